This design comes from an exercise in tuning for small area on the open sky130 flow, not from production work.
Where RTL was checked, it was by simulation tests only, not by an equivalence proof against the original.
The runs stand in the order in which they began. Some may have run side by side, so a run need not build on the results above it, and the first need not be the original design.
Not every run is shown, and edits may drop behaviour that the tests do not exercise.
Only the layout flow was run in run 3; the RTL was not checked for function there.
The clock input has no modelled driver; a real chip could not lean on it and would need a root buffer or a full tree.

==> flow/design.v <==
`timescale 1ns / 100ps
module crc(
  input [7:0] data_in,
  input crc_en,
  output [31:0] crc_out,
  input rst,
  input clk);
  reg [31:0] lfsr_q,lfsr_c;
  assign crc_out = lfsr_q;
  always @(*) begin
    lfsr_c[0] = lfsr_q[24] ^ lfsr_q[30] ^ data_in[0] ^ data_in[6];
    lfsr_c[1] = lfsr_q[24] ^ lfsr_q[25] ^ lfsr_q[30] ^ lfsr_q[31] ^ data_in[0] ^ data_in[1] ^ data_in[6] ^ data_in[7];
    lfsr_c[2] = lfsr_q[24] ^ lfsr_q[25] ^ lfsr_q[26] ^ lfsr_q[30] ^ lfsr_q[31] ^ data_in[0] ^ data_in[1] ^ data_in[2] ^ data_in[6] ^ data_in[7];
    lfsr_c[3] = lfsr_q[25] ^ lfsr_q[26] ^ lfsr_q[27] ^ lfsr_q[31] ^ data_in[1] ^ data_in[2] ^ data_in[3] ^ data_in[7];
    lfsr_c[4] = lfsr_q[24] ^ lfsr_q[26] ^ lfsr_q[27] ^ lfsr_q[28] ^ lfsr_q[30] ^ data_in[0] ^ data_in[2] ^ data_in[3] ^ data_in[4] ^ data_in[6];
    lfsr_c[5] = lfsr_q[24] ^ lfsr_q[25] ^ lfsr_q[27] ^ lfsr_q[28] ^ lfsr_q[29] ^ lfsr_q[30] ^ lfsr_q[31] ^ data_in[0] ^ data_in[1] ^ data_in[3] ^ data_in[4] ^ data_in[5] ^ data_in[6] ^ data_in[7];
    lfsr_c[6] = lfsr_q[25] ^ lfsr_q[26] ^ lfsr_q[28] ^ lfsr_q[29] ^ lfsr_q[30] ^ lfsr_q[31] ^ data_in[1] ^ data_in[2] ^ data_in[4] ^ data_in[5] ^ data_in[6] ^ data_in[7];
    lfsr_c[7] = lfsr_q[24] ^ lfsr_q[26] ^ lfsr_q[27] ^ lfsr_q[29] ^ lfsr_q[31] ^ data_in[0] ^ data_in[2] ^ data_in[3] ^ data_in[5] ^ data_in[7];
    lfsr_c[8] = lfsr_q[0] ^ lfsr_q[24] ^ lfsr_q[25] ^ lfsr_q[27] ^ lfsr_q[28] ^ data_in[0] ^ data_in[1] ^ data_in[3] ^ data_in[4];
    lfsr_c[9] = lfsr_q[1] ^ lfsr_q[25] ^ lfsr_q[26] ^ lfsr_q[28] ^ lfsr_q[29] ^ data_in[1] ^ data_in[2] ^ data_in[4] ^ data_in[5];
    lfsr_c[10] = lfsr_q[2] ^ lfsr_q[24] ^ lfsr_q[26] ^ lfsr_q[27] ^ lfsr_q[29] ^ data_in[0] ^ data_in[2] ^ data_in[3] ^ data_in[5];
    lfsr_c[11] = lfsr_q[3] ^ lfsr_q[24] ^ lfsr_q[25] ^ lfsr_q[27] ^ lfsr_q[28] ^ data_in[0] ^ data_in[1] ^ data_in[3] ^ data_in[4];
    lfsr_c[12] = lfsr_q[4] ^ lfsr_q[24] ^ lfsr_q[25] ^ lfsr_q[26] ^ lfsr_q[28] ^ lfsr_q[29] ^ lfsr_q[30] ^ data_in[0] ^ data_in[1] ^ data_in[2] ^ data_in[4] ^ data_in[5] ^ data_in[6];
    lfsr_c[13] = lfsr_q[5] ^ lfsr_q[25] ^ lfsr_q[26] ^ lfsr_q[27] ^ lfsr_q[29] ^ lfsr_q[30] ^ lfsr_q[31] ^ data_in[1] ^ data_in[2] ^ data_in[3] ^ data_in[5] ^ data_in[6] ^ data_in[7];
    lfsr_c[14] = lfsr_q[6] ^ lfsr_q[26] ^ lfsr_q[27] ^ lfsr_q[28] ^ lfsr_q[30] ^ lfsr_q[31] ^ data_in[2] ^ data_in[3] ^ data_in[4] ^ data_in[6] ^ data_in[7];
    lfsr_c[15] = lfsr_q[7] ^ lfsr_q[27] ^ lfsr_q[28] ^ lfsr_q[29] ^ lfsr_q[31] ^ data_in[3] ^ data_in[4] ^ data_in[5] ^ data_in[7];
    lfsr_c[16] = lfsr_q[8] ^ lfsr_q[24] ^ lfsr_q[28] ^ lfsr_q[29] ^ data_in[0] ^ data_in[4] ^ data_in[5];
    lfsr_c[17] = lfsr_q[9] ^ lfsr_q[25] ^ lfsr_q[29] ^ lfsr_q[30] ^ data_in[1] ^ data_in[5] ^ data_in[6];
    lfsr_c[18] = lfsr_q[10] ^ lfsr_q[26] ^ lfsr_q[30] ^ lfsr_q[31] ^ data_in[2] ^ data_in[6] ^ data_in[7];
    lfsr_c[19] = lfsr_q[11] ^ lfsr_q[27] ^ lfsr_q[31] ^ data_in[3] ^ data_in[7];
    lfsr_c[20] = lfsr_q[12] ^ lfsr_q[28] ^ data_in[4];
    lfsr_c[21] = lfsr_q[13] ^ lfsr_q[29] ^ data_in[5];
    lfsr_c[22] = lfsr_q[14] ^ lfsr_q[24] ^ data_in[0];
    lfsr_c[23] = lfsr_q[15] ^ lfsr_q[24] ^ lfsr_q[25] ^ lfsr_q[30] ^ data_in[0] ^ data_in[1] ^ data_in[6];
    lfsr_c[24] = lfsr_q[16] ^ lfsr_q[25] ^ lfsr_q[26] ^ lfsr_q[31] ^ data_in[1] ^ data_in[2] ^ data_in[7];
    lfsr_c[25] = lfsr_q[17] ^ lfsr_q[26] ^ lfsr_q[27] ^ data_in[2] ^ data_in[3];
    lfsr_c[26] = lfsr_q[18] ^ lfsr_q[24] ^ lfsr_q[27] ^ lfsr_q[28] ^ lfsr_q[30] ^ data_in[0] ^ data_in[3] ^ data_in[4] ^ data_in[6];
    lfsr_c[27] = lfsr_q[19] ^ lfsr_q[25] ^ lfsr_q[28] ^ lfsr_q[29] ^ lfsr_q[31] ^ data_in[1] ^ data_in[4] ^ data_in[5] ^ data_in[7];
    lfsr_c[28] = lfsr_q[20] ^ lfsr_q[26] ^ lfsr_q[29] ^ lfsr_q[30] ^ data_in[2] ^ data_in[5] ^ data_in[6];
    lfsr_c[29] = lfsr_q[21] ^ lfsr_q[27] ^ lfsr_q[30] ^ lfsr_q[31] ^ data_in[3] ^ data_in[6] ^ data_in[7];
    lfsr_c[30] = lfsr_q[22] ^ lfsr_q[28] ^ lfsr_q[31] ^ data_in[4] ^ data_in[7];
    lfsr_c[31] = lfsr_q[23] ^ lfsr_q[29] ^ data_in[5];
  end  
  always @(posedge clk) begin
    if(rst) begin
      lfsr_q <= {32{1'b1}};
    end
    else begin
      lfsr_q <= crc_en ? lfsr_c : lfsr_q;
    end
  end  
endmodule  
`timescale 1ns / 100ps
module TX_MAC (
	TX_CLK,
	SYS_RST,
	TX_START,
	TX_BUSY,
	GMII_TXD,
	GMII_TX_EN,
	CONTROL_IN
);
input wire TX_CLK;
input wire SYS_RST;
input wire TX_START;
output reg TX_BUSY;
output reg [7:0] GMII_TXD;
output reg GMII_TX_EN;
input wire [7:0] CONTROL_IN;
reg tx_start_d;
reg tx_start_dd;
reg [7:0] control_in_d;
parameter ENABLE_PADDING = 1'b1;
parameter MIN_FRAME_LENGTH = 64;
parameter [2:0] IDLE 		= 3'b000,	 
		 PREAMBLE 	= 3'b001,	 
		 CNTRL 		= 3'b010,	 
		 PAYLOAD	= 3'b011,	 
	         PAD		= 3'b100,	 
		 FCS		= 3'b101,	 
		 IFG		= 3'b110;	 
reg [2:0] state;
reg [15:0] frame_count; 
reg crc_update;
reg crc_reset;
wire [31:0] crc_out;
reg [7:0] data_count;
reg [7:0] data_out_count;
reg [7:0] IFG_delay_count;
crc inst_crc(
  .data_in(GMII_TXD),
  .crc_en(crc_update),
  .crc_out(crc_out),
  .rst(crc_reset),
  .clk(TX_CLK)
);
always @(posedge TX_CLK) begin
	if(SYS_RST) begin
		tx_start_d <= 1'b0;
		tx_start_dd <= 1'b0;
	end
	else begin
		tx_start_d <= TX_START;
		tx_start_dd <= tx_start_d;		
	end
end
always @(posedge TX_CLK) begin
	if(SYS_RST) begin
		control_in_d <= 8'h00;
	end
	else begin
		if(TX_BUSY == 1'b1) begin
			control_in_d <= CONTROL_IN;	
		end	
		else begin
			control_in_d <= 8'h00;	
		end
	end
end
always @(posedge TX_CLK) begin
	if(SYS_RST) begin
		state <= IDLE;
		GMII_TXD <= 8'h00;
		GMII_TX_EN <= 1'b0;
		TX_BUSY	<= 1'b0;
		frame_count <= 16'd0;
		data_count <= 8'h00;
		data_out_count <= 8'h00;
		crc_update <= 1'b0;
		crc_reset <= 1'b1;
		IFG_delay_count <= 8'h00;
	end
	else begin
	case(state)
	IDLE:		begin  
			if(tx_start_d == 1'b1 && tx_start_dd == 1'b0) begin
				TX_BUSY <= 1'b1;
				frame_count <= 16'd0;
				data_count <= 8'h00;
				data_out_count <= 8'h00;
				GMII_TXD <= 8'h00;
				GMII_TX_EN <= 1'b0;
				crc_update <= 1'b0;
				crc_reset <= 1'b1;
				IFG_delay_count <= 8'h0C;
				state <= PREAMBLE;
			end			
			end
	PREAMBLE:	begin
			frame_count <= frame_count + 1'b1;
			crc_reset <= 1'b1;
			crc_update <= 1'b0;
			GMII_TXD <= 8'h55;
			GMII_TX_EN <= 1'b1;
			if(frame_count == 16'd7) begin
				GMII_TXD <= 8'hD5;
				state	 <= CNTRL;
				crc_reset <= 1'b0;
				crc_update <= 1'b1;
			end		
			end
	CNTRL:		begin
			frame_count <= frame_count + 1'b1;
			data_count <= control_in_d[7:0];
			GMII_TXD <= control_in_d[7:0];
			state <= PAYLOAD; 						
			end
	PAYLOAD:	begin
			frame_count <= frame_count + 1'b1;
			GMII_TXD <= data_out_count[7:0];
			data_out_count <= data_out_count + 1'b1;
			if(data_out_count == data_count[7:0]) begin
				if(ENABLE_PADDING && (frame_count < MIN_FRAME_LENGTH-5)) begin
					state <= PAD;	
				end
				else begin								
				state <= FCS;
				data_out_count <= 8'h00;
				frame_count <= 16'd0;
				end
			end			
			end		
	PAD:		begin
			frame_count <= frame_count + 1'b1;
			GMII_TXD <= 8'h00;
			if(frame_count == (MIN_FRAME_LENGTH -5)) begin
				frame_count <= 16'd0;
				state <= FCS;
			end
			end
	FCS:		begin
			frame_count <= frame_count + 1'b1;
			case(frame_count)
				16'd0: begin GMII_TXD <= crc_out[7:0]; end
				16'd1: begin GMII_TXD <= crc_out[15:8]; end
				16'd2: begin GMII_TXD <= crc_out[23:16]; end
				16'd3: begin GMII_TXD <= crc_out[31:24]; end			
			endcase
			if(frame_count == 16'd3) begin
				frame_count <= 16'd0;				
				IFG_delay_count <= 8'h0C;
				crc_reset <= 1'b1;
				crc_update <= 1'b0;			
				state <= IFG;
			end
			end
	IFG:		begin
			frame_count <= frame_count + 1'b1;
			GMII_TXD <= 8'h00;
			if(frame_count == (IFG_delay_count[7:0])) begin
				TX_BUSY <= 1'b0;
				frame_count <= 16'd0;
				GMII_TX_EN <= 1'b0;
				state <= IDLE;
			end			
			end
	endcase	
	end
end
endmodule
==> flow/run.sh <==
#!/bin/bash
# synth_recipe.tcl (not shown) runs the flow's synth.tcl, then flattens the netlist and writes it again
# the make line also repeats each setting of config.mk as NAME=value (left out here)
make -C /OpenROAD-flow-scripts/flow DESIGN_CONFIG=/design/flow/config.mk WORK_HOME=/design/flow/orfs CLKGATE_MAP_FILE= SYNTH_SCRIPT=/design/flow/synth_recipe.tcl finish
==> flow/config.mk <==
export PLATFORM = sky130hd
export DESIGN_NAME = TX_MAC
export DESIGN_NICKNAME = TX_MAC
export VERILOG_FILES = /design/flow/design.v
export SDC_FILE = /design/flow/constraint.sdc
export NUM_CORES = 4
export LEC_CHECK = 0
export CAP_MARGIN = 20
export CORE_MARGIN = 2
export CORE_UTILIZATION = 40
export SLEW_MARGIN = 20
==> flow/constraint.sdc <==
create_clock -name core_clock -period 8.0 [get_ports {TX_CLK}]
set_input_delay 1.6000 -clock core_clock [delete_from_list [all_inputs] [get_ports {TX_CLK}]]
set_output_delay 1.6000 -clock core_clock [all_outputs]
set_load 0.01 [all_outputs]
==> results of run 1 <==
==> worst max path at each step <==
stage,start,endpoint
detailed placement,SYS_RST,GMII_TXD[6]
CTS,GMII_TXD[7],GMII_TXD[7]
finish,GMII_TXD[6],GMII_TXD[6]
global placement,SYS_RST,GMII_TXD[6]
global route,frame_count[0],frame_count[8]
floorplan,SYS_RST,GMII_TXD[6]
==> per-layer routing <==
layer	vias to the layer above	share of wire [%]	GRT usage (%)
met5	-	0	0
met4	0	1.7	5.38
met3	17	4.0	5.27
met2	72	46	31.0
met1	1942	48	25.4
li1	2036	-	-
==> cells in the mapped netlist (all sizes together) (2+ instances only) <==
library cell  instances
or2                   3
nor2                 45
a22o                  6
a311oi                6
nand4                13
a211o                 3
xor2                 26
and3b                 3
nor3                 13
nand4b                2
nand3                21
mux2i                12
nand2                79
or3b                  2
o21ai                38
nor2b                 5
or3                   2
a211oi                4
nand2b                3
a222oi                5
nor4                  5
and3                  9
a22oi                 2
o211ai                2
a31oi                 3
buf                  10
xnor2                70
nand3b                4
and2                  8
ha                    5
o31ai                 6
dfxtp                90
a221oi                4
clkbuf               28
a21oi                27
inv                   5
a31o                  3
==> cells by family (layout without fill, tap and decap cells) <==
family	after synthesis	after routing	synth area share [%]
AO/OA/AOI/OAI	117	117	15.8
adder cells (fa/ha/maj)	5	5	1.26
buffers and inverters	43	42	3.44
XOR/XNOR	96	96	18.2
flip-flops	90	90	36.4
multiplexers	12	12	2.42
AND/OR/NAND/NOR	220	220	22.6
==> registers in the layout, indices dropped and copies added (netlist names), 3 cells and up <==
register	cells
inst_crc.lfsr_q	32
control_in_d	8
state	3
data_count	8
GMII_TXD	8
data_out_count	8
frame_count	16
==> stage by stage <==
stage	setup slack, ps	hold WS [ps]
4_1_cts	4960	467
5_1_grt	4920	488
6_report	4990	459
2_1_floorplan	5440	431
3_5_place_dp	4760	458
3_3_place_gp	4800	452
==> cells in the final DEF, fill, tap and decap left out, drive strengths merged, types with 4 or more instances in the layout <==
cell type / Yosys / final
xor2: 26 / 26
a21oi: 27 / 27
and2: 8 / 8
nor2: 45 / 45
a222oi: 5 / 5
clkbuf: 28 / 12
nor3: 13 / 13
clkdlybuf4s50: 0 / 20
nor4: 5 / 5
o31ai: 6 / 6
o21ai: 38 / 38
xnor2: 70 / 70
mux2i: 12 / 12
nor2b: 5 / 5
ha: 5 / 5
nand3b: 4 / 4
a221oi: 4 / 4
a211oi: 4 / 4
nand3: 21 / 21
nand4: 13 / 13
dfxtp: 90 / 90
inv: 5 / 5
a311oi: 6 / 6
nand2: 79 / 79
and3: 9 / 9
a22o: 6 / 6
==> area by class of cell <==
cell class	instances	area (sq um)	area share (%)
clock inverters	3	15.0	0.273
repair buffers	22	215	3.91
flip-flops and latches	90	1800	32.7
multi-input cells	450	2990	54.3
inverters	5	18.8	0.341
well taps	168	210	3.82
clock buffers	12	256	4.66
==> results.txt, run 1 <==
Row count -> 40
Floorplan die width -> 115 um
Worst R2R Setup Slack -> 5230 ps
Final instance area -> 0.00550 sq mm
GR Overflow Total -> 0
CTS tree -> built
Clock transition at the registers of the reported paths -> 60 ps
Finished Layout Cells -> 750
Startpoint Class -> flip-flop
Syn Inst Count -> 583
Vias per cell -> 5.42
Critical path endpoint category -> primary output
Slowest stage delay, CP -> 590 ps
Area grow syn2layout -> 11.1%
Core ar. -> 0.0121 sq mm
Yosys Warn Count -> 2
RSZ-0062 raised after global routing -> no
Top FF cell, synth -> dfxtp_1
Max-capacitance violation count -> 0
Number of top-level pins -> 21
Peak Freq -> 0.332 GHz
Post-synthesis area per instance -> 8.50 sq um
Number of flops mapped to enable cells by yosys -> 0
Postcts setup bufs -> 0
Hold Path Depth -> 2
Synth area leader -> dfxtp_1
Top cell type's share of synthesized area -> 36.4%
Final Max Slew Viols -> 0
Worst Tran Pin Value -> 1090 ps
Largest net degree at the start of global routing -> 36
Crit Path Max Fanout -> 3
Clock period minus worst slack -> 3010 ps
Setup TNS -> 0 ps
Top delay family on crit path -> buffers and inverters
Hold EP -> data_count[6]
Cell area after placement -> 0.00523 sq mm
H-tree levels -> 3
Routed wire length -> 12000 um
Later-pin clock latency in the skew report -> 350 ps
Reg2reg path depth -> 7
RD Place Congestion -> 0.847
Reg-to-reg endpoint -> GMII_TXD[1]
Outcome -> finished clean
Die area -> 0.0133 sq mm
Share of cells above drive strength 1 -> 7.22%
CP cell instances -> clkdlybuf4s50_1
Ys async rst share -> 0%
Hold Path Origin -> control_in_d[6]
Buffers on Ports -> 20
Fin crit share -> 37.6%
Worst Skew -> 9.40 ps
DR vias -> 4067
Syn nets -> 599
Nets@finish -> 594
Gates resized, CTS repair -> 0
Root buf cell -> clkbuf_16
Worst slew margin -> 27.5%
Initial core utilization -> 41.1%
Ant diodes -> 0
CTS Hold Buffers Added -> 0
Slowest CP cell -> clkdlybuf4s50_1
Final Hold Fails -> 0
Setup CP Type -> reg -> out
Post-Synthesis Cell Area -> 0.00495 sq mm
Final ANT Viol Nets -> 0
DP HPWL -> 8510 um
Final Util -> 45.6%
Clk sink count -> 90
CP Depth -> 1
First-pass GRT wire length -> 19800 um
Drt initial violations -> 260
Number of remaining DRC errors -> 0
Crit path required time -> 6400 ps
Layout fillers -> 1215
Final setup violation count -> 0
Largest cells by area after synthesis -> dfxtp_1 (36%), xnor2_1 (11%), nand2_1 (6.0%)
Vias in the first global route -> 3883
Seq/Total Area, Yosys -> 36.4%
Inst Count DP -> 735
Crit path buf inv count -> 1
Synth Register Bits -> 90
HP Class -> reg -> reg
GRT Overall Usage -> 19.3%
Initial antenna violation count -> 0
Reg-to-reg startpoint -> frame_count[0]
Post-synth cell types -> 57
First drt pass iteration count -> 4
Routed wire length per instance -> 16.0 um
Critical Path AT -> 1410 ps
Clock Tree Buf Depth -> 2
Num CTS Buffers -> 9
Die H -> 115 um
Power of run 1 is not shown: the default activity estimate is doubtful for this run.
==> run 2: changes to the inputs <==
--- a/flow/design.v
+++ b/flow/design.v
@@ -68,27 +68,15 @@
 output reg GMII_TX_EN;
 input wire [7:0] CONTROL_IN;
+localparam [2:0] IDLE = 3'd0, PRE = 3'd1, PAY = 3'd2, PAD = 3'd3, TAIL = 3'd4;
 reg tx_start_d;
 reg tx_start_dd;
-reg [7:0] control_in_d;
-parameter ENABLE_PADDING = 1'b1;
-parameter MIN_FRAME_LENGTH = 64;
-parameter [2:0] IDLE 		= 3'b000,	 
-		 PREAMBLE 	= 3'b001,	 
-		 CNTRL 		= 3'b010,	 
-		 PAYLOAD	= 3'b011,	 
-	         PAD		= 3'b100,	 
-		 FCS		= 3'b101,	 
-		 IFG		= 3'b110;	 
 reg [2:0] state;
-reg [15:0] frame_count; 
-reg crc_update;
-reg crc_reset;
+reg [7:0] cnt;		 
+reg [7:0] hold;		 
 wire [31:0] crc_out;
-reg [7:0] data_count;
-reg [7:0] data_out_count;
-reg [7:0] IFG_delay_count;
+wire crc_reset = (state == IDLE) | ((state == PRE) & ~cnt[3]);
 crc inst_crc(
   .data_in(GMII_TXD),
-  .crc_en(crc_update),
+  .crc_en(1'b1),
   .crc_out(crc_out),
   .rst(crc_reset),
@@ -102,118 +90,81 @@
 	else begin
 		tx_start_d <= TX_START;
-		tx_start_dd <= tx_start_d;		
+		tx_start_dd <= tx_start_d;
 	end
 end
-always @(posedge TX_CLK) begin
-	if(SYS_RST) begin
-		control_in_d <= 8'h00;
-	end
-	else begin
-		if(TX_BUSY == 1'b1) begin
-			control_in_d <= CONTROL_IN;	
-		end	
-		else begin
-			control_in_d <= 8'h00;	
+always @(*) begin
+	TX_BUSY = 1'b1;
+	GMII_TX_EN = 1'b1;
+	GMII_TXD = 8'h00;
+	case(state)
+	PRE: begin
+		if(cnt[3:0] == 4'd0) GMII_TX_EN = 1'b0;
+		else if(cnt[3] == 1'b0) GMII_TXD = 8'h55;
+		else if(cnt[0] == 1'b0) GMII_TXD = 8'hD5;
+		else GMII_TXD = hold;
 		end
-	end
+	PAY:	GMII_TXD = cnt;
+	PAD:	GMII_TXD = 8'h00;
+	TAIL:	GMII_TXD = hold;
+	default: begin
+		TX_BUSY = 1'b0;
+		GMII_TX_EN = 1'b0;
+		end
+	endcase
 end
+wire min_len = cnt[7] | cnt[6] | (cnt[5] & cnt[4] & (cnt[3] | cnt[2] | cnt[1]));	 
 always @(posedge TX_CLK) begin
 	if(SYS_RST) begin
 		state <= IDLE;
-		GMII_TXD <= 8'h00;
-		GMII_TX_EN <= 1'b0;
-		TX_BUSY	<= 1'b0;
-		frame_count <= 16'd0;
-		data_count <= 8'h00;
-		data_out_count <= 8'h00;
-		crc_update <= 1'b0;
-		crc_reset <= 1'b1;
-		IFG_delay_count <= 8'h00;
 	end
 	else begin
 	case(state)
-	IDLE:		begin  
-			if(tx_start_d == 1'b1 && tx_start_dd == 1'b0) begin
-				TX_BUSY <= 1'b1;
-				frame_count <= 16'd0;
-				data_count <= 8'h00;
-				data_out_count <= 8'h00;
-				GMII_TXD <= 8'h00;
-				GMII_TX_EN <= 1'b0;
-				crc_update <= 1'b0;
-				crc_reset <= 1'b1;
-				IFG_delay_count <= 8'h0C;
-				state <= PREAMBLE;
-			end			
+	IDLE:	begin
+		cnt <= 8'd0;
+		if(tx_start_d == 1'b1 && tx_start_dd == 1'b0)
+			state <= PRE;
+		end
+	PRE:	begin
+		cnt <= cnt + 1'b1;
+		if(cnt[2:0] == 3'd7)
+			hold <= CONTROL_IN;
+		if(cnt[3] & cnt[0]) begin
+			cnt <= 8'd0;
+			state <= PAY;
+		end
+		end
+	PAY:	begin
+		cnt <= cnt + 1'b1;
+		if(cnt == hold) begin
+			if(min_len) begin
+				cnt <= 8'd1;
+				hold <= crc_out[7:0];
+				state <= TAIL;
 			end
-	PREAMBLE:	begin
-			frame_count <= frame_count + 1'b1;
-			crc_reset <= 1'b1;
-			crc_update <= 1'b0;
-			GMII_TXD <= 8'h55;
-			GMII_TX_EN <= 1'b1;
-			if(frame_count == 16'd7) begin
-				GMII_TXD <= 8'hD5;
-				state	 <= CNTRL;
-				crc_reset <= 1'b0;
-				crc_update <= 1'b1;
-			end		
-			end
-	CNTRL:		begin
-			frame_count <= frame_count + 1'b1;
-			data_count <= control_in_d[7:0];
-			GMII_TXD <= control_in_d[7:0];
-			state <= PAYLOAD; 						
-			end
-	PAYLOAD:	begin
-			frame_count <= frame_count + 1'b1;
-			GMII_TXD <= data_out_count[7:0];
-			data_out_count <= data_out_count + 1'b1;
-			if(data_out_count == data_count[7:0]) begin
-				if(ENABLE_PADDING && (frame_count < MIN_FRAME_LENGTH-5)) begin
-					state <= PAD;	
-				end
-				else begin								
-				state <= FCS;
-				data_out_count <= 8'h00;
-				frame_count <= 16'd0;
-				end
-			end			
-			end		
-	PAD:		begin
-			frame_count <= frame_count + 1'b1;
-			GMII_TXD <= 8'h00;
-			if(frame_count == (MIN_FRAME_LENGTH -5)) begin
-				frame_count <= 16'd0;
-				state <= FCS;
-			end
-			end
-	FCS:		begin
-			frame_count <= frame_count + 1'b1;
-			case(frame_count)
-				16'd0: begin GMII_TXD <= crc_out[7:0]; end
-				16'd1: begin GMII_TXD <= crc_out[15:8]; end
-				16'd2: begin GMII_TXD <= crc_out[23:16]; end
-				16'd3: begin GMII_TXD <= crc_out[31:24]; end			
-			endcase
-			if(frame_count == 16'd3) begin
-				frame_count <= 16'd0;				
-				IFG_delay_count <= 8'h0C;
-				crc_reset <= 1'b1;
-				crc_update <= 1'b0;			
-				state <= IFG;
-			end
-			end
-	IFG:		begin
-			frame_count <= frame_count + 1'b1;
-			GMII_TXD <= 8'h00;
-			if(frame_count == (IFG_delay_count[7:0])) begin
-				TX_BUSY <= 1'b0;
-				frame_count <= 16'd0;
-				GMII_TX_EN <= 1'b0;
-				state <= IDLE;
-			end			
-			end
-	endcase	
+			else
+				state <= PAD;
+		end
+		end
+	PAD:	begin
+		cnt <= cnt + 1'b1;
+		if(cnt[5:0] == 6'd50) begin
+			cnt <= 8'd1;
+			hold <= crc_out[7:0];
+			state <= TAIL;
+		end
+		end
+	TAIL:	begin
+		cnt <= cnt + 1'b1;
+		case(cnt[3:0])
+			4'd1: hold <= crc_out[15:8];
+			4'd2: hold <= crc_out[23:16];
+			4'd3: hold <= crc_out[31:24];
+			default: hold <= 8'h00;
+		endcase
+		if(cnt[4])
+			state <= IDLE;
+		end
+	default: state <= IDLE;
+	endcase
 	end
 end
==> results.txt, run 2 <==
Synth area leader -> dfxtp_1 (unchanged)
Later-pin clock latency in the skew report -> 310 ps (was 350 ps)
H-tree levels -> 2 (was 3)
Clock period minus worst slack -> 4430 ps (was 3010 ps)
Reg-to-reg startpoint -> state[1] (was frame_count[0])
Biggest register -> inst_crc.lfsr_q (unchanged)
Top cell type's share of synthesized area -> 20.8% (was 36.4%)
Multi-input logic area -> 0.00222 sq mm (was 0.00299 sq mm)
CTS tree -> built (unchanged)
Gates resized, CTS repair -> 0 (unchanged)
Worst R2R Setup Slack -> 4270 ps (was 5230 ps)
Ant diodes -> 0 (unchanged)
CP cell instances -> or3b_1 -> nor3_2 -> o21ai_0 -> nand2_1 -> clkdlybuf4s50_1 (was clkdlybuf4s50_1)
Slowest CP cell -> dfxtp_1 (was clkdlybuf4s50_1)
Most frequent cells in the layout -> nand2_1 (50), dfxtp_1 (37), xnor2_1 (36), nor2_1 (25), a21oi_1 (21) (was dfxtp_1 (90), nand2_1 (79), xnor2_1 (62), nor2_1 (45), o21ai_0 (34))
DR vias -> 2682 (was 4067)
Yosys Warn Count -> 2 (unchanged)
Top delay family on crit path -> simple AND/OR/NAND/NOR gates (was buffers and inverters)
Root buf cell -> clkbuf_8 (was clkbuf_16)
Ys async rst share -> 0% (unchanged)
Area grow syn2layout -> 9.87% (was 11.1%)
Postcts setup bufs -> 0 (unchanged)
Clock transition at the registers of the reported paths -> 100 ps (was 60 ps)
Floorplan die width -> 98.4 um (was 115 um)
Clk sink count -> 53 (was 90)
Vias per cell -> 5.63 (was 5.42)
Crit Path Max Fanout -> 22 (was 3)
Initial antenna violation count -> 0 (unchanged)
Share of cells above drive strength 1 -> 8.42% (was 7.22%)
Syn Inst Count -> 361 (was 583)
Worst Tran Pin Value -> 1090 ps (about the same)
Die area -> 0.00967 sq mm (was 0.0133 sq mm)
Setup CP Type -> reg -> out (unchanged)
Core ar. -> 0.00868 sq mm (was 0.0121 sq mm)
Routed wire length per instance -> 18.9 um (was 16.0 um)
Nets@finish -> 384 (was 594)
Post-Synthesis Cell Area -> 0.00356 sq mm (was 0.00495 sq mm)
Post-synthesis area per instance -> 9.86 sq um (was 8.50 sq um)
Buffers on Ports -> 20 (unchanged)
First drt pass iteration count -> 5 (was 4)
Worst Skew -> 3.55 ps (was 9.40 ps)
Syn nets -> 378 (was 599)
Slowest stage delay, CP -> 730 ps (was 590 ps)
Setup crit start -> state[0] (was GMII_TXD[6])
Routed wire length -> 8980 um (was 12000 um)
Number of remaining DRC errors -> 0 (unchanged)
Initial core utilization -> 41.0% (was 41.1%)
Final Hold Fails -> 0 (unchanged)
CTS Hold Buffers Added -> 0 (unchanged)
Number of flops mapped to enable cells by yosys -> 16 (was 0)
Critical path endpoint category -> primary output (unchanged)
Largest cells by area after synthesis -> dfxtp_1 (21%), edfxtp_1 (13%), xnor2_1 (8.9%) (was dfxtp_1 (36%), xnor2_1 (11%), nand2_1 (6.0%))
Vias in the first global route -> 2617 (was 3883)
Drt initial violations -> 162 (was 260)
Max reg flops -> 32 (unchanged)
Synth Register Bits -> 53 (was 90)
Outcome -> finished clean (unchanged)
RD Place Congestion -> 0.922 (was 0.847)
RSZ-0062 raised after global routing -> no (unchanged)
GR Overflow Total -> 0 (unchanged)
Largest net degree at the start of global routing -> 31 (was 36)
Sequential cell area -> 0.00122 sq mm (was 0.00180 sq mm)
Top flop regs -> inst_crc.lfsr_q: 32 flops, cnt: 8 flops, hold: 8 flops (was inst_crc.lfsr_q: 32 flops, frame_count: 16 flops)
Worst slew margin -> 25.9% (was 27.5%)
Synth cell count leaders -> nand2_1 (50), dfxtp_1 (37), xnor2_1 (36), nor2_1 (25), a21oi_1 (21) (was dfxtp_1 (90), nand2_1 (79), xnor2_1 (62), nor2_1 (45), o21ai_0 (34))
Clock Tree Buf Depth -> 2 (unchanged)
Crit path required time -> 6400 ps (about the same)
HP Class -> reg -> reg (unchanged)
Critical Path AT -> 2830 ps (was 1410 ps)
GRT Overall Usage -> 19.1% (was 19.3%)
Fin crit share -> 55.4% (was 37.6%)
Crit path buf inv count -> 1 (unchanged)
Number of top-level pins -> 21 (unchanged)
Max-capacitance violation count -> 0 (unchanged)
DP HPWL -> 6700 um (was 8510 um)
Layout fillers -> 874 (was 1215)
Startpoint Class -> flip-flop (unchanged)
Seq/Total Area, Yosys -> 34.3% (was 36.4%)
Setup TNS -> 0 ps (unchanged)
Num CTS Buffers -> 5 (was 9)
Row count -> 34 (was 40)
Peak Freq -> 0.226 GHz (was 0.332 GHz)
Count leader, synth -> nand2_1 (was dfxtp_1)
Final ANT Viol Nets -> 0 (unchanged)
Final setup violation count -> 0 (unchanged)
Top FF cell, synth -> dfxtp_1 (unchanged)
First-pass GRT wire length -> 14400 um (was 19800 um)
Die H -> 98.4 um (was 115 um)
Post-synth cell types -> 66 (was 57)
Most common cell after layout, fill and taps aside -> nand2_1 (was dfxtp_1)
Hold Path Origin -> tx_start_d (was control_in_d[6])
Final Max Slew Viols -> 0 (unchanged)
## run 2: final timing paths
check,depth (start not counted),end
worst max-delay path,5,GMII_TXD[2]
worst min-delay path,1,tx_start_dd
worst max register to register,7,inst_crc.lfsr_q[15]
worst min register to register,1,tx_start_dd
## run 2: final cells by class
class	count	area share [%]
timing repair buffer	20	5.12
multi-input combinational	278	56.8
clock buffer	6	2.11
tap	108	3.45
sequential	53	31.2
clock inverter	2	0.448
inverter	9	0.863
## run 2: per-layer routing
metal	global-route usage [%]	share of wire, %	vias up
met4	4.43	0.97	0
met2	30.6	48	112
met5	0	0	-
li1	-	-	1269
met3	3.79	7.7	9
met1	26.7	44	1292
## run 2: through the flow
stage | instance area (sq um) | instances | hold WS (ps) | worst slack, ps | utilization, %
floorplan | 3560 | 361 | 439 | 4760 | -
global placement | 3800 | 468 | 455 | 3940 | 43.8
detailed placement | 3800 | 468 | 463 | 3940 | 43.8
CTS | 3900 | 476 | 478 | 3580 | 45.0
global route | 3910 | 476 | 492 | 3340 | 45.1
finish | 3910 | 476 | 477 | 3570 | 45.1
## run 2: cell families after synthesis
family / after synthesis / synth area share (%)
multiplexers: 2 / 0.562
AO/OA/AOI/OAI: 70 / 14.9
XOR/XNOR: 76 / 26.2
flip-flops: 53 / 34.3
adder cells (fa/ha/maj): 6 / 2.11
AND/OR/NAND/NOR: 124 / 18.1
buffers and inverters: 30 / 3.72
Power of run 2 is not shown: the default activity estimate is doubtful for this run.
==> run 3: changes to the inputs <==
==> flow/design.v (replaced) <==
`timescale 1ns / 100ps
module crc(
  input [7:0] data_in,
  input crc_en,
  output [31:0] crc_out,
  input rst,
  input clk);
  reg [31:0] lfsr_q;
  wire [31:0] lfsr_c;
  wire [7:0] e = (lfsr_q[31:24] ^ data_in) & {8{~rst}};
  assign crc_out = lfsr_q;
  assign lfsr_c[0] = (e[0] ^ e[6]) | rst;
  assign lfsr_c[1] = (e[0] ^ e[1] ^ e[6] ^ e[7]) | rst;
  assign lfsr_c[2] = (e[0] ^ e[1] ^ e[2] ^ e[6] ^ e[7]) | rst;
  assign lfsr_c[3] = (e[1] ^ e[2] ^ e[3] ^ e[7]) | rst;
  assign lfsr_c[4] = (e[0] ^ e[2] ^ e[3] ^ e[4] ^ e[6]) | rst;
  assign lfsr_c[5] = (e[0] ^ e[1] ^ e[3] ^ e[4] ^ e[5] ^ e[6] ^ e[7]) | rst;
  assign lfsr_c[6] = (e[1] ^ e[2] ^ e[4] ^ e[5] ^ e[6] ^ e[7]) | rst;
  assign lfsr_c[7] = (e[0] ^ e[2] ^ e[3] ^ e[5] ^ e[7]) | rst;
  assign lfsr_c[8] = lfsr_q[0] ^ e[0] ^ e[1] ^ e[3] ^ e[4];
  assign lfsr_c[9] = lfsr_q[1] ^ e[1] ^ e[2] ^ e[4] ^ e[5];
  assign lfsr_c[10] = lfsr_q[2] ^ e[0] ^ e[2] ^ e[3] ^ e[5];
  assign lfsr_c[11] = lfsr_q[3] ^ e[0] ^ e[1] ^ e[3] ^ e[4];
  assign lfsr_c[12] = lfsr_q[4] ^ e[0] ^ e[1] ^ e[2] ^ e[4] ^ e[5] ^ e[6];
  assign lfsr_c[13] = lfsr_q[5] ^ e[1] ^ e[2] ^ e[3] ^ e[5] ^ e[6] ^ e[7];
  assign lfsr_c[14] = lfsr_q[6] ^ e[2] ^ e[3] ^ e[4] ^ e[6] ^ e[7];
  assign lfsr_c[15] = lfsr_q[7] ^ e[3] ^ e[4] ^ e[5] ^ e[7];
  assign lfsr_c[16] = lfsr_q[8] ^ e[0] ^ e[4] ^ e[5];
  assign lfsr_c[17] = lfsr_q[9] ^ e[1] ^ e[5] ^ e[6];
  assign lfsr_c[18] = lfsr_q[10] ^ e[2] ^ e[6] ^ e[7];
  assign lfsr_c[19] = lfsr_q[11] ^ e[3] ^ e[7];
  assign lfsr_c[20] = lfsr_q[12] ^ e[4];
  assign lfsr_c[21] = lfsr_q[13] ^ e[5];
  assign lfsr_c[22] = lfsr_q[14] ^ e[0];
  assign lfsr_c[23] = lfsr_q[15] ^ e[0] ^ e[1] ^ e[6];
  assign lfsr_c[24] = lfsr_q[16] ^ e[1] ^ e[2] ^ e[7];
  assign lfsr_c[25] = lfsr_q[17] ^ e[2] ^ e[3];
  assign lfsr_c[26] = lfsr_q[18] ^ e[0] ^ e[3] ^ e[4] ^ e[6];
  assign lfsr_c[27] = lfsr_q[19] ^ e[1] ^ e[4] ^ e[5] ^ e[7];
  assign lfsr_c[28] = lfsr_q[20] ^ e[2] ^ e[5] ^ e[6];
  assign lfsr_c[29] = lfsr_q[21] ^ e[3] ^ e[6] ^ e[7];
  assign lfsr_c[30] = lfsr_q[22] ^ e[4] ^ e[7];
  assign lfsr_c[31] = lfsr_q[23] ^ e[5];
  always @(posedge clk)
    lfsr_q <= lfsr_c;
endmodule  
`timescale 1ns / 100ps
module TX_MAC (
	TX_CLK,
	SYS_RST,
	TX_START,
	TX_BUSY,
	GMII_TXD,
	GMII_TX_EN,
	CONTROL_IN
);
input wire TX_CLK;
input wire SYS_RST;
input wire TX_START;
output reg TX_BUSY;
output reg [7:0] GMII_TXD;
output reg GMII_TX_EN;
input wire [7:0] CONTROL_IN;
localparam [2:0] IDLE = 3'd0, PRE = 3'd1, PAY = 3'd2, PAD = 3'd3, TAIL = 3'd4;
reg tx_start_d;
reg tx_start_dd;
reg [2:0] state;
reg [7:0] cnt;		 
reg [7:0] hold;		 
wire [31:0] crc_out;
wire crc_reset = (state == IDLE) | ((state == PRE) & ~cnt[3]);
crc inst_crc(
  .data_in(GMII_TXD),
  .crc_en(1'b1),
  .crc_out(crc_out),
  .rst(crc_reset),
  .clk(TX_CLK)
);
always @(posedge TX_CLK) begin
	if(SYS_RST) begin
		tx_start_d <= 1'b0;
		tx_start_dd <= 1'b0;
	end
	else begin
		tx_start_d <= TX_START;
		tx_start_dd <= tx_start_d;
	end
end
always @(*) begin
	TX_BUSY = 1'b1;
	GMII_TX_EN = 1'b1;
	GMII_TXD = 8'h00;
	case(state)
	PRE: begin
		if(cnt[3:0] == 4'd0) GMII_TX_EN = 1'b0;
		else if(cnt[3] == 1'b0) GMII_TXD = 8'h55;
		else if(cnt[0] == 1'b0) GMII_TXD = 8'hD5;
		else GMII_TXD = hold;
		end
	PAY:	GMII_TXD = cnt;
	PAD:	GMII_TXD = 8'h00;
	TAIL:	GMII_TXD = hold;
	default: begin
		TX_BUSY = 1'b0;
		GMII_TX_EN = 1'b0;
		end
	endcase
end
wire min_len = cnt[7] | cnt[6] | (cnt[5] & cnt[4] & (cnt[3] | cnt[2] | cnt[1]));	 
always @(posedge TX_CLK) begin
	if(SYS_RST) begin
		state <= IDLE;
	end
	else begin
	case(state)
	IDLE:	begin
		cnt <= 8'd0;
		if(tx_start_d == 1'b1 && tx_start_dd == 1'b0)
			state <= PRE;
		end
	PRE:	begin
		cnt <= cnt + 1'b1;
		if(cnt[2:0] == 3'd7)
			hold <= CONTROL_IN;
		if(cnt[3] & cnt[0]) begin
			cnt <= 8'd0;
			state <= PAY;
		end
		end
	PAY:	begin
		cnt <= cnt + 1'b1;
		if(cnt == hold) begin
			if(min_len) begin
				cnt <= 8'd1;
				hold <= crc_out[7:0];
				state <= TAIL;
			end
			else
				state <= PAD;
		end
		end
	PAD:	begin
		cnt <= cnt + 1'b1;
		if(cnt[5:0] == 6'd50) begin
			cnt <= 8'd1;
			hold <= crc_out[7:0];
			state <= TAIL;
		end
		end
	TAIL:	begin
		cnt <= cnt + 1'b1;
		case(cnt[3:0])
			4'd1: hold <= crc_out[15:8];
			4'd2: hold <= crc_out[23:16];
			4'd3: hold <= crc_out[31:24];
			default: hold <= 8'h00;
		endcase
		if(cnt[4])
			state <= IDLE;
		end
	default: state <= IDLE;
	endcase
	end
end
endmodule
==> flow/flow/run.sh (new file) <==
#!/bin/bash
set -e
HERE=$(pwd)
export BUFFER_PORTS_ARGS="-buffer_cell sky130_fd_sc_hd__buf_1"
export POST_FLOORPLAN_TCL="$HERE/flow/downsize.tcl"
export CTS_ARGS="-sink_clustering_enable -repair_clock_nets -dont_use_dummy_load -buf_list sky130_fd_sc_hd__clkbuf_8"
bash standard.sh > standard.log 2>&1
==> flow/flow/downsize.tcl (new file) <==
# Swap every combinational cell to the smallest-area cell of the same
# function (same base name, drive strength 0 or 1). Registers are kept.
set db [ord::get_db]
set block [ord::get_db_block]
set n 0
foreach inst [$block getInsts] {
  set name [[$inst getMaster] getName]
  if {![regexp {^(sky130_fd_sc_hd__[a-z0-9]+)_([0-9]+)$} $name -> base drv]} { continue }
  if {[regexp {__(df|edf|sdf|dl|clk|conb|tap|fill|decap|diode)} $base]} { continue }
  set best ""
  set best_area 1e9
  foreach d {0 1} {
    set m [$db findMaster ${base}_$d]
    if {$m == "NULL"} { continue }
    set a [expr {[$m getWidth] * [$m getHeight]}]
    if {$a < $best_area} { set best $m; set best_area $a }
  }
  if {$best == ""} { continue }
  set cur [$inst getMaster]
  if {[expr {[$cur getWidth] * [$cur getHeight]}] > $best_area} {
    $inst swapMaster $best
    incr n
  }
}
puts "downsize: swapped $n instances"
==> flow/standard.sh (new file) <==
#!/bin/bash
# synth_recipe.tcl (not shown) runs the flow's synth.tcl, then flattens the netlist and writes it again
# the make line also repeats each setting of config.mk as NAME=value (left out here)
make -C /OpenROAD-flow-scripts/flow DESIGN_CONFIG=/design/flow/config.mk WORK_HOME=/design/flow/orfs CLKGATE_MAP_FILE= SYNTH_SCRIPT=/design/flow/synth_recipe.tcl "${@:-finish}"
removed: flow/run.sh
==> results.txt, run 3 <==
Seq/Total Area, Yosys -> 34.7% (was 34.3%)
Vias in the first global route -> 2547 (was 2617)
GR Overflow Total -> 0 (unchanged)
Max-capacitance violation count -> 0 (unchanged)
Routed wire length per instance -> 18.1 um (was 18.9 um)
Worst slew margin -> 23.3% (was 25.9%)
Ys async rst share -> 0% (unchanged)
CTS Hold Buffers Added -> 0 (unchanged)
Drt initial violations -> 201 (was 162)
Number of top-level pins -> 21 (unchanged)
Floorplan die width -> 97.9 um (was 98.4 um)
Hold EP -> inst_crc.lfsr_q[19] (was tx_start_dd)
Setup CP Type -> reg -> out (unchanged)
Reg2reg path depth -> 7 (unchanged)
Reg-to-reg endpoint -> inst_crc.lfsr_q[5] (was inst_crc.lfsr_q[15])
Post-synth cell types -> 63 (was 66)
Post-Synthesis Cell Area -> 0.00352 sq mm (was 0.00356 sq mm)
Biggest register -> inst_crc.lfsr_q (unchanged)
Worst Tran Pin Value -> 1130 ps (was 1090 ps)
RSZ-0062 raised after global routing -> no (unchanged)
Startpoint Class -> flip-flop (unchanged)
Initial core utilization -> 40.8% (was 41.0%)
DR vias -> 2731 (was 2682)
Clk sink count -> 53 (unchanged)
Worst R2R Setup Slack -> 3840 ps (was 4270 ps)
Number of remaining DRC errors -> 0 (unchanged)
Met1 GRT Util -> 24.9% (was 26.7%)
Slowest CP cell -> dfxtp_1 (unchanged)
Clock period minus worst slack -> 4540 ps (was 4430 ps)
Postcts setup bufs -> 0 (unchanged)
Met2 Use GR -> 29.3% (was 30.6%)
Worst Skew -> 24.9 ps (was 3.55 ps)
First-pass GRT wire length -> 13700 um (was 14400 um)
Crit path required time -> 6400 ps (about the same)
Largest cells by area after synthesis -> dfxtp_1 (21%), edfxtp_1 (14%), xnor2_1 (11%) (was dfxtp_1 (21%), edfxtp_1 (13%), xnor2_1 (8.9%))
Gr busiest metal -> met2 (unchanged)
Buffers on Ports -> 20 (unchanged)
Syn Inst Count -> 367 (was 361)
Core ar. -> 0.00864 sq mm (was 0.00868 sq mm)
Max reg flops -> 32 (unchanged)
CTS tree -> built (unchanged)
Final Hold Fails -> 0 (unchanged)
Reg-to-reg startpoint -> state[1] (unchanged)
Crit Path Max Fanout -> 28 (was 22)
Die H -> 97.9 um (was 98.4 um)
Synth Register Bits -> 53 (unchanged)
Initial antenna violation count -> 0 (unchanged)
Synth area leader -> dfxtp_1 (unchanged)
Synth cell count leaders -> xnor2_1 (44), dfxtp_1 (37), nor2_1 (28), a21oi_1 (27), nand2_1 (24) (was nand2_1 (50), dfxtp_1 (37), xnor2_1 (36), nor2_1 (25), a21oi_1 (21))
Setup TNS -> 0 ps (unchanged)
CP cell instances -> nor2b_1 -> a21oi_1 -> o21ai_0 -> buf_1 (was or3b_1 -> nor3_2 -> o21ai_0 -> nand2_1 -> clkdlybuf4s50_1)
Num CTS Buffers -> 5 (unchanged)
Number of flops mapped to enable cells by yosys -> 16 (unchanged)
Area grow syn2layout -> 1.14% (was 9.87%)
Final ANT Viol Nets -> 0 (unchanged)
Routed wire length -> 8670 um (was 8980 um)
Top cell type's share of synthesized area -> 21.0% (was 20.8%)
Vias per cell -> 5.71 (was 5.63)
Clock transition at the registers of the reported paths -> 100 ps (about the same)
RD Place Congestion -> 0.854 (was 0.922)
Top flop regs -> inst_crc.lfsr_q: 32 flops, cnt: 8 flops, hold: 8 flops (unchanged)
Fin crit share -> 56.8% (was 55.4%)
Syn nets -> 384 (was 378)
Yosys Warn Count -> 2 (unchanged)
Post-synthesis area per instance -> 9.60 sq um (was 9.86 sq um)
Critical Path AT -> 2940 ps (was 2830 ps)
Critical path endpoint category -> primary output (unchanged)
Share of cells above drive strength 1 -> 2.70% (was 8.42%)
First drt pass iteration count -> 5 (unchanged)
Row count -> 34 (unchanged)
Clock Tree Buf Depth -> 2 (unchanged)
Top FF cell, synth -> dfxtp_1 (unchanged)
Outcome -> finished clean (unchanged)
Hold Path Origin -> inst_crc.lfsr_q[11] (was tx_start_d)
DP HPWL -> 6170 um (was 6700 um)
HP Class -> reg -> reg (unchanged)
GRT Overall Usage -> 17.9% (was 19.1%)
H-tree levels -> 2 (unchanged)
Ant diodes -> 0 (unchanged)
Later-pin clock latency in the skew report -> 310 ps (about the same)
Most frequent cells in the layout -> xnor2_1 (48), dfxtp_1 (37), nor2_1 (28), a21oi_1 (27), nand2_1 (24) (was nand2_1 (50), dfxtp_1 (37), xnor2_1 (36), nor2_1 (25), a21oi_1 (21))
Met3 Use GR -> 2.58% (was 3.79%)
Gates resized, CTS repair -> 0 (unchanged)
Die area -> 0.00958 sq mm (was 0.00967 sq mm)
Hold Path Depth -> 1 (unchanged)
Nets@finish -> 389 (was 384)
Slowest stage delay, CP -> 910 ps (was 730 ps)
Root buf cell -> clkbuf_8 (unchanged)
Count leader, synth -> xnor2_1 (was nand2_1)
Largest net degree at the start of global routing -> 29 (was 31)
Most common cell after layout, fill and taps aside -> xnor2_1 (was nand2_1)
Peak Freq -> 0.220 GHz (was 0.226 GHz)
Final setup violation count -> 0 (unchanged)
Final Max Slew Viols -> 0 (unchanged)
-- run 3: worst max-delay path: cells and delay by family (launching register included) --
family	cells	cell delay, ps
and+or+nand+nor	1	830
buffers and inverters	1	210
DFF	1	910
AOI/OAI and AO/OA	2	700
-- run 3: cells by family (layout without fill, tap and decap cells) --
| family | after synthesis | count (layout) | synth area share (%) |
|---|---|---|---|
| AOI/OAI and AO/OA | 77 | 77 | 15.2 |
| xor gates and xnor gates | 73 | 73 | 21.8 |
| adders and majority gates | 6 | 6 | 2.13 |
| buffers and inverters | 33 | 36 | 4.51 |
| DFF | 53 | 53 | 34.7 |
| muxes | 8 | 8 | 2.91 |
| and+or+nand+nor | 117 | 117 | 18.8 |
-- run 3: cell type report --
cell class	instances	area [sq um]
clock buffer	5	68.8
fill	838	5070
inverter	9	33.8
multi-input combinational	281	2010
sequential	53	1220
tap	108	135
timing repair buffer	22	90.1
-- run 3: worst max-delay path by stage --
stage	depth (start not counted)	to	slack (ps)	startpoint
final	4	GMII_TXD[0]	3460	state[1]
after global routing	4	GMII_TXD[0]	3360	state[1]
after CTS	4	GMII_TXD[0]	3510	state[1]
after detailed placement	4	GMII_TXD[0]	3820	state[1]
after global placement	4	GMII_TXD[0]	3950	state[1]
after floorplan	7	GMII_TX_EN	4910	state[1]
-- run 3: metal layers --
metal | share of wire [%] | wire, um
met1 | 46 | 3970
met2 | 48 | 4170
met3 | 4.5 | 392
met4 | 1.5 | 134
met5 | 0 | 0
-- run 3: per-stage QoR --
stage | cells | cell area (sq um) | hold slack [ps] | setup slack [ps] | util (%)
2_1_floorplan | 367 | 3520 | 430 | 4910 | -
3_3_place_gp | 473 | 3490 | 439 | 3950 | 40.5
3_5_place_dp | 473 | 3490 | 447 | 3820 | 40.5
4_1_cts | 478 | 3560 | 462 | 3510 | 41.3
5_1_grt | 478 | 3560 | 479 | 3360 | 41.3
6_report | 478 | 3560 | 461 | 3460 | 41.3
Power of run 3 is not shown: the default activity estimate is doubtful for this run.
==> run 4: changes to the inputs <==
==> flow/design.v (replaced) <==
`timescale 1ns / 100ps
module crc(
  input [7:0] data_in,
  input crc_en,
  output [31:0] crc_out,
  input rst,
  input clk);
  reg [31:0] lfsr_q;
  wire [31:0] lfsr_c;
  wire [7:0] e = (lfsr_q[31:24] ^ data_in) & {8{~rst}};
  wire [43:8] t;
  assign t[8] = e[2] ^ e[7];
  assign t[9] = e[0] ^ e[6];
  assign t[10] = e[1] ^ e[4];
  assign t[11] = e[5] ^ t[10];
  assign t[12] = e[0] ^ e[3];
  assign t[13] = e[3] ^ e[7];
  assign t[14] = e[1] ^ t[8];
  assign t[15] = e[6] ^ t[8];
  assign t[16] = e[3] ^ e[4];
  assign t[17] = e[5] ^ e[6];
  assign t[18] = e[3] ^ t[14];
  assign t[19] = t[9] ^ t[16];
  assign t[20] = e[2] ^ t[11];
  assign t[21] = t[10] ^ t[12];
  assign t[22] = e[4] ^ e[5];
  assign t[23] = e[5] ^ t[12];
  assign t[24] = e[1] ^ t[9];
  assign t[25] = e[6] ^ t[13];
  assign t[26] = e[0] ^ t[22];
  assign t[27] = e[2] ^ t[19];
  assign t[28] = e[2] ^ t[17];
  assign t[29] = t[9] ^ t[20];
  assign t[30] = t[9] ^ t[11];
  assign t[31] = e[7] ^ t[24];
  assign t[32] = e[4] ^ e[7];
  assign t[33] = e[2] ^ e[3];
  assign t[34] = t[15] ^ t[16];
  assign t[35] = t[13] ^ t[22];
  assign t[36] = t[13] ^ t[30];
  assign t[37] = e[2] ^ t[23];
  assign t[38] = t[11] ^ t[15];
  assign t[39] = t[17] ^ t[18];
  assign t[40] = e[1] ^ t[17];
  assign t[41] = e[7] ^ t[11];
  assign t[42] = t[9] ^ t[14];
  assign t[43] = t[8] ^ t[23];
  assign lfsr_c[0] = t[9] | rst;
  assign lfsr_c[1] = t[31] | rst;
  assign lfsr_c[2] = t[42] | rst;
  assign lfsr_c[3] = t[18] | rst;
  assign lfsr_c[4] = t[27] | rst;
  assign lfsr_c[5] = t[36] | rst;
  assign lfsr_c[6] = t[38] | rst;
  assign lfsr_c[7] = t[43] | rst;
  assign lfsr_c[8] = lfsr_q[0] ^ t[21];
  assign lfsr_c[9] = lfsr_q[1] ^ t[20];
  assign lfsr_c[10] = lfsr_q[2] ^ t[37];
  assign lfsr_c[11] = lfsr_q[3] ^ t[21];
  assign lfsr_c[12] = lfsr_q[4] ^ t[29];
  assign lfsr_c[13] = lfsr_q[5] ^ t[39];
  assign lfsr_c[14] = lfsr_q[6] ^ t[34];
  assign lfsr_c[15] = lfsr_q[7] ^ t[35];
  assign lfsr_c[16] = lfsr_q[8] ^ t[26];
  assign lfsr_c[17] = lfsr_q[9] ^ t[40];
  assign lfsr_c[18] = lfsr_q[10] ^ t[15];
  assign lfsr_c[19] = lfsr_q[11] ^ t[13];
  assign lfsr_c[20] = lfsr_q[12] ^ e[4];
  assign lfsr_c[21] = lfsr_q[13] ^ e[5];
  assign lfsr_c[22] = lfsr_q[14] ^ e[0];
  assign lfsr_c[23] = lfsr_q[15] ^ t[24];
  assign lfsr_c[24] = lfsr_q[16] ^ t[14];
  assign lfsr_c[25] = lfsr_q[17] ^ t[33];
  assign lfsr_c[26] = lfsr_q[18] ^ t[19];
  assign lfsr_c[27] = lfsr_q[19] ^ t[41];
  assign lfsr_c[28] = lfsr_q[20] ^ t[28];
  assign lfsr_c[29] = lfsr_q[21] ^ t[25];
  assign lfsr_c[30] = lfsr_q[22] ^ t[32];
  assign lfsr_c[31] = lfsr_q[23] ^ e[5];
  assign crc_out = lfsr_q;
  always @(posedge clk)
    lfsr_q <= lfsr_c;
endmodule  
`timescale 1ns / 100ps
module TX_MAC (
	TX_CLK,
	SYS_RST,
	TX_START,
	TX_BUSY,
	GMII_TXD,
	GMII_TX_EN,
	CONTROL_IN
);
input wire TX_CLK;
input wire SYS_RST;
input wire TX_START;
output wire TX_BUSY;
output wire [7:0] GMII_TXD;
output wire GMII_TX_EN;
input wire [7:0] CONTROL_IN;
reg tx_start_d;
reg tx_start_dd;
reg pre;	 
reg pay;	 
reg pad;	 
reg tail;	 
reg [7:0] cnt;
reg [7:0] hold;		 
wire [31:0] crc_out;
wire idle = ~(pre | pay | pad | tail);
wire crc_reset = idle | (pre & ~cnt[3]);
crc inst_crc(
  .data_in(GMII_TXD),
  .crc_en(1'b1),
  .crc_out(crc_out),
  .rst(crc_reset),
  .clk(TX_CLK)
);
always @(posedge TX_CLK) begin
	if(SYS_RST) begin
		tx_start_d <= 1'b0;
		tx_start_dd <= 1'b0;
	end
	else begin
		tx_start_d <= TX_START;
		tx_start_dd <= tx_start_d;
	end
end
wire pre_first = pre & (cnt[3:0] == 4'd0);
wire pre_55 = pre & ~cnt[3] & (cnt[2:0] != 3'd0);
wire pre_sfd = pre & cnt[3] & ~cnt[0];
wire pre_len = pre & cnt[3] & cnt[0];
wire out_hold = pre_len | (tail & ~cnt[3] & ~(cnt[2] & (cnt[1] | cnt[0])));	 
wire out_55 = pre_55 | pre_sfd;
assign TX_BUSY = ~idle;
assign GMII_TX_EN = ~idle & ~pre_first;
assign GMII_TXD = ({8{pay}} & cnt) | ({8{out_hold}} & hold) |
		  {pre_sfd, out_55, 1'b0, out_55, 1'b0, out_55, 1'b0, out_55};
wire min_len = cnt[7] | cnt[6] | (cnt[5] & cnt[4] & (cnt[3] | cnt[2] | cnt[1]));	 
wire pay_end = pay & (cnt == hold);
wire to_tail = (pay_end & min_len) | (pad & (cnt[5:0] == 6'd50));
always @(posedge TX_CLK) begin
	if(SYS_RST) begin
		pre <= 1'b0;
		pay <= 1'b0;
		pad <= 1'b0;
		tail <= 1'b0;
	end
	else begin
		pre <= (idle & tx_start_d & ~tx_start_dd) | (pre & ~pre_len);
		pay <= pre_len | (pay & ~pay_end);
		pad <= (pay_end & ~min_len) | (pad & ~to_tail);
		tail <= to_tail | (tail & ~cnt[4]);
	end
end
wire h_ctl = pre & (cnt[2:0] == 3'd7);
wire h_keep = (pre & ~h_ctl) | (pay & ~pay_end) | pad & ~to_tail;
wire h_b0 = to_tail;
wire h_b1 = tail & (cnt[3:0] == 4'd1);
wire h_b2 = tail & (cnt[3:0] == 4'd2);
wire h_b3 = tail & (cnt[3:0] == 4'd3);
always @(posedge TX_CLK) begin
	cnt <= ({8{~idle & ~pre_len & ~to_tail}} & (cnt + 1'b1)) | {7'd0, to_tail};
	hold <= ({8{h_ctl}} & CONTROL_IN) | ({8{h_keep}} & hold) |
		({8{h_b0}} & crc_out[7:0]) | ({8{h_b1}} & crc_out[15:8]) |
		({8{h_b2}} & crc_out[23:16]) | ({8{h_b3}} & crc_out[31:24]);
end
endmodule
--- a/flow/flow/run.sh
+++ b/flow/flow/run.sh
@@ -1,3 +1,11 @@
 #!/bin/bash
+# The standard flow (standard.sh: the standard synthesis, then ORFS from
+# floorplan to finish) with three changes that only affect cell sizing:
+#  - port buffers use the smallest buffer cell (buf_1),
+#  - combinational cells are swapped to their smallest drive strength right
+#    after floorplanning (downsize.tcl); the later repair steps upsize again
+#    where timing, slew or capacitance need it,
+#  - the clock tree is built from clkbuf_8 without dummy loads.
+# Every tool's output goes to standard.log (and ORFS's own logs).
 set -e
 HERE=$(pwd)
--- a/flow/config.mk
+++ b/flow/config.mk
@@ -8,4 +8,4 @@
 export CAP_MARGIN = 20
 export CORE_MARGIN = 2
-export CORE_UTILIZATION = 40
+export CORE_UTILIZATION = 65
 export SLEW_MARGIN = 20
==> results.txt, run 4 <==
Synth cell count leaders -> dfxtp_1 (54), xnor2_1 (42), nand2_1 (31), xor2_1 (22), nor2_1 (19) (was xnor2_1 (44), dfxtp_1 (37), nor2_1 (28), a21oi_1 (27), nand2_1 (24))
First-pass GRT wire length -> 10400 um (was 13700 um)
Worst Skew -> 17.1 ps (was 24.9 ps)
Reg2reg path depth -> 9 (was 7)
Cell area after placement -> 0.00276 sq mm (was 0.00349 sq mm)
Yosys Warn Count -> 2 (unchanged)
Top cell type's share of synthesized area -> 38.1% (was 21.0%)
Die H -> 70.0 um (was 97.9 um)
Final Hold Fails -> 0 (unchanged)
Nets@finish -> 313 (was 389)
H-tree levels -> 2 (unchanged)
Ys async rst share -> 0% (unchanged)
RSZ-0062 raised after global routing -> no (unchanged)
Most frequent cells in the layout -> dfxtp_1 (54), xnor2_1 (42), nand2_1 (31), xor2_1 (31) (was xnor2_1 (48), dfxtp_1 (37), nor2_1 (28), a21oi_1 (27), nand2_1 (24))
Reg-to-reg endpoint -> inst_crc.lfsr_q[6] (was inst_crc.lfsr_q[5])
XOR/XNOR share of the synthesized area -> 26.1% (was 21.8%)
Share of cells above drive strength 1 -> 3.39% (was 2.70%)
Crit path required time -> 6400 ps (about the same)
Ant diodes -> 0 (unchanged)
Initial antenna violation count -> 0 (unchanged)
First drt pass iteration count -> 4 (was 5)
Drt initial violations -> 175 (was 201)
Crit Path Max Fanout -> 9 (was 28)
Post-Synth Simple-Gate Area -> 13.9% (was 18.8%)
Startpoint Class -> flip-flop (unchanged)
Compound-Gate Fraction of Synth Area -> 11.7% (was 15.2%)
Outcome -> finished clean (unchanged)
Critical path endpoint category -> primary output (unchanged)
Number of flops mapped to enable cells by yosys -> 0 (was 16)
Synth Register Bits -> 54 (was 53)
Clk sink count -> 54 (was 53)
Worst R2R Setup Slack -> 4000 ps (was 3840 ps)
Post-synth cell types -> 40 (was 63)
Number of remaining DRC errors -> 0 (unchanged)
Peak Freq -> 0.242 GHz (was 0.220 GHz)
Later-pin clock latency in the skew report -> 310 ps (about the same)
Top FF cell, synth -> dfxtp_1 (unchanged)
Initial core utilization -> 66.5% (was 40.8%)
Top delay family on crit path -> compound AO/OA/AOI/OAI gates (was flip-flops)
Top flop regs -> inst_crc.lfsr_q: 32 flops, cnt: 8 flops, hold: 8 flops (unchanged)
Largest net degree at the start of global routing -> 17 (was 29)
Buffers on Ports -> 20 (unchanged)
Clock period minus worst slack -> 4140 ps (was 4540 ps)
Slowest CP cell -> o21ai_0 (was dfxtp_1)
Slowest stage delay, CP -> 770 ps (was 910 ps)
Area grow syn2layout -> -0.309% (was 1.14%)
DP HPWL -> 4660 um (was 6170 um)
Floorplan die width -> 70.0 um (was 97.9 um)
Setup crit start -> cnt[0] (was state[1])
Clock transition at the registers of the reported paths -> 100 ps (about the same)
Syn nets -> 297 (was 384)
Fin crit share -> 51.7% (was 56.8%)
Final ANT Viol Nets -> 0 (unchanged)
Row count -> 24 (was 34)
Final setup violation count -> 0 (unchanged)
RD Place Congestion -> 0.912 (was 0.854)
Crit path buf inv count -> 2 (was 1)
Vias in the first global route -> 1970 (was 2547)
Largest family of logic cells by synthesized area -> XOR/XNOR gates (unchanged)
Gates resized, CTS repair -> 0 (unchanged)
Worst Tran Pin Value -> 989 ps (was 1130 ps)
Post-Synthesis Cell Area -> 0.00284 sq mm (was 0.00352 sq mm)
Biggest register -> inst_crc.lfsr_q (unchanged)
Reg-to-reg startpoint -> cnt[0] (was state[1])
Final worst slack -> 3860 ps (was 3460 ps)
Vias per cell -> 5.83 (was 5.71)
HP Class -> reg -> reg (unchanged)
Mux contribution to synthesized area -> 4.85% (was 2.91%)
CP Depth -> 6 (was 4)
Place WS -> 4050 ps (was 3820 ps)
Num CTS Buffers -> 5 (unchanged)
GRT Overall Usage -> 28.0% (was 17.9%)
DR vias -> 2022 (was 2731)
Largest cells by area after synthesis -> dfxtp_1 (38%), xnor2_1 (13%), xor2_1 (6.8%) (was dfxtp_1 (21%), edfxtp_1 (14%), xnor2_1 (11%))
CTS tree -> built (unchanged)
Setup TNS -> 0 ps (unchanged)
Number of top-level pins -> 21 (unchanged)
Core ar. -> 0.00426 sq mm (was 0.00864 sq mm)
Routed wire length -> 6410 um (was 8670 um)
Post-synthesis area per instance -> 10.1 sq um (was 9.60 sq um)
Final instance area -> 0.00283 sq mm (was 0.00356 sq mm)
CP cell instances -> inv_1 -> ha_1 -> and2b_1 -> o21ai_0 -> a221o_1 -> buf_1 (was nor2b_1 -> a21oi_1 -> o21ai_0 -> buf_1)
Synth area leader -> dfxtp_1 (unchanged)
Final Max Slew Viols -> 0 (unchanged)
Seq/Total Area, Yosys -> 38.1% (was 34.7%)
Count leader, synth -> dfxtp_1 (was xnor2_1)
Die area -> 0.00491 sq mm (was 0.00958 sq mm)
Most common cell after layout, fill and taps aside -> dfxtp_1 (was xnor2_1)
Clock Tree Buf Depth -> 2 (unchanged)
Critical Path AT -> 2540 ps (was 2940 ps)
CTS Hold Buffers Added -> 0 (unchanged)
Metal-1 WL -> 2830 um (was 3970 um)
Setup CP Type -> reg -> out (unchanged)
Routed length on met3 -> 273 um (was 392 um)
Max-capacitance violation count -> 0 (unchanged)
Layout fillers -> 372 (was 838)
Max reg flops -> 32 (unchanged)
Worst slew margin -> 33.4% (was 23.3%)
Routed wire length per instance -> 18.5 um (was 18.1 um)
Postcts setup bufs -> 0 (unchanged)
WL met2 -> 3170 um (was 4170 um)
Root buf cell -> clkbuf_8 (unchanged)
Critical Path End -> GMII_TXD[6] (was GMII_TXD[0])
GR Overflow Total -> 0 (unchanged)
Adder-cell share of the synthesized area -> 2.21% (was 2.13%)
Max Used Layer -> met4 (unchanged)
Syn Inst Count -> 281 (was 367)
[run 4: cell count changes after synthesis, moves of 10 or more]
cell	delta
edfxtp_1	-16
a221o_1	+13
a21oi_1	-22
dfxtp_1	+17
nor2b_1	-10
a32o_1	-10
[run 4: kinds of logic after synthesis]
| family | Yosys count |
|---|---|
| simple gates | 81 |
| flops | 54 |
| mux | 7 |
| fa+ha+maj | 5 |
| xor+xnor | 74 |
| buf+inv | 21 |
| compound gates | 39 |
[run 4: worst register-to-register path: stages (launching register included)]
cell and delay, ps:
dfxtp_1 410, inv_1 160, ha_1 190, and2b_1 170, o21ai_0 780, a221o_1 340, mux2i_1 660, xor2_1 460
xor2_1 360, mux2_2 370
[run 4: metrics by stage]
stage	hold slack (ps)	utilization (%)	std cells
3_3_place_gp	439	64.7	342
4_1_cts	459	66.3	347
5_1_grt	482	66.3	347
2_1_floorplan	430	-	281
3_5_place_dp	444	64.7	342
6_report	461	66.3	347
[run 4: per-layer routing]
layer,vias to the layer above,track usage [%]
li1,989,-
met1,969,37.6
met2,52,45.1
met3,12,5.48
met4,0,9.83
met5,-,0
[run 4: final cells by class]
cell class	instances	area (sq um)	area share, %
tap	52	65.1	2.30
timing repair buffer	21	82.6	2.92
clock buffer	5	68.8	2.43
multi-input combinational	206	1500	52.9
inverter	9	33.8	1.20
sequential	54	1080	38.2
[run 4: how the worst min path moves through the flow]
stage	startpoint	cells past startpoint	to	slack (ps)
after floorplan	inst_crc.lfsr_q[17]	1	inst_crc.lfsr_q[25]	430
after detailed placement	inst_crc.lfsr_q[23]	1	inst_crc.lfsr_q[31]	440
final	inst_crc.lfsr_q[11]	1	inst_crc.lfsr_q[19]	460
after global placement	inst_crc.lfsr_q[11]	1	inst_crc.lfsr_q[19]	440
after CTS	inst_crc.lfsr_q[11]	1	inst_crc.lfsr_q[19]	460
after global routing	inst_crc.lfsr_q[4]	1	inst_crc.lfsr_q[12]	480
Power of run 4 is not shown: the default activity estimate is doubtful for this run.
==> run 5: changes to the inputs <==
--- a/flow/config.mk
+++ b/flow/config.mk
@@ -8,4 +8,4 @@
 export CAP_MARGIN = 20
 export CORE_MARGIN = 2
-export CORE_UTILIZATION = 65
+export CORE_UTILIZATION = 40
 export SLEW_MARGIN = 20
==> results.txt, run 5 <==
Outcome -> finished clean (unchanged)
Drt initial violations -> 160 (was 175)
Vias in the first global route -> 1996 (was 1970)
Clock Tree Buf Depth -> 2 (unchanged)
Initial core utilization -> 41.5% (was 66.5%)
Slowest CP cell -> o21ai_0 (unchanged)
Place WS -> 3930 ps (was 4050 ps)
Clock transition at the registers of the reported paths -> 110 ps (was 100 ps)
Seq/Total Area, Yosys -> 38.1% (unchanged)
Syn nets -> 297 (unchanged)
RSZ-0062 raised after global routing -> no (unchanged)
CTS tree -> built (unchanged)
Routed wire length -> 6610 um (was 6410 um)
Mux contribution to synthesized area -> 4.85% (unchanged)
Setup TNS -> 0 ps (unchanged)
Final Max Slew Viols -> 0 (unchanged)
Adder-cell share of the synthesized area -> 2.21% (unchanged)
Buffers on Ports -> 20 (unchanged)
Area grow syn2layout -> 1.90% (was -0.309%)
Core ar. -> 0.00683 sq mm (was 0.00426 sq mm)
Layout fillers -> 706 (was 372)
Die area -> 0.00778 sq mm (was 0.00491 sq mm)
Vias per cell -> 5.24 (was 5.83)
Synth cell count leaders -> dfxtp_1 (54), xnor2_1 (42), nand2_1 (31), xor2_1 (22), nor2_1 (19) (unchanged)
CTS Hold Buffers Added -> 0 (unchanged)
Top delay family on crit path -> compound AO/OA/AOI/OAI gates (unchanged)
H-tree levels -> 2 (unchanged)
Num CTS Buffers -> 5 (unchanged)
Most frequent cells in the layout -> dfxtp_1 (54), xnor2_1 (42), nand2_1 (31), xor2_1 (31) (unchanged)
Crit path required time -> 6400 ps (about the same)
Fin crit share -> 50.7% (was 51.7%)
DP HPWL -> 4950 um (was 4660 um)
GR Overflow Total -> 0 (unchanged)
Post-synth cell types -> 40 (unchanged)
Final worst slack -> 3940 ps (was 3860 ps)
XOR/XNOR share of the synthesized area -> 26.1% (unchanged)
Crit path buf inv count -> 2 (unchanged)
Synth Register Bits -> 54 (unchanged)
Final ANT Viol Nets -> 0 (unchanged)
Max reg flops -> 32 (unchanged)
Biggest register -> inst_crc.lfsr_q (unchanged)
Post-Synth Simple-Gate Area -> 13.9% (unchanged)
Routed wire length per instance -> 16.9 um (was 18.5 um)
HP Class -> reg -> reg (unchanged)
Clock period minus worst slack -> 4060 ps (was 4140 ps)
Top flop regs -> inst_crc.lfsr_q: 32 flops, cnt: 8 flops, hold: 8 flops (unchanged)
Worst slew margin -> 36.8% (was 33.4%)
First-pass GRT wire length -> 10300 um (was 10400 um)
Final Hold Fails -> 0 (unchanged)
Startpoint Class -> flip-flop (unchanged)
Floorplan die width -> 88.2 um (was 70.0 um)
GRT Overall Usage -> 17.7% (was 28.0%)
CP cell instances -> inv_1 -> ha_1 -> and2b_1 -> o21ai_0 -> a221o_1 -> buf_1 (unchanged)
Largest family of logic cells by synthesized area -> XOR/XNOR gates (unchanged)
Post-Synthesis Cell Area -> 0.00284 sq mm (unchanged)
Die H -> 88.2 um (was 70.0 um)
Max-capacitance violation count -> 0 (unchanged)
Largest net degree at the start of global routing -> 18 (was 17)
Largest cells by area after synthesis -> dfxtp_1 (38%), xnor2_1 (13%), xor2_1 (6.8%) (unchanged)
Number of flops mapped to enable cells by yosys -> 0 (unchanged)
First drt pass iteration count -> 5 (was 4)
Crit Path Max Fanout -> 9 (unchanged)
Share of cells above drive strength 1 -> 3.72% (was 3.39%)
Most common cell after layout, fill and taps aside -> dfxtp_1 (unchanged)
Number of top-level pins -> 21 (unchanged)
Slowest stage delay, CP -> 660 ps (was 770 ps)
Critical path endpoint category -> primary output (unchanged)
Clk sink count -> 54 (unchanged)
Count leader, synth -> dfxtp_1 (unchanged)
DR vias -> 2055 (was 2022)
Yosys Warn Count -> 2 (unchanged)
Peak Freq -> 0.246 GHz (was 0.242 GHz)
Top cell type's share of synthesized area -> 38.1% (unchanged)
Number of remaining DRC errors -> 0 (unchanged)
Later-pin clock latency in the skew report -> 310 ps (about the same)
Critical Path AT -> 2460 ps (was 2540 ps)
Worst Tran Pin Value -> 938 ps (was 989 ps)
Post-synthesis area per instance -> 10.1 sq um (unchanged)
RD Place Congestion -> 0.889 (was 0.912)
Nets@finish -> 314 (was 313)
Ys async rst share -> 0% (unchanged)
Row count -> 30 (was 24)
Initial antenna violation count -> 0 (unchanged)
Top FF cell, synth -> dfxtp_1 (unchanged)
Gates resized, CTS repair -> 0 (unchanged)
Worst Skew -> 28.0 ps (was 17.1 ps)
Compound-Gate Fraction of Synth Area -> 11.7% (unchanged)
Root buf cell -> clkbuf_8 (unchanged)
Ant diodes -> 0 (unchanged)
Syn Inst Count -> 281 (unchanged)
Setup CP Type -> reg -> out (unchanged)
Postcts setup bufs -> 0 (unchanged)
Synth area leader -> dfxtp_1 (unchanged)
Final setup violation count -> 0 (unchanged)
[run 5: cell counts after synthesis]
Identical to the previous run, type by type.
[run 5: logic make-up after synthesis]
family / Yosys count
AOI/OAI and AO/OA: 39
adders and majority gates: 5
and+or+nand+nor: 81
buffers and inverters: 21
DFF: 54
muxes: 7
xor gates and xnor gates: 74
[run 5: layout make-up]
class / count / area [sq um] / area share (%)
multi-input cells: 206 / 1500 / 51.8
flip-flops and latches: 54 / 1080 / 37.4
well taps: 96 / 120 / 4.16
repair buffers: 22 / 90.1 / 3.12
clock buffers: 5 / 68.8 / 2.38
inverters: 9 / 33.8 / 1.17
[run 5: path summary, 6_finish.rpt]
check | cells past startpoint | endpoint | slack (ps) | startpoint
max | 6 | GMII_TXD[4] | 3940 | cnt[0]
min reg2reg | 1 | inst_crc.lfsr_q[20] | 450 | inst_crc.lfsr_q[12]
max reg2reg | 9 | inst_crc.lfsr_q[6] | 3960 | cnt[0]
min | 1 | inst_crc.lfsr_q[20] | 450 | inst_crc.lfsr_q[12]
[run 5: per-stage QoR]
| stage | instance area (sq um) | hold WS, ps | util [%] | cells |
|---|---|---|---|---|
| global placement | 2820 | 440 | 41.3 | 387 |
| floorplan | 2840 | 430 | - | 281 |
| global route | 2890 | 473 | 42.3 | 392 |
| detailed placement | 2820 | 448 | 41.3 | 387 |
| CTS | 2890 | 450 | 42.3 | 392 |
| finish | 2890 | 447 | 42.3 | 392 |
[run 5: metal layers]
layer | global-route usage (%) | up-vias | part of all wire (%) | wire length [um]
met2 | 28.7 | 98 | 46 | 3070
met3 | 3.39 | 14 | 6.9 | 457
met1 | 23.8 | 960 | 45 | 2960
met5 | 0 | - | 0 | 0
li1 | - | 983 | - | -
met4 | 5.92 | 0 | 1.9 | 125
Power of run 5 is not shown: the default activity estimate is doubtful for this run.
==> run 6: changes to the inputs <==
==> flow/flow/run.sh (replaced) <==
#!/bin/bash
# The standard flow (standard.sh) with changes that only affect how the
# logic is mapped and sized:
#  - synthesis is synth_recipe.tcl unchanged except that ABC maps with an
#    area-oriented script (flow/abc_area.script, see flow/abc_proc.tcl);
#  - port buffers use the smallest buffer cell (buf_1);
#  - combinational cells are swapped to their smallest drive strength right
#    after floorplanning (flow/downsize.tcl); the later repair steps upsize
#    again where timing, slew or capacitance need it;
#  - the clock tree is built from clkbuf_8 without dummy loads.
# Tool output: flow_synth.log / standard.log here, and ORFS's own logs.
set -e
HERE=$(pwd)
export FLOW_ABC_SCRIPT="$HERE/flow/abc_area.script"
{ head -n 1 synth_recipe.tcl; cat flow/abc_proc.tcl; tail -n +2 synth_recipe.tcl; } > my_synth.tcl
sed "s|SYNTH_SCRIPT=[^ ]*synth_recipe.tcl|SYNTH_SCRIPT=$HERE/my_synth.tcl|" standard.sh > my_standard.sh
grep -q "SYNTH_SCRIPT=$HERE/my_synth.tcl" my_standard.sh
export BUFFER_PORTS_ARGS="-buffer_cell sky130_fd_sc_hd__buf_1"
export POST_FLOORPLAN_TCL="$HERE/flow/downsize.tcl"
export CTS_ARGS="-sink_clustering_enable -repair_clock_nets -dont_use_dummy_load -buf_list sky130_fd_sc_hd__clkbuf_8"
bash my_standard.sh > standard.log 2>&1
==> flow/flow/abc_area.script (new file) <==
&get -n
&st
&dch
&nf -R 1000 -p
&put
==> flow/flow/abc_proc.tcl (new file) <==
# Map with an area-oriented ABC script (flow/abc_area.script) in place of the
# ABC script the standard synthesis passes; everything else is unchanged, so
# the registers are the standard synthesis's.
proc abc {args} {
  set i [lsearch -exact $args -script]
  if {$i >= 0} {
    lset args [expr {$i + 1}] $::env(FLOW_ABC_SCRIPT)
  }
  yosys abc {*}$args
}
==> results.txt, run 6 <==
Later-pin clock latency in the skew report -> 310 ps (about the same)
Final hold slack -> 457 ps (was 447 ps)
Worst slew margin -> 33.4% (was 36.8%)
Startpoint Class -> flip-flop (unchanged)
Gates resized, CTS repair -> 0 (unchanged)
Area grow syn2layout -> 10.7% (was 1.90%)
Largest cells by area after synthesis -> dfxtp_1 (43%), xnor2_1 (13%), xor2_1 (10%) (was dfxtp_1 (38%), xnor2_1 (13%), xor2_1 (6.8%))
Drt initial violations -> 174 (was 160)
Number of remaining DRC errors -> 0 (unchanged)
Post-synthesis area per instance -> 9.27 sq um (was 10.1 sq um)
Hold Path Depth -> 1 (unchanged)
CTS tree -> built (unchanged)
Clk sink count -> 54 (unchanged)
Hold EP -> inst_crc.lfsr_q[18] (was inst_crc.lfsr_q[20])
Outcome -> finished clean (unchanged)
Final setup violation count -> 0 (unchanged)
Post-Synthesis Cell Area -> 0.00249 sq mm (was 0.00284 sq mm)
Synth area leader -> dfxtp_1 (unchanged)
H-tree levels -> 2 (unchanged)
Max reg flops -> 32 (unchanged)
GR Overflow Total -> 0 (unchanged)
Hold Path Origin -> inst_crc.lfsr_q[10] (was inst_crc.lfsr_q[12])
Number of flops mapped to enable cells by yosys -> 0 (unchanged)
First-pass GRT wire length -> 10500 um (was 10300 um)
Clock period minus worst slack -> 4020 ps (was 4060 ps)
Critical path endpoint category -> flip-flop (was primary output)
Count leader, synth -> dfxtp_1 (unchanged)
Fin crit share -> 50.2% (was 50.7%)
HP Class -> reg -> reg (unchanged)
Die H -> 83.0 um (was 88.2 um)
Slowest CP cell -> a211oi_1 (was o21ai_0)
Finished Layout Cells -> 373 (was 392)
Worst R2R Setup Slack -> 3980 ps (was 3960 ps)
Most common cell after layout, fill and taps aside -> dfxtp_1 (unchanged)
Inst Count DP -> 368 (was 387)
Vias per cell -> 5.38 (was 5.24)
Ant diodes -> 0 (unchanged)
Reg-to-reg endpoint -> inst_crc.lfsr_q[12] (was inst_crc.lfsr_q[6])
Die area -> 0.00688 sq mm (was 0.00778 sq mm)
Largest net degree at the start of global routing -> 17 (was 18)
RSZ-0062 raised after global routing -> no (unchanged)
Reg-to-reg startpoint -> cnt[0] (unchanged)
Final Hold Fails -> 0 (unchanged)
Slowest stage delay, CP -> 740 ps (was 660 ps)
DR vias -> 2008 (was 2055)
Setup CP Type -> reg -> reg (was reg -> out)
Yosys Warn Count -> 2 (unchanged)
Postcts setup bufs -> 0 (unchanged)
CTS Hold Buffers Added -> 0 (unchanged)
Syn Inst Count -> 269 (was 281)
Ys async rst share -> 0% (unchanged)
Crit Path Max Fanout -> 8 (was 9)
First drt pass iteration count -> 5 (unchanged)
Peak Freq -> 0.249 GHz (was 0.246 GHz)
Initial core utilization -> 41.6% (was 41.5%)
Post-synth cell types -> 28 (was 40)
Crit path required time -> 8230 ps (was 6400 ps)
Synth cell count leaders -> dfxtp_1 (54), nand2_1 (41), xnor2_1 (38), xor2_1 (29) (was dfxtp_1 (54), xnor2_1 (42), nand2_1 (31), xor2_1 (22), nor2_1 (19))
Worst Tran Pin Value -> 989 ps (was 938 ps)
Most frequent CP cell -> xor2_1
Nets@finish -> 316 (was 314)
Top flop regs -> inst_crc.lfsr_q: 32 flops, cnt: 8 flops, hold: 8 flops (unchanged)
Setup TNS -> 0 ps (unchanged)
Routed wire length -> 6390 um (was 6610 um)
Most frequent cells in the layout -> dfxtp_1 (54), nand2_1 (41), xnor2_1 (38), xor2_1 (29), buf_1 (20) (was dfxtp_1 (54), xnor2_1 (42), nand2_1 (31), xor2_1 (31))
GRT Overall Usage -> 19.3% (was 17.7%)
Clock transition at the registers of the reported paths -> 100 ps (was 110 ps)
Biggest register -> inst_crc.lfsr_q (unchanged)
Share of cells above drive strength 1 -> 3.02% (was 3.72%)
Top FF cell, synth -> dfxtp_1 (unchanged)
Worst Skew -> 18.0 ps (was 28.0 ps)
DP HPWL -> 4660 um (was 4950 um)
Floorplan die width -> 83.0 um (was 88.2 um)
Reg2reg path depth -> 12 (was 9)
Max-capacitance violation count -> 0 (unchanged)
CP cell instances -> clkinv_1 -> ha_1 -> nor2b_1 -> o21ai_0 -> a22oi_1 -> nand2_1 -> nor2_1 -> a211oi_1 -> xor2_1 -> xor2_1 -> xor2_1 -> xnor2_1 (was inv_1 -> ha_1 -> and2b_1 -> o21ai_0 -> a221o_1 -> buf_1)
Buffers on Ports -> 20 (unchanged)
Final ANT Viol Nets -> 0 (unchanged)
Initial antenna violation count -> 0 (unchanged)
Row count -> 28 (was 30)
Core ar. -> 0.00599 sq mm (was 0.00683 sq mm)
Vias in the first global route -> 1956 (was 1996)
Critical Path AT -> 4250 ps (was 2460 ps)
Routed wire length per instance -> 17.1 um (was 16.9 um)
Number of top-level pins -> 21 (unchanged)
Root buf cell -> clkbuf_8 (unchanged)
Num CTS Buffers -> 5 (unchanged)
Syn nets -> 285 (was 297)
Final Max Slew Viols -> 0 (unchanged)
RD Place Congestion -> 0.876 (was 0.889)
Clock Tree Buf Depth -> 2 (unchanged)
Top cell type's share of synthesized area -> 43.3% (was 38.1%)
Synth Register Bits -> 54 (unchanged)
Seq/Total Area, Yosys -> 43.3% (was 38.1%)
==> run 6: cells by family after synthesis <==
family          after synthesis  share of synthesized area [%]
fa+ha+maj                     5                           2.51
buf+inv                       4                          0.602
xor+xnor                     67                           23.5
compound gates               48                           13.0
simple gates                 91                           17.0
flops                        54                           43.3
==> run 6: final cells by class <==
class / instances / area (sq um)
fill: 583 / 3230
multi-input combinational: 211 / 1400
sequential: 54 / 1080
timing repair buffer: 24 / 105
tap: 75 / 93.8
clock buffer: 5 / 68.8
inverter: 4 / 15.0
==> run 6: worst max path at each step <==
stage                               end  slack (ps)  cells after the start   start
floorplan           inst_crc.lfsr_q[13]        4680                     11  cnt[0]
detailed placement   inst_crc.lfsr_q[9]        4000                     12  cnt[0]
finish              inst_crc.lfsr_q[12]        3980                     12  cnt[0]
global placement     inst_crc.lfsr_q[9]        4110                     11  cnt[0]
global route         inst_crc.lfsr_q[9]        3570                     12  cnt[0]
CTS                  inst_crc.lfsr_q[9]        3970                     12  cnt[0]
==> run 6: through the flow <==
step	utilization [%]	area (sq um)	setup WS, ps
6_report	46.1	2760	3980
5_1_grt	46.1	2760	3570
4_1_cts	46.1	2760	3970
3_5_place_dp	45.0	2690	4000
3_3_place_gp	45.0	2690	4110
2_1_floorplan	-	2490	4680
==> run 6: critical path: cells and delay by family, from the launching register on <==
family	cells	cell delay (ps)
compound gates	3	1600
xor+xnor	4	1290
fa+ha+maj	1	210
buf+inv	1	130
flops	1	400
simple gates	3	330
==> run 6: routing by layer <==
metal,GRT usage [%],vias to the layer above,part of all wire [%]
li1,-,994,-
met1,26.1,928,45
met2,29.2,67,45
met3,4.27,19,6.8
met4,8.79,0,3.4
met5,0,-,0
Power of run 6 is not shown: the default activity estimate is doubtful for this run.
==> run 7: changes to the inputs <==
--- a/flow/design.v
+++ b/flow/design.v
@@ -9,72 +9,68 @@
   wire [31:0] lfsr_c;
   wire [7:0] e = (lfsr_q[31:24] ^ data_in) & {8{~rst}};
-  wire [43:8] t;
-  assign t[8] = e[2] ^ e[7];
-  assign t[9] = e[0] ^ e[6];
-  assign t[10] = e[1] ^ e[4];
-  assign t[11] = e[5] ^ t[10];
-  assign t[12] = e[0] ^ e[3];
-  assign t[13] = e[3] ^ e[7];
-  assign t[14] = e[1] ^ t[8];
-  assign t[15] = e[6] ^ t[8];
-  assign t[16] = e[3] ^ e[4];
-  assign t[17] = e[5] ^ e[6];
-  assign t[18] = e[3] ^ t[14];
-  assign t[19] = t[9] ^ t[16];
-  assign t[20] = e[2] ^ t[11];
-  assign t[21] = t[10] ^ t[12];
-  assign t[22] = e[4] ^ e[5];
-  assign t[23] = e[5] ^ t[12];
-  assign t[24] = e[1] ^ t[9];
-  assign t[25] = e[6] ^ t[13];
-  assign t[26] = e[0] ^ t[22];
-  assign t[27] = e[2] ^ t[19];
-  assign t[28] = e[2] ^ t[17];
-  assign t[29] = t[9] ^ t[20];
-  assign t[30] = t[9] ^ t[11];
-  assign t[31] = e[7] ^ t[24];
-  assign t[32] = e[4] ^ e[7];
-  assign t[33] = e[2] ^ e[3];
-  assign t[34] = t[15] ^ t[16];
-  assign t[35] = t[13] ^ t[22];
-  assign t[36] = t[13] ^ t[30];
-  assign t[37] = e[2] ^ t[23];
-  assign t[38] = t[11] ^ t[15];
-  assign t[39] = t[17] ^ t[18];
-  assign t[40] = e[1] ^ t[17];
-  assign t[41] = e[7] ^ t[11];
-  assign t[42] = t[9] ^ t[14];
-  assign t[43] = t[8] ^ t[23];
-  assign lfsr_c[0] = t[9] | rst;
-  assign lfsr_c[1] = t[31] | rst;
-  assign lfsr_c[2] = t[42] | rst;
-  assign lfsr_c[3] = t[18] | rst;
-  assign lfsr_c[4] = t[27] | rst;
-  assign lfsr_c[5] = t[36] | rst;
-  assign lfsr_c[6] = t[38] | rst;
-  assign lfsr_c[7] = t[43] | rst;
-  assign lfsr_c[8] = lfsr_q[0] ^ t[21];
-  assign lfsr_c[9] = lfsr_q[1] ^ t[20];
-  assign lfsr_c[10] = lfsr_q[2] ^ t[37];
-  assign lfsr_c[11] = lfsr_q[3] ^ t[21];
-  assign lfsr_c[12] = lfsr_q[4] ^ t[29];
-  assign lfsr_c[13] = lfsr_q[5] ^ t[39];
-  assign lfsr_c[14] = lfsr_q[6] ^ t[34];
-  assign lfsr_c[15] = lfsr_q[7] ^ t[35];
-  assign lfsr_c[16] = lfsr_q[8] ^ t[26];
-  assign lfsr_c[17] = lfsr_q[9] ^ t[40];
-  assign lfsr_c[18] = lfsr_q[10] ^ t[15];
-  assign lfsr_c[19] = lfsr_q[11] ^ t[13];
+  wire [31:0] t;
+  assign t[0] = e[3] ^ e[7];
+  assign t[1] = e[0] ^ e[6];
+  assign t[2] = e[4] ^ e[5];
+  assign t[3] = e[1] ^ e[2];
+  assign t[4] = e[7] ^ t[3];
+  assign t[5] = e[1] ^ t[1];
+  assign t[6] = e[6] ^ t[0];
+  assign t[7] = e[2] ^ e[3];
+  assign t[8] = e[0] ^ e[5];
+  assign t[9] = t[7] ^ t[8];
+  assign t[10] = t[2] ^ t[3];
+  assign t[11] = e[7] ^ t[9];
+  assign t[12] = t[0] ^ t[2];
+  assign t[13] = t[5] ^ t[8];
+  assign t[14] = t[3] ^ t[13];
+  assign t[15] = e[6] ^ t[2];
+  assign t[16] = t[9] ^ t[15];
+  assign t[17] = t[12] ^ t[14];
+  assign t[18] = t[5] ^ t[11];
+  assign t[19] = e[4] ^ t[8];
+  assign t[20] = t[4] ^ t[15];
+  assign t[21] = e[4] ^ e[7];
+  assign t[22] = t[9] ^ t[10];
+  assign t[23] = t[5] ^ t[12];
+  assign t[24] = t[1] ^ t[4];
+  assign t[25] = t[9] ^ t[18];
+  assign t[26] = t[1] ^ t[10];
+  assign t[27] = t[6] ^ t[7];
+  assign t[28] = e[2] ^ t[16];
+  assign t[29] = t[10] ^ t[12];
+  assign t[30] = t[0] ^ t[8];
+  assign t[31] = t[22] ^ t[30];
+  assign lfsr_c[0] = t[1] | rst;
+  assign lfsr_c[1] = t[25] | rst;
+  assign lfsr_c[2] = t[24] | rst;
+  assign lfsr_c[3] = t[29] | rst;
+  assign lfsr_c[4] = t[16] | rst;
+  assign lfsr_c[5] = t[23] | rst;
+  assign lfsr_c[6] = t[20] | rst;
+  assign lfsr_c[7] = t[11] | rst;
+  assign lfsr_c[8] = lfsr_q[0] ^ t[22];
+  assign lfsr_c[9] = lfsr_q[1] ^ t[10];
+  assign lfsr_c[10] = lfsr_q[2] ^ t[9];
+  assign lfsr_c[11] = lfsr_q[3] ^ t[22];
+  assign lfsr_c[12] = lfsr_q[4] ^ t[26];
+  assign lfsr_c[13] = lfsr_q[5] ^ t[18];
+  assign lfsr_c[14] = lfsr_q[6] ^ t[17];
+  assign lfsr_c[15] = lfsr_q[7] ^ t[12];
+  assign lfsr_c[16] = lfsr_q[8] ^ t[19];
+  assign lfsr_c[17] = lfsr_q[9] ^ t[13];
+  assign lfsr_c[18] = lfsr_q[10] ^ t[27];
+  assign lfsr_c[19] = lfsr_q[11] ^ t[0];
   assign lfsr_c[20] = lfsr_q[12] ^ e[4];
   assign lfsr_c[21] = lfsr_q[13] ^ e[5];
   assign lfsr_c[22] = lfsr_q[14] ^ e[0];
-  assign lfsr_c[23] = lfsr_q[15] ^ t[24];
-  assign lfsr_c[24] = lfsr_q[16] ^ t[14];
-  assign lfsr_c[25] = lfsr_q[17] ^ t[33];
-  assign lfsr_c[26] = lfsr_q[18] ^ t[19];
-  assign lfsr_c[27] = lfsr_q[19] ^ t[41];
-  assign lfsr_c[28] = lfsr_q[20] ^ t[28];
-  assign lfsr_c[29] = lfsr_q[21] ^ t[25];
-  assign lfsr_c[30] = lfsr_q[22] ^ t[32];
+  assign lfsr_c[23] = lfsr_q[15] ^ t[5];
+  assign lfsr_c[24] = lfsr_q[16] ^ t[4];
+  assign lfsr_c[25] = lfsr_q[17] ^ t[7];
+  assign lfsr_c[26] = lfsr_q[18] ^ t[28];
+  assign lfsr_c[27] = lfsr_q[19] ^ t[31];
+  assign lfsr_c[28] = lfsr_q[20] ^ t[14];
+  assign lfsr_c[29] = lfsr_q[21] ^ t[6];
+  assign lfsr_c[30] = lfsr_q[22] ^ t[21];
   assign lfsr_c[31] = lfsr_q[23] ^ e[5];
   assign crc_out = lfsr_q;
==> results.txt, run 7 <==
Max reg flops -> 32 (unchanged)
Root buf cell -> clkbuf_8 (unchanged)
RD Place Congestion -> 0.828 (was 0.876)
Clock period minus worst slack -> 4070 ps (was 4020 ps)
Place WS -> 4020 ps (was 4000 ps)
CTS tree -> built (unchanged)
Largest net degree at the start of global routing -> 18 (was 17)
Ant diodes -> 0 (unchanged)
Syn nets -> 282 (was 285)
GRT Overall Usage -> 20.1% (was 19.3%)
Crit path required time -> 8180 ps (was 8230 ps)
Vias per cell -> 5.49 (was 5.38)
Most frequent cells in the layout -> dfxtp_1 (54), nand2_1 (41), xnor2_1 (38), xor2_1 (28), buf_1 (20) (was dfxtp_1 (54), nand2_1 (41), xnor2_1 (38), xor2_1 (29), buf_1 (20))
Synth Register Bits -> 54 (unchanged)
Clock Tree Buf Depth -> 2 (unchanged)
Number of flops mapped to enable cells by yosys -> 0 (unchanged)
Count leader, synth -> dfxtp_1 (unchanged)
Gates resized, CTS repair -> 0 (unchanged)
Worst Skew -> 25.5 ps (was 18.0 ps)
Post-synthesis area per instance -> 9.30 sq um (was 9.27 sq um)
Final Max Slew Viols -> 0 (unchanged)
Peak Freq -> 0.246 GHz (was 0.249 GHz)
Biggest register -> inst_crc.lfsr_q (unchanged)
DR vias -> 2022 (was 2008)
Startpoint Class -> flip-flop (unchanged)
Final ANT Viol Nets -> 0 (unchanged)
Die H -> 82.7 um (was 83.0 um)
Clock transition at the registers of the reported paths -> 90 ps (was 100 ps)
Synth area leader -> dfxtp_1 (unchanged)
Routed wire length per instance -> 17.2 um (was 17.1 um)
Max-capacitance violation count -> 0 (unchanged)
Syn Inst Count -> 266 (was 269)
Postcts setup bufs -> 0 (unchanged)
Worst slew margin -> 38.4% (was 33.4%)
Final worst slack -> 3930 ps (was 3980 ps)
Synth cell count leaders -> dfxtp_1 (54), nand2_1 (41), xnor2_1 (38), xor2_1 (28), a21oi_1 (15) (was dfxtp_1 (54), nand2_1 (41), xnor2_1 (38), xor2_1 (29))
Post-Synthesis Cell Area -> 0.00247 sq mm (was 0.00249 sq mm)
Ys async rst share -> 0% (unchanged)
RSZ-0062 raised after global routing -> no (unchanged)
Initial antenna violation count -> 0 (unchanged)
Setup CP Type -> reg -> reg (unchanged)
GR Overflow Total -> 0 (unchanged)
Clk sink count -> 54 (unchanged)
Outcome -> finished clean (unchanged)
Row count -> 28 (unchanged)
Post-synth cell types -> 28 (unchanged)
Final Hold Fails -> 0 (unchanged)
Most common cell after layout, fill and taps aside -> dfxtp_1 (unchanged)
Number of top-level pins -> 21 (unchanged)
Buffers on Ports -> 20 (unchanged)
Die area -> 0.00683 sq mm (was 0.00688 sq mm)
First-pass GRT wire length -> 10100 um (was 10500 um)
Final setup violation count -> 0 (unchanged)
Top FF cell, synth -> dfxtp_1 (unchanged)
Drt initial violations -> 166 (was 174)
Critical Path AT -> 4250 ps (about the same)
Number of remaining DRC errors -> 0 (unchanged)
Num CTS Buffers -> 5 (unchanged)
Share of cells above drive strength 1 -> 2.39% (was 3.02%)
CTS Hold Buffers Added -> 0 (unchanged)
Fin crit share -> 50.9% (was 50.2%)
Area grow syn2layout -> 10.2% (was 10.7%)
Worst Tran Pin Value -> 914 ps (was 989 ps)
HP Class -> reg -> reg (unchanged)
First drt pass iteration count -> 6 (was 5)
Initial core utilization -> 41.6% (about the same)
Top cell type's share of synthesized area -> 43.7% (was 43.3%)
Vias in the first global route -> 1876 (was 1956)
DP HPWL -> 4690 um (was 4660 um)
Largest cells by area after synthesis -> dfxtp_1 (44%), xnor2_1 (13%), xor2_1 (9.9%) (was dfxtp_1 (43%), xnor2_1 (13%), xor2_1 (10%))
Core ar. -> 0.00596 sq mm (was 0.00599 sq mm)
H-tree levels -> 2 (unchanged)
Routed wire length -> 6330 um (was 6390 um)
Seq/Total Area, Yosys -> 43.7% (was 43.3%)
Nets@finish -> 311 (was 316)
Later-pin clock latency in the skew report -> 310 ps (about the same)
Critical path endpoint category -> flip-flop (unchanged)
Crit Path Max Fanout -> 8 (unchanged)
Floorplan die width -> 82.7 um (was 83.0 um)
Setup TNS -> 0 ps (unchanged)
Yosys Warn Count -> 2 (unchanged)
Top flop regs -> inst_crc.lfsr_q: 32 flops, cnt: 8 flops, hold: 8 flops (unchanged)
[run 7: metrics by stage]
stage | utilization [%] | hold slack, ps | cell area (sq um) | std cells
2_1_floorplan | - | 428 | 2470 | 266
3_5_place_dp | 44.6 | 442 | 2660 | 363
6_report | 45.8 | 460 | 2730 | 368
3_3_place_gp | 44.6 | 443 | 2660 | 363
5_1_grt | 45.8 | 482 | 2730 | 368
4_1_cts | 45.8 | 461 | 2730 | 368
[run 7: final timing paths]
kind / start / endpoint / slack [ps] / cells past startpoint
max reg2reg: cnt[0] / inst_crc.lfsr_q[14] / 3930 / 13
min: inst_crc.lfsr_q[11] / inst_crc.lfsr_q[19] / 460 / 1
min reg2reg: inst_crc.lfsr_q[11] / inst_crc.lfsr_q[19] / 460 / 1
max: cnt[0] / inst_crc.lfsr_q[14] / 3930 / 13
[run 7: cells by family after synthesis]
logic type               count (synthesis)  share of synthesized area [%]
AO/OA/AOI/OAI                           49                           13.3
adder cells (fa/ha/maj)                  5                           2.53
AND/OR/NAND/NOR                         88                           16.5
flip-flops                              54                           43.7
XOR/XNOR                                66                           23.4
buffers and inverters                    4                          0.606
[run 7: layout make-up]
type                       instances  area, sq um
fill                             599         3230
multi-input combinational        208         1380
sequential                        54         1080
tap                               75         93.8
timing repair buffer              22         90.1
clock buffer                       5         68.8
inverter                           4         15.0
[run 7: critical path, cell delays in order, from the launching register on]
cell and delay (ps):
dfxtp_1 410, clkinv_1 130, ha_1 200, nor2b_1 50, o21ai_0 710, a22oi_1 140
nand2_1 170, nor2_1 60, a211oi_1 600, xnor2_1 310, xor2_1 540, xor2_1 290
xnor2_1 210, xnor2_1 110
[run 7: layer usage]
| layer | vias up | GRT usage, % | part of all wire [%] |
|---|---|---|---|
| met1 | 966 | 26.6 | 45 |
| met3 | 11 | 3.70 | 5.8 |
| met5 | - | 0 | 0 |
| met4 | 0 | 6.89 | 1.8 |
| li1 | 984 | - | - |
| met2 | 61 | 33.0 | 47 |
Power of run 7 is not shown: the default activity estimate is doubtful for this run.
==> run 8: changes to the inputs <==
--- a/flow/flow/run.sh
+++ b/flow/flow/run.sh
@@ -8,6 +8,4 @@
 #    after floorplanning (flow/downsize.tcl); the later repair steps upsize
 #    again where timing, slew or capacitance need it;
-#  - the clock tree is built from clkbuf_8 without dummy loads.
-# Tool output: flow_synth.log / standard.log here, and ORFS's own logs.
 set -e
 HERE=$(pwd)
@@ -19,3 +17,4 @@
 export POST_FLOORPLAN_TCL="$HERE/flow/downsize.tcl"
 export CTS_ARGS="-sink_clustering_enable -repair_clock_nets -dont_use_dummy_load -buf_list sky130_fd_sc_hd__clkbuf_8"
+export PRE_CTS_TCL="$HERE/flow/clkroot.tcl"
 bash my_standard.sh > standard.log 2>&1
==> flow/flow/clkroot.tcl (new file) <==
rename clock_tree_synthesis tritoncts_clock_tree_synthesis
proc clock_tree_synthesis {args} {
  tritoncts_clock_tree_synthesis {*}$args
  set block [ord::get_db_block]
  set port_net [[$block findBTerm TX_CLK] getNet]
  set drv [$port_net getITerms]
  if {[llength $drv] != 1} { puts "clkroot: port drives [llength $drv] pins, kept"; return }
  set root [[lindex $drv 0] getInst]
  if {![string match *clkbuf* [[$root getMaster] getName]]} { puts "clkroot: no root buffer"; return }
  set out_net ""
  foreach it [$root getITerms] {
    if {[$it isOutputSignal]} { set out_net [$it getNet] }
  }
  set loads {}
  foreach it [$out_net getITerms] {
    if {[$it getInst] != $root} { lappend loads $it }
  }
  set ok 1
  foreach it $loads {
    if {![string match *clkbuf* [[[$it getInst] getMaster] getName]]} { set ok 0 }
  }
  if {!$ok || [llength $loads] > 4} { puts "clkroot: root drives [llength $loads] pins, kept"; return }
  foreach it $loads {
    $it disconnect
    $it connect $port_net
  }
  set name [$root getName]
  odb::dbInst_destroy $root
  odb::dbNet_destroy $out_net
  puts "clkroot: removed root buffer $name, port drives [llength $loads] leaf buffers"
}
--- a/flow/config.mk
+++ b/flow/config.mk
@@ -9,3 +9,4 @@
 export CORE_MARGIN = 2
 export CORE_UTILIZATION = 40
+export GPL_TIMING_DRIVEN = 0
 export SLEW_MARGIN = 20
==> results.txt, run 8 <==
Outcome -> finished clean (unchanged)
Sequential cell area -> 0.00108 sq mm (unchanged)
Syn nets -> 282 (unchanged)
Most frequent cells in the layout -> dfxtp_1 (54), nand2_1 (41), xnor2_1 (38), xor2_1 (28), buf_1 (20) (unchanged)
GRT Overall Usage -> 18.7% (was 20.1%)
Row count -> 28 (unchanged)
Biggest register -> inst_crc.lfsr_q (unchanged)
Number of top-level pins -> 21 (unchanged)
Hold Path Origin -> inst_crc.lfsr_q[29] (was inst_crc.lfsr_q[11])
Adder-cell share of the synthesized area -> 2.53% (unchanged)
Hold Path Depth -> 2 (was 1)
Buffers on Ports -> 20 (unchanged)
Floorplan die width -> 82.7 um (unchanged)
Worst Tran Pin Value -> 1060 ps (was 914 ps)
Initial core utilization -> 41.6% (unchanged)
Fin crit share -> 57.6% (was 50.9%)
Clock period minus worst slack -> 4610 ps (was 4070 ps)
DP HPWL -> 4440 um (was 4690 um)
Share of cells above drive strength 1 -> 1.72% (was 2.39%)
Crit Path Max Fanout -> 8 (unchanged)
Final Max Slew Viols -> 0 (unchanged)
First drt pass iteration count -> 5 (was 6)
DR vias -> 1927 (was 2022)
Final setup violation count -> 0 (unchanged)
Synth area leader -> dfxtp_1 (unchanged)
Largest cells by area after synthesis -> dfxtp_1 (44%), xnor2_1 (13%), xor2_1 (9.9%) (unchanged)
XOR/XNOR share of the synthesized area -> 23.4% (unchanged)
Post-synth cell types -> 28 (unchanged)
Routed wire length -> 5910 um (was 6330 um)
Vias in the first global route -> 1839 (was 1876)
Reg2reg path depth -> 13 (unchanged)
Peak Freq -> 0.217 GHz (was 0.246 GHz)
Final Hold Fails -> 0 (unchanged)
Met2 Use GR -> 32.0% (was 33.0%)
Synth Register Bits -> 54 (unchanged)
Critical Path AT -> 4640 ps (was 4250 ps)
HP Class -> reg -> reg (unchanged)
CTS Hold Buffers Added -> 0 (unchanged)
Final hold slack -> 458 ps (was 460 ps)
Number of remaining DRC errors -> 0 (unchanged)
Nets@finish -> 309 (was 311)
Top cell type's share of synthesized area -> 43.7% (unchanged)
Routed wire length per instance -> 16.1 um (was 17.2 um)
Core ar. -> 0.00596 sq mm (unchanged)
Synth cell count leaders -> dfxtp_1 (54), nand2_1 (41), xnor2_1 (38), xor2_1 (28), a21oi_1 (15) (unchanged)
Clock transition at the registers of the reported paths -> 100 ps (was 90 ps)
Reg-to-reg endpoint -> inst_crc.lfsr_q[14] (unchanged)
Ant diodes -> 0 (unchanged)
Crit path required time -> 8030 ps (was 8180 ps)
Seq/Total Area, Yosys -> 43.7% (unchanged)
Die H -> 82.7 um (unchanged)
Later-pin clock latency in the skew report -> 160 ps (was 310 ps)
Mux contribution to synthesized area -> 0% (unchanged)
Met3 Use GR -> 3.04% (was 3.70%)
Compound-Gate Fraction of Synth Area -> 13.3% (unchanged)
Drt initial violations -> 150 (was 166)
Top FF cell, synth -> dfxtp_1 (unchanged)
Worst slew margin -> 28.7% (was 38.4%)
Syn Inst Count -> 266 (unchanged)
Max-capacitance violation count -> 0 (unchanged)
Postcts setup bufs -> 0 (unchanged)
Ys async rst share -> 0% (unchanged)
GR Overflow Total -> 0 (unchanged)
Setup CP Type -> reg -> reg (unchanged)
Largest net degree at the start of global routing -> 17 (was 18)
Gates resized, CTS repair -> 0 (unchanged)
Gr busiest metal -> met2 (unchanged)
Setup TNS -> 0 ps (unchanged)
Hold EP -> hold[5] (was inst_crc.lfsr_q[19])
Top flop regs -> inst_crc.lfsr_q: 32 flops, cnt: 8 flops, hold: 8 flops (unchanged)
Largest family of logic cells by synthesized area -> XOR/XNOR gates (unchanged)
Post-synthesis area per instance -> 9.30 sq um (unchanged)
RD Place Congestion -> 0.818 (was 0.828)
Startpoint Class -> flip-flop (unchanged)
Max reg flops -> 32 (unchanged)
Final ANT Viol Nets -> 0 (unchanged)
RSZ-0062 raised after global routing -> no (unchanged)
Layout fillers -> 624 (was 599)
Setup crit start -> cnt[0] (unchanged)
Multi-input logic area -> 0.00138 sq mm (unchanged)
Reg-to-reg startpoint -> cnt[0] (unchanged)
Initial antenna violation count -> 0 (unchanged)
Yosys Warn Count -> 2 (unchanged)
Count leader, synth -> dfxtp_1 (unchanged)
Most common cell after layout, fill and taps aside -> dfxtp_1 (unchanged)
Number of flops mapped to enable cells by yosys -> 0 (unchanged)
Worst R2R Setup Slack -> 3390 ps (was 3930 ps)
Clk sink count -> 54 (unchanged)
Die area -> 0.00683 sq mm (unchanged)
Critical path endpoint category -> flip-flop (unchanged)
Post-Synthesis Cell Area -> 0.00247 sq mm (unchanged)
First-pass GRT wire length -> 9410 um (was 10100 um)
Post-Synth Simple-Gate Area -> 16.5% (unchanged)
Vias per cell -> 5.27 (was 5.49)
Area grow syn2layout -> 9.35% (was 10.2%)
Worst Skew -> 16.6 ps (was 25.5 ps)
Met1 GRT Util -> 24.0% (was 26.6%)
==> run 8: cell counts after synthesis <==
No cell type changed its count.
==> run 8: cell type report <==
cell class                      count  area share [%]
Tap cell                           75            3.47
Sequential cell                    54            39.9
Timing Repair Buffer               21            3.05
Clock buffer                        4            2.03
Inverter                            4           0.555
Multi-Input combinational cell    208            50.9
==> run 8: how the worst max path moves through the flow <==
| stage | to | slack [ps] | cells after the start |
|---|---|---|---|
| floorplan | inst_crc.lfsr_q[28] | 4510 | 12 |
| global placement | inst_crc.lfsr_q[14] | 3370 | 13 |
| detailed placement | inst_crc.lfsr_q[14] | 3400 | 13 |
| CTS | inst_crc.lfsr_q[14] | 3360 | 13 |
| global route | inst_crc.lfsr_q[14] | 3010 | 13 |
| finish | inst_crc.lfsr_q[14] | 3390 | 13 |
==> run 8: cells by family (layout without fill, tap and decap cells) <==
family	Yosys count	in the layout
xor gates and xnor gates	66	66
adders and majority gates	5	5
DFF	54	54
AOI/OAI and AO/OA	49	49
and+or+nand+nor	88	88
buffers and inverters	4	29
==> run 8: layer usage <==
| metal | routed length, um | up-vias |
|---|---|---|
| li1 | - | 978 |
| met1 | 2760 | 905 |
| met2 | 2840 | 32 |
| met3 | 145 | 12 |
| met4 | 160 | 0 |
| met5 | 0 | - |
==> run 8: through the flow <==
step | util (%) | worst slack [ps] | instance area (sq um) | cells
4_1_cts | 45.4 | 3360 | 2710 | 366
6_report | 45.4 | 3390 | 2710 | 366
2_1_floorplan | - | 4510 | 2470 | 266
3_5_place_dp | 44.5 | 3400 | 2650 | 362
5_1_grt | 45.4 | 3010 | 2710 | 366
3_3_place_gp | 44.4 | 3370 | 2640 | 361
==> run 8: worst max-delay path, cell delays in order, from the launching register on <==
cell,delay (ps)
dfxtp_1,410
clkinv_1,140
ha_1,200
nor2b_1,50
o21ai_0,820
a22oi_1,140
nand2_1,170
nor2_1,50
a211oi_1,800
xnor2_1,360
xor2_1,660
xor2_1,210
xnor2_1,360
xnor2_1,120
Power of run 8 is not shown: the default activity estimate is doubtful for this run.
==> run 9: changes to the inputs <==
--- a/flow/design.v
+++ b/flow/design.v
@@ -9,57 +9,56 @@
   wire [31:0] lfsr_c;
   wire [7:0] e = (lfsr_q[31:24] ^ data_in) & {8{~rst}};
-  wire [31:0] t;
-  assign t[0] = e[3] ^ e[7];
-  assign t[1] = e[0] ^ e[6];
-  assign t[2] = e[4] ^ e[5];
-  assign t[3] = e[1] ^ e[2];
-  assign t[4] = e[7] ^ t[3];
-  assign t[5] = e[1] ^ t[1];
-  assign t[6] = e[6] ^ t[0];
-  assign t[7] = e[2] ^ e[3];
-  assign t[8] = e[0] ^ e[5];
+  wire [30:0] t;
+  assign t[0] = e[0] ^ e[6];
+  assign t[1] = e[3] ^ e[7];
+  assign t[2] = e[1] ^ e[2];
+  assign t[3] = e[4] ^ e[5];
+  assign t[4] = e[7] ^ t[2];
+  assign t[5] = e[1] ^ t[0];
+  assign t[6] = e[2] ^ e[6];
+  assign t[7] = e[5] ^ t[6];
+  assign t[8] = t[1] ^ t[3];
   assign t[9] = t[7] ^ t[8];
   assign t[10] = t[2] ^ t[3];
-  assign t[11] = e[7] ^ t[9];
-  assign t[12] = t[0] ^ t[2];
-  assign t[13] = t[5] ^ t[8];
-  assign t[14] = t[3] ^ t[13];
-  assign t[15] = e[6] ^ t[2];
-  assign t[16] = t[9] ^ t[15];
-  assign t[17] = t[12] ^ t[14];
-  assign t[18] = t[5] ^ t[11];
-  assign t[19] = e[4] ^ t[8];
-  assign t[20] = t[4] ^ t[15];
-  assign t[21] = e[4] ^ e[7];
-  assign t[22] = t[9] ^ t[10];
-  assign t[23] = t[5] ^ t[12];
-  assign t[24] = t[1] ^ t[4];
-  assign t[25] = t[9] ^ t[18];
-  assign t[26] = t[1] ^ t[10];
-  assign t[27] = t[6] ^ t[7];
-  assign t[28] = e[2] ^ t[16];
-  assign t[29] = t[10] ^ t[12];
-  assign t[30] = t[0] ^ t[8];
-  assign t[31] = t[22] ^ t[30];
-  assign lfsr_c[0] = t[1] | rst;
-  assign lfsr_c[1] = t[25] | rst;
-  assign lfsr_c[2] = t[24] | rst;
-  assign lfsr_c[3] = t[29] | rst;
-  assign lfsr_c[4] = t[16] | rst;
-  assign lfsr_c[5] = t[23] | rst;
-  assign lfsr_c[6] = t[20] | rst;
-  assign lfsr_c[7] = t[11] | rst;
-  assign lfsr_c[8] = lfsr_q[0] ^ t[22];
+  assign t[11] = t[0] ^ t[4];
+  assign t[12] = e[0] ^ t[3];
+  assign t[13] = t[11] ^ t[12];
+  assign t[14] = t[9] ^ t[11];
+  assign t[15] = e[6] ^ t[14];
+  assign t[16] = t[13] ^ t[15];
+  assign t[17] = t[10] ^ t[14];
+  assign t[18] = t[2] ^ t[15];
+  assign t[19] = t[5] ^ t[8];
+  assign t[20] = t[8] ^ t[10];
+  assign t[21] = t[2] ^ t[7];
+  assign t[22] = e[4] ^ e[7];
+  assign t[23] = e[1] ^ t[15];
+  assign t[24] = e[2] ^ e[3];
+  assign t[25] = t[0] ^ t[10];
+  assign t[26] = e[7] ^ t[5];
+  assign t[27] = t[6] ^ t[13];
+  assign t[28] = t[17] ^ t[26];
+  assign t[29] = e[7] ^ t[6];
+  assign t[30] = e[6] ^ t[1];
+  assign lfsr_c[0] = t[0] | rst;
+  assign lfsr_c[1] = t[26] | rst;
+  assign lfsr_c[2] = t[11] | rst;
+  assign lfsr_c[3] = t[20] | rst;
+  assign lfsr_c[4] = t[18] | rst;
+  assign lfsr_c[5] = t[19] | rst;
+  assign lfsr_c[6] = t[13] | rst;
+  assign lfsr_c[7] = t[16] | rst;
+  assign lfsr_c[8] = lfsr_q[0] ^ t[14];
   assign lfsr_c[9] = lfsr_q[1] ^ t[10];
-  assign lfsr_c[10] = lfsr_q[2] ^ t[9];
-  assign lfsr_c[11] = lfsr_q[3] ^ t[22];
-  assign lfsr_c[12] = lfsr_q[4] ^ t[26];
-  assign lfsr_c[13] = lfsr_q[5] ^ t[18];
-  assign lfsr_c[14] = lfsr_q[6] ^ t[17];
-  assign lfsr_c[15] = lfsr_q[7] ^ t[12];
-  assign lfsr_c[16] = lfsr_q[8] ^ t[19];
-  assign lfsr_c[17] = lfsr_q[9] ^ t[13];
-  assign lfsr_c[18] = lfsr_q[10] ^ t[27];
-  assign lfsr_c[19] = lfsr_q[11] ^ t[0];
+  assign lfsr_c[10] = lfsr_q[2] ^ t[17];
+  assign lfsr_c[11] = lfsr_q[3] ^ t[14];
+  assign lfsr_c[12] = lfsr_q[4] ^ t[25];
+  assign lfsr_c[13] = lfsr_q[5] ^ t[28];
+  assign lfsr_c[14] = lfsr_q[6] ^ t[9];
+  assign lfsr_c[15] = lfsr_q[7] ^ t[8];
+  assign lfsr_c[16] = lfsr_q[8] ^ t[12];
+  assign lfsr_c[17] = lfsr_q[9] ^ t[21];
+  assign lfsr_c[18] = lfsr_q[10] ^ t[29];
+  assign lfsr_c[19] = lfsr_q[11] ^ t[1];
   assign lfsr_c[20] = lfsr_q[12] ^ e[4];
   assign lfsr_c[21] = lfsr_q[13] ^ e[5];
@@ -67,10 +66,10 @@
   assign lfsr_c[23] = lfsr_q[15] ^ t[5];
   assign lfsr_c[24] = lfsr_q[16] ^ t[4];
-  assign lfsr_c[25] = lfsr_q[17] ^ t[7];
-  assign lfsr_c[26] = lfsr_q[18] ^ t[28];
-  assign lfsr_c[27] = lfsr_q[19] ^ t[31];
-  assign lfsr_c[28] = lfsr_q[20] ^ t[14];
-  assign lfsr_c[29] = lfsr_q[21] ^ t[6];
-  assign lfsr_c[30] = lfsr_q[22] ^ t[21];
+  assign lfsr_c[25] = lfsr_q[17] ^ t[24];
+  assign lfsr_c[26] = lfsr_q[18] ^ t[23];
+  assign lfsr_c[27] = lfsr_q[19] ^ t[27];
+  assign lfsr_c[28] = lfsr_q[20] ^ t[7];
+  assign lfsr_c[29] = lfsr_q[21] ^ t[30];
+  assign lfsr_c[30] = lfsr_q[22] ^ t[22];
   assign lfsr_c[31] = lfsr_q[23] ^ e[5];
   assign crc_out = lfsr_q;
==> results.txt, run 9 <==
Gates resized, CTS repair -> 0 (unchanged)
Initial core utilization -> 41.6% (about the same)
Synth Register Bits -> 54 (unchanged)
Top delay family on crit path -> XOR/XNOR gates (was compound AO/OA/AOI/OAI gates)
HP Class -> reg -> reg (unchanged)
Met2 Use GR -> 31.0% (was 32.0%)
DP HPWL -> 4480 um (was 4440 um)
Vias in the first global route -> 1880 (was 1839)
GRT Overall Usage -> 19.2% (was 18.7%)
RD Place Congestion -> 0.842 (was 0.818)
Final worst slack -> 2970 ps (was 3390 ps)
Top cell type's share of synthesized area -> 43.9% (was 43.7%)
First drt pass iteration count -> 4 (was 5)
Vias per cell -> 5.35 (was 5.27)
Final setup violation count -> 0 (unchanged)
Ys async rst share -> 0% (unchanged)
Met1 GRT Util -> 25.1% (was 24.0%)
Final Max Slew Viols -> 0 (unchanged)
CP cell instances -> clkinv_1 -> ha_1 -> nor2b_1 -> o21ai_0 -> a221o_1 -> nor2_1 -> a211oi_1 -> xnor2_1 -> xor2_1 -> xor2_1 -> xnor2_1 -> xor2_1 -> mux2_1 (was clkinv_1 -> ha_1 -> nor2b_1 -> o21ai_0 -> a22oi_1 -> nand2_1 -> nor2_1 -> a211oi_1 -> xnor2_1 -> xor2_1 -> xor2_1 -> xnor2_1 -> xnor2_1)
Largest cells by area after synthesis -> dfxtp_1 (44%), xnor2_1 (15%), xor2_1 (7.5%) (was dfxtp_1 (44%), xnor2_1 (13%), xor2_1 (9.9%))
Inst Count DP -> 355 (was 362)
Row count -> 28 (unchanged)
Routed wire length -> 5960 um (was 5910 um)
Yosys Warn Count -> 2 (unchanged)
Top FF cell, synth -> dfxtp_1 (unchanged)
Finished Layout Cells -> 359 (was 366)
Number of top-level pins -> 21 (unchanged)
Number of flops mapped to enable cells by yosys -> 0 (unchanged)
Most frequent CP cell -> xor2_1 (was xnor2_1)
Postcts setup bufs -> 0 (unchanged)
Area grow syn2layout -> 9.10% (was 9.35%)
Clock transition at the registers of the reported paths -> 100 ps (about the same)
Worst Tran Pin Value -> 1150 ps (was 1060 ps)
RSZ-0062 raised after global routing -> no (unchanged)
Cell area after placement -> 0.00263 sq mm (was 0.00265 sq mm)
Count leader, synth -> dfxtp_1 (unchanged)
Die area -> 0.00680 sq mm (was 0.00683 sq mm)
Ant diodes -> 0 (unchanged)
Final Hold Fails -> 0 (unchanged)
Buffers on Ports -> 20 (unchanged)
Syn nets -> 276 (was 282)
Slowest CP cell -> a211oi_1 (was o21ai_0)
Synth cell count leaders -> dfxtp_1 (54), xnor2_1 (43), nand2_1 (36), xor2_1 (21), nor2_1 (14) (was dfxtp_1 (54), nand2_1 (41), xnor2_1 (38), xor2_1 (28), a21oi_1 (15))
Seq/Total Area, Yosys -> 43.9% (was 43.7%)
Syn Inst Count -> 260 (was 266)
Critical Path AT -> 5080 ps (was 4640 ps)
Crit Path Max Fanout -> 8 (unchanged)
Final ANT Viol Nets -> 0 (unchanged)
Synth area leader -> dfxtp_1 (unchanged)
Clk sink count -> 54 (unchanged)
DR vias -> 1919 (was 1927)
Startpoint Class -> flip-flop (unchanged)
Core ar. -> 0.00592 sq mm (was 0.00596 sq mm)
Place WS -> 2900 ps (was 3400 ps)
Met3 Use GR -> 4.02% (was 3.04%)
Floorplan die width -> 82.5 um (was 82.7 um)
First-pass GRT wire length -> 9490 um (was 9410 um)
Worst Skew -> 15.6 ps (was 16.6 ps)
Critical path endpoint category -> flip-flop (unchanged)
Crit path buf inv count -> 1 (unchanged)
Nets@finish -> 302 (was 309)
Biggest register -> inst_crc.lfsr_q (unchanged)
Final instance area -> 0.00269 sq mm (was 0.00271 sq mm)
Largest net degree at the start of global routing -> 17 (unchanged)
Crit path required time -> 8050 ps (was 8030 ps)
Slowest stage delay, CP -> 780 ps (was 820 ps)
Most frequent cells in the layout -> dfxtp_1 (54), xnor2_1 (43), nand2_1 (36), xor2_1 (21), buf_1 (20) (was dfxtp_1 (54), nand2_1 (41), xnor2_1 (38), xor2_1 (28), buf_1 (20))
Drt initial violations -> 124 (was 150)
Setup CP Type -> reg -> reg (unchanged)
Later-pin clock latency in the skew report -> 150 ps (was 160 ps)
Max reg flops -> 32 (unchanged)
Max-capacitance violation count -> 0 (unchanged)
Gr busiest metal -> met2 (unchanged)
CTS Hold Buffers Added -> 0 (unchanged)
Worst slew margin -> 23.1% (was 28.7%)
Number of remaining DRC errors -> 0 (unchanged)
Most common cell after layout, fill and taps aside -> dfxtp_1 (unchanged)
Routed wire length per instance -> 16.6 um (was 16.1 um)
Die H -> 82.5 um (was 82.7 um)
GR Overflow Total -> 0 (unchanged)
Clock period minus worst slack -> 5030 ps (was 4610 ps)
Post-Synthesis Cell Area -> 0.00246 sq mm (was 0.00247 sq mm)
Initial antenna violation count -> 0 (unchanged)
Peak Freq -> 0.199 GHz (was 0.217 GHz)
Top flop regs -> inst_crc.lfsr_q: 32 flops, cnt: 8 flops, hold: 8 flops (unchanged)
Setup TNS -> 0 ps (unchanged)
Post-synthesis area per instance -> 9.47 sq um (was 9.30 sq um)
Post-synth cell types -> 29 (was 28)
Fin crit share -> 62.9% (was 57.6%)
Outcome -> finished clean (unchanged)
Share of cells above drive strength 1 -> 1.41% (was 1.72%)
## run 9: cell types whose count changed in the layout (fill, tap and decap cells not counted), sizes merged, moves of 2 or more
cell   previous run  this run
a22oi             7         3
xor2             28        21
nand2            41        36
xnor2            38        43
a221o             1         5
a21oi            15        13
## run 9: final cells by class
class / instances / area [sq um]
clock buffer: 4 / 55.1
fill: 593 / 3230
sequential: 54 / 1080
tap: 75 / 93.8
inverter: 4 / 15.0
multi-input combinational: 202 / 1370
timing repair buffer: 20 / 75.1
## run 9: metrics by stage
| step | util [%] | hold slack [ps] |
|---|---|---|
| detailed placement | 44.4 | 445 |
| finish | 45.4 | 457 |
| global route | 45.4 | 470 |
| floorplan | - | 428 |
| global placement | 44.4 | 437 |
| CTS | 45.4 | 457 |
## run 9: layer usage
metal | wire, um | share of wire [%]
met5 | 0 | 0
met4 | 154 | 2.6
met3 | 280 | 4.7
met2 | 2800 | 47
met1 | 2730 | 46
## run 9: path summary, 6_finish.rpt
check | start | to | slack [ps] | depth (start not counted)
worst max register to register | cnt[0] | inst_crc.lfsr_q[7] | 2970 | 13
worst max-delay path | cnt[0] | inst_crc.lfsr_q[7] | 2970 | 13
worst min-delay path | inst_crc.lfsr_q[20] | inst_crc.lfsr_q[28] | 460 | 1
worst min register to register | inst_crc.lfsr_q[20] | inst_crc.lfsr_q[28] | 460 | 1
## run 9: kinds of logic after synthesis
group	Yosys count	share of synthesized area, %
AOI/OAI and AO/OA	46	13.3
muxes	1	0.457
xor gates and xnor gates	64	22.8
DFF	54	43.9
adders and majority gates	5	2.54
and+or+nand+nor	86	16.5
buffers and inverters	4	0.610
Power of run 9 is not shown: the default activity estimate is doubtful for this run.
==> run 10: changes to the inputs <==
--- a/flow/design.v
+++ b/flow/design.v
@@ -97,11 +97,13 @@
 reg tx_start_dd;
 reg pre;	 
-reg pay;	 
-reg pad;	 
-reg tail;	 
+reg pay_f;	 
+reg tail_f;	 
 reg [7:0] cnt;
 reg [7:0] hold;		 
 wire [31:0] crc_out;
-wire idle = ~(pre | pay | pad | tail);
+wire idle = ~(pre | pay_f | tail_f);
+wire pay = pay_f & ~tail_f;
+wire pad = pay_f & tail_f;
+wire tail = tail_f & ~pay_f;
 wire crc_reset = idle | (pre & ~cnt[3]);
 crc inst_crc(
@@ -138,13 +140,11 @@
 	if(SYS_RST) begin
 		pre <= 1'b0;
-		pay <= 1'b0;
-		pad <= 1'b0;
-		tail <= 1'b0;
+		pay_f <= 1'b0;
+		tail_f <= 1'b0;
 	end
 	else begin
 		pre <= (idle & tx_start_d & ~tx_start_dd) | (pre & ~pre_len);
-		pay <= pre_len | (pay & ~pay_end);
-		pad <= (pay_end & ~min_len) | (pad & ~to_tail);
-		tail <= to_tail | (tail & ~cnt[4]);
+		pay_f <= pre_len | (pay_f & ~to_tail);
+		tail_f <= (pay_end & ~min_len) | (pad & ~to_tail) | to_tail | (tail & ~cnt[4]);
 	end
 end
==> results.txt, run 10 <==
Post-synthesis area per instance -> 9.62 sq um (was 9.47 sq um)
Final Max Slew Viols -> 0 (unchanged)
Fin crit share -> 61.7% (was 62.9%)
Nets@finish -> 297 (was 302)
Buffers on Ports -> 20 (unchanged)
RSZ-0062 raised after global routing -> no (unchanged)
CP cell instances -> clkinv_1 -> ha_1 -> nor2b_1 -> o31ai_1 -> a221o_1 -> nor2_1 -> a211oi_1 -> xnor2_1 -> xor2_1 -> xor2_1 -> xnor2_1 -> xor2_1 -> mux2_1 (was clkinv_1 -> ha_1 -> nor2b_1 -> o21ai_0 -> a221o_1 -> nor2_1 -> a211oi_1 -> xnor2_1 -> xor2_1 -> xor2_1 -> xnor2_1 -> xor2_1 -> mux2_1)
Clock period minus worst slack -> 4930 ps (was 5030 ps)
Count leader, synth -> dfxtp_1 (unchanged)
Syn Inst Count -> 254 (was 260)
Final instance area -> 0.00268 sq mm (was 0.00269 sq mm)
Cell area after placement -> 0.00262 sq mm (was 0.00263 sq mm)
Setup CP Type -> reg -> reg (unchanged)
Most frequent cells in the layout -> dfxtp_1 (53), xnor2_1 (34), xor2_1 (30), nand2_1 (28), buf_1 (20) (was dfxtp_1 (54), xnor2_1 (43), nand2_1 (36), xor2_1 (21), buf_1 (20))
DR vias -> 1882 (was 1919)
Final setup violation count -> 0 (unchanged)
Crit Path Max Fanout -> 8 (unchanged)
Biggest register -> inst_crc.lfsr_q (unchanged)
First-pass GRT wire length -> 9630 um (was 9490 um)
Yosys Warn Count -> 2 (unchanged)
Initial antenna violation count -> 0 (unchanged)
Max-capacitance violation count -> 0 (unchanged)
Initial core utilization -> 41.3% (was 41.6%)
Crit path buf inv count -> 1 (unchanged)
Post-synth cell types -> 30 (was 29)
Drt initial violations -> 159 (was 124)
Final ANT Viol Nets -> 0 (unchanged)
Worst slew margin -> 32.6% (was 23.1%)
Synth Register Bits -> 53 (was 54)
Top FF cell, synth -> dfxtp_1 (unchanged)
Largest net degree at the start of global routing -> 16 (was 17)
Ys async rst share -> 0% (unchanged)
CTS Hold Buffers Added -> 0 (unchanged)
First drt pass iteration count -> 4 (unchanged)
Synth cell count leaders -> dfxtp_1 (53), xnor2_1 (34), xor2_1 (30), nand2_1 (28), nor2_1 (15) (was dfxtp_1 (54), xnor2_1 (43), nand2_1 (36), xor2_1 (21), nor2_1 (14))
Slowest stage delay, CP -> 800 ps (was 780 ps)
Seq/Total Area, Yosys -> 43.4% (was 43.9%)
Area grow syn2layout -> 9.68% (was 9.10%)
Final Hold Fails -> 0 (unchanged)
Later-pin clock latency in the skew report -> 150 ps (about the same)
Routed wire length -> 5700 um (was 5960 um)
GR Overflow Total -> 0 (unchanged)
Syn nets -> 270 (was 276)
Crit path required time -> 8040 ps (was 8050 ps)
Critical Path AT -> 4970 ps (was 5080 ps)
Die area -> 0.00675 sq mm (was 0.00680 sq mm)
Worst Tran Pin Value -> 1000 ps (was 1150 ps)
Gates resized, CTS repair -> 0 (unchanged)
Clock transition at the registers of the reported paths -> 90 ps (was 100 ps)
Number of flops mapped to enable cells by yosys -> 0 (unchanged)
HP Class -> reg -> reg (unchanged)
Most common cell after layout, fill and taps aside -> dfxtp_1 (unchanged)
Synth area leader -> dfxtp_1 (unchanged)
Most frequent CP cell -> xor2_1 (unchanged)
Max reg flops -> 32 (unchanged)
Startpoint Class -> flip-flop (unchanged)
Slowest CP cell -> o31ai_1 (was a211oi_1)
Number of remaining DRC errors -> 0 (unchanged)
Core ar. -> 0.00592 sq mm (unchanged)
Setup TNS -> 0 ps (unchanged)
Top cell type's share of synthesized area -> 43.4% (was 43.9%)
Top delay family on crit path -> compound AO/OA/AOI/OAI gates (was XOR/XNOR gates)
Top flop regs -> inst_crc.lfsr_q: 32 flops, cnt: 8 flops, hold: 8 flops (unchanged)
Row count -> 28 (unchanged)
GRT Overall Usage -> 18.8% (was 19.2%)
Post-Synthesis Cell Area -> 0.00244 sq mm (was 0.00246 sq mm)
RD Place Congestion -> 0.821 (was 0.842)
Largest cells by area after synthesis -> dfxtp_1 (43%), xnor2_1 (12%), xor2_1 (11%) (was dfxtp_1 (44%), xnor2_1 (15%), xor2_1 (7.5%))
Ant diodes -> 0 (unchanged)
Peak Freq -> 0.203 GHz (was 0.199 GHz)
Postcts setup bufs -> 0 (unchanged)
Number of top-level pins -> 21 (unchanged)
Die H -> 82.1 um (was 82.5 um)
Share of cells above drive strength 1 -> 2.15% (was 1.41%)
Critical path endpoint category -> flip-flop (unchanged)
Vias in the first global route -> 1894 (was 1880)
Routed wire length per instance -> 16.1 um (was 16.6 um)
Clk sink count -> 53 (was 54)
DP HPWL -> 4400 um (was 4480 um)
Vias per cell -> 5.32 (was 5.35)
Floorplan die width -> 82.1 um (was 82.5 um)
Worst Skew -> 16.1 ps (was 15.6 ps)
Outcome -> finished clean (unchanged)
-- run 10: cell types whose count changed after synthesis, sizes merged, moves of 2 or more --
cell   previous run  this run
o31ai             0         3
a21oi            13        10
xor2             21        30
nor2b             8        11
xnor2            43        34
nand4             7         3
nand2            36        28
nand3             6         8
a22oi             3         6
-- run 10: per-stage QoR --
stage	hold slack [ps]	util, %	std cells	setup slack (ps)
after global routing	479	45.2	354	2620
after CTS	464	45.2	354	3070
final	463	45.2	354	3070
after global placement	442	44.1	349	2960
after detailed placement	451	44.3	350	3100
after floorplan	431	-	254	3990
-- run 10: layout make-up --
class | instances | area, sq um
inverters | 3 | 11.3
multi-input cells | 198 | 1380
well taps | 75 | 93.8
repair buffers | 21 | 82.6
clock buffers | 4 | 55.1
fillers | 573 | 3240
flip-flops and latches | 53 | 1060
-- run 10: cell families after synthesis --
kind of cell    Yosys count  synth area share (%)
flops                    53                  43.4
buf+inv                   3                 0.461
compound gates           47                  14.1
xor+xnor                 64                  23.0
mux                       1                 0.461
simple gates             81                  16.0
fa+ha+maj                 5                  2.56
-- run 10: per-layer routing --
layer  up-vias  track usage (%)  share of wire (%)
li1        953                -                  -
met1       904             24.2                 47
met2        25             33.4                 51
met3         0             3.04                2.7
met4         0             3.33                  0
met5         -                0                  0
-- run 10: worst paths after layout --
check | start | to | slack [ps] | depth (start not counted)
worst max register to register | cnt[0] | inst_crc.lfsr_q[7] | 3070 | 13
worst min register to register | inst_crc.lfsr_q[11] | inst_crc.lfsr_q[19] | 460 | 1
worst min-delay path | inst_crc.lfsr_q[11] | inst_crc.lfsr_q[19] | 460 | 1
worst max-delay path | cnt[0] | inst_crc.lfsr_q[7] | 3070 | 13
Power of run 10 is not shown: the default activity estimate is doubtful for this run.
==> run 11: changes to the inputs <==
--- a/flow/design.v
+++ b/flow/design.v
@@ -115,12 +115,9 @@
 );
 always @(posedge TX_CLK) begin
-	if(SYS_RST) begin
+	if(SYS_RST)
 		tx_start_d <= 1'b0;
-		tx_start_dd <= 1'b0;
-	end
-	else begin
+	else
 		tx_start_d <= TX_START;
-		tx_start_dd <= tx_start_d;
-	end
+	tx_start_dd <= tx_start_d;
 end
 wire pre_first = pre & (cnt[3:0] == 4'd0);
@@ -150,5 +147,5 @@
 end
 wire h_ctl = pre & (cnt[2:0] == 3'd7);
-wire h_keep = (pre & ~h_ctl) | (pay & ~pay_end) | pad & ~to_tail;
+wire h_keep = (pre & cnt[3]) | (pay & ~pay_end);
 wire h_b0 = to_tail;
 wire h_b1 = tail & (cnt[3:0] == 4'd1);
==> results.txt, run 11 <==
Outcome -> finished clean (unchanged)
Reg-to-reg endpoint -> inst_crc.lfsr_q[7] (unchanged)
Setup TNS -> 0 ps (unchanged)
Most frequent CP cell -> xor2_1 (unchanged)
Final setup violation count -> 0 (unchanged)
Worst Skew -> 32.4 ps (was 16.1 ps)
Nets@finish -> 301 (was 297)
RSZ-0062 raised after global routing -> no (unchanged)
Synth area leader -> dfxtp_1 (unchanged)
Startpoint Class -> flip-flop (unchanged)
Worst R2R Setup Slack -> 2890 ps (was 3070 ps)
Vias per cell -> 5.32 (about the same)
Later-pin clock latency in the skew report -> 160 ps (was 150 ps)
Slowest stage delay, CP -> 890 ps (was 800 ps)
Routed wire length per instance -> 16.4 um (was 16.1 um)
Final Hold Fails -> 0 (unchanged)
Max reg flops -> 32 (unchanged)
Largest cells by area after synthesis -> dfxtp_1 (44%), xnor2_1 (17%), xor2_1 (6.1%) (was dfxtp_1 (43%), xnor2_1 (12%), xor2_1 (11%))
Number of flops mapped to enable cells by yosys -> 0 (unchanged)
Top cell type's share of synthesized area -> 43.7% (was 43.4%)
Crit path buf inv count -> 1 (unchanged)
Syn nets -> 274 (was 270)
Drt initial violations -> 195 (was 159)
Fin crit share -> 63.9% (was 61.7%)
Core ar. -> 0.00589 sq mm (was 0.00592 sq mm)
Synth Register Bits -> 53 (unchanged)
Hold Path Depth -> 0 (was 1)
Ys async rst share -> 0% (unchanged)
Floorplan die width -> 81.9 um (was 82.1 um)
Hold Path Origin -> tx_start_d (was inst_crc.lfsr_q[11])
Worst Tran Pin Value -> 1090 ps (was 1000 ps)
Postcts setup bufs -> 0 (unchanged)
Top delay family on crit path -> XOR/XNOR gates (was compound AO/OA/AOI/OAI gates)
Max-capacitance violation count -> 0 (unchanged)
Critical path endpoint category -> flip-flop (unchanged)
Post-synthesis area per instance -> 9.42 sq um (was 9.62 sq um)
Crit path required time -> 8040 ps (about the same)
Synth cell count leaders -> dfxtp_1 (53), xnor2_1 (47), nand2_1 (37), xor2_1 (17), nor2_1 (14) (was dfxtp_1 (53), xnor2_1 (34), xor2_1 (30), nand2_1 (28), nor2_1 (15))
Seq/Total Area, Yosys -> 43.7% (was 43.4%)
GRT Overall Usage -> 19.5% (was 18.8%)
Final ANT Viol Nets -> 0 (unchanged)
Number of remaining DRC errors -> 0 (unchanged)
Post-synth cell types -> 29 (was 30)
Die area -> 0.00671 sq mm (was 0.00675 sq mm)
Critical Path AT -> 5160 ps (was 4970 ps)
Clock period minus worst slack -> 5110 ps (was 4930 ps)
Biggest register -> inst_crc.lfsr_q (unchanged)
First-pass GRT wire length -> 9660 um (was 9630 um)
Top flop regs -> inst_crc.lfsr_q: 32 flops, cnt: 8 flops, hold: 8 flops (unchanged)
Hold EP -> tx_start_dd (was inst_crc.lfsr_q[19])
Clk sink count -> 53 (unchanged)
CTS Hold Buffers Added -> 0 (unchanged)
First drt pass iteration count -> 7 (was 4)
Initial antenna violation count -> 0 (unchanged)
Top FF cell, synth -> dfxtp_1 (unchanged)
Multi-input logic area -> 0.00136 sq mm (was 0.00138 sq mm)
Die H -> 81.9 um (was 82.1 um)
Final Max Slew Viols -> 0 (unchanged)
CP cell instances -> clkinv_1 -> ha_1 -> nor2b_1 -> o31ai_2 -> a22oi_1 -> o21ai_0 -> o21ai_0 -> xor2_1 -> xnor2_1 -> xor2_1 -> xor2_1 -> xnor2_1 -> mux2_1 (was clkinv_1 -> ha_1 -> nor2b_1 -> o31ai_1 -> a221o_1 -> nor2_1 -> a211oi_1 -> xnor2_1 -> xor2_1 -> xor2_1 -> xnor2_1 -> xor2_1 -> mux2_1)
Layout fillers -> 602 (was 573)
Peak Freq -> 0.196 GHz (was 0.203 GHz)
Share of cells above drive strength 1 -> 2.47% (was 2.15%)
HP Class -> reg -> reg (unchanged)
Clock transition at the registers of the reported paths -> 110 ps (was 90 ps)
Sequential cell area -> 0.00106 sq mm (unchanged)
Crit Path Max Fanout -> 8 (unchanged)
RD Place Congestion -> 0.837 (was 0.821)
Reg2reg path depth -> 13 (unchanged)
Routed wire length -> 5870 um (was 5700 um)
Setup CP Type -> reg -> reg (unchanged)
Largest net degree at the start of global routing -> 19 (was 16)
Reg-to-reg startpoint -> cnt[0] (unchanged)
Count leader, synth -> dfxtp_1 (unchanged)
Syn Inst Count -> 258 (was 254)
Yosys Warn Count -> 2 (unchanged)
Ant diodes -> 0 (unchanged)
DP HPWL -> 4420 um (was 4400 um)
Post-Synthesis Cell Area -> 0.00243 sq mm (was 0.00244 sq mm)
Row count -> 28 (unchanged)
Number of top-level pins -> 21 (unchanged)
Slowest CP cell -> o21ai_0 (was o31ai_1)
Most common cell after layout, fill and taps aside -> dfxtp_1 (unchanged)
Gates resized, CTS repair -> 0 (unchanged)
DR vias -> 1903 (was 1882)
GR Overflow Total -> 0 (unchanged)
Vias in the first global route -> 1884 (was 1894)
Most frequent cells in the layout -> dfxtp_1 (53), xnor2_1 (47), nand2_1 (37), buf_1 (20), xor2_1 (17) (was dfxtp_1 (53), xnor2_1 (34), xor2_1 (30), nand2_1 (28), buf_1 (20))
Worst slew margin -> 26.6% (was 32.6%)
Initial core utilization -> 41.3% (about the same)
Buffers on Ports -> 20 (unchanged)
Area grow syn2layout -> 10.0% (was 9.68%)
run 11: final cells by class:
type                            count  share of cell area, %
Timing Repair Buffer               21                   3.09
Clock buffer                        4                   2.06
Inverter                            5                  0.702
Multi-Input combinational cell    200                   51.0
Tap cell                           75                   3.51
Sequential cell                    53                   39.7
run 11: cells by family after synthesis:
logic type / share of synthesized area (%)
adders and majority gates: 2.57
AOI/OAI and AO/OA: 13.6
xor gates and xnor gates: 23.1
and+or+nand+nor: 15.8
muxes: 0.463
DFF: 43.7
buffers and inverters: 0.772
run 11: worst max-delay path by stage:
stage	slack, ps	cells after the start	start	end
final	2890	13	cnt[0]	inst_crc.lfsr_q[7]
after global routing	2540	13	cnt[0]	inst_crc.lfsr_q[7]
after CTS	2840	13	cnt[0]	inst_crc.lfsr_q[7]
after detailed placement	2940	13	cnt[0]	inst_crc.lfsr_q[7]
after global placement	2830	13	cnt[0]	inst_crc.lfsr_q[7]
after floorplan	3930	13	cnt[0]	inst_crc.lfsr_q[7]
run 11: stage by stage:
stage	hold WS, ps	cells	instance area, sq um	worst slack (ps)	util, %
floorplan	331	258	2430	3930	-
global placement	337	353	2600	2830	44.2
detailed placement	346	354	2610	2940	44.4
CTS	408	358	2670	2840	45.3
global route	416	358	2670	2540	45.4
finish	399	358	2670	2890	45.4
run 11: layer usage:
metal | wire, um | GRT usage [%] | vias up
met5 | 0 | 0 | -
met4 | 52 | 6.33 | 0
met3 | 274 | 3.08 | 6
met2 | 2800 | 30.6 | 43
met1 | 2740 | 27.2 | 895
li1 | - | - | 959
Power of run 11 is not shown: the default activity estimate is doubtful for this run.
==> run 12: changes to the inputs <==
--- a/flow/config.mk
+++ b/flow/config.mk
@@ -6,7 +6,7 @@
 export NUM_CORES = 4
 export LEC_CHECK = 0
-export CAP_MARGIN = 20
+export CAP_MARGIN = 0
 export CORE_MARGIN = 2
 export CORE_UTILIZATION = 40
 export GPL_TIMING_DRIVEN = 0
-export SLEW_MARGIN = 20
+export SLEW_MARGIN = 0
==> results.txt, run 12 <==
Outcome -> finished clean (unchanged)
Largest family of logic cells by synthesized area -> XOR/XNOR gates (unchanged)
Inst Count DP -> 353 (was 354)
Buffers on Ports -> 20 (unchanged)
Startpoint Class -> flip-flop (unchanged)
Post-Synth Simple-Gate Area -> 15.8% (unchanged)
Met1 GRT Util -> 26.9% (was 27.2%)
Later-pin clock latency in the skew report -> 150 ps (was 160 ps)
Ys async rst share -> 0% (unchanged)
Final worst slack -> 2910 ps (was 2890 ps)
Synth cell count leaders -> dfxtp_1 (53), xnor2_1 (47), nand2_1 (37), xor2_1 (17), nor2_1 (14) (unchanged)
RD Place Congestion -> 0.837 (unchanged)
Fin crit share -> 63.7% (was 63.9%)
Layout fillers -> 612 (was 602)
Worst Tran Pin Value -> 1140 ps (was 1090 ps)
Top cell type's share of synthesized area -> 43.7% (unchanged)
Post-synthesis area per instance -> 9.42 sq um (unchanged)
Die H -> 81.9 um (unchanged)
Syn nets -> 274 (unchanged)
Max-capacitance violation count -> 0 (unchanged)
Final Hold Fails -> 0 (unchanged)
Crit path buf inv count -> 1 (unchanged)
Vias in the first global route -> 1814 (was 1884)
Worst R2R Setup Slack -> 2910 ps (was 2890 ps)
Reg-to-reg startpoint -> cnt[0] (unchanged)
Setup CP Type -> reg -> reg (unchanged)
Met3 Use GR -> 3.63% (was 3.08%)
Most frequent cells in the layout -> dfxtp_1 (53), xnor2_1 (47), nand2_1 (37), buf_1 (20), xor2_1 (17) (unchanged)
Adder-cell share of the synthesized area -> 2.57% (unchanged)
Top delay family on crit path -> compound AO/OA/AOI/OAI gates (was XOR/XNOR gates)
Post-synth cell types -> 29 (unchanged)
Post-Synthesis Cell Area -> 0.00243 sq mm (unchanged)
Biggest register -> inst_crc.lfsr_q (unchanged)
Synth Register Bits -> 53 (unchanged)
GRT Overall Usage -> 19.3% (was 19.5%)
Floorplan die width -> 81.9 um (unchanged)
Clock period minus worst slack -> 5090 ps (was 5110 ps)
Final setup violation count -> 0 (unchanged)
Initial antenna violation count -> 0 (unchanged)
Clk sink count -> 53 (unchanged)
HP Class -> reg -> reg (unchanged)
Most common cell after layout, fill and taps aside -> dfxtp_1 (unchanged)
Final Util -> 45.2% (was 45.4%)
XOR/XNOR share of the synthesized area -> 23.1% (unchanged)
Critical path endpoint category -> flip-flop (unchanged)
Initial core utilization -> 41.3% (unchanged)
Most frequent CP cell -> xor2_1 (unchanged)
Drt initial violations -> 210 (was 195)
Gr busiest metal -> met2 (unchanged)
Mux contribution to synthesized area -> 0.463% (unchanged)
Number of remaining DRC errors -> 0 (unchanged)
Routed wire length -> 5890 um (was 5870 um)
Sequential cell area -> 0.00106 sq mm (unchanged)
Routed wire length per instance -> 16.5 um (was 16.4 um)
Count leader, synth -> dfxtp_1 (unchanged)
Hold EP -> tx_start_dd (unchanged)
Place WS -> 2950 ps (was 2940 ps)
Crit path required time -> 8040 ps (about the same)
Final ANT Viol Nets -> 0 (unchanged)
Met2 Use GR -> 31.7% (was 30.6%)
Setup TNS -> 0 ps (unchanged)
First drt pass iteration count -> 4 (was 7)
Reg-to-reg endpoint -> inst_crc.lfsr_q[7] (unchanged)
Multi-input logic area -> 0.00136 sq mm (about the same)
Core ar. -> 0.00589 sq mm (unchanged)
Yosys Warn Count -> 2 (unchanged)
Postcts setup bufs -> 0 (unchanged)
Gates resized, CTS repair -> 0 (unchanged)
DP HPWL -> 4410 um (was 4420 um)
Worst slew margin -> 23.0% (was 26.6%)
RSZ-0062 raised after global routing -> no (unchanged)
Peak Freq -> 0.196 GHz (about the same)
Worst Skew -> 12.2 ps (was 32.4 ps)
Nets@finish -> 300 (was 301)
Crit Path Max Fanout -> 8 (unchanged)
Top FF cell, synth -> dfxtp_1 (unchanged)
GR Overflow Total -> 0 (unchanged)
DR vias -> 1863 (was 1903)
Share of cells above drive strength 1 -> 1.77% (was 2.47%)
Largest cells by area after synthesis -> dfxtp_1 (44%), xnor2_1 (17%), xor2_1 (6.1%) (unchanged)
Vias per cell -> 5.22 (was 5.32)
Final Max Slew Viols -> 0 (unchanged)
Finished Layout Cells -> 357 (was 358)
Slowest stage delay, CP -> 780 ps (was 890 ps)
Largest net degree at the start of global routing -> 16 (was 19)
Max reg flops -> 32 (unchanged)
First-pass GRT wire length -> 9600 um (was 9660 um)
Seq/Total Area, Yosys -> 43.7% (unchanged)
Clock transition at the registers of the reported paths -> 90 ps (was 110 ps)
Die area -> 0.00671 sq mm (unchanged)
Compound-Gate Fraction of Synth Area -> 13.6% (unchanged)
Hold Path Depth -> 0 (unchanged)
Top flop regs -> inst_crc.lfsr_q: 32 flops, cnt: 8 flops, hold: 8 flops (unchanged)
Hold Path Origin -> tx_start_d (unchanged)
Slowest CP cell -> o31ai_1 (was o21ai_0)
Area grow syn2layout -> 9.53% (was 10.0%)
Number of top-level pins -> 21 (unchanged)
Number of flops mapped to enable cells by yosys -> 0 (unchanged)
Synth area leader -> dfxtp_1 (unchanged)
Syn Inst Count -> 258 (unchanged)
CP cell instances -> clkinv_1 -> ha_1 -> nor2b_1 -> o31ai_1 -> a221o_1 -> nor2_1 -> a211oi_1 -> xnor2_1 -> xor2_1 -> xor2_1 -> xor2_1 -> xnor2_1 -> mux2_1 (was clkinv_1 -> ha_1 -> nor2b_1 -> o31ai_2 -> a22oi_1 -> o21ai_0 -> o21ai_0 -> xor2_1 -> xnor2_1 -> xor2_1 -> xor2_1 -> xnor2_1 -> mux2_1)
Ant diodes -> 0 (unchanged)
Critical Path AT -> 5140 ps (was 5160 ps)
CTS Hold Buffers Added -> 0 (unchanged)
Reg2reg path depth -> 13 (unchanged)
Row count -> 28 (unchanged)
## run 12: cell types whose count changed in the layout (fill, tap and decap cells not counted), sizes merged
| cell | change |
|---|---|
| buf | -1 |
## run 12: logic make-up after synthesis
| family | Yosys count |
|---|---|
| XOR/XNOR | 64 |
| multiplexers | 1 |
| AND/OR/NAND/NOR | 83 |
| flip-flops | 53 |
| adder cells (fa/ha/maj) | 5 |
| buffers and inverters | 5 |
| AO/OA/AOI/OAI | 47 |
## run 12: layer usage
layer / vias to the layer above / part of all wire (%)
met1: 856 / 48
met3: 3 / 5.2
met2: 46 / 47
met4: 0 / 0.63
li1: 958 / -
met5: - / 0
## run 12: area by class of cell
type | count | area share [%]
inverters | 5 | 0.705
clock buffers | 4 | 2.07
multi-input cells | 200 | 51.0
flip-flops and latches | 53 | 39.9
repair buffers | 20 | 2.82
well taps | 75 | 3.53
## run 12: how the worst max path moves through the flow
stage / start / to / slack, ps / depth (start not counted)
after CTS: cnt[0] / inst_crc.lfsr_q[7] / 2910 / 13
final: cnt[0] / inst_crc.lfsr_q[7] / 2910 / 13
after floorplan: cnt[0] / inst_crc.lfsr_q[7] / 3930 / 13
after global placement: cnt[0] / inst_crc.lfsr_q[7] / 2830 / 13
after detailed placement: cnt[0] / inst_crc.lfsr_q[7] / 2950 / 13
after global routing: cnt[0] / inst_crc.lfsr_q[7] / 2500 / 13
## run 12: per-stage QoR
step | area [sq um] | hold WS, ps
final | 2660 | 358
after global routing | 2660 | 372
after CTS | 2660 | 362
after detailed placement | 2610 | 346
after global placement | 2600 | 337
after floorplan | 2430 | 331
Power of run 12 is not shown: the default activity estimate is doubtful for this run.

==> separate check: timing with driven ports <==
No port has a modelled driver above. Below, the same layouts with a new extraction and two added sets of constraints.
Step 1: set_driving_cell puts a clkbuf_16 on TX_CLK and a buf_2 on each other input, an assumption about the parent block.
Step 2 times the ports against the registers' clock, not the clock port: input delays grow and output delays shrink by t, the midpoint of the rising clock arrivals with the driver on.
a / b / c = ideal / step 1 / step 2; a / b = the first two.
run | t (ns) | slack for setup (ns) | latest minus earliest clock arrival (ns) | pins driven straight from the clock port
run 1 | 0.388 | 4.992 / 4.952 / 4.783 | 0.009 / 0.009 | 1
run 2 | 0.338 | 3.569 / 3.538 / 3.876 | 0.004 / 0.004 | 1
run 3 | 0.327 | 3.459 / 3.427 / 3.753 | 0.025 / 0.025 | 1
run 4 | 0.328 | 3.861 / 3.834 / 4.001 | 0.017 / 0.017 | 1
run 5 | 0.328 | 3.942 / 3.913 / 3.963 | 0.028 / 0.028 | 1
run 6 | 0.328 | 3.984 / 3.984 / 3.984 | 0.018 / 0.018 | 1
run 7 | 0.331 | 3.930 / 3.930 / 3.930 | 0.026 / 0.025 | 1
run 8 | 0.204 | 3.390 / 3.390 / 3.390 | 0.017 / 0.017 | 4
run 9 | 0.207 | 2.970 / 2.971 / 2.971 | 0.015 / 0.016 | 4
run 10 | 0.195 | 3.067 / 3.067 / 3.067 | 0.016 / 0.017 | 4
run 11 | 0.201 | 2.886 / 2.886 / 2.886 | 0.032 / 0.033 | 4
run 12 | 0.198 | 2.906 / 2.906 / 2.906 | 0.012 / 0.013 | 4
After both steps every run listed still meets setup and hold. The setup slack of run 1, which loses most, moves by -0.040 ns with the drivers and by -0.209 ns with both steps.
